Background: an optimization exercise with open tools, aiming at a short achievable clock period and few clock cycles. Do not read the settings as production practice.
The RTL was checked by simulation tests, not by an equivalence proof against the original design.
Runs are listed by start time; runs that overlapped did not see each other's results, and the first one shown may already differ from the original design.
Not every run is shown, and edits may drop behaviour that the tests do not exercise.
Power figures rest on the tool's default switching activity, not on a simulated workload.

==> design.v <==
/*verilator lint_off MULTITOP*/
module compare_1bit (
    input   logic   a_i,
    input   logic   b_i,
    output  logic   equal_o,
    output  logic   alarger_o,
    output  logic   blarger_o
);
    assign equal_o    = a_i~^b_i;
    assign alarger_o  = a_i&(~b_i);
    assign blarger_o  = (~a_i)&b_i;
endmodule
module compare_4bit (
    input logic [3:0] a_i,
    input logic [3:0] b_i,
    output logic equal_o,
    output logic alarger_o,
    output logic blarger_o
);
    logic [3:0] eq_t;
    logic [3:0] al_t;
    logic unused_01,unused_02,unused_03,unused_04;
    assign equal_o    = &eq_t;
    assign alarger_o  = al_t[3]|(al_t[2]&eq_t[3])|(al_t[1]&eq_t[3]&eq_t[2])|(al_t[0]&eq_t[3]&eq_t[2]&eq_t[1]);
    assign blarger_o  = ~(equal_o|alarger_o);                
    compare_1bit compare10(.a_i(a_i[0]),.b_i(b_i[0]),.equal_o(eq_t[0]),.alarger_o(al_t[0]),.blarger_o(unused_01));
    compare_1bit compare11(.a_i(a_i[1]),.b_i(b_i[1]),.equal_o(eq_t[1]),.alarger_o(al_t[1]),.blarger_o(unused_02));
    compare_1bit compare12(.a_i(a_i[2]),.b_i(b_i[2]),.equal_o(eq_t[2]),.alarger_o(al_t[2]),.blarger_o(unused_03));
    compare_1bit compare13(.a_i(a_i[3]),.b_i(b_i[3]),.equal_o(eq_t[3]),.alarger_o(al_t[3]),.blarger_o(unused_04));                                                                                                          
endmodule
/*verilator lint_off MULTITOP*/
module compare_8bit (
    input logic [7:0] a_i,
    input logic [7:0] b_i,
    output logic equal_o,
    output logic alarger_o,
    output logic blarger_o
);
    logic [1:0] eq_t;
    logic [1:0] al_t;
    logic unused_01,unused_02;
    assign equal_o   = &eq_t;
    assign alarger_o = al_t[1]|(al_t[0]&eq_t[1]);
    assign blarger_o = ~(equal_o|alarger_o);                
    compare_4bit compare40(.a_i(a_i[3:0]),.b_i(b_i[3:0]),.equal_o(eq_t[0]),.alarger_o(al_t[0]),.blarger_o(unused_01));
    compare_4bit compare41(.a_i(a_i[7:4]),.b_i(b_i[7:4]),.equal_o(eq_t[1]),.alarger_o(al_t[1]),.blarger_o(unused_02));
endmodule
/*verilator lint_off MULTITOP*/
module compare_16bit (
    input   logic   [15:0]  a_i,
    input   logic   [15:0]  b_i,
    output  logic           equal_o,
    output  logic           alarger_o,
    output  logic           blarger_o
);
    logic [3:0] eq_t;
    logic [3:0] al_t;
    logic unused_01,unused_02,unused_03,unused_04;
    assign equal_o   = &eq_t;
    assign alarger_o = al_t[3]|(al_t[2]&eq_t[3])|(al_t[1]&eq_t[3]&eq_t[2])|(al_t[0]&eq_t[3]&eq_t[2]&eq_t[1]);
    assign blarger_o = ~(equal_o|alarger_o);                
    compare_4bit compare10(.a_i(a_i[  3:0]),.b_i(b_i[  3:0]),.equal_o(eq_t[0]),.alarger_o(al_t[0]),.blarger_o(unused_01));
    compare_4bit compare11(.a_i(a_i[  7:4]),.b_i(b_i[  7:4]),.equal_o(eq_t[1]),.alarger_o(al_t[1]),.blarger_o(unused_02));
    compare_4bit compare12(.a_i(a_i[ 11:8]),.b_i(b_i[ 11:8]),.equal_o(eq_t[2]),.alarger_o(al_t[2]),.blarger_o(unused_03));
    compare_4bit compare13(.a_i(a_i[15:12]),.b_i(b_i[15:12]),.equal_o(eq_t[3]),.alarger_o(al_t[3]),.blarger_o(unused_04));                                                                                                                       
endmodule
module compare_32bit_u (
    input logic [31:0] a_i,
    input logic [31:0] b_i,
    output logic equal_o,
    output logic alarger_o,
    output logic blarger_o
);
    logic [1:0] el_t;
    logic [1:0] al_t;
    logic unused_01,unused_02;
    assign equal_o    = &el_t;
    assign alarger_o  = al_t[1]|(al_t[0]&el_t[1]);
    assign blarger_o  = ~(equal_o|alarger_o);            
    compare_16bit compare160(.a_i(a_i[15:0]),.b_i(b_i[15:0]),.equal_o(el_t[0]),.alarger_o(al_t[0]),.blarger_o(unused_01));
    compare_16bit compare161(.a_i(a_i[31:16]),.b_i(b_i[31:16]),.equal_o(el_t[1]),.alarger_o(al_t[1]),.blarger_o(unused_02));
endmodule
/*verilator lint_off MULTITOP*/
module compare_32bit_s (
    input logic [31:0] a_i,
    input logic [31:0] b_i,
    output logic equal_o,
    output logic alarger_o,
    output logic blarger_o
);
    logic [1:0] eq_t;
    logic [1:0] al_t;
    logic [1:0] bl_t;
    logic [31:0] a_t;
    logic [31:0] b_t;
    logic unused_01,unused_02,unused_03,unused_04;
    assign a_t = ~(a_i)+1;
    assign b_t = ~(b_i)+1;
    compare_32bit_u compare32u_0(.a_i(a_i[31:0]),.b_i(b_i[31:0]),.equal_o(eq_t[0]),.alarger_o(al_t[0]),.blarger_o(bl_t[0]));
    compare_32bit_u compare32u_1(.a_i(a_t[31:0]),.b_i(b_t[31:0]),.equal_o(eq_t[1]),.alarger_o(al_t[1]),.blarger_o(bl_t[1]));
    always_comb begin 
        case({a_i[31],b_i[31]})
        2'b00:  begin 
            equal_o     =   eq_t[0];
            alarger_o   =   al_t[0];
            blarger_o   =   bl_t[0];
        end
        2'b01:  begin 
            equal_o     =   1'b0;
            alarger_o   =   1'b1;
            blarger_o   =   1'b0;
        end
        2'b10:  begin 
            equal_o     =   1'b0;
            alarger_o   =   1'b0;
            blarger_o   =   1'b1;
        end
        2'b11:  begin 
            equal_o     =   eq_t[1];
            alarger_o   =   ~al_t[1] & ~eq_t[1];
            blarger_o   =   ~bl_t[1] & ~eq_t[1];
        end
        default: begin 
        end 
        endcase
    end
endmodule
/*verilator lint_off UNUSED*/
module logic_shift_left_32bit(
    input logic [31:0] data_i,
    input logic [4:0] shamt_i,  
    output logic [31:0] data_o
);
    logic [31:0] temp_data;
    always_comb begin
        temp_data = data_i;
        if (shamt_i[0]) temp_data = {temp_data[30:0], 1'b0};
        if (shamt_i[1]) temp_data = {temp_data[29:0], 2'b0};
        if (shamt_i[2]) temp_data = {temp_data[27:0], 4'b0};
        if (shamt_i[3]) temp_data = {temp_data[23:0], 8'b0};
        if (shamt_i[4]) temp_data = {temp_data[15:0], 16'b0};
    end
    assign data_o = temp_data;
endmodule
/*verilator lint_off UNUSED*/
module logic_shift_right_32bit(
    input logic [31:0] data_i, 
    input logic [4:0] shamt_i,  
    output logic [31:0] data_o
);
    logic [31:0] temp_data;
    always_comb begin
        temp_data = data_i;
        if (shamt_i[0]) temp_data = {1'b0, temp_data[31:1]};
        if (shamt_i[1]) temp_data = {2'b0, temp_data[31:2]};
        if (shamt_i[2]) temp_data = {4'b0, temp_data[31:4]};
        if (shamt_i[3]) temp_data = {8'b0, temp_data[31:8]};
        if (shamt_i[4]) temp_data = {16'b0, temp_data[31:16]};
    end
    assign data_o = temp_data;
endmodule
module arithmetic_shift_right_32bit(
    input logic [31:0] data_i,
    input logic [4:0] shamt_i,  
    output logic [31:0] data_o
);
    logic [31:0] temp_data;
    logic sign_bit;
    assign sign_bit = data_i[31];
    always_comb begin
        temp_data = data_i;
        if (shamt_i[0]) temp_data = {sign_bit, temp_data[31:1]};
        if (shamt_i[1]) temp_data = { {2{sign_bit}}, temp_data[31:2]};
        if (shamt_i[2]) temp_data = { {4{sign_bit}}, temp_data[31:4]};
        if (shamt_i[3]) temp_data = { {8{sign_bit}}, temp_data[31:8]};
        if (shamt_i[4]) temp_data = { {16{sign_bit}}, temp_data[31:16]};
    end
    assign data_o = temp_data;
endmodule
/*verilator lint_off UNUSED*/
module ALU(
    input signed [31:0] operand_a_i,
    input signed [31:0] operand_b_i,
    input logic [3:0] alu_op_i,
    output logic [31:0] alu_data
);
    logic [31:0] tmp_sub_data;
    logic [31:0] tmp_sll_data;
    logic [31:0] tmp_srl_data;
    logic [31:0] tmp_sra_data;
    logic [31:0] tmp_op_b_sub;
    logic_shift_left_32bit SLL(
        .data_i   (operand_a_i),
        .shamt_i  (operand_b_i[4:0]),
        .data_o   (tmp_sll_data)
    );
    logic_shift_right_32bit SRL(
        .data_i   (operand_a_i),
        .shamt_i  (operand_b_i[4:0]),
        .data_o   (tmp_srl_data)
    );
    arithmetic_shift_right_32bit SRA(
        .data_i   (operand_a_i),
        .shamt_i  (operand_b_i[4:0]),
        .data_o   (tmp_sra_data)
    );
    assign tmp_sub_data = operand_a_i + (~(operand_b_i) + 32'd1);
    always_comb begin
        case(alu_op_i)
            4'b0000: alu_data = operand_a_i + operand_b_i;
            4'b1000: alu_data = tmp_sub_data;
            4'b0010: begin
                if (operand_a_i[31] ^ operand_b_i[31]) begin
                    alu_data = (operand_a_i[31])?(32'd1):(32'd0);
                end
                else begin
                    alu_data = (tmp_sub_data[31])?(32'd1):(32'd0);
                end
            end
            4'b0011: begin 
                if (operand_a_i[31] ^ operand_b_i[31]) begin
                    alu_data = {31'b0,operand_b_i[31]};
                end
                else begin
                    alu_data  = (tmp_sub_data[31])?(32'd1):(32'd0);
                end
            end
            4'b0100: alu_data = operand_a_i ^ operand_b_i;
            4'b0110:  alu_data = operand_a_i | operand_b_i;
            4'b0111: alu_data = operand_a_i & operand_b_i;
            4'b0001: alu_data = tmp_sll_data;
            4'b0101: alu_data = tmp_srl_data;
            4'b1101: alu_data = tmp_sra_data;
				4'b1001 : alu_data = operand_b_i;
            default:  alu_data = 32'd0;
        endcase
    end
endmodule
/*verilator lint_off UNUSED*/
module brcomp(
    input   logic [31:0]  instr_i,
    input   logic [31:0]  operand_a_i,
    input   logic [31:0]  operand_b_i,
    input   logic         br_unsigned_i,
    output  logic         br_sel_o
);
    logic unused_01,unused_02;
    logic br_less_u;
    logic br_less_s;
    logic br_equal_u;
    logic br_equal_s;
    logic br_less;
    logic br_equal;
    compare_32bit_u compare32_u(
        .a_i(operand_a_i),
        .b_i(operand_b_i),
        .equal_o(br_equal_u),
        .alarger_o(unused_01),    
        .blarger_o(br_less_u)
    );
    compare_32bit_s compare32_s(
        .a_i(operand_a_i),
        .b_i(operand_b_i),
        .equal_o(br_equal_s),
        .alarger_o(unused_02),    
        .blarger_o(br_less_s)
    );
    always_comb
      if(instr_i[6:2] == 5'b11000)  
        case(instr_i [14:12])  
          3'b000:  
            br_sel_o = br_equal;
          3'b001:  
            br_sel_o = !br_equal;           
          3'b100:  
            br_sel_o = br_less;
          3'b101:  
            br_sel_o = (br_equal | !br_less);          
          3'b110:  
            br_sel_o = br_less;                 
          3'b111:  
            br_sel_o = (br_equal | !br_less);                       
          default:  
            br_sel_o = 1'b0;                
        endcase
      else if(instr_i[6:2] == 5'b11011 || instr_i[6:2] == 5'b11001) 
             br_sel_o = 1'b1;
      else br_sel_o = 1'b0;
assign br_less  = (br_unsigned_i)? br_less_u :br_less_s;
assign br_equal = (br_unsigned_i)? br_equal_u:br_equal_s;
endmodule
/*verilator lint_off UNUSED*/
module immgen(
    input logic [31:0] instr_i,
    output logic [31:0] imm_o
);
    always_comb begin
        case(instr_i[6:2])
            5'b01101,5'b00101: begin
                imm_o = {instr_i[31:12],12'b0};
            end
            5'b11011: begin
                if (instr_i[31]) imm_o = {11'h7FF,instr_i[31],instr_i[19:12],instr_i[20],instr_i[30:21],1'b0};
                else imm_o = {11'h0,instr_i[31],instr_i[19:12],instr_i[20],instr_i[30:21],1'b0};
            end
            5'b11001,5'b00000: begin
                if (instr_i[31]) imm_o = {20'hFFFFF,instr_i[31:20]};
                else imm_o = {20'h0,instr_i[31:20]};
            end
            5'b11000: begin
                if (instr_i[31]) imm_o = {19'h7FFFF,instr_i[31],instr_i[7],instr_i[30:25],instr_i[11:8],1'b0};
                else imm_o = {19'h0,instr_i[31],instr_i[7],instr_i[30:25],instr_i[11:8],1'b0};
            end
            5'b01000: begin
            if (instr_i[31]) imm_o = {20'hFFFFF,instr_i[31:25],instr_i[11:7]};
            else imm_o = {20'h0,instr_i[31:25],instr_i[11:7]};
            end
            5'b00100: begin
                if (instr_i[14:12] == 3'b001 | instr_i[14:12] == 3'b101) begin
                    imm_o = {27'h0,instr_i[24:20]};
                end 
                else begin
                    if (instr_i[31]) imm_o = {20'hFFFFF,instr_i[31:20]};
                    else imm_o = {20'h0,instr_i[31:20]};
                end
            end
            default: imm_o = 32'h0;
        endcase
    end
endmodule
/*verilator lint_off UNUSED*/
module ctrl_unit(
    input logic [31:0] instr_i,
    output logic is_load_o,
    output logic is_rs2_o,
    output logic br_unsigned_o, 
    output logic rd_wren_o,
    output logic op_a_sel_o,
    output logic op_b_sel_o,
    output logic mem_wren_o,
    output logic [3:0] alu_op_o,
    output logic [2:0] mem_op_o,
    output logic [1:0] wb_sel_o,
    output logic o_insn_vld   
);
    localparam CLEAR = 1'b0;
    localparam SET = 1'b1;
    always_comb begin
        is_load_o     = CLEAR;
        is_rs2_o      = CLEAR;
        br_unsigned_o = CLEAR;
        rd_wren_o     = CLEAR;
        op_a_sel_o    = 1'b0;
        op_b_sel_o    = 1'b0;
        mem_wren_o    = CLEAR;
        alu_op_o      = 4'b0000;
        mem_op_o      = 3'b010;
        wb_sel_o      = 2'b00;
        o_insn_vld    = SET; 
        case(instr_i[6:2])
            5'b01101: begin
                rd_wren_o     = SET;
                op_b_sel_o    = 1'b1;
                alu_op_o      = 4'b1001;
                o_insn_vld    = CLEAR;
            end
            5'b00101: begin
                rd_wren_o     = SET;
                op_a_sel_o    = 1'b1;
                op_b_sel_o    = 1'b1;
                o_insn_vld    = CLEAR;
            end
            5'b11011: begin
                rd_wren_o     = SET;
                wb_sel_o      = 2'b10;
                op_a_sel_o    = 1'b1;
                op_b_sel_o    = 1'b1;
                o_insn_vld    = CLEAR;
            end
            5'b11001: begin
                rd_wren_o     = SET;
                wb_sel_o      = 2'b10;
                op_b_sel_o    = 1'b1;
                o_insn_vld    = CLEAR;
            end
            5'b11000: begin
                br_unsigned_o = ((instr_i[14:12] == 3'b110) || (instr_i[14:12] == 3'b111));
                op_a_sel_o    = 1'b1;
                op_b_sel_o    = 1'b1;
                is_rs2_o      = SET;
                o_insn_vld    = CLEAR;
            end
            5'b00000: begin
                rd_wren_o     = SET;
                op_b_sel_o    = 1'b1;
                mem_op_o      = instr_i[14:12];
                wb_sel_o      = 2'b01;
                is_load_o     = SET;
                o_insn_vld    = CLEAR;
            end
            5'b01000: begin
                mem_wren_o    = SET;
                mem_op_o      = instr_i[14:12];
                op_b_sel_o    = 1'b1;
                is_rs2_o      = SET;
                o_insn_vld    = CLEAR;
            end
            5'b00100: begin
                rd_wren_o     = SET;
                alu_op_o      = {((instr_i[14:12] == 3'b001)||(instr_i[14:12] == 3'b101)) ? instr_i[30] : 1'b0, instr_i[14:12]};
                op_b_sel_o    = 1'b1;
                o_insn_vld    = CLEAR;
            end
            5'b01100: begin
                rd_wren_o     = SET;
                alu_op_o      = {instr_i[30], instr_i[14:12]};
                is_rs2_o      = SET;
                o_insn_vld    = CLEAR;
            end
            default: begin
                o_insn_vld    = CLEAR; 
            end
        endcase
    end
endmodule
/*verilator lint_off UNUSED*/
module reg_file(
    input logic clk_i,
    input logic rst_ni,
    input logic rd_wren_i,
    input logic [4:0] rs1_addr_i,
    input logic [4:0] rs2_addr_i,
    input logic [4:0] rd_addr_i,
    input logic [31:0] rd_data_i,
    output logic [31:0] rs1_data_o,
    output logic [31:0] rs2_data_o
    );
logic [31:0] memory [0:31];
logic Write;
logic CheckRd;
assign rs1_data_o = memory[rs1_addr_i];
assign rs2_data_o = memory[rs2_addr_i];
assign CheckRd = (|rd_addr_i);  
assign Write = rd_wren_i & CheckRd;
always @(posedge clk_i)
    begin
       if (Write) begin 
           memory[0] <= 32'd0;
           memory[rd_addr_i] <= rd_data_i;
       end
       else 
           memory[0] <= 32'd0;
    end
endmodule 
module IF_ID(
    input logic clk_i,
    input logic rst_ni,
    input logic enable_i,
    input logic [31:0] pc_i,
    input logic [31:0] instr_i,
    output logic [31:0] pc_o,
    output logic [31:0] instr_o
);
    always_ff @(posedge clk_i) begin
        if (!rst_ni) begin           
            pc_o    <= 32'h0;
            instr_o <= 32'h00000013;
        end                          
        else if (enable_i) begin
            pc_o    <= pc_i;
            instr_o <= instr_i;
        end
    end
endmodule
module ID_EX(
    input logic clk_i,
    input logic rst_ni,
    input logic enable_i,
    input logic is_rs2_i,
    input logic rd_wren_i,
    input logic is_load_i,
    input logic mem_wren_i,
    input logic op_sel_a_i,
    input logic op_sel_b_i,
    input logic br_unsigned_i,
    input logic [1:0] wb_sel_i,
    input logic [2:0] mem_op_i,
    input logic [3:0] alu_op_i,
    input logic [31:0] pc_i,
    input logic [31:0] instr_i,
    input logic [31:0] rs1_data_i,
    input logic [31:0] rs2_data_i,
    output logic is_rs2_o,
    output logic rd_wren_o,
    output logic is_load_o,
    output logic mem_wren_o,
    output logic op_sel_a_o,
    output logic op_sel_b_o,
    output logic br_unsigned_o,
    output logic [1:0] wb_sel_o,
    output logic [2:0] mem_op_o,
    output logic [3:0] alu_op_o,
    output logic [31:0] pc_o,
    output logic [31:0] instr_o,
    output logic [31:0] rs1_data_o,
    output logic [31:0] rs2_data_o
);
    always_ff @(posedge clk_i) begin
        if (!rst_ni) begin               
            is_rs2_o      <= 1'b0;
            rd_wren_o     <= 1'b0;
            is_load_o     <= 1'b0;
            mem_wren_o    <= 1'b0;
            op_sel_a_o    <= 1'b0;
            op_sel_b_o    <= 1'b0;
            br_unsigned_o <= 1'b0;
            wb_sel_o      <= 2'h0;
            mem_op_o      <= 3'h0;
            alu_op_o      <= 4'h0;
            pc_o          <= 32'h0;
            instr_o       <= 32'h00000013;
            rs1_data_o    <= 32'h0;
            rs2_data_o    <= 32'h0;
        end
        else if (enable_i) begin         
            is_rs2_o      <= is_rs2_i;
            rd_wren_o     <= rd_wren_i;
            is_load_o     <= is_load_i;
            mem_wren_o    <= mem_wren_i;
            op_sel_a_o    <= op_sel_a_i;
            op_sel_b_o    <= op_sel_b_i;
            br_unsigned_o <= br_unsigned_i;
            wb_sel_o      <= wb_sel_i;
            mem_op_o      <= mem_op_i;
            alu_op_o      <= alu_op_i;
            pc_o          <= pc_i;
            instr_o       <= instr_i;
            rs1_data_o    <= rs1_data_i;
            rs2_data_o    <= rs2_data_i;
        end
    end
endmodule
module EX_ME(
    input logic clk_i,
    input logic rst_ni,
    input logic enable_i,
    input logic rd_wren_i,
    input logic is_load_i,
    input logic mem_wren_i,
    input logic [1:0] wb_sel_i,
    input logic [2:0] mem_op_i,
    input logic [31:0] pc_i,
    input logic [31:0] instr_i,
    input logic [31:0] rs2_data_i,
    input logic [31:0] alu_data_i,
    output logic rd_wren_o,
    output logic is_load_o,
    output logic mem_wren_o,
    output logic [1:0] wb_sel_o,
    output logic [2:0] mem_op_o,
    output logic [31:0] pc_o,
    output logic [31:0] instr_o,
    output logic [31:0] rs2_data_o,
    output logic [31:0] alu_data_o
);
    always_ff @(posedge clk_i) begin
        if (!rst_ni) begin           
            rd_wren_o   <= 1'b0;
            is_load_o   <= 1'b0;
            mem_wren_o  <= 1'b0;
            wb_sel_o    <= 2'h0;
            mem_op_o    <= 3'h0;
            pc_o        <= 32'h0;
            instr_o     <= 32'h00000013;
            rs2_data_o  <= 32'h0;
            alu_data_o  <= 32'h0;
        end
        else if (enable_i) begin     
            rd_wren_o   <= rd_wren_i;
            is_load_o   <= is_load_i;
            mem_wren_o  <= mem_wren_i;
            wb_sel_o    <= wb_sel_i;
            mem_op_o    <= mem_op_i;
            pc_o        <= pc_i;
            instr_o     <= instr_i;
            rs2_data_o  <= rs2_data_i;
            alu_data_o  <= alu_data_i;
        end
    end
endmodule
module ME_WB(
    input logic clk_i,
    input logic rst_ni,
    input logic enable_i,
    input logic rd_wren_i,
    input logic is_load_i,
    input logic mem_wren_i,
    input logic [1:0] wb_sel_i,
    input logic [31:0] pc_i,
    input logic [31:0] instr_i,
    input logic [31:0] alu_data_i,
    input logic [31:0] ld_data_i,
    output logic rd_wren_o,
    output logic is_load_o,
    output logic mem_wren_o,
    output logic [1:0] wb_sel_o,
    output logic [31:0] pc_o,
    output logic [31:0] instr_o,
    output logic [31:0] alu_data_o,
    output logic [31:0] ld_data_o
);
    always_ff @(posedge clk_i) begin
        if (!rst_ni) begin
            rd_wren_o   <= 1'h0;
            is_load_o   <= 1'h0;
            mem_wren_o  <= 1'h0;
            wb_sel_o    <= 2'h0;
            pc_o        <= 32'h0;
            instr_o     <= 32'h00000013;
            alu_data_o  <= 32'h0;
            ld_data_o   <= 32'h0;
        end
        else if (enable_i) begin
            rd_wren_o   <= rd_wren_i;
            is_load_o   <= is_load_i;
            mem_wren_o  <= mem_wren_i;
            wb_sel_o    <= wb_sel_i;
            pc_o        <= pc_i;
            instr_o     <= instr_i;
            alu_data_o  <= alu_data_i;
            ld_data_o   <= ld_data_i;
        end
    end  
endmodule
module LSU (
  input logic clk_i, rst_ni, st_en_i,
  input logic [31:0] addr_i,
  input logic [31:0] st_data_i,
  input logic [31:0] io_sw_i,
  output logic        dmem_we_o,
  output logic [31:0] dmem_addr_o,
  output logic [31:0] dmem_wdata_o,
  input  logic [31:0] dmem_rdata_i,
  output logic [31:0] ld_data_o,
  output logic [31:0] io_ledr_o,
  output logic [31:0] io_ledg_o,
  output logic [ 6:0] io_hex0_o, io_hex1_o, io_hex2_o, io_hex3_o, io_hex4_o, io_hex5_o, io_hex6_o, io_hex7_o,
  output logic [31:0] io_lcd_o);
logic ouput_wren;
logic [1:0] sel_addr;  
localparam sel_IM = 2'b00;
localparam sel_DM = 2'b01;
localparam sel_IO = 2'b11;
localparam sel_NO = 2'b10;
logic [31:0] output_memory [0:15];         
logic [31:0] data_input, data_output;
always_comb case (addr_i[15:13])
                3'b000: sel_addr = sel_IM;  
                3'b001: sel_addr = sel_DM;  
                3'b011: sel_addr = sel_IO;  
                default: begin
                sel_addr = sel_NO;
                end
            endcase
always_comb begin
          if (!st_en_i) begin
            case (sel_addr)
            sel_IM: ld_data_o = dmem_rdata_i;
            sel_DM: ld_data_o = dmem_rdata_i;
            sel_IO: if (addr_i[11]) ld_data_o = data_input;  
                  else ld_data_o = data_output;
            default: begin
                        ld_data_o = 0;
                  end
            endcase
          end
          else ld_data_o = 0;
          end
assign dmem_addr_o  = addr_i;
assign dmem_wdata_o = st_data_i;
assign dmem_we_o    = ((sel_addr==sel_IM)|(sel_addr==sel_DM))&st_en_i;
assign data_input = io_sw_i;
assign data_output = output_memory[addr_i[5:2]];
assign io_ledr_o = output_memory[0];
assign io_ledg_o = output_memory[4];
assign io_hex0_o = output_memory[8][6:0];
assign io_hex1_o = output_memory[8][14:8];
assign io_hex2_o = output_memory[8][22:16];
assign io_hex3_o = output_memory[8][30:24];
assign io_hex4_o = output_memory[9][6:0];
assign io_hex5_o = output_memory[9][14:8];
assign io_hex6_o = output_memory[9][22:16];
assign io_hex7_o = output_memory[9][30:24];
assign io_lcd_o  = output_memory[12];
assign ouput_wren = (sel_addr==sel_IO)&st_en_i&(!addr_i[11]);
always_ff @(posedge clk_i)
      begin
        if (!rst_ni) begin
          for (int i = 0; i < 16; i++) output_memory[i] <= 32'h0;
          end
        else if (ouput_wren) begin
          output_memory[addr_i[5:2]] <= st_data_i;
          end
      end
endmodule
/*verilator lint_off UNUSED*/
module hazard_detect(
    input logic br_sel_i,
    input logic id_is_rs2_i,
    input logic ex_is_rs2_i,
    input logic ex_is_load_i,
    input logic mem_is_load_i,
    input logic wb_is_load_i,
    input logic ex_rd_wren_i,
    input logic mem_rd_wren_i,
    input logic wb_rd_wren_i,
    input logic [4:0] ex_rs1_addr_i,
    input logic [4:0] ex_rs2_addr_i,
    input logic [4:0] ex_rd_addr_i,
    input logic [4:0] mem_rd_addr_i,
    input logic [4:0] wb_rd_addr_i,
    input logic [4:0] id_rs1_addr_i,
    input logic [4:0] id_rs2_addr_i,
    output logic id_enable_o,
    output logic ex_enable_o,
    output logic mem_enable_o,
    output logic wb_enable_o,
    output logic pc_enable_o,
    output logic id_reset_no,
    output logic ex_reset_no,
    output logic mem_reset_no,
    output logic wb_reset_no
);
    logic hazard_1,hazard_2,hazard_3;
    assign hazard_1 = (wb_rd_wren_i)  && (wb_rd_addr_i != 5'h0)  && ((wb_rd_addr_i == id_rs1_addr_i)  || ((wb_rd_addr_i == id_rs2_addr_i)  && (id_is_rs2_i)));
    assign hazard_2 = (ex_rd_wren_i)  && (ex_rd_addr_i != 5'h0)  && (ex_is_load_i)          
                      && ((ex_rd_addr_i == id_rs1_addr_i)  || ((ex_rd_addr_i == id_rs2_addr_i)  && (id_is_rs2_i)));
    assign hazard_3 = (ex_is_load_i) && (mem_is_load_i) && (ex_rd_wren_i) && (mem_rd_wren_i) && (ex_rd_addr_i != 5'h0) && (mem_rd_addr_i != 5'h0)
                      && ((ex_rd_addr_i == id_rs1_addr_i)  || ((ex_rd_addr_i == id_rs2_addr_i)  && (id_is_rs2_i)))
                      && ((mem_rd_addr_i == id_rs1_addr_i) || ((mem_rd_addr_i == id_rs2_addr_i) && (id_is_rs2_i)));
    always_comb begin
        id_enable_o  = 1'b1;
        ex_enable_o  = 1'b1;
        mem_enable_o = 1'b1;
        wb_enable_o  = 1'b1;
        pc_enable_o  = 1'b1;
        id_reset_no  = 1'b1;
        ex_reset_no  = 1'b1;
        mem_reset_no = 1'b1;
        wb_reset_no  = 1'b1;
        if (hazard_1 || hazard_2 || hazard_3) begin
            ex_reset_no = 1'b0;
            id_enable_o = 1'b0;
            pc_enable_o = br_sel_i;
        end
        if (br_sel_i) begin
            id_reset_no = 1'b0;
            ex_reset_no = 1'b0;
        end
    end
endmodule
module forwarding_unit(
    input logic mem_rd_wren_i,
    input logic wb_rd_wren_i,
    input logic [4:0] mem_rd_addr_i,
    input logic [4:0] wb_rd_addr_i,
    input logic [4:0] ex_rs1_addr_i,
    input logic [4:0] ex_rs2_addr_i,
    output logic [1:0] forward_a_o,
    output logic [1:0] forward_b_o
);
    always_comb begin
        forward_a_o = 2'b00;
        forward_b_o = 2'b00;
        if ((mem_rd_wren_i) && (mem_rd_addr_i != 5'h0) && (mem_rd_addr_i == ex_rs1_addr_i)) begin
            forward_a_o = 2'b10;
        end
        else if ((wb_rd_wren_i) && (wb_rd_addr_i != 5'h0) && (wb_rd_addr_i == ex_rs1_addr_i)) begin
            forward_a_o = 2'b11;
        end
        if ((mem_rd_wren_i) && (mem_rd_addr_i != 5'h0) && (mem_rd_addr_i == ex_rs2_addr_i)) begin
            forward_b_o = 2'b10;
        end
        else if ((wb_rd_wren_i) && (wb_rd_addr_i != 5'h0) && (wb_rd_addr_i == ex_rs2_addr_i)) begin
            forward_b_o = 2'b11;
        end
    end
endmodule
/*verilator lint_off UNUSED*/
module singlecycle(
    input logic clk_i,
    input logic rst_ni,
    input logic [31:0] io_sw_i,
    output logic [31:0] imem_addr_o,
    input logic [31:0] imem_rdata_i,
    output logic        dmem_we_o,
    output logic [31:0] dmem_addr_o,
    output logic [31:0] dmem_wdata_o,
    input logic [31:0] dmem_rdata_i,
    output logic [31:0] io_lcd_o,
    output logic [31:0] io_ledg_o,
    output logic [31:0] io_ledr_o,
    output logic [ 6:0] io_hex0_o,
    output logic [ 6:0] io_hex1_o,
    output logic [ 6:0] io_hex2_o,
    output logic [ 6:0] io_hex3_o,
    output logic [ 6:0] io_hex4_o,
    output logic [ 6:0] io_hex5_o,
    output logic [ 6:0] io_hex6_o,
    output logic [ 6:0] io_hex7_o
);
    logic id_rst_ni,ex_rst_ni,mem_rst_ni,wb_rst_ni;
    logic enable_ID,enable_EX,enable_ME,enable_WB;
    logic is_rs2_ID,is_rs2_EX;
    logic rd_wren_ID,rd_wren_EX,rd_wren_ME,rd_wren_WB;
    logic is_load_ID,is_load_EX,is_load_ME,is_load_WB;
    logic mem_wren_ID,mem_wren_EX,mem_wren_ME,mem_wren_WB;
    logic op_a_sel_ID,op_a_sel_EX;
    logic op_b_sel_ID,op_b_sel_EX;
    logic br_unsigned_ID,br_unsigned_EX;
    logic pc_enable;
    logic br_sel;
    logic [1:0] forward_a,forward_b;
    logic [1:0] wb_sel_ID,wb_sel_EX,wb_sel_ME,wb_sel_WB;
    logic [2:0] mem_op_ID,mem_op_EX,mem_op_ME;
    logic [3:0] alu_op_ID,alu_op_EX;
    logic [31:0] rs1_data_ID,rs1_data_EX,rs1_data_WB;
    logic [31:0] rs2_data_ID,rs2_data_EX,rs2_data_ME,rs2_data_WB;
    logic [31:0] alu_data_EX,alu_data_ME,alu_data_WB;
    logic [31:0] ld_data_ME,ld_data_WB;
    logic [31:0] next_pc;
    logic [31:0] operand_a,operand_b;
    logic [31:0] wb_data_WB;
    logic [31:0] pc_IF,pc_ID,pc_EX,pc_ME,pc_WB,pc_four_IF,pc_four_WB;
    logic [31:0] imm_EX;
    logic [31:0] instr_IF,instr_ID,instr_EX,instr_ME,instr_WB;
    logic id_hd_rst_ni,ex_hd_rst_ni,mem_hd_rst_ni,wb_hd_rst_ni;
    assign imem_addr_o = pc_IF;
    assign instr_IF    = imem_rdata_i;
    assign id_rst_ni  = rst_ni & id_hd_rst_ni;
    assign ex_rst_ni  = rst_ni & ex_hd_rst_ni;
    assign mem_rst_ni = rst_ni & mem_hd_rst_ni;
    assign wb_rst_ni  = rst_ni & wb_hd_rst_ni;
    IF_ID reg01(
        .clk_i    (clk_i),
        .rst_ni   (id_rst_ni),
        .enable_i (enable_ID),
        .pc_i     (pc_IF),
        .instr_i  (instr_IF),
        .pc_o     (pc_ID),
        .instr_o  (instr_ID)
    );
    reg_file RF(
        .clk_i      (clk_i),
        .rst_ni     (rst_ni),
        .rs1_addr_i (instr_ID[19:15]), 
        .rs2_addr_i (instr_ID[24:20]), 
        .rd_addr_i  (instr_WB[11:7]),
        .rd_data_i  (wb_data_WB),
        .rd_wren_i  (rd_wren_WB),
        .rs1_data_o (rs1_data_ID),
        .rs2_data_o (rs2_data_ID)
    );
    ctrl_unit CU(
        .instr_i        (instr_ID),
        .is_load_o      (is_load_ID),
        .is_rs2_o       (is_rs2_ID),
        .br_unsigned_o  (br_unsigned_ID), 
        .rd_wren_o      (rd_wren_ID),
        .op_a_sel_o     (op_a_sel_ID),
        .op_b_sel_o     (op_b_sel_ID),
        .mem_wren_o     (mem_wren_ID),
        .alu_op_o       (alu_op_ID),
        .mem_op_o       (mem_op_ID),
        .wb_sel_o       (wb_sel_ID),
        .o_insn_vld     ()
    );
    ID_EX reg02(
        .clk_i          (clk_i),
        .rst_ni         (ex_rst_ni),
        .enable_i       (enable_EX),
        .is_rs2_i       (is_rs2_ID),
        .rd_wren_i      (rd_wren_ID),
        .is_load_i      (is_load_ID),
        .mem_wren_i     (mem_wren_ID),
        .op_sel_a_i     (op_a_sel_ID),
        .op_sel_b_i     (op_b_sel_ID),
        .br_unsigned_i  (br_unsigned_ID),
        .wb_sel_i       (wb_sel_ID),
        .mem_op_i       (mem_op_ID),
        .alu_op_i       (alu_op_ID),
        .pc_i           (pc_ID),
        .instr_i        (instr_ID),
        .rs1_data_i     (rs1_data_ID),
        .rs2_data_i     (rs2_data_ID),
        .is_rs2_o       (is_rs2_EX),
        .rd_wren_o      (rd_wren_EX),
        .is_load_o      (is_load_EX),
        .mem_wren_o     (mem_wren_EX),
        .op_sel_a_o     (op_a_sel_EX),
        .op_sel_b_o     (op_b_sel_EX),
        .br_unsigned_o  (br_unsigned_EX),
        .wb_sel_o       (wb_sel_EX),
        .mem_op_o       (mem_op_EX),
        .alu_op_o       (alu_op_EX),
        .pc_o           (pc_EX),
        .instr_o        (instr_EX),
        .rs1_data_o     (rs1_data_EX),
        .rs2_data_o     (rs2_data_EX)
    );
    immgen IG(
        .instr_i (instr_EX),
        .imm_o   (imm_EX)
    );
    ALU alu(
        .operand_a_i (operand_a),
        .operand_b_i (operand_b),
        .alu_op_i    (alu_op_EX),
        .alu_data  (alu_data_EX)
    );
    brcomp BC(
        .instr_i        (instr_EX),
        .operand_a_i     (rs1_data_WB),
        .operand_b_i     (rs2_data_WB),
        .br_unsigned_i  (br_unsigned_EX),
        .br_sel_o       (br_sel)
    );
    EX_ME reg03(
        .clk_i      (clk_i),
        .rst_ni     (mem_rst_ni),
        .enable_i   (enable_ME),
        .rd_wren_i  (rd_wren_EX),
        .is_load_i  (is_load_EX),
        .mem_wren_i (mem_wren_EX),
        .wb_sel_i   (wb_sel_EX),
        .mem_op_i   (mem_op_EX),
        .pc_i       (pc_EX),
        .instr_i    (instr_EX),
        .rs2_data_i (rs2_data_WB),
        .alu_data_i (alu_data_EX),
        .rd_wren_o  (rd_wren_ME),
        .is_load_o  (is_load_ME),
        .mem_wren_o (mem_wren_ME),
        .wb_sel_o   (wb_sel_ME),
        .mem_op_o   (mem_op_ME),
        .pc_o       (pc_ME),
        .instr_o    (instr_ME),
        .rs2_data_o (rs2_data_ME),
        .alu_data_o (alu_data_ME)
    );
    LSU lsu(
        .clk_i      (clk_i),
        .rst_ni     (rst_ni),
        .st_en_i    (mem_wren_ME),
        .addr_i     (alu_data_ME),
        .st_data_i  (rs2_data_ME),
        .io_sw_i    (io_sw_i),
        .dmem_we_o    (dmem_we_o),
        .dmem_addr_o  (dmem_addr_o),
        .dmem_wdata_o (dmem_wdata_o),
        .dmem_rdata_i (dmem_rdata_i),
        .ld_data_o  (ld_data_ME),
        .io_lcd_o   (io_lcd_o),
        .io_ledg_o  (io_ledg_o),
        .io_ledr_o  (io_ledr_o),
        .io_hex0_o  (io_hex0_o),
        .io_hex1_o  (io_hex1_o),
        .io_hex2_o  (io_hex2_o),
        .io_hex3_o  (io_hex3_o),
        .io_hex4_o  (io_hex4_o),
        .io_hex5_o  (io_hex5_o),
        .io_hex6_o  (io_hex6_o),
        .io_hex7_o  (io_hex7_o)
    );
    ME_WB reg04(
        .clk_i       (clk_i),
        .rst_ni      (wb_rst_ni),
        .enable_i    (enable_WB),
        .rd_wren_i   (rd_wren_ME),
        .is_load_i   (is_load_ME),
        .mem_wren_i  (mem_wren_ME),
        .wb_sel_i    (wb_sel_ME),
        .pc_i        (pc_ME),
        .instr_i     (instr_ME),
        .alu_data_i  (alu_data_ME),
        .ld_data_i   (ld_data_ME),
        .rd_wren_o   (rd_wren_WB),
        .is_load_o   (is_load_WB),
        .mem_wren_o  (mem_wren_WB),
        .wb_sel_o    (wb_sel_WB),
        .pc_o        (pc_WB),
        .instr_o     (instr_WB),
        .alu_data_o  (alu_data_WB),
        .ld_data_o   (ld_data_WB)
    );
    hazard_detect HD(
        .br_sel_i       (br_sel),
        .id_is_rs2_i    (is_rs2_ID),
        .ex_is_rs2_i    (is_rs2_EX),
        .ex_is_load_i   (is_load_EX),
        .mem_is_load_i  (is_load_ME),
        .wb_is_load_i   (is_load_WB),
        .ex_rd_wren_i   (rd_wren_EX),
        .mem_rd_wren_i  (rd_wren_ME),
        .wb_rd_wren_i   (rd_wren_WB),
        .ex_rs1_addr_i  (instr_EX[19:15]),
        .ex_rs2_addr_i  (instr_EX[24:20]),
        .ex_rd_addr_i   (instr_EX[11:7]),
        .mem_rd_addr_i  (instr_ME[11:7]),
        .wb_rd_addr_i   (instr_WB[11:7]),
        .id_rs1_addr_i  (instr_ID[19:15]),
        .id_rs2_addr_i  (instr_ID[24:20]),
        .id_enable_o    (enable_ID),
        .ex_enable_o    (enable_EX),
        .mem_enable_o   (enable_ME),
        .wb_enable_o    (enable_WB),
        .pc_enable_o    (pc_enable),
        .id_reset_no    (id_hd_rst_ni),
        .ex_reset_no    (ex_hd_rst_ni),
        .mem_reset_no   (mem_hd_rst_ni),
        .wb_reset_no    (wb_hd_rst_ni)
    );
    forwarding_unit FU(
        .mem_rd_wren_i  (rd_wren_ME),
        .wb_rd_wren_i   (rd_wren_WB),
        .mem_rd_addr_i  (instr_ME[11:7]),
        .wb_rd_addr_i   (instr_WB[11:7]),
        .ex_rs1_addr_i  (instr_EX[19:15]),
        .ex_rs2_addr_i  (instr_EX[24:20]),
        .forward_a_o    (forward_a),
        .forward_b_o    (forward_b)
    );
    assign pc_four_WB = pc_WB + 32'h4;
    always_comb begin
        case (wb_sel_WB)
            2'b00:  wb_data_WB = alu_data_WB;
            2'b01: wb_data_WB = ld_data_WB;
            2'b10:  wb_data_WB = pc_four_WB;
            default: wb_data_WB = 32'h0;
        endcase
    end
    assign pc_four_IF = pc_IF + 32'h4;
    assign next_pc = (br_sel)?(alu_data_EX):(pc_four_IF);
    assign operand_a = (op_a_sel_EX)?(pc_EX):(rs1_data_WB);
    assign operand_b = (op_b_sel_EX)?(imm_EX):(rs2_data_WB);
    always_ff @(posedge clk_i) begin
        if (!rst_ni) pc_IF <= 32'h0;
        else pc_IF <= (pc_enable)?(next_pc):(pc_IF);
    end
    always_comb begin
        case(forward_a)
            2'b00:        rs1_data_WB = rs1_data_EX;
            2'b10:    rs1_data_WB = alu_data_ME;
            2'b11: rs1_data_WB = wb_data_WB;
            default:               rs1_data_WB = 32'h0;
        endcase
    end
    always_comb begin
        case(forward_b)
            2'b00:        rs2_data_WB = rs2_data_EX;
            2'b10:    rs2_data_WB = alu_data_ME;
            2'b11: rs2_data_WB = wb_data_WB;
            default:               rs2_data_WB = 32'h0;
        endcase
    end
endmodule
==> run.sh <==
#!/bin/bash
# synth_recipe.tcl (not shown) runs the flow's synth.tcl, then flattens the netlist and writes it again
# the make line also repeats each setting of config.mk as NAME=value (left out here)
make -C /OpenROAD-flow-scripts/flow DESIGN_CONFIG=/design/flow/config.mk WORK_HOME=/design/flow/orfs CLKGATE_MAP_FILE= SYNTH_SCRIPT=/design/flow/synth_recipe.tcl finish
==> config.mk <==
export PLATFORM = sky130hd
export DESIGN_NAME = singlecycle
export DESIGN_NICKNAME = singlecycle
export VERILOG_FILES = /design/flow/design.v
export SDC_FILE = /design/flow/constraint.sdc
export NUM_CORES = 4
export LEC_CHECK = 0
export CAP_MARGIN = 20
export CORE_MARGIN = 2
export CORE_UTILIZATION = 40
export SLEW_MARGIN = 20
==> constraint.sdc <==
create_clock -name core_clock -period 10.0 [get_ports {clk_i}]
set_input_delay 2.0000 -clock core_clock [delete_from_list [all_inputs] [get_ports {clk_i}]]
set_output_delay 2.0000 -clock core_clock [all_outputs]
set_load 0.01 [all_outputs]
==> flow_summary.yaml, run 1 <==
synth:
  synth_flop_cell: "edfxtp_1"
  syn-instance-count: 7323
  syn_area_um2: 100700
  synth-simple-area-share_pct: 10.90
  synth-xor-area-share_pct: 1.416
  synth_seq_cells: 1977
  synth_top_family_by_area: "multiplexers"
  yosysSeqAreaShare_pct: 54.27
  yosysWarnings: 17
  synthAdderAreaFrac_pct: 2.130
  async_flop_share_pct: 0
  synth_mux_area_share_pct: 21.43
  synth-compound-area-share_pct: 6.626
  synth-edff-count: 1504
  synth.distinct_cells: 120
  avgSynthCellArea_um2: 13.75
setup_path:
  path_max_fanout: 33
  worst-r2r-cell-count: 26
  r2r-end: "reg02.mem_wren_o$_SDFF_PN0_"
  path_class: "reg -> reg"
  start_kind: "flip-flop"
  ff2ff_setup_slack_ns: 0.98
  crit_path_frequent_cell: "nand2_1"
  cp_slowest_stage_delay_ns: 0.76
  cpMaxStageDelayCell: "dfxtp_2"
  worstSetupEndpointType: "flip-flop"
  critPathTopFamily: "simple AND/OR/NAND/NOR gates"
  path_buf_inv: 2
  cp.required_ns: 10.74
  crit-reg2reg-launch: "reg04.wb_sel_o[0]$_SDFF_PN0_"
  arrival_ns: 9.76
placed_design:
  dp_hpwl_mm: 261.4
  portBuffers: 344
  gp_congestion: 1.032
  post-place-ws_ns: 1.325
  dp_cells: 10710
clock_network:
  cts_post_setup_buffers_inserted: 0
  htree_levels: 4
  numCtsBuffers: 210
  cts_tree: "done"
  cts.sinks: 1977
  cts-root-buf: "clkbuf_16"
  clk_pin_slew_ns: 0.06
  cts-resized-gates: 0
  clk_latency_ns: 0.89
  cts_hold_buf: 0
  cts_buffer_depth: 3
hold_path:
  hp-start: "reg01.instr_o[26]$_SDFFE_PN0P_"
  holdCritPathClass: "reg -> reg"
  whs_path_depth: 1
  min_to: "reg02.instr_o[26]$_SDFF_PN0_"
final_layout:
  layout_common_cells: "1504 x edfxtp_1, 812 x mux4_2, 699 x and2_1"
  drive_above_1_share_pct: 21.14
  fin_nets: 7838
  areaGrowthSynthToFinish_pct: 14.93
  fin_cells: 11110
  final_common_cell: "edfxtp_1"
  nFillCells: 22000
  fin_util_pct: 46.15
die:
  num_rows: 184
  die-area_um2: 255700
  dieHeight_um: 505.7
  coreArea_um2: 250700
  die_x_um: 505.7
  initial_core_util_pct: 40.15
  io_pins: 347
timing:
  rsz0062_at_grt: "no"
  min_period_ns: 9.021
  timing.fmax_mhz: 110.9
  period_share_pct: 90.21
  max-slew-margin-rel_pct: 13.93
  setup-tns-final_ns: 0
  setup_slack_ns: 0.9793
  fin_skew_ns: 0.09328
  final-hold-violation-count: 0
  setup_viol: 0
  tightestPinTransition_ns: 1.291
  slew_viol_final: 0
routing:
  vias_per_cell: 6.240
  drt-wirelength-per-cell_um: 34.69
  wl_mm: 385.5
  route.detailed.drc: 0
  postRouteAntennaNets: 0
  drt_iter0_drc: 9336
  num_vias: 69330
  drt_pass1_iterations: 9
global_route:
  grt_max_degree: 129
  grt_pass1_wl_mm: 534.3
  grt_pass1_vias: 68070
  antenna_found_initial: 29
  grt_overflow_total: 0
  grt_use_total_pct: 29.53
power_and_ir_drop:
  ir_drop_mv: 0.1643
  power_leakage_nw: 39.12
  p_per_area_nw_per_um2: 183.4
job:
  maxCapViolCount: 0
outcome:
  status: "finished clean"
## Yosys cell counts, types with 12 or more instances
library cell	number	area share, %
inv_1	155	0.58
o21a_1	15	0.11
nand4_1	48	0.30
o21ai_1	23	0.11
or3_1	17	0.11
a221oi_1	17	0.15
o31a_1	16	0.14
nor2b_1	23	0.14
nand2b_1	34	0.21
xor2_1	46	0.40
edfxtp_1	1504	45
buf_2	62	0.31
dfxtp_1	473	9.4
a21o_1	36	0.27
nor3_1	109	0.54
a211oi_1	75	0.56
or4_1	17	0.13
and3_1	34	0.21
o31ai_1	35	0.26
o221ai_1	25	0.22
a31oi_1	29	0.18
mux2i_1	292	2.9
mux4_2	812	18
clkbuf_1	391	1.5
o22ai_1	47	0.29
o21ai_0	176	0.88
and2_1	700	4.4
xnor2_1	113	0.98
ha_1	165	2.1
nor2_1	589	2.2
o21bai_1	12	0.089
and4_1	15	0.13
nor4_1	36	0.22
a211o_1	14	0.12
mux2_2	20	0.22
buf_1	89	0.33
o211ai_1	42	0.31
nand3_1	104	0.52
buf_4	64	0.48
a21oi_1	225	1.1
a22oi_1	21	0.16
o221a_2	16	0.18
nand2_1	355	1.3
## stage by stage
stage | cell area (um2) | power, mW | hold slack (ns)
after floorplan | 100800 | 11.61 | 0.4119
after global placement | 108500 | 13.34 | 0.4166
after detailed placement | 108500 | 13.35 | 0.4177
after CTS | 115600 | 21.23 | 0.4193
after global routing | 115700 | 21.80 | 0.4426
final | 115700 | 21.22 | 0.4056
## power by group
part	total [mW]	leakage, nW	switching (mW)	internal [mW]
Sequential	9.42	18.3	0.318	9.10
Combinational	3.88	17.3	2.48	1.40
Clock	7.93	3.48	3.41	4.52
Total	21.2	39.1	6.21	15.0
## worst max path at each step
stage,slack (ns),cells past startpoint,to,from
detailed placement,1.33,26,reg02.pc_o[2]$_SDFF_PN0_,reg04.instr_o[9]$_SDFF_PN0_
finish,0.98,26,reg02.mem_wren_o$_SDFF_PN0_,reg04.wb_sel_o[0]$_SDFF_PN0_
CTS,1.29,25,reg02.wb_sel_o[0]$_SDFF_PN0_,reg04.instr_o[9]$_SDFF_PN0_
global placement,1.40,23,reg02.pc_o[9]$_SDFF_PN0_,reg04.instr_o[9]$_SDFF_PN0_
global route,0.67,26,reg02.is_load_o$_SDFF_PN0_,reg04.instr_o[9]$_SDFF_PN0_
floorplan,2.31,32,pc_IF[31]$_SDFFE_PN0P_,reg04.wb_sel_o[0]$_SDFF_PN0_
## logic make-up after synthesis
family | Yosys count
AOI/OAI and AO/OA | 971
xor gates and xnor gates | 161
adders and majority gates | 169
buffers and inverters | 771
DFF | 1977
muxes | 1132
other | 1
and+or+nand+nor | 2141
## layout make-up
cell class | count | area [um2] | share of cell area [%]
Tap cell | 3348 | 4189 | 3.621
Antenna cell | 10 | 25.02 | 0.02163
Sequential cell | 1977 | 54690 | 47.27
Clock inverter | 115 | 1250 | 1.080
Inverter | 161 | 609.3 | 0.5267
Timing Repair Buffer | 615 | 5558 | 4.804
Clock buffer | 280 | 5858 | 5.063
Multi-Input combinational cell | 4606 | 43520 | 37.61
## state kept, by name (all words and copies together) (netlist names), 32 cells and up
register,count
reg04.ld_data_o,32
lsu.output_memory,512
reg03.alu_data_o,32
reg02.rs1_data_o,32
reg01.pc_o,32
reg03.pc_o,32
reg03.rs2_data_o,32
pc_IF,32
reg02.pc_o,32
reg04.pc_o,32
RF.memory,1024
reg02.rs2_data_o,32
reg04.alu_data_o,32
## layer usage
layer,vias up,part of all wire (%),global-route usage (%)
met5,-,0.0093,0
met4,6,5.1,13.40
met1,36060,39,39.68
met3,778,9.0,5.383
met2,3890,46,46.67
li1,28600,-,-
Testbench counts, summed over its fixed seeds: cycles 207,589.
==> run 2: changes to the inputs <==
==> design.v (replaced) <==
module singlecycle(
    input  logic        clk_i,
    input  logic        rst_ni,
    input  logic [31:0] io_sw_i,
    output logic [31:0] imem_addr_o,
    input  logic [31:0] imem_rdata_i,
    output logic        dmem_we_o,
    output logic [31:0] dmem_addr_o,
    output logic [31:0] dmem_wdata_o,
    input  logic [31:0] dmem_rdata_i,
    output logic [31:0] io_lcd_o,
    output logic [31:0] io_ledg_o,
    output logic [31:0] io_ledr_o,
    output logic [ 6:0] io_hex0_o,
    output logic [ 6:0] io_hex1_o,
    output logic [ 6:0] io_hex2_o,
    output logic [ 6:0] io_hex3_o,
    output logic [ 6:0] io_hex4_o,
    output logic [ 6:0] io_hex5_o,
    output logic [ 6:0] io_hex6_o,
    output logic [ 6:0] io_hex7_o
);
    logic [31:0] pc_q;
    logic        id_v_q;
    logic [31:0] id_pc_q, id_pc4_q, id_ins_q;
    logic        ex_rd_we_q, ex_ld_q, ex_st_q;
    logic [4:0]  ex_rd_q;
    logic        ex_c_al_q, ex_c_eq_q, ex_c_ne_q, ex_c_lt_q, ex_c_ge_q, ex_c_ltu_q, ex_c_geu_q;
    logic        ex_jalr_q;
    logic        ex_s_add_q, ex_s_slt_q, ex_s_sltu_q, ex_s_xor_q, ex_s_or_q, ex_s_and_q;
    logic        ex_s_sll_q, ex_s_srl_q, ex_s_sra_q, ex_s_k_q, ex_sub_q;
    logic        ex_fa_q, ex_fb_q, ex_fs_q;
    logic [31:0] ex_a_q, ex_b_q, ex_s_q, ex_k_q, ex_alt_q;
    logic        me_rd_we_q, me_ld_q, me_we_q, me_iowe_q, me_ldm_q, me_ldio_q, me_ldsw_q;
    logic [4:0]  me_rd_q;
    logic [31:0] me_res_q, me_addr_q, me_wd_q;
    logic [31:0] rf [1:31];
    logic [31:0] iom [0:15];
    logic [31:0] me_ld_data, me_result;
    assign dmem_addr_o  = me_addr_q;
    assign dmem_wdata_o = me_wd_q;
    assign dmem_we_o    = me_we_q;
    assign me_ld_data = ({32{me_ldm_q}}  & dmem_rdata_i)
                      | ({32{me_ldio_q}} & iom[me_addr_q[5:2]])
                      | ({32{me_ldsw_q}} & io_sw_i);
    assign me_result  = me_ld_q ? me_ld_data : me_res_q;
    always_ff @(posedge clk_i) begin
        if (!rst_ni) begin
            for (int i = 0; i < 16; i++) iom[i] <= 32'h0;
        end else if (me_iowe_q) begin
            iom[me_addr_q[5:2]] <= me_wd_q;
        end
    end
    always_ff @(posedge clk_i) begin
        if (me_rd_we_q) rf[me_rd_q] <= me_result;
    end
    assign io_ledr_o = iom[0];
    assign io_ledg_o = iom[4];
    assign io_hex0_o = iom[8][6:0];
    assign io_hex1_o = iom[8][14:8];
    assign io_hex2_o = iom[8][22:16];
    assign io_hex3_o = iom[8][30:24];
    assign io_hex4_o = iom[9][6:0];
    assign io_hex5_o = iom[9][14:8];
    assign io_hex6_o = iom[9][22:16];
    assign io_hex7_o = iom[9][30:24];
    assign io_lcd_o  = iom[12];
    logic [31:0] a, b, sdat, sum, bx, res;
    logic        eq, lt, ltu, ex_redirect;
    logic [31:0] ex_target;
    assign a    = ex_fa_q ? me_res_q : ex_a_q;
    assign b    = ex_fb_q ? me_res_q : ex_b_q;
    assign sdat = ex_fs_q ? me_res_q : ex_s_q;
    assign bx   = b ^ {32{ex_sub_q}};
    assign sum  = a + bx + {31'b0, ex_sub_q};
    assign eq   = (a == b);
    assign ltu  = (a < b);
    assign lt   = (a[31] ^ b[31]) ? a[31] : ltu;
    assign res  = ({32{ex_s_add_q}}  & sum)
                | ({32{ex_s_slt_q}}  & {31'b0, lt})
                | ({32{ex_s_sltu_q}} & {31'b0, ltu})
                | ({32{ex_s_xor_q}}  & (a ^ b))
                | ({32{ex_s_or_q}}   & (a | b))
                | ({32{ex_s_and_q}}  & (a & b))
                | ({32{ex_s_sll_q}}  & (a << b[4:0]))
                | ({32{ex_s_srl_q}}  & (a >> b[4:0]))
                | ({32{ex_s_sra_q}}  & ((a >> b[4:0]) | ({32{a[31]}} & ~(32'hFFFFFFFF >> b[4:0]))))
                | ({32{ex_s_k_q}}    & ex_k_q);
    assign ex_redirect = ex_c_al_q | (ex_c_eq_q & eq) | (ex_c_ne_q & ~eq)
                       | (ex_c_lt_q & lt) | (ex_c_ge_q & ~lt)
                       | (ex_c_ltu_q & ltu) | (ex_c_geu_q & ~ltu);
    assign ex_target = ex_jalr_q ? sum : ex_alt_q;
    always_ff @(posedge clk_i) begin
        if (!rst_ni) begin
            me_rd_we_q <= 1'b0; me_ld_q <= 1'b0; me_we_q <= 1'b0; me_iowe_q <= 1'b0;
            me_ldm_q <= 1'b0; me_ldio_q <= 1'b0; me_ldsw_q <= 1'b0;
        end else begin
            me_rd_we_q <= ex_rd_we_q;
            me_ld_q    <= ex_ld_q;
            me_we_q    <= ex_st_q & (sum[15:14] == 2'b00);
            me_iowe_q  <= ex_st_q & (sum[15:13] == 3'b011) & ~sum[11];
            me_ldm_q   <= ex_ld_q & (sum[15:14] == 2'b00);
            me_ldio_q  <= ex_ld_q & (sum[15:13] == 3'b011) & ~sum[11];
            me_ldsw_q  <= ex_ld_q & (sum[15:13] == 3'b011) &  sum[11];
        end
        me_rd_q   <= ex_rd_q;
        me_res_q  <= res;
        me_addr_q <= sum;
        me_wd_q   <= sdat;
    end
    logic [31:0] ins;
    logic [4:0]  opc, rs1, rs2, rd;
    logic [2:0]  f3;
    logic is_lui, is_auipc, is_jal, is_jalr, is_br, is_ld, is_st, is_opi, is_op;
    logic use1, use2, wr, b_imm, stall, id_go, id_redirect, pred;
    logic [31:0] immI, immS, immB, immJ, immU, imm_pc, id_sum, rs1v, rs2v;
    assign ins = id_ins_q;
    assign opc = ins[6:2];
    assign rs1 = ins[19:15];
    assign rs2 = ins[24:20];
    assign rd  = ins[11:7];
    assign f3  = ins[14:12];
    assign is_lui   = (opc == 5'b01101);
    assign is_auipc = (opc == 5'b00101);
    assign is_jal   = (opc == 5'b11011);
    assign is_jalr  = (opc == 5'b11001);
    assign is_br    = (opc == 5'b11000);
    assign is_ld    = (opc == 5'b00000);
    assign is_st    = (opc == 5'b01000);
    assign is_opi   = (opc == 5'b00100);
    assign is_op    = (opc == 5'b01100);
    assign use1 = is_jalr | is_br | is_ld | is_st | is_opi | is_op;
    assign use2 = is_br | is_st | is_op;
    assign wr   = (is_lui | is_auipc | is_jal | is_jalr | is_ld | is_opi | is_op) & (rd != 5'd0);
    assign b_imm = is_jalr | is_ld | is_st | is_opi;
    assign immI = {{20{ins[31]}}, ins[31:20]};
    assign immS = {{20{ins[31]}}, ins[31:25], ins[11:7]};
    assign immB = {{19{ins[31]}}, ins[31], ins[7], ins[30:25], ins[11:8], 1'b0};
    assign immJ = {{11{ins[31]}}, ins[31], ins[19:12], ins[20], ins[30:21], 1'b0};
    assign immU = {ins[31:12], 12'b0};
    assign imm_pc = is_br ? immB : (is_jal ? immJ : immU);
    assign id_sum = id_pc_q + imm_pc;
    assign rs1v = (rs1 == 5'd0) ? 32'h0 : ((me_rd_we_q && me_rd_q == rs1) ? me_result : rf[rs1]);
    assign rs2v = (rs2 == 5'd0) ? 32'h0 : ((me_rd_we_q && me_rd_q == rs2) ? me_result : rf[rs2]);
    assign stall = id_v_q & ex_ld_q & ex_rd_we_q &
                   ((use1 & (ex_rd_q == rs1)) | (use2 & (ex_rd_q == rs2)));
    assign id_go = id_v_q & ~stall & ~ex_redirect;
    assign pred  = is_jal | (is_br & ins[31]);
    assign id_redirect = id_v_q & ~stall & pred;
    always_ff @(posedge clk_i) begin
        if (!rst_ni || !id_go) begin
            ex_rd_we_q <= 1'b0; ex_ld_q <= 1'b0; ex_st_q <= 1'b0;
            ex_c_al_q <= 1'b0; ex_c_eq_q <= 1'b0; ex_c_ne_q <= 1'b0; ex_c_lt_q <= 1'b0;
            ex_c_ge_q <= 1'b0; ex_c_ltu_q <= 1'b0; ex_c_geu_q <= 1'b0;
        end else begin
            ex_rd_we_q <= wr;
            ex_ld_q    <= is_ld;
            ex_st_q    <= is_st;
            ex_c_al_q  <= is_jalr;
            ex_c_eq_q  <= is_br & (pred ? (f3 == 3'b001) : (f3 == 3'b000));
            ex_c_ne_q  <= is_br & (pred ? (f3 == 3'b000) : (f3 == 3'b001));
            ex_c_lt_q  <= is_br & (pred ? (f3 == 3'b101) : (f3 == 3'b100));
            ex_c_ge_q  <= is_br & (pred ? (f3 == 3'b100) : (f3 == 3'b101));
            ex_c_ltu_q <= is_br & (pred ? (f3 == 3'b111) : (f3 == 3'b110));
            ex_c_geu_q <= is_br & (pred ? (f3 == 3'b110) : (f3 == 3'b111));
        end
        ex_jalr_q  <= is_jalr;
        ex_rd_q    <= rd;
        ex_sub_q   <= is_op & ins[30] & (f3 == 3'b000);
        ex_s_add_q <= ((is_op | is_opi) & (f3 == 3'b000)) | is_ld | is_st;
        ex_s_slt_q <= (is_op | is_opi) & (f3 == 3'b010);
        ex_s_sltu_q<= (is_op | is_opi) & (f3 == 3'b011);
        ex_s_xor_q <= (is_op | is_opi) & (f3 == 3'b100);
        ex_s_or_q  <= (is_op | is_opi) & (f3 == 3'b110);
        ex_s_and_q <= (is_op | is_opi) & (f3 == 3'b111);
        ex_s_sll_q <= (is_op | is_opi) & (f3 == 3'b001);
        ex_s_srl_q <= (is_op | is_opi) & (f3 == 3'b101) & ~ins[30];
        ex_s_sra_q <= (is_op | is_opi) & (f3 == 3'b101) &  ins[30];
        ex_s_k_q   <= is_lui | is_auipc | is_jal | is_jalr;
        ex_k_q     <= is_lui ? immU : (is_auipc ? id_sum : id_pc4_q);
        ex_alt_q   <= pred ? id_pc4_q : id_sum;
        ex_fa_q    <= ex_rd_we_q & (ex_rd_q == rs1);
        ex_fb_q    <= ~b_imm & ex_rd_we_q & (ex_rd_q == rs2);
        ex_fs_q    <= ex_rd_we_q & (ex_rd_q == rs2);
        ex_a_q     <= rs1v;
        ex_b_q     <= b_imm ? (is_st ? immS : immI) : rs2v;
        ex_s_q     <= rs2v;
    end
    logic [31:0] pc4, pc_next;
    assign pc4 = pc_q + 32'd4;
    assign imem_addr_o = pc_q;
    always_comb begin
        if (ex_redirect)      pc_next = ex_target;
        else if (stall)       pc_next = pc_q;
        else if (id_redirect) pc_next = id_sum;
        else                  pc_next = pc4;
    end
    always_ff @(posedge clk_i) begin
        if (!rst_ni) begin
            pc_q   <= 32'h0;
            id_v_q <= 1'b0;
        end else begin
            pc_q <= pc_next;
            if (ex_redirect || (id_redirect && !stall)) id_v_q <= 1'b0;
            else if (!stall)                            id_v_q <= 1'b1;
        end
        if (!stall) begin
            id_pc_q  <= pc_q;
            id_pc4_q <= pc4;
            id_ins_q <= imem_rdata_i;
        end
    end
endmodule
--- a/config.mk
+++ b/config.mk
@@ -5,7 +5,9 @@
 export SDC_FILE = /design/flow/constraint.sdc
 export NUM_CORES = 4
 export LEC_CHECK = 0
+export ABC_CLOCK_PERIOD_IN_PS = 3000
 export CAP_MARGIN = 20
 export CORE_MARGIN = 2
 export CORE_UTILIZATION = 40
+export SETUP_SLACK_MARGIN = 5
 export SLEW_MARGIN = 20
==> flow_summary.yaml, run 2 <==
outcome:
  status: "finished clean"
power_and_ir_drop:
  power_frac_comb_pct: 19.3
  fin_total_pwr_mw: 21.15
  p_per_area_nw_per_um2: 193.6
  internal_power_mw: 14.97
  power_leakage_nw: 38.17
  power.switching_mw: 6.179
  p_clk_share_pct: 36.5
  switching_share_pct: 29.21
  seq_power_share_pct: 44.2
  ir_drop_mv: 0.1515
timing:
  timing.fmax_mhz: 198.3
  setup_viol: 0
  max-slew-margin-rel_pct: 16.25
  min_period_ns: 5.044
  setup_slack_ns: 4.956
  fin_skew_ns: 0.09445
  final-hold-violation-count: 0
  setup-tns-final_ns: 0
  slew_viol_final: 0
  period_share_pct: 50.44
  rsz0062_at_grt: "yes"
  tightestPinTransition_ns: 1.256
setup_path:
  critPathTopFamily: "compound AO/OA/AOI/OAI gates"
  worstPathCellList: "clkbuf_8 -> mux2i_1 -> inv_1 -> ha_1 -> a2111o_1 -> o211ai_1 -> a311oi_1 -> buf_4 -> o21ai_0 -> o21ai_0 -> xnor2_1 -> nand2_1 -> a221oi_1"
  cp.required_ns: 10.76
  cpMaxStageDelayCell: "mux2i_1"
  crit-reg2reg-launch: "ex_fa_q$_DFF_P_"
  worstSetupEndpointType: "flip-flop"
  start_kind: "flip-flop"
  path_buf_inv: 3
  startpoint: "ex_fa_q$_DFF_P_"
  path_max_fanout: 34
  arrival_ns: 5.80
  cp_slowest_stage_delay_ns: 0.61
  path_class: "reg -> reg"
  crit_path_frequent_cell: "o21ai_0"
synth:
  syn_area_um2: 94770
  synth_flop_cell: "edfxtp_1"
  synth_most_common_cell: "edfxtp_1"
  synth-edff-count: 1596
  synth_area_leaders: "edfxtp_1 51%, mux4_2 16%, dfxtp_1 7.1%"
  synth_seq_cells: 1932
  async_flop_share_pct: 0
  avgSynthCellArea_um2: 14.39
  yosysSeqAreaShare_pct: 57.67
  yosysWarnings: 1
  syn-instance-count: 6585
  synth.distinct_cells: 77
  synth_top_cells_by_count: "1596 x edfxtp_1, 656 x mux4_2, 523 x and2_1"
  yosys.area.top_type_share_pct: 50.57
  yosys.area.top_type: "edfxtp_1"
die:
  io_pins: 347
  coreArea_um2: 235400
  initial_core_util_pct: 40.26
  die_x_um: 490.8
  die-area_um2: 240800
  num_rows: 178
  dieHeight_um: 490.8
global_route:
  grt_pass1_wl_mm: 476.1
  antenna_found_initial: 20
  grt_pass1_vias: 61100
  grt_overflow_total: 0
  grt_use_total_pct: 27.75
  grt_max_degree: 110
clock_network:
  clk_pin_slew_ns: 0.06
  cts.sinks: 1932
  htree_levels: 4
  clk_latency_ns: 0.91
  cts_buffer_depth: 3
  numCtsBuffers: 207
  cts_tree: "done"
  cts-root-buf: "clkbuf_16"
final_layout:
  drive_above_1_share_pct: 20.90
  final_common_cell: "edfxtp_1"
  nFillCells: 20480
  largest_reg_flops: 992
  areaGrowthSynthToFinish_pct: 15.28
  fin_nets: 7044
  layout_common_cells: "1596 x edfxtp_1, 656 x mux4_2, 523 x and2_1"
  fin_area_um2: 109300
routing:
  drt_iter0_drc: 8173
  vias_per_cell: 6.206
  drt_pass1_iterations: 6
  postRouteAntennaNets: 0
  drt-wirelength-per-cell_um: 33.79
  num_vias: 62830
  route.detailed.drc: 0
  wl_mm: 342.1
hold_path:
  hp-start: "ex_rd_q[0]$_DFF_P_"
  holdCritPathClass: "reg -> reg"
placed_design:
  portBuffers: 344
  dp_hpwl_mm: 222.1
  dpl_cell_area_um2: 102000
  post-place-ws_ns: 3.867
  gp_congestion: 0.9906
job:
  maxCapViolCount: 0
run 2: cell count changes in the layout (fill, tap and decap cells not counted), moves of 41 or more:
cell	change
nand3_1	-58
mux2_2	+82
a211oi_1	+41
dfxtp_1	-137
buf_4	-71
mux4_2	-156
inv_1	-41
nor2_1	-266
and2_1	-176
edfxtp_1	+92
nor3_1	-51
o21ai_0	+81
run 2: cell families (layout without fill, tap and decap cells):
family	after synthesis	in the layout	synth area share, %
buf+inv	694	1074	3.070
other cells	0	9	0
simple gates	1496	1496	8.065
mux	1065	1065	20.06
fa+ha+maj	160	160	2.128
flops	1932	1932	57.67
compound gates	1108	1108	7.812
xor+xnor	130	130	1.201
run 2: path summary, 6_finish.rpt:
| kind | end | slack, ns | cells past startpoint |
|---|---|---|---|
| max | pc_q[22]$_SDFFE_PN0P_ | 4.96 | 13 |
| min reg2reg | me_rd_q[0]$_DFF_P_ | 0.39 | 0 |
| min | me_rd_q[0]$_DFF_P_ | 0.39 | 0 |
| max reg2reg | pc_q[22]$_SDFFE_PN0P_ | 4.96 | 13 |
run 2: timing repair:
action,in CTS,in global routing
cloned,1,1
endpoints found under the setup margin,179,149
resized for setup,23,24
buffers inserted,9,2
hold endpoints to repair,0,0
hold buffers,0,0
pin swaps,1,1
run 2: cell type report:
cell class	count	area (um2)	area share, %
Sequential cell	1932	54700	50.07
Multi-Input combinational cell	3959	38010	34.79
Clock buffer	294	5833	5.339
Timing Repair Buffer	560	5235	4.792
Tap cell	3150	3941	3.607
Clock inverter	94	1022	0.9356
Inverter	124	475.5	0.4352
Antenna cell	9	22.52	0.02061
Timing Repair inverter	2	12.51	0.01145
run 2: per-layer routing:
metal	routed length [um]	global-route usage [%]	vias up
li1	-	-	26010
met5	39	0	-
met3	33860	6.320	613
met4	14510	11.29	6
met1	133700	37.04	32740
met2	159900	43.82	3463
run 2: worst reg2reg max path, cell delays in order, from the launching register on:
cell and delay, ns:
dfxtp_2 0.32, clkbuf_8 0.40, mux2i_1 0.63, inv_1 0.35
ha_1 0.45, a2111o_1 0.45, o211ai_1 0.26, a311oi_1 0.14
buf_4 0.20, o21ai_0 0.61, o21ai_0 0.20, xnor2_1 0.52
nand2_1 0.12, a221oi_1 0.29
run 2: power groups by stage:
stage	Combinational, mW	Sequential (mW)	Clock [mW]
floorplan	2.43	9.31	0
detailed placement	3.99	9.52	0
CTS	4.02	9.36	7.81
finish	4.08	9.36	7.72
global route	4.24	9.39	8.12
global placement	3.98	9.52	0
run 2: stage by stage:
stage                     hold WS [ns]  utilization, %  std cells
after CTS                       0.3963           46.32      10110
after global placement          0.3862           43.33       9708
after floorplan                 0.3741               -       6585
after global routing            0.4024           46.40      10120
final                           0.3936           46.41      10120
after detailed placement        0.3860           43.34       9710
Testbench counts for the RTL of run 2, summed over its fixed seeds: cycles 193,791.
==> run 3: changes to the inputs <==
--- a/design.v
+++ b/design.v
@@ -23,6 +23,7 @@
     logic [31:0] pc_q;
     logic        id_v_q;
     logic [31:0] id_pc_q, id_pc4_q, id_ins_q;
+    logic        ex_kill_q;
     logic        ex_rd_we_q, ex_ld_q, ex_st_q;
     logic [4:0]  ex_rd_q;
     logic        ex_c_al_q, ex_c_eq_q, ex_c_ne_q, ex_c_lt_q, ex_c_ge_q, ex_c_ltu_q, ex_c_geu_q;
@@ -65,17 +66,34 @@
     assign io_hex6_o = iom[9][22:16];
     assign io_hex7_o = iom[9][30:24];
     assign io_lcd_o  = iom[12];
-    logic [31:0] a, b, sdat, sum, bx, res;
+    logic [31:0] m, a, b, sdat, bx0, mx, res;
+    logic [31:0] sum00, sum10, sum01, sum11, sum;
+    logic        eq00, eq10, eq01, ltu00, ltu10, ltu01, lt00, lt10, lt01;
     logic        eq, lt, ltu, ex_redirect;
     logic [31:0] ex_target;
-    assign a    = ex_fa_q ? me_res_q : ex_a_q;
-    assign b    = ex_fb_q ? me_res_q : ex_b_q;
-    assign sdat = ex_fs_q ? me_res_q : ex_s_q;
-    assign bx   = b ^ {32{ex_sub_q}};
-    assign sum  = a + bx + {31'b0, ex_sub_q};
-    assign eq   = (a == b);
-    assign ltu  = (a < b);
-    assign lt   = (a[31] ^ b[31]) ? a[31] : ltu;
+    assign m    = me_res_q;
+    assign a    = ex_fa_q ? m : ex_a_q;
+    assign b    = ex_fb_q ? m : ex_b_q;
+    assign sdat = ex_fs_q ? m : ex_s_q;
+    assign bx0   = ex_b_q ^ {32{ex_sub_q}};
+    assign mx    = m ^ {32{ex_sub_q}};
+    assign sum00 = ex_a_q + bx0 + {31'b0, ex_sub_q};
+    assign sum10 = m      + bx0 + {31'b0, ex_sub_q};
+    assign sum01 = ex_a_q + mx  + {31'b0, ex_sub_q};
+    assign sum11 = m      + mx  + {31'b0, ex_sub_q};
+    assign sum   = ex_fa_q ? (ex_fb_q ? sum11 : sum10) : (ex_fb_q ? sum01 : sum00);
+    assign eq00  = (ex_a_q == ex_b_q);
+    assign eq10  = (m == ex_b_q);
+    assign eq01  = (ex_a_q == m);
+    assign ltu00 = (ex_a_q < ex_b_q);
+    assign ltu10 = (m < ex_b_q);
+    assign ltu01 = (ex_a_q < m);
+    assign lt00  = (ex_a_q[31] ^ ex_b_q[31]) ? ex_a_q[31] : ltu00;
+    assign lt10  = (m[31] ^ ex_b_q[31])      ? m[31]      : ltu10;
+    assign lt01  = (ex_a_q[31] ^ m[31])      ? ex_a_q[31] : ltu01;
+    assign eq  = ex_fa_q ? (ex_fb_q | eq10) : (ex_fb_q ? eq01 : eq00);
+    assign ltu = ex_fa_q ? (~ex_fb_q & ltu10) : (ex_fb_q ? ltu01 : ltu00);
+    assign lt  = ex_fa_q ? (~ex_fb_q & lt10) : (ex_fb_q ? lt01 : lt00);
     assign res  = ({32{ex_s_add_q}}  & sum)
                 | ({32{ex_s_slt_q}}  & {31'b0, lt})
                 | ({32{ex_s_sltu_q}} & {31'b0, ltu})
@@ -86,12 +104,12 @@
                 | ({32{ex_s_srl_q}}  & (a >> b[4:0]))
                 | ({32{ex_s_sra_q}}  & ((a >> b[4:0]) | ({32{a[31]}} & ~(32'hFFFFFFFF >> b[4:0]))))
                 | ({32{ex_s_k_q}}    & ex_k_q);
-    assign ex_redirect = ex_c_al_q | (ex_c_eq_q & eq) | (ex_c_ne_q & ~eq)
+    assign ex_redirect = ~ex_kill_q & (ex_c_al_q | (ex_c_eq_q & eq) | (ex_c_ne_q & ~eq)
                        | (ex_c_lt_q & lt) | (ex_c_ge_q & ~lt)
-                       | (ex_c_ltu_q & ltu) | (ex_c_geu_q & ~ltu);
+                       | (ex_c_ltu_q & ltu) | (ex_c_geu_q & ~ltu));
     assign ex_target = ex_jalr_q ? sum : ex_alt_q;
     always_ff @(posedge clk_i) begin
-        if (!rst_ni) begin
+        if (!rst_ni || ex_kill_q) begin
             me_rd_we_q <= 1'b0; me_ld_q <= 1'b0; me_we_q <= 1'b0; me_iowe_q <= 1'b0;
             me_ldm_q <= 1'b0; me_ldio_q <= 1'b0; me_ldsw_q <= 1'b0;
         end else begin
@@ -112,7 +130,7 @@
     logic [4:0]  opc, rs1, rs2, rd;
     logic [2:0]  f3;
     logic is_lui, is_auipc, is_jal, is_jalr, is_br, is_ld, is_st, is_opi, is_op;
-    logic use1, use2, wr, b_imm, stall, id_go, id_redirect, pred;
+    logic use1, use2, wr, b_imm, stall, id_go, pred;
     logic [31:0] immI, immS, immB, immJ, immU, imm_pc, id_sum, rs1v, rs2v;
     assign ins = id_ins_q;
     assign opc = ins[6:2];
@@ -138,16 +156,17 @@
     assign immB = {{19{ins[31]}}, ins[31], ins[7], ins[30:25], ins[11:8], 1'b0};
     assign immJ = {{11{ins[31]}}, ins[31], ins[19:12], ins[20], ins[30:21], 1'b0};
     assign immU = {ins[31:12], 12'b0};
-    assign imm_pc = is_br ? immB : (is_jal ? immJ : immU);
+    assign imm_pc = is_br ? immB : immU;
     assign id_sum = id_pc_q + imm_pc;
     assign rs1v = (rs1 == 5'd0) ? 32'h0 : ((me_rd_we_q && me_rd_q == rs1) ? me_result : rf[rs1]);
     assign rs2v = (rs2 == 5'd0) ? 32'h0 : ((me_rd_we_q && me_rd_q == rs2) ? me_result : rf[rs2]);
     assign stall = id_v_q & ex_ld_q & ex_rd_we_q &
                    ((use1 & (ex_rd_q == rs1)) | (use2 & (ex_rd_q == rs2)));
-    assign id_go = id_v_q & ~stall & ~ex_redirect;
-    assign pred  = is_jal | (is_br & ins[31]);
-    assign id_redirect = id_v_q & ~stall & pred;
-    always_ff @(posedge clk_i) begin
+    assign id_go = id_v_q & ~stall;
+    assign pred  = is_br & ins[31];
+    always_ff @(posedge clk_i) begin
+        if (!rst_ni) ex_kill_q <= 1'b0;
+        else         ex_kill_q <= ex_redirect;
         if (!rst_ni || !id_go) begin
             ex_rd_we_q <= 1'b0; ex_ld_q <= 1'b0; ex_st_q <= 1'b0;
             ex_c_al_q <= 1'b0; ex_c_eq_q <= 1'b0; ex_c_ne_q <= 1'b0; ex_c_lt_q <= 1'b0;
@@ -163,6 +182,7 @@
             ex_c_ge_q  <= is_br & (pred ? (f3 == 3'b100) : (f3 == 3'b101));
             ex_c_ltu_q <= is_br & (pred ? (f3 == 3'b111) : (f3 == 3'b110));
             ex_c_geu_q <= is_br & (pred ? (f3 == 3'b110) : (f3 == 3'b111));
+            if (is_br & pred & ((f3 == 3'b010) | (f3 == 3'b011))) ex_c_al_q <= 1'b1;
         end
         ex_jalr_q  <= is_jalr;
         ex_rd_q    <= rd;
@@ -179,21 +199,27 @@
         ex_s_k_q   <= is_lui | is_auipc | is_jal | is_jalr;
         ex_k_q     <= is_lui ? immU : (is_auipc ? id_sum : id_pc4_q);
         ex_alt_q   <= pred ? id_pc4_q : id_sum;
-        ex_fa_q    <= ex_rd_we_q & (ex_rd_q == rs1);
-        ex_fb_q    <= ~b_imm & ex_rd_we_q & (ex_rd_q == rs2);
-        ex_fs_q    <= ex_rd_we_q & (ex_rd_q == rs2);
+        ex_fa_q    <= ex_rd_we_q & ~ex_kill_q & (ex_rd_q == rs1);
+        ex_fb_q    <= ~b_imm & ex_rd_we_q & ~ex_kill_q & (ex_rd_q == rs2);
+        ex_fs_q    <= ex_rd_we_q & ~ex_kill_q & (ex_rd_q == rs2);
         ex_a_q     <= rs1v;
         ex_b_q     <= b_imm ? (is_st ? immS : immI) : rs2v;
         ex_s_q     <= rs2v;
     end
-    logic [31:0] pc4, pc_next;
+    logic [31:0] pc4, pc_pred, pc_next, if_ins, if_imm, if_target;
+    logic        if_pred;
+    assign imem_addr_o = pc_q;
+    assign if_ins = imem_rdata_i;
     assign pc4 = pc_q + 32'd4;
-    assign imem_addr_o = pc_q;
+    assign if_pred = (if_ins[6:2] == 5'b11011) | ((if_ins[6:2] == 5'b11000) & if_ins[31]);
+    assign if_imm  = if_ins[3] ? {{11{if_ins[31]}}, if_ins[31], if_ins[19:12], if_ins[20], if_ins[30:21], 1'b0}
+                               : {{19{if_ins[31]}}, if_ins[31], if_ins[7], if_ins[30:25], if_ins[11:8], 1'b0};
+    assign if_target = pc_q + if_imm;
+    assign pc_pred = if_pred ? if_target : pc4;
     always_comb begin
-        if (ex_redirect)      pc_next = ex_target;
-        else if (stall)       pc_next = pc_q;
-        else if (id_redirect) pc_next = id_sum;
-        else                  pc_next = pc4;
+        if (ex_redirect) pc_next = ex_target;
+        else if (stall)  pc_next = pc_q;
+        else             pc_next = pc_pred;
     end
     always_ff @(posedge clk_i) begin
         if (!rst_ni) begin
@@ -201,8 +227,8 @@
             id_v_q <= 1'b0;
         end else begin
             pc_q <= pc_next;
-            if (ex_redirect || (id_redirect && !stall)) id_v_q <= 1'b0;
-            else if (!stall)                            id_v_q <= 1'b1;
+            if (ex_redirect) id_v_q <= 1'b0;
+            else if (!stall) id_v_q <= 1'b1;
         end
         if (!stall) begin
             id_pc_q  <= pc_q;
==> flow_summary.yaml, run 3 <==
setup_path:
  arrival_ns: 5.72
  worst-r2r-cell-count: 14
  path_max_fanout: 30
  cp.required_ns: 10.76
  r2r-end: "pc_q[30]$_SDFFE_PN0P_"
  path_class: "reg -> reg"
  crit-reg2reg-launch: "ex_a_q[27]$_SDFF_PN0_"
  start_kind: "flip-flop"
  worstSetupEndpointType: "flip-flop"
  ff2ff_setup_slack_ns: 5.04
routing:
  drt-wirelength-per-cell_um: 33.62
  vias_per_cell: 6.286
  wl_mm: 394.0
  num_vias: 73660
  postRouteAntennaNets: 0
  drt_iter0_drc: 9857
  drt_pass1_iterations: 6
  route.detailed.drc: 0
hold_path:
  hp-start: "ex_rd_q[4]$_DFF_P_"
  whs_path_depth: 0
  holdCritPathClass: "reg -> reg"
  min_to: "me_rd_q[4]$_DFF_P_"
clock_network:
  numCtsBuffers: 201
  cts.sinks: 1933
  cts-root-buf: "clkbuf_16"
  cts_tree: "done"
  htree_levels: 4
  cts_buffer_depth: 3
  clk_pin_slew_ns: 0.06
  clk_latency_ns: 0.95
timing:
  slew_viol_final: 0
  rsz0062_at_grt: "yes"
  setup-tns-final_ns: 0
  final-hold-violation-count: 0
  setup_viol: 0
  max-slew-margin-rel_pct: 16.60
  setup_slack_ns: 5.044
  min_period_ns: 4.956
  fin_skew_ns: 0.1661
  tightestPinTransition_ns: 1.238
  timing.fmax_mhz: 201.8
  period_share_pct: 49.56
synth:
  synth_most_common_cell: "edfxtp_1"
  synth-edff-count: 1596
  syn-instance-count: 7943
  async_flop_share_pct: 0
  yosys.area.top_type: "edfxtp_1"
  synth_area_leaders: "edfxtp_1 46%, mux4_2 15%, dfxtp_1 6.5%"
  synth_seq_cells: 1933
  synth_flop_cell: "edfxtp_1"
  avgSynthCellArea_um2: 13.07
  yosys.area.top_type_share_pct: 46.18
  yosysWarnings: 1
  syn_area_um2: 103800
  yosysSeqAreaShare_pct: 52.68
  synth_top_cells_by_count: "1596 x edfxtp_1, 698 x mux4_2, 547 x nor2_1"
  synth.distinct_cells: 98
die:
  dieHeight_um: 513.4
  initial_core_util_pct: 40.10
  coreArea_um2: 258800
  die-area_um2: 263500
  num_rows: 187
  io_pins: 347
  die_x_um: 513.4
final_layout:
  largest_reg_flops: 992
  layout_common_cells: "1596 x edfxtp_1, 698 x mux4_2, 534 x and2_1"
  areaGrowthSynthToFinish_pct: 14.33
  final_common_cell: "edfxtp_1"
  fin_nets: 8575
  drive_above_1_share_pct: 18.35
job:
  maxCapViolCount: 0
outcome:
  status: "finished clean"
placed_design:
  dp_hpwl_mm: 267.3
  portBuffers: 344
  post-place-ws_ns: 3.776
  gp_congestion: 0.9677
global_route:
  antenna_found_initial: 35
  grt_overflow_total: 0
  grt_max_degree: 159
  grt_use_total_pct: 29.19
  grt_pass1_wl_mm: 546.9
  grt_pass1_vias: 71070
power_and_ir_drop:
  ir_drop_mv: 0.1976
  p_per_area_nw_per_um2: 187.6
  power_leakage_nw: 43.10
==> run 3: cell types whose count changed after synthesis, sizes merged, moves of 52 or more <==
cell   before  now
nand3      46   98
ha        158  342
inv       119  219
xor2       45  156
nor2      321  548
a21oi     266  457
nand2     337  497
==> run 3: area by class of cell <==
| cell class | instances | area (um2) |
|---|---|---|
| fill | 22870 | 140100 |
| inverter | 222 | 833.3 |
| sequential | 1933 | 54720 |
| multi-input combinational | 5168 | 46560 |
| clock inverter | 107 | 1214 |
| tap | 3402 | 4257 |
| clock buffer | 267 | 5449 |
| timing repair buffer | 604 | 5587 |
| antenna | 14 | 35.03 |
==> run 3: layer usage <==
layer / up-vias / GRT usage (%) / routed length [um] / share of wire (%)
li1: 30940 / - / - / -
met1: 37870 / 39.36 / 156700 / 40
met2: 4080 / 45.78 / 180500 / 46
met3: 744 / 6.627 / 39170 / 9.9
met4: 20 / 11.41 / 17440 / 4.4
met5: - / 0 / 121 / 0.031
==> run 3: worst max-delay path by stage <==
stage                                from                  endpoint  slack [ns]  depth (start not counted)
floorplan                          rst_ni  iom[15][0]$_SDFFCE_PN0P_        4.68                          3
global placement          imem_rdata_i[3]     pc_q[28]$_SDFFE_PN0P_        3.72                         16
detailed placement        imem_rdata_i[3]     pc_q[28]$_SDFFE_PN0P_        3.78                         16
CTS                 id_ins_q[5]$_DFFE_PN_        ex_k_q[31]$_DFF_P_        4.79                         16
global route        id_ins_q[5]$_DFFE_PN_        ex_k_q[31]$_DFF_P_        4.91                         19
finish              ex_a_q[27]$_SDFF_PN0_     pc_q[30]$_SDFFE_PN0P_        5.04                         14
==> run 3: what timing repair did <==
item | CTS | global route
setup buffers | 3 | 15
gates cloned | 0 | 1
hold buffers | 0 | 0
gates resized for setup | 20 | 38
setup endpoints to repair | 32 | 76
pin swaps | 2 | 5
==> run 3: per-stage QoR <==
stage	power, mW	util, %	instances	hold slack, ns	area, um2
CTS	22.22	45.71	11690	0.3932	118300
global placement	14.71	43.09	11310	0.3854	111500
global route	22.90	45.84	11700	0.3933	118600
detailed placement	14.73	43.09	11310	0.3808	111500
floorplan	12.42	-	7943	0.3730	103800
finish	22.26	45.85	11720	0.3925	118700
==> run 3: power breakdown <==
part	switching (mW)	total, mW	internal, mW
Clock	3.36	7.54	4.19
Sequential	0.448	9.47	9.02
Combinational	3.22	5.25	2.02
==> run 3: cell families (layout without fill, tap and decap cells) <==
logic type                 Yosys count  in the layout  share of synthesized area [%]
buffers and inverters              842           1200                          3.354
adders and majority gates          347            347                          4.220
other                                0             14                              0
AOI/OAI and AO/OA                 1522           1522                          9.621
DFF                               1933           1933                          52.68
and+or+nand+nor                   1998           1998                          9.417
muxes                             1027           1027                          18.39
xor gates and xnor gates           274            274                          2.312
==> run 3: worst max-delay path, stage by stage (launching register included) <==
cell and delay [ns]:
dfxtp_1 0.75, ha_1 0.26, nand3_1 0.16, nor4_1 0.62, and4_1 0.44, a221oi_1 0.11
a21o_1 0.29, mux2_1 0.34, nor4b_1 0.31, a31oi_2 0.17, buf_4 0.27, nand2_2 0.27
buf_4 0.31, nor2_1 0.15, a211o_1 0.31
Testbench counts for the RTL of run 3, summed over its fixed seeds: cycles 184,348.
==> run 4: changes to the inputs <==
--- a/design.v
+++ b/design.v
@@ -23,37 +23,69 @@
     logic [31:0] pc_q;
     logic        id_v_q;
     logic [31:0] id_pc_q, id_pc4_q, id_ins_q;
+    logic        id_pred_q;
     logic        ex_kill_q;
     logic        ex_rd_we_q, ex_ld_q, ex_st_q;
     logic [4:0]  ex_rd_q;
     logic        ex_c_al_q, ex_c_eq_q, ex_c_ne_q, ex_c_lt_q, ex_c_ge_q, ex_c_ltu_q, ex_c_geu_q;
-    logic        ex_jalr_q;
+    logic        ex_jalr_q, ex_bu_q, ex_pred_q;
+    logic [5:0]  ex_bidx_q;
+    logic [63:0] bht_v_q, bht_t_q;
+    logic        me_bu_q, me_btk_q;
+    logic [5:0]  me_bidx_q;
     logic        ex_s_add_q, ex_s_slt_q, ex_s_sltu_q, ex_s_xor_q, ex_s_or_q, ex_s_and_q;
     logic        ex_s_sll_q, ex_s_srl_q, ex_s_sra_q, ex_s_k_q, ex_sub_q;
     logic        ex_fa_q, ex_fb_q, ex_fs_q;
-    logic [31:0] ex_a_q, ex_b_q, ex_s_q, ex_k_q, ex_alt_q;
-    logic        me_rd_we_q, me_ld_q, me_we_q, me_iowe_q, me_ldm_q, me_ldio_q, me_ldsw_q;
+    logic [31:0] ex_a_q, ex_b_q, ex_bn_q, ex_s_q, ex_k_q, ex_alt_q;
+    logic        me_rd_we_q, me_ld_q, me_we_q, me_ldm_q, me_ldsw_q;
+    logic [15:0] me_iowe_q, me_iord_q;    
     logic [4:0]  me_rd_q;
     logic [31:0] me_res_q, me_addr_q, me_wd_q;
     logic [31:0] rf [1:31];
     logic [31:0] iom [0:15];
+    function automatic logic predict(input logic [31:0] w);
+        logic same, z1, z2, t;
+        same = (w[19:15] == w[24:20]);
+        z1   = (w[19:15] == 5'd0);
+        z2   = (w[24:20] == 5'd0);
+        case (w[14:12])
+            3'b000:  t = same;
+            3'b001:  t = ~same;
+            3'b100:  t = ~same & ~z2;
+            3'b101:  t = same | z2;
+            3'b110:  t = ~same & ~z2;
+            3'b111:  t = same | z2;
+            default: t = 1'b0;
+        endcase
+        predict = w[31] | t;
+    endfunction
     logic [31:0] me_ld_data, me_result;
     assign dmem_addr_o  = me_addr_q;
     assign dmem_wdata_o = me_wd_q;
     assign dmem_we_o    = me_we_q;
+    logic [31:0] me_io_data;
+    always_comb begin
+        me_io_data = 32'h0;
+        for (int i = 0; i < 16; i++) me_io_data = me_io_data | ({32{me_iord_q[i]}} & iom[i]);
+    end
     assign me_ld_data = ({32{me_ldm_q}}  & dmem_rdata_i)
-                      | ({32{me_ldio_q}} & iom[me_addr_q[5:2]])
+                      | me_io_data
                       | ({32{me_ldsw_q}} & io_sw_i);
     assign me_result  = me_ld_q ? me_ld_data : me_res_q;
     always_ff @(posedge clk_i) begin
         if (!rst_ni) begin
             for (int i = 0; i < 16; i++) iom[i] <= 32'h0;
-        end else if (me_iowe_q) begin
-            iom[me_addr_q[5:2]] <= me_wd_q;
+        end else begin
+            for (int i = 0; i < 16; i++) if (me_iowe_q[i]) iom[i] <= me_wd_q;
         end
     end
     always_ff @(posedge clk_i) begin
         if (me_rd_we_q) rf[me_rd_q] <= me_result;
+    end
+    always_ff @(posedge clk_i) begin
+        if (!rst_ni) bht_v_q <= 64'h0;
+        else if (me_bu_q) bht_v_q[me_bidx_q] <= 1'b1;
+        if (me_bu_q) bht_t_q[me_bidx_q] <= me_btk_q;
     end
     assign io_ledr_o = iom[0];
     assign io_ledg_o = iom[4];
@@ -66,7 +98,7 @@
     assign io_hex6_o = iom[9][22:16];
     assign io_hex7_o = iom[9][30:24];
     assign io_lcd_o  = iom[12];
-    logic [31:0] m, a, b, sdat, bx0, mx, res;
+    logic [31:0] m, a, b, sdat, res;
     logic [31:0] sum00, sum10, sum01, sum11, sum;
     logic        eq00, eq10, eq01, ltu00, ltu10, ltu01, lt00, lt10, lt01;
     logic        eq, lt, ltu, ex_redirect;
@@ -75,27 +107,33 @@
     assign a    = ex_fa_q ? m : ex_a_q;
     assign b    = ex_fb_q ? m : ex_b_q;
     assign sdat = ex_fs_q ? m : ex_s_q;
-    assign bx0   = ex_b_q ^ {32{ex_sub_q}};
-    assign mx    = m ^ {32{ex_sub_q}};
-    assign sum00 = ex_a_q + bx0 + {31'b0, ex_sub_q};
-    assign sum10 = m      + bx0 + {31'b0, ex_sub_q};
-    assign sum01 = ex_a_q + mx  + {31'b0, ex_sub_q};
-    assign sum11 = m      + mx  + {31'b0, ex_sub_q};
+    logic [31:0] sum01a, sum01s;
+    logic        co00, co10, co01, unused_co;
+    ks_add32 add00 (.a(ex_a_q), .b(ex_bn_q), .ci(ex_sub_q), .s(sum00), .co(unused_co));
+    ks_add32 add10 (.a(m),      .b(ex_bn_q), .ci(ex_sub_q), .s(sum10), .co());
+    ks_add32 add01a(.a(ex_a_q), .b(m),       .ci(1'b0),     .s(sum01a), .co());
+    ks_add32 add01s(.a(ex_a_q), .b(~m),      .ci(1'b1),     .s(sum01s), .co());
+    assign sum01 = ex_sub_q ? sum01s : sum01a;
+    assign sum11 = ex_sub_q ? 32'h0 : {m[30:0], 1'b0};
     assign sum   = ex_fa_q ? (ex_fb_q ? sum11 : sum10) : (ex_fb_q ? sum01 : sum00);
+    ks_add32 cmp00 (.a(ex_a_q), .b(~ex_b_q), .ci(1'b1), .s(), .co(co00));
+    ks_add32 cmp10 (.a(m),      .b(~ex_b_q), .ci(1'b1), .s(), .co(co10));
+    ks_add32 cmp01 (.a(ex_a_q), .b(~m),      .ci(1'b1), .s(), .co(co01));
     assign eq00  = (ex_a_q == ex_b_q);
     assign eq10  = (m == ex_b_q);
     assign eq01  = (ex_a_q == m);
-    assign ltu00 = (ex_a_q < ex_b_q);
-    assign ltu10 = (m < ex_b_q);
-    assign ltu01 = (ex_a_q < m);
+    assign ltu00 = ~co00;
+    assign ltu10 = ~co10;
+    assign ltu01 = ~co01;
     assign lt00  = (ex_a_q[31] ^ ex_b_q[31]) ? ex_a_q[31] : ltu00;
     assign lt10  = (m[31] ^ ex_b_q[31])      ? m[31]      : ltu10;
     assign lt01  = (ex_a_q[31] ^ m[31])      ? ex_a_q[31] : ltu01;
     assign eq  = ex_fa_q ? (ex_fb_q | eq10) : (ex_fb_q ? eq01 : eq00);
     assign ltu = ex_fa_q ? (~ex_fb_q & ltu10) : (ex_fb_q ? ltu01 : ltu00);
     assign lt  = ex_fa_q ? (~ex_fb_q & lt10) : (ex_fb_q ? lt01 : lt00);
-    assign res  = ({32{ex_s_add_q}}  & sum)
-                | ({32{ex_s_slt_q}}  & {31'b0, lt})
+    logic [31:0] res_other;
+    assign res  = ({32{ex_s_add_q}} & sum) | res_other;
+    assign res_other = ({32{ex_s_slt_q}}  & {31'b0, lt})
                 | ({32{ex_s_sltu_q}} & {31'b0, ltu})
                 | ({32{ex_s_xor_q}}  & (a ^ b))
                 | ({32{ex_s_or_q}}   & (a | b))
@@ -110,27 +148,32 @@
     assign ex_target = ex_jalr_q ? sum : ex_alt_q;
     always_ff @(posedge clk_i) begin
         if (!rst_ni || ex_kill_q) begin
-            me_rd_we_q <= 1'b0; me_ld_q <= 1'b0; me_we_q <= 1'b0; me_iowe_q <= 1'b0;
-            me_ldm_q <= 1'b0; me_ldio_q <= 1'b0; me_ldsw_q <= 1'b0;
+            me_rd_we_q <= 1'b0; me_ld_q <= 1'b0; me_we_q <= 1'b0; me_iowe_q <= 16'h0;
+            me_ldm_q <= 1'b0; me_iord_q <= 16'h0; me_ldsw_q <= 1'b0;
         end else begin
             me_rd_we_q <= ex_rd_we_q;
             me_ld_q    <= ex_ld_q;
             me_we_q    <= ex_st_q & (sum[15:14] == 2'b00);
-            me_iowe_q  <= ex_st_q & (sum[15:13] == 3'b011) & ~sum[11];
+            for (int i = 0; i < 16; i++) begin
+                me_iowe_q[i] <= ex_st_q & (sum[15:13] == 3'b011) & ~sum[11] & (sum[5:2] == i);
+                me_iord_q[i] <= ex_ld_q & (sum[15:13] == 3'b011) & ~sum[11] & (sum[5:2] == i);
+            end
             me_ldm_q   <= ex_ld_q & (sum[15:14] == 2'b00);
-            me_ldio_q  <= ex_ld_q & (sum[15:13] == 3'b011) & ~sum[11];
             me_ldsw_q  <= ex_ld_q & (sum[15:13] == 3'b011) &  sum[11];
         end
         me_rd_q   <= ex_rd_q;
         me_res_q  <= res;
         me_addr_q <= sum;
         me_wd_q   <= sdat;
+        me_bu_q   <= ex_bu_q & ~ex_kill_q & ~ex_c_al_q;
+        me_btk_q  <= ex_pred_q ^ ex_redirect;
+        me_bidx_q <= ex_bidx_q;
     end
     logic [31:0] ins;
     logic [4:0]  opc, rs1, rs2, rd;
     logic [2:0]  f3;
     logic is_lui, is_auipc, is_jal, is_jalr, is_br, is_ld, is_st, is_opi, is_op;
-    logic use1, use2, wr, b_imm, stall, id_go, pred;
+    logic use1, use2, wr, b_imm, stall, id_go, pred, id_jal;
     logic [31:0] immI, immS, immB, immJ, immU, imm_pc, id_sum, rs1v, rs2v;
     assign ins = id_ins_q;
     assign opc = ins[6:2];
@@ -156,14 +199,15 @@
     assign immB = {{19{ins[31]}}, ins[31], ins[7], ins[30:25], ins[11:8], 1'b0};
     assign immJ = {{11{ins[31]}}, ins[31], ins[19:12], ins[20], ins[30:21], 1'b0};
     assign immU = {ins[31:12], 12'b0};
-    assign imm_pc = is_br ? immB : immU;
-    assign id_sum = id_pc_q + imm_pc;
+    assign imm_pc = is_br ? immB : (is_jal ? immJ : immU);
+    ks_add32 idadd(.a(id_pc_q), .b(imm_pc), .ci(1'b0), .s(id_sum), .co());
     assign rs1v = (rs1 == 5'd0) ? 32'h0 : ((me_rd_we_q && me_rd_q == rs1) ? me_result : rf[rs1]);
     assign rs2v = (rs2 == 5'd0) ? 32'h0 : ((me_rd_we_q && me_rd_q == rs2) ? me_result : rf[rs2]);
     assign stall = id_v_q & ex_ld_q & ex_rd_we_q &
                    ((use1 & (ex_rd_q == rs1)) | (use2 & (ex_rd_q == rs2)));
     assign id_go = id_v_q & ~stall;
-    assign pred  = is_br & ins[31];
+    assign id_jal = id_v_q & is_jal;
+    assign pred  = is_br & id_pred_q;
     always_ff @(posedge clk_i) begin
         if (!rst_ni) ex_kill_q <= 1'b0;
         else         ex_kill_q <= ex_redirect;
@@ -185,6 +229,9 @@
             if (is_br & pred & ((f3 == 3'b010) | (f3 == 3'b011))) ex_c_al_q <= 1'b1;
         end
         ex_jalr_q  <= is_jalr;
+        ex_bu_q    <= is_br & id_go;
+        ex_pred_q  <= pred;
+        ex_bidx_q  <= id_pc_q[7:2];
         ex_rd_q    <= rd;
         ex_sub_q   <= is_op & ins[30] & (f3 == 3'b000);
         ex_s_add_q <= ((is_op | is_opi) & (f3 == 3'b000)) | is_ld | is_st;
@@ -204,21 +251,32 @@
         ex_fs_q    <= ex_rd_we_q & ~ex_kill_q & (ex_rd_q == rs2);
         ex_a_q     <= rs1v;
         ex_b_q     <= b_imm ? (is_st ? immS : immI) : rs2v;
+        ex_bn_q    <= b_imm ? (is_st ? immS : immI) : ((is_op & ins[30] & (f3 == 3'b000)) ? ~rs2v : rs2v);
         ex_s_q     <= rs2v;
     end
-    logic [31:0] pc4, pc_pred, pc_next, if_ins, if_imm, if_target;
+    logic [31:0] pc4, pc_pred, pc_next, if_ins, if_target;
     logic        if_pred;
     assign imem_addr_o = pc_q;
     assign if_ins = imem_rdata_i;
     assign pc4 = pc_q + 32'd4;
-    assign if_pred = (if_ins[6:2] == 5'b11011) | ((if_ins[6:2] == 5'b11000) & if_ins[31]);
-    assign if_imm  = if_ins[3] ? {{11{if_ins[31]}}, if_ins[31], if_ins[19:12], if_ins[20], if_ins[30:21], 1'b0}
-                               : {{19{if_ins[31]}}, if_ins[31], if_ins[7], if_ins[30:25], if_ins[11:8], 1'b0};
-    assign if_target = pc_q + if_imm;
+    assign if_pred = (if_ins[6:2] == 5'b11000) & (bht_v_q[pc_q[7:2]] ? bht_t_q[pc_q[7:2]] : predict(if_ins));
+    logic [13:0] if_lo_b;
+    logic [31:0] if_tb;
+    logic [18:0] pc_hb, pc_hb_p, pc_hb_m;
+    assign if_lo_b = {1'b0, pc_q[12:0]} + {1'b0, if_ins[31], if_ins[7], if_ins[30:25], if_ins[11:8], 1'b0};
+    assign pc_hb   = pc_q[31:13];
+    assign pc_hb_p = pc_q[31:13] + 19'd1;
+    assign pc_hb_m = pc_q[31:13] - 19'd1;
+    assign if_tb[12:0]  = if_lo_b[12:0];
+    assign if_tb[31:13] = ({19{if_lo_b[13] == if_ins[31]}}  & pc_hb)
+                        | ({19{if_lo_b[13] & ~if_ins[31]}}  & pc_hb_p)
+                        | ({19{~if_lo_b[13] & if_ins[31]}}  & pc_hb_m);
+    assign if_target = if_tb;
     assign pc_pred = if_pred ? if_target : pc4;
     always_comb begin
         if (ex_redirect) pc_next = ex_target;
         else if (stall)  pc_next = pc_q;
+        else if (id_jal) pc_next = id_sum;
         else             pc_next = pc_pred;
     end
     always_ff @(posedge clk_i) begin
@@ -227,13 +285,42 @@
             id_v_q <= 1'b0;
         end else begin
             pc_q <= pc_next;
-            if (ex_redirect) id_v_q <= 1'b0;
-            else if (!stall) id_v_q <= 1'b1;
+            if (ex_redirect)      id_v_q <= 1'b0;
+            else if (stall)       id_v_q <= id_v_q;
+            else                  id_v_q <= ~id_jal;
         end
         if (!stall) begin
             id_pc_q  <= pc_q;
             id_pc4_q <= pc4;
+            id_pred_q <= if_pred;
             id_ins_q <= imem_rdata_i;
         end
     end
 endmodule
+module ks_add32(
+    input  logic [31:0] a,
+    input  logic [31:0] b,
+    input  logic        ci,
+    output logic [31:0] s,
+    output logic        co
+);
+    logic [5:0][31:0] g, p;
+    always_comb begin
+        g[0] = a & b;
+        p[0] = a ^ b;
+        g[0][0] = (a[0] & b[0]) | ((a[0] ^ b[0]) & ci);
+        for (int l = 0; l < 5; l++) begin
+            for (int i = 0; i < 32; i++) begin
+                if (i >= (1 << l)) begin
+                    g[l+1][i] = g[l][i] | (p[l][i] & g[l][i - (1 << l)]);
+                    p[l+1][i] = p[l][i] & p[l][i - (1 << l)];
+                end else begin
+                    g[l+1][i] = g[l][i];
+                    p[l+1][i] = p[l][i];
+                end
+            end
+        end
+        s  = (a ^ b) ^ {g[5][30:0], ci};
+        co = g[5][31];
+    end
+endmodule
==> flow/run.sh (new file) <==
#!/bin/bash
set -euo pipefail
bash standard.sh SETUP_SLACK_MARGIN=6.5 finish > layout.log 2>&1
==> standard.sh (new file) <==
#!/bin/bash
# synth_recipe.tcl (not shown) runs the flow's synth.tcl, then flattens the netlist and writes it again
# the make line also repeats each setting of config.mk as NAME=value (left out here)
make -C /OpenROAD-flow-scripts/flow DESIGN_CONFIG=/design/flow/config.mk WORK_HOME=/design/flow/orfs CLKGATE_MAP_FILE= SYNTH_SCRIPT=/design/flow/synth_recipe.tcl "${@:-finish}"
--- a/config.mk
+++ b/config.mk
@@ -5,9 +5,8 @@
 export SDC_FILE = /design/flow/constraint.sdc
 export NUM_CORES = 4
 export LEC_CHECK = 0
-export ABC_CLOCK_PERIOD_IN_PS = 3000
 export CAP_MARGIN = 20
 export CORE_MARGIN = 2
 export CORE_UTILIZATION = 40
-export SETUP_SLACK_MARGIN = 5
 export SLEW_MARGIN = 20
+export TNS_END_PERCENT = 10
removed: run.sh
==> flow_summary.yaml, run 4 <==
die:
  coreArea_um2: 270800
  die-area_um2: 276500
  die_x_um: 525.9
  initial_core_util_pct: 40.23
  num_rows: 191
  dieHeight_um: 525.9
  io_pins: 347
power_and_ir_drop:
  power.switching_mw: 7.028
  switching_share_pct: 30.28
  p_per_area_nw_per_um2: 176.4
  seq_power_share_pct: 42.2
  ir_drop_mv: 0.1502
  p_clk_share_pct: 36.7
  power_frac_comb_pct: 21.1
  power_leakage_nw: 46.77
  internal_power_mw: 16.18
timing:
  timing.fmax_mhz: 221.2
  slew_viol_final: 0
  tightestPinTransition_ns: 1.377
  setup-tns-final_ns: 0
  timing.hold.ws_ns: 0.3244
  rsz0062_at_grt: "yes"
  setup_viol: 0
  min_period_ns: 4.522
  final-hold-violation-count: 0
  period_share_pct: 45.22
  max-slew-margin-rel_pct: 8.204
  fin_skew_ns: 0.1098
routing:
  route.detailed.drc: 0
  wl_mm: 446.2
  vias_per_cell: 6.366
  drt_pass1_iterations: 9
  drt-wirelength-per-cell_um: 32.87
  num_vias: 86410
  postRouteAntennaNets: 0
  drt_iter0_drc: 11490
synth:
  async_flop_share_pct: 0
  avgSynthCellArea_um2: 11.61
  synth_area_leaders: "edfxtp_1 32%, dfxtp_1 18%, mux4_2 11%"
  yosysWarnings: 3
  synth_most_common_cell: "nor2_1"
  synth_seq_cells: 2140
  yosys.area.top_type: "edfxtp_1"
  yosysSeqAreaShare_pct: 49.89
  syn-instance-count: 9380
  yosys.area.top_type_share_pct: 31.67
  synth.distinct_cells: 92
  syn_area_um2: 108900
  synth_top_cells_by_count: "1226 x nor2_1, 1149 x edfxtp_1, 991 x dfxtp_1"
  synth_flop_cell: "edfxtp_1"
  synth-edff-count: 1149
setup_path:
  ff2ff_setup_slack_ns: 5.56
  cp.required_ns: 10.75
  worstPathCellList: "buf_8 -> ha_4 -> inv_2 -> fa_2 -> nor2b_2 -> o21ai_2 -> a21boi_2 -> o21ai_2 -> a211oi_2 -> o21ai_2 -> nand2b_1 -> a21o_1 -> a21o_1 -> inv_2 -> ha_4 -> a221oi_4 -> a21oi_2 -> mux2_4 -> mux2_4 -> mux2i_1 -> o22ai_1"
  worstSetupEndpointType: "flip-flop"
  cp_slowest_stage_delay_ns: 0.36
  path_buf_inv: 3
  arrival_ns: 5.28
  path_class: "in -> reg"
  crit-reg2reg-launch: "id_ins_q[6]$_DFFE_PN_"
  crit_path_frequent_cell: "o21ai_2"
  cpMaxStageDelayCell: "fa_2"
  r2r-end: "ex_k_q[31]$_DFF_P_"
  path_max_fanout: 7
  worst-r2r-cell-count: 17
  critPathTopFamily: "compound AO/OA/AOI/OAI gates"
  start_kind: "input pin"
placed_design:
  dp_hpwl_mm: 280.5
  dpl_cell_area_um2: 116100
  gp_congestion: 0.9445
  portBuffers: 344
final_layout:
  final_common_cell: "edfxtp_1"
  largest_reg_flops: 992
  areaGrowthSynthToFinish_pct: 20.81
  multiInputGateArea_um2: 54360
  seqCellArea_um2: 54590
  fin_nets: 10210
  fin_area_um2: 131600
  drive_above_1_share_pct: 22.54
  layout_common_cells: "1149 x edfxtp_1, 1148 x nor2_1, 878 x dfxtp_1"
  nFillCells: 23740
clock_network:
  cts_buffer_depth: 4
  cts-root-buf: "clkbuf_16"
  cts_hold_buf: 0
  numCtsBuffers: 229
  htree_levels: 4
  cts.sinks: 2140
  clk_latency_ns: 0.93
  clk_pin_slew_ns: 0.06
  cts_tree: "done"
global_route:
  grt_pass1_vias: 81350
  antenna_found_initial: 32
  grt_overflow_total: 0
  grt_use_total_pct: 29.91
  grt_pass1_wl_mm: 601.8
  grt_max_degree: 247
job:
  maxCapViolCount: 0
outcome:
  status: "finished clean"
hold_path:
  holdCritPathClass: "reg -> reg"
  whs_path_depth: 0
  hp-start: "ex_bidx_q[2]$_DFF_P_"
  min_to: "me_bidx_q[2]$_DFF_P_"
-- run 4: per-layer routing --
metal	wire, um	GRT usage [%]
met3	47770	5.388
met1	174600	40.07
met5	45	0
met4	24970	15.17
met2	198900	46.44
-- run 4: worst max-delay path by stage --
stage	endpoint	from	cells past startpoint
floorplan	pc_q[31]$_SDFFE_PN0P_	imem_rdata_i[8]	21
global placement	pc_q[30]$_SDFFE_PN0P_	imem_rdata_i[8]	21
detailed placement	pc_q[25]$_SDFFE_PN0P_	imem_rdata_i[8]	21
CTS	pc_q[23]$_SDFFE_PN0P_	imem_rdata_i[8]	21
global route	pc_q[23]$_SDFFE_PN0P_	imem_rdata_i[8]	21
finish	pc_q[23]$_SDFFE_PN0P_	imem_rdata_i[8]	21
-- run 4: layout make-up --
type                    count  share of cell area [%]
flip-flops and latches   2140                   41.48
multi-input cells        6272                   41.31
repair buffers            935                   7.469
clock buffers             309                   4.884
well taps                3570                   3.394
clock inverters           107                  0.7330
inverters                 219                  0.6893
diodes                     22                 0.04183
-- run 4: through the flow --
step	util, %	instances	total power, mW	setup WS (ns)
final	48.60	13570	23.21	5.478
after global placement	42.87	12780	14.02	3.645
after CTS	46.76	13330	22.80	5.527
after global routing	48.59	13550	23.84	5.335
after detailed placement	42.88	12780	14.05	3.708
after floorplan	-	9380	12.17	4.989
-- run 4: what timing repair did --
action | 4_1_cts | 5_1_grt
endpoints found under the setup margin | 686 | 1023
endpoints found under the hold margin | 0 | 0
buffers inserted | 124 | 183
gates cloned | 9 | 39
resized for setup | 453 | 720
pin swaps | 104 | 200
-- run 4: cell families after synthesis --
group	synth area share (%)
xor+xnor	1.592
simple gates	9.510
flops	49.89
fa+ha+maj	3.616
mux	19.68
buf+inv	3.735
compound gates	11.99
-- run 4: power groups by stage --
stage / registers [mW] / clock network (mW) / logic [mW]
after floorplan: 9.88 / 0 / 2.29
after global placement: 10.0 / 0 / 4.01
after detailed placement: 10.0 / 0 / 4.03
after CTS: 9.83 / 8.57 / 4.40
after global routing: 9.81 / 8.93 / 5.09
final: 9.81 / 8.51 / 4.89
Testbench counts for the RTL of run 4, summed over its fixed seeds: cycles 171,293.
==> run 5: changes to the inputs <==
--- a/design.v
+++ b/design.v
@@ -23,16 +23,21 @@
     logic [31:0] pc_q;
     logic        id_v_q;
     logic [31:0] id_pc_q, id_pc4_q, id_ins_q;
-    logic        id_pred_q;
+    logic        id_hit_q, id_take_q;    
+    logic [8:0]  id_cls_q;
+    logic        id_use1_q, id_use2_q, id_wr_q, id_bimm_q, id_static_q;
+    logic [31:0] id_immpc_q, id_immx_q, id_immu_q;
     logic        ex_kill_q;
     logic        ex_rd_we_q, ex_ld_q, ex_st_q;
     logic [4:0]  ex_rd_q;
     logic        ex_c_al_q, ex_c_eq_q, ex_c_ne_q, ex_c_lt_q, ex_c_ge_q, ex_c_ltu_q, ex_c_geu_q;
-    logic        ex_jalr_q, ex_bu_q, ex_pred_q;
-    logic [5:0]  ex_bidx_q;
-    logic [63:0] bht_v_q, bht_t_q;
+    logic        ex_jalr_q, ex_bu_q, ex_jal_q, ex_pred_q;
+    logic [31:0] ex_pc_q, ex_btgt_q;
+    logic [31:0] btb_v_q, btb_t_q;
+    logic [24:0] btb_tag_q [0:31];
+    logic [31:0] btb_tgt_q [0:31];
     logic        me_bu_q, me_btk_q;
-    logic [5:0]  me_bidx_q;
+    logic [31:0] me_bpc_q, me_btgt_q;
     logic        ex_s_add_q, ex_s_slt_q, ex_s_sltu_q, ex_s_xor_q, ex_s_or_q, ex_s_and_q;
     logic        ex_s_sll_q, ex_s_srl_q, ex_s_sra_q, ex_s_k_q, ex_sub_q;
     logic        ex_fa_q, ex_fb_q, ex_fs_q;
@@ -41,6 +46,9 @@
     logic [15:0] me_iowe_q, me_iord_q;    
     logic [4:0]  me_rd_q;
     logic [31:0] me_res_q, me_addr_q, me_wd_q;
+    logic        wb_we_q;
+    logic [4:0]  wb_rd_q;
+    logic [31:0] wb_data_q;
     logic [31:0] rf [1:31];
     logic [31:0] iom [0:15];
     function automatic logic predict(input logic [31:0] w);
@@ -80,12 +88,20 @@
         end
     end
     always_ff @(posedge clk_i) begin
-        if (me_rd_we_q) rf[me_rd_q] <= me_result;
+        if (!rst_ni) wb_we_q <= 1'b0;
+        else         wb_we_q <= me_rd_we_q;
+        wb_rd_q   <= me_rd_q;
+        wb_data_q <= me_result;
+        if (wb_we_q) rf[wb_rd_q] <= wb_data_q;
     end
     always_ff @(posedge clk_i) begin
-        if (!rst_ni) bht_v_q <= 64'h0;
-        else if (me_bu_q) bht_v_q[me_bidx_q] <= 1'b1;
-        if (me_bu_q) bht_t_q[me_bidx_q] <= me_btk_q;
+        if (!rst_ni) btb_v_q <= 32'h0;
+        else if (me_bu_q) btb_v_q[me_bpc_q[6:2]] <= 1'b1;
+        if (me_bu_q) begin
+            btb_t_q[me_bpc_q[6:2]]   <= me_btk_q;
+            btb_tag_q[me_bpc_q[6:2]] <= me_bpc_q[31:7];
+            btb_tgt_q[me_bpc_q[6:2]] <= me_btgt_q;
+        end
     end
     assign io_ledr_o = iom[0];
     assign io_ledg_o = iom[4];
@@ -165,49 +181,45 @@
         me_res_q  <= res;
         me_addr_q <= sum;
         me_wd_q   <= sdat;
-        me_bu_q   <= ex_bu_q & ~ex_kill_q & ~ex_c_al_q;
-        me_btk_q  <= ex_pred_q ^ ex_redirect;
-        me_bidx_q <= ex_bidx_q;
+        me_bu_q   <= (ex_bu_q | ex_jal_q) & ~ex_kill_q & ~ex_c_al_q;
+        me_btk_q  <= ex_jal_q | (ex_pred_q ^ ex_redirect);
+        me_bpc_q  <= ex_pc_q;
+        me_btgt_q <= ex_btgt_q;
     end
     logic [31:0] ins;
     logic [4:0]  opc, rs1, rs2, rd;
     logic [2:0]  f3;
     logic is_lui, is_auipc, is_jal, is_jalr, is_br, is_ld, is_st, is_opi, is_op;
-    logic use1, use2, wr, b_imm, stall, id_go, pred, id_jal;
-    logic [31:0] immI, immS, immB, immJ, immU, imm_pc, id_sum, rs1v, rs2v;
+    logic use1, use2, wr, b_imm, stall, id_go, pred, id_redirect;
+    logic [31:0] id_fix_pc;
+    logic [31:0] immU, imm_pc, id_sum, rs1v, rs2v;
     assign ins = id_ins_q;
     assign opc = ins[6:2];
     assign rs1 = ins[19:15];
     assign rs2 = ins[24:20];
     assign rd  = ins[11:7];
     assign f3  = ins[14:12];
-    assign is_lui   = (opc == 5'b01101);
-    assign is_auipc = (opc == 5'b00101);
-    assign is_jal   = (opc == 5'b11011);
-    assign is_jalr  = (opc == 5'b11001);
-    assign is_br    = (opc == 5'b11000);
-    assign is_ld    = (opc == 5'b00000);
-    assign is_st    = (opc == 5'b01000);
-    assign is_opi   = (opc == 5'b00100);
-    assign is_op    = (opc == 5'b01100);
-    assign use1 = is_jalr | is_br | is_ld | is_st | is_opi | is_op;
-    assign use2 = is_br | is_st | is_op;
-    assign wr   = (is_lui | is_auipc | is_jal | is_jalr | is_ld | is_opi | is_op) & (rd != 5'd0);
-    assign b_imm = is_jalr | is_ld | is_st | is_opi;
-    assign immI = {{20{ins[31]}}, ins[31:20]};
-    assign immS = {{20{ins[31]}}, ins[31:25], ins[11:7]};
-    assign immB = {{19{ins[31]}}, ins[31], ins[7], ins[30:25], ins[11:8], 1'b0};
-    assign immJ = {{11{ins[31]}}, ins[31], ins[19:12], ins[20], ins[30:21], 1'b0};
-    assign immU = {ins[31:12], 12'b0};
-    assign imm_pc = is_br ? immB : (is_jal ? immJ : immU);
+    assign {is_lui, is_auipc, is_jal, is_jalr, is_br, is_ld, is_st, is_opi, is_op} = id_cls_q;
+    assign use1 = id_use1_q;
+    assign use2 = id_use2_q;
+    assign wr   = id_wr_q;
+    assign b_imm = id_bimm_q;
+    assign immU = id_immu_q;
+    assign imm_pc = id_immpc_q;
     ks_add32 idadd(.a(id_pc_q), .b(imm_pc), .ci(1'b0), .s(id_sum), .co());
-    assign rs1v = (rs1 == 5'd0) ? 32'h0 : ((me_rd_we_q && me_rd_q == rs1) ? me_result : rf[rs1]);
-    assign rs2v = (rs2 == 5'd0) ? 32'h0 : ((me_rd_we_q && me_rd_q == rs2) ? me_result : rf[rs2]);
+    logic [31:0] rf1, rf2;
+    assign rf1  = (wb_we_q && wb_rd_q == rs1) ? wb_data_q : rf[rs1];
+    assign rf2  = (wb_we_q && wb_rd_q == rs2) ? wb_data_q : rf[rs2];
+    assign rs1v = (rs1 == 5'd0) ? 32'h0 : ((me_rd_we_q && me_rd_q == rs1) ? me_result : rf1);
+    assign rs2v = (rs2 == 5'd0) ? 32'h0 : ((me_rd_we_q && me_rd_q == rs2) ? me_result : rf2);
     assign stall = id_v_q & ex_ld_q & ex_rd_we_q &
                    ((use1 & (ex_rd_q == rs1)) | (use2 & (ex_rd_q == rs2)));
     assign id_go = id_v_q & ~stall;
-    assign id_jal = id_v_q & is_jal;
-    assign pred  = is_br & id_pred_q;
+    assign id_redirect = id_v_q & ~stall &
+                         (id_take_q ? ~(is_br | is_jal)
+                                    : (is_jal | (is_br & ~id_hit_q & id_static_q)));
+    assign id_fix_pc = (is_br | is_jal) ? id_sum : id_pc4_q;
+    assign pred  = is_br & (id_hit_q ? id_take_q : id_static_q);
     always_ff @(posedge clk_i) begin
         if (!rst_ni) ex_kill_q <= 1'b0;
         else         ex_kill_q <= ex_redirect;
@@ -230,8 +242,10 @@
         end
         ex_jalr_q  <= is_jalr;
         ex_bu_q    <= is_br & id_go;
+        ex_jal_q   <= is_jal & id_go;
         ex_pred_q  <= pred;
-        ex_bidx_q  <= id_pc_q[7:2];
+        ex_pc_q    <= id_pc_q;
+        ex_btgt_q  <= id_sum;
         ex_rd_q    <= rd;
         ex_sub_q   <= is_op & ins[30] & (f3 == 3'b000);
         ex_s_add_q <= ((is_op | is_opi) & (f3 == 3'b000)) | is_ld | is_st;
@@ -250,33 +264,39 @@
         ex_fb_q    <= ~b_imm & ex_rd_we_q & ~ex_kill_q & (ex_rd_q == rs2);
         ex_fs_q    <= ex_rd_we_q & ~ex_kill_q & (ex_rd_q == rs2);
         ex_a_q     <= rs1v;
-        ex_b_q     <= b_imm ? (is_st ? immS : immI) : rs2v;
-        ex_bn_q    <= b_imm ? (is_st ? immS : immI) : ((is_op & ins[30] & (f3 == 3'b000)) ? ~rs2v : rs2v);
+        ex_b_q     <= b_imm ? id_immx_q : rs2v;
+        ex_bn_q    <= b_imm ? id_immx_q : ((is_op & ins[30] & (f3 == 3'b000)) ? ~rs2v : rs2v);
         ex_s_q     <= rs2v;
     end
-    logic [31:0] pc4, pc_pred, pc_next, if_ins, if_target;
-    logic        if_pred;
+    logic [31:0] pc4, pc_pred, pc_next;
     assign imem_addr_o = pc_q;
-    assign if_ins = imem_rdata_i;
     assign pc4 = pc_q + 32'd4;
-    assign if_pred = (if_ins[6:2] == 5'b11000) & (bht_v_q[pc_q[7:2]] ? bht_t_q[pc_q[7:2]] : predict(if_ins));
-    logic [13:0] if_lo_b;
-    logic [31:0] if_tb;
-    logic [18:0] pc_hb, pc_hb_p, pc_hb_m;
-    assign if_lo_b = {1'b0, pc_q[12:0]} + {1'b0, if_ins[31], if_ins[7], if_ins[30:25], if_ins[11:8], 1'b0};
-    assign pc_hb   = pc_q[31:13];
-    assign pc_hb_p = pc_q[31:13] + 19'd1;
-    assign pc_hb_m = pc_q[31:13] - 19'd1;
-    assign if_tb[12:0]  = if_lo_b[12:0];
-    assign if_tb[31:13] = ({19{if_lo_b[13] == if_ins[31]}}  & pc_hb)
-                        | ({19{if_lo_b[13] & ~if_ins[31]}}  & pc_hb_p)
-                        | ({19{~if_lo_b[13] & if_ins[31]}}  & pc_hb_m);
-    assign if_target = if_tb;
-    assign pc_pred = if_pred ? if_target : pc4;
+    logic [31:0] w;
+    logic [4:0]  wop;
+    logic [8:0]  w_cls;
+    logic        w_lui, w_auipc, w_jal, w_jalr, w_br, w_ld, w_st, w_opi, w_op;
+    assign w   = imem_rdata_i;
+    assign wop = w[6:2];
+    assign w_lui   = (wop == 5'b01101);
+    assign w_auipc = (wop == 5'b00101);
+    assign w_jal   = (wop == 5'b11011);
+    assign w_jalr  = (wop == 5'b11001);
+    assign w_br    = (wop == 5'b11000);
+    assign w_ld    = (wop == 5'b00000);
+    assign w_st    = (wop == 5'b01000);
+    assign w_opi   = (wop == 5'b00100);
+    assign w_op    = (wop == 5'b01100);
+    assign w_cls   = {w_lui, w_auipc, w_jal, w_jalr, w_br, w_ld, w_st, w_opi, w_op};
+    logic [4:0]  if_idx;
+    logic        if_hit, if_take;
+    assign if_idx  = pc_q[6:2];
+    assign if_hit  = btb_v_q[if_idx] & (btb_tag_q[if_idx] == pc_q[31:7]);
+    assign if_take = if_hit & btb_t_q[if_idx];
+    assign pc_pred = if_take ? btb_tgt_q[if_idx] : pc4;
     always_comb begin
         if (ex_redirect) pc_next = ex_target;
         else if (stall)  pc_next = pc_q;
-        else if (id_jal) pc_next = id_sum;
+        else if (id_redirect) pc_next = id_fix_pc;
         else             pc_next = pc_pred;
     end
     always_ff @(posedge clk_i) begin
@@ -287,12 +307,24 @@
             pc_q <= pc_next;
             if (ex_redirect)      id_v_q <= 1'b0;
             else if (stall)       id_v_q <= id_v_q;
-            else                  id_v_q <= ~id_jal;
+            else                  id_v_q <= ~id_redirect;
         end
         if (!stall) begin
             id_pc_q  <= pc_q;
             id_pc4_q <= pc4;
-            id_pred_q <= if_pred;
+            id_hit_q  <= if_hit;
+            id_cls_q  <= w_cls;
+            id_use1_q <= w_jalr | w_br | w_ld | w_st | w_opi | w_op;
+            id_use2_q <= w_br | w_st | w_op;
+            id_wr_q   <= (w_lui | w_auipc | w_jal | w_jalr | w_ld | w_opi | w_op) & (w[11:7] != 5'd0);
+            id_bimm_q <= w_jalr | w_ld | w_st | w_opi;
+            id_static_q <= predict(w);
+            id_immpc_q <= w_br  ? {{19{w[31]}}, w[31], w[7], w[30:25], w[11:8], 1'b0}
+                        : w_jal ? {{11{w[31]}}, w[31], w[19:12], w[20], w[30:21], 1'b0}
+                        :         {w[31:12], 12'b0};
+            id_immx_q  <= w_st ? {{20{w[31]}}, w[31:25], w[11:7]} : {{20{w[31]}}, w[31:20]};
+            id_immu_q  <= {w[31:12], 12'b0};
+            id_take_q <= if_take;
             id_ins_q <= imem_rdata_i;
         end
     end
==> flow/run.sh (replaced) <==
#!/bin/bash
set -euo pipefail
bash standard.sh SETUP_SLACK_MARGIN=6.5 MATCH_CELL_FOOTPRINT=0 \
  "BUFFER_PORTS_ARGS=-buffer_cell sky130_fd_sc_hd__buf_4" finish > layout.log 2>&1
--- a/config.mk
+++ b/config.mk
@@ -9,4 +9,3 @@
 export CORE_MARGIN = 2
 export CORE_UTILIZATION = 40
 export SLEW_MARGIN = 20
-export TNS_END_PERCENT = 10
==> flow_summary.yaml, run 5 <==
outcome:
  status: "finished clean"
timing:
  final-hold-violation-count: 0
  slew_viol_final: 0
  setup_viol: 0
  timing.fmax_mhz: 240.6
  period_share_pct: 41.56
  setup-tns-final_ns: 0
  max-slew-margin-rel_pct: 20.15
  fin_skew_ns: 0.07353
  rsz0062_at_grt: "yes"
  min_period_ns: 4.156
  tightestPinTransition_ns: 1.185
synth:
  synth_top_cells_by_count: "2986 x edfxtp_1, 1243 x nor2_1, 1120 x dfxtp_1"
  yosys.area.top_type: "edfxtp_1"
  yosysSeqAreaShare_pct: 62.24
  synth.distinct_cells: 91
  synth-edff-count: 2986
  synth_seq_cells: 4106
  yosys.area.top_type_share_pct: 49.79
  avgSynthCellArea_um2: 14.80
  async_flop_share_pct: 0
  synth_area_leaders: "edfxtp_1 50%, mux4_2 13%, dfxtp_1 12%"
  syn_area_um2: 180100
  yosysWarnings: 3
  synth_most_common_cell: "edfxtp_1"
  syn-instance-count: 12170
  synth_flop_cell: "edfxtp_1"
final_layout:
  fin_cells: 19380
  layout_common_cells: "2986 x edfxtp_1, 1158 x nor2_1, 1063 x mux4_2"
  areaGrowthSynthToFinish_pct: 20.12
  drive_above_1_share_pct: 30.59
  fin_area_um2: 216300
  largest_reg_flops: 1024
  fin_nets: 13420
  fin_util_pct: 48.21
  final_common_cell: "edfxtp_1"
setup_path:
  start_kind: "flip-flop"
  worstSetupEndpointType: "flip-flop"
  ff2ff_setup_slack_ns: 5.84
  arrival_ns: 5.03
  path_max_fanout: 8
  cp.required_ns: 10.87
  path_class: "reg -> reg"
placed_design:
  dp_cells: 17920
  dpl_cell_area_um2: 189900
  dp_hpwl_mm: 383.0
  portBuffers: 344
  gp_congestion: 0.9716
die:
  dieHeight_um: 675.0
  die_x_um: 675.0
  coreArea_um2: 448800
  initial_core_util_pct: 40.13
  die-area_um2: 455600
  num_rows: 246
  io_pins: 347
clock_network:
  clk_latency_ns: 1.04
  cts_hold_buf: 0
  clk_pin_slew_ns: 0.07
  cts_buffer_depth: 4
  htree_levels: 5
  cts-root-buf: "clkbuf_16"
  numCtsBuffers: 418
  cts.sinks: 4106
  cts_tree: "done"
power_and_ir_drop:
  power.switching_mw: 11.39
  fin_total_pwr_mw: 42.15
  p_per_area_nw_per_um2: 194.8
  power_frac_comb_pct: 16.1
  seq_power_share_pct: 45.4
  switching_share_pct: 27.03
  p_clk_share_pct: 38.5
  power_leakage_nw: 73.19
  ir_drop_mv: 0.1597
  internal_power_mw: 30.76
routing:
  drt-wirelength-per-cell_um: 33.00
  postRouteAntennaNets: 0
  num_vias: 118300
  wl_mm: 639.4
  route.detailed.drc: 0
  drt_iter0_drc: 16400
  drt_pass1_iterations: 8
  vias_per_cell: 6.106
job:
  maxCapViolCount: 0
hold_path:
  holdCritPathClass: "reg -> reg"
  hp-start: "ex_pc_q[6]$_DFF_P_"
global_route:
  grt_max_degree: 173
  antenna_found_initial: 65
  grt_pass1_wl_mm: 880.4
  grt_pass1_vias: 112300
  grt_use_total_pct: 27.20
  grt_overflow_total: 0
==> run 5: cell types whose count changed after synthesis, moves of 76 or more <==
cell,change
a22oi_1,+76
inv_1,+83
mux2i_1,+97
dfxtp_1,+129
mux4_2,+534
clkbuf_1,+84
edfxtp_1,+1837
==> run 5: repair_timing <==
action	4_1_cts	5_1_grt
setup buffers	433	148
pin swaps	172	145
gates resized for setup	1237	304
cloned	41	15
setup endpoints to repair	1862	1000
==> run 5: final cells by class <==
class	count	area, um2
sequential	4106	112800
clock inverter	203	2349
clock buffer	584	11870
timing repair buffer	1310	13530
tap	5952	7447
inverter	298	1196
multi-input combinational	6889	67100
fill	38300	232400
antenna	32	80.08
timing repair inverter	1	11.26
==> run 5: stage by stage <==
| stage | setup slack [ns] | hold slack, ns |
|---|---|---|
| finish | 5.844 | 0.3206 |
| global route | 5.795 | 0.3255 |
| CTS | 5.998 | 0.3171 |
| detailed placement | 4.276 | 0.3121 |
| global placement | 4.199 | 0.3104 |
| floorplan | 5.582 | 0.3096 |
==> run 5: kinds of logic after synthesis <==
logic type / Yosys count / synth area share, %
AO/OA/AOI/OAI: 1845 / 6.897
buffers and inverters: 1180 / 2.739
multiplexers: 2088 / 19.05
flip-flops: 4106 / 62.24
adder cells (fa/ha/maj): 293 / 2.065
AND/OR/NAND/NOR: 2425 / 5.876
XOR/XNOR: 233 / 1.133
==> run 5: power groups by stage <==
stage | Clock, mW | Combinational [mW] | Sequential (mW)
final | 16.2 | 6.80 | 19.1
after global routing | 17.0 | 7.05 | 19.2
after CTS | 16.4 | 6.31 | 19.1
after detailed placement | 0 | 5.33 | 19.6
after global placement | 0 | 5.34 | 19.5
after floorplan | 0 | 3.33 | 19.2
==> run 5: worst paths after layout <==
check	endpoint	cells past startpoint
worst max-delay path	pc_q[2]$_SDFFE_PN0N_	13
worst min register to register	me_bpc_q[6]$_DFF_P_	0
worst max register to register	pc_q[2]$_SDFFE_PN0N_	13
worst min-delay path	me_bpc_q[6]$_DFF_P_	0
==> run 5: layer usage <==
metal  up-vias  global-route usage, %  wire length (um)
met4        18                  13.21             35440
li1      49100                      -                 -
met5         -                      0               119
met1     61310                  37.57            253500
met3      1290                  5.295             64530
met2      6586                  41.27            285800
==> run 5: worst max-delay path, stage by stage (launching register included) <==
cell and delay [ns]:
dfxtp_4 0.48, buf_16 0.18, buf_4 0.13, mux4_2 0.49, a22oi_2 0.29, nand4_1 0.35, xor2_2 0.30, or4_4 0.61
nor3_4 0.17, buf_12 0.18, nand2_8 0.09, or4_1 0.40, a31oi_1 0.18, a211oi_2 0.08
Testbench counts for the RTL of run 5, summed over its fixed seeds: cycles 174,045.
==> run 6: changes to the inputs <==
--- a/design.v
+++ b/design.v
@@ -23,7 +23,9 @@
     logic [31:0] pc_q;
     logic        id_v_q;
     logic [31:0] id_pc_q, id_pc4_q, id_ins_q;
-    logic        id_hit_q, id_take_q;    
+    logic        id_hit_q, id_t_q, id_take_q;
+    logic [25:0] id_tag_q;
+    logic [31:0] id_rs1oh_q, id_rs2oh_q;    
     logic [8:0]  id_cls_q;
     logic        id_use1_q, id_use2_q, id_wr_q, id_bimm_q, id_static_q;
     logic [31:0] id_immpc_q, id_immx_q, id_immu_q;
@@ -32,10 +34,11 @@
     logic [4:0]  ex_rd_q;
     logic        ex_c_al_q, ex_c_eq_q, ex_c_ne_q, ex_c_lt_q, ex_c_ge_q, ex_c_ltu_q, ex_c_geu_q;
     logic        ex_jalr_q, ex_bu_q, ex_jal_q, ex_pred_q;
+    logic        ex_f_eq_q, ex_f_ne_q, ex_f_lt_q, ex_f_ge_q, ex_f_ltu_q, ex_f_geu_q;   
     logic [31:0] ex_pc_q, ex_btgt_q;
-    logic [31:0] btb_v_q, btb_t_q;
-    logic [24:0] btb_tag_q [0:31];
-    logic [31:0] btb_tgt_q [0:31];
+    logic [15:0] btb_v_q, btb_t_q;
+    logic [25:0] btb_tag_q [0:15];
+    logic [31:0] btb_tgt_q [0:15];
     logic        me_bu_q, me_btk_q;
     logic [31:0] me_bpc_q, me_btgt_q;
     logic        ex_s_add_q, ex_s_slt_q, ex_s_sltu_q, ex_s_xor_q, ex_s_or_q, ex_s_and_q;
@@ -95,12 +98,12 @@
         if (wb_we_q) rf[wb_rd_q] <= wb_data_q;
     end
     always_ff @(posedge clk_i) begin
-        if (!rst_ni) btb_v_q <= 32'h0;
-        else if (me_bu_q) btb_v_q[me_bpc_q[6:2]] <= 1'b1;
+        if (!rst_ni) btb_v_q <= 16'h0;
+        else if (me_bu_q) btb_v_q[me_bpc_q[5:2]] <= 1'b1;
         if (me_bu_q) begin
-            btb_t_q[me_bpc_q[6:2]]   <= me_btk_q;
-            btb_tag_q[me_bpc_q[6:2]] <= me_bpc_q[31:7];
-            btb_tgt_q[me_bpc_q[6:2]] <= me_btgt_q;
+            btb_t_q[me_bpc_q[5:2]]   <= me_btk_q;
+            btb_tag_q[me_bpc_q[5:2]] <= me_bpc_q[31:6];
+            btb_tgt_q[me_bpc_q[5:2]] <= me_btgt_q;
         end
     end
     assign io_ledr_o = iom[0];
@@ -124,23 +127,25 @@
     assign b    = ex_fb_q ? m : ex_b_q;
     assign sdat = ex_fs_q ? m : ex_s_q;
     logic [31:0] sum01a, sum01s;
-    logic        co00, co10, co01, unused_co;
-    ks_add32 add00 (.a(ex_a_q), .b(ex_bn_q), .ci(ex_sub_q), .s(sum00), .co(unused_co));
-    ks_add32 add10 (.a(m),      .b(ex_bn_q), .ci(ex_sub_q), .s(sum10), .co());
+    logic        unused_co;
+    logic [31:0] sum00a, sum00s, sum10a, sum10s;
+    ks_add32 add00a(.a(ex_a_q), .b(ex_bn_q), .ci(1'b0), .s(sum00a), .co(unused_co));
+    ks_add32 add00s(.a(ex_a_q), .b(ex_bn_q), .ci(1'b1), .s(sum00s), .co());
+    ks_add32 add10a(.a(m),      .b(ex_bn_q), .ci(1'b0), .s(sum10a), .co());
+    ks_add32 add10s(.a(m),      .b(ex_bn_q), .ci(1'b1), .s(sum10s), .co());
+    assign sum00 = ex_sub_q ? sum00s : sum00a;
+    assign sum10 = ex_sub_q ? sum10s : sum10a;
     ks_add32 add01a(.a(ex_a_q), .b(m),       .ci(1'b0),     .s(sum01a), .co());
     ks_add32 add01s(.a(ex_a_q), .b(~m),      .ci(1'b1),     .s(sum01s), .co());
     assign sum01 = ex_sub_q ? sum01s : sum01a;
     assign sum11 = ex_sub_q ? 32'h0 : {m[30:0], 1'b0};
     assign sum   = ex_fa_q ? (ex_fb_q ? sum11 : sum10) : (ex_fb_q ? sum01 : sum00);
-    ks_add32 cmp00 (.a(ex_a_q), .b(~ex_b_q), .ci(1'b1), .s(), .co(co00));
-    ks_add32 cmp10 (.a(m),      .b(~ex_b_q), .ci(1'b1), .s(), .co(co10));
-    ks_add32 cmp01 (.a(ex_a_q), .b(~m),      .ci(1'b1), .s(), .co(co01));
+    cmp_ltu32 cmp00 (.a(ex_a_q), .b(ex_b_q), .lt(ltu00));
+    cmp_ltu32 cmp10 (.a(m),      .b(ex_b_q), .lt(ltu10));
+    cmp_ltu32 cmp01 (.a(ex_a_q), .b(m),      .lt(ltu01));
     assign eq00  = (ex_a_q == ex_b_q);
     assign eq10  = (m == ex_b_q);
     assign eq01  = (ex_a_q == m);
-    assign ltu00 = ~co00;
-    assign ltu10 = ~co10;
-    assign ltu01 = ~co01;
     assign lt00  = (ex_a_q[31] ^ ex_b_q[31]) ? ex_a_q[31] : ltu00;
     assign lt10  = (m[31] ^ ex_b_q[31])      ? m[31]      : ltu10;
     assign lt01  = (ex_a_q[31] ^ m[31])      ? ex_a_q[31] : ltu01;
@@ -162,6 +167,9 @@
                        | (ex_c_lt_q & lt) | (ex_c_ge_q & ~lt)
                        | (ex_c_ltu_q & ltu) | (ex_c_geu_q & ~ltu));
     assign ex_target = ex_jalr_q ? sum : ex_alt_q;
+    logic ex_taken;
+    assign ex_taken = (ex_f_eq_q & eq) | (ex_f_ne_q & ~eq) | (ex_f_lt_q & lt) | (ex_f_ge_q & ~lt)
+                    | (ex_f_ltu_q & ltu) | (ex_f_geu_q & ~ltu);
     always_ff @(posedge clk_i) begin
         if (!rst_ni || ex_kill_q) begin
             me_rd_we_q <= 1'b0; me_ld_q <= 1'b0; me_we_q <= 1'b0; me_iowe_q <= 16'h0;
@@ -182,7 +190,7 @@
         me_addr_q <= sum;
         me_wd_q   <= sdat;
         me_bu_q   <= (ex_bu_q | ex_jal_q) & ~ex_kill_q & ~ex_c_al_q;
-        me_btk_q  <= ex_jal_q | (ex_pred_q ^ ex_redirect);
+        me_btk_q  <= ex_jal_q | ex_taken;
         me_bpc_q  <= ex_pc_q;
         me_btgt_q <= ex_btgt_q;
     end
@@ -207,19 +215,30 @@
     assign immU = id_immu_q;
     assign imm_pc = id_immpc_q;
     ks_add32 idadd(.a(id_pc_q), .b(imm_pc), .ci(1'b0), .s(id_sum), .co());
-    logic [31:0] rf1, rf2;
-    assign rf1  = (wb_we_q && wb_rd_q == rs1) ? wb_data_q : rf[rs1];
-    assign rf2  = (wb_we_q && wb_rd_q == rs2) ? wb_data_q : rf[rs2];
-    assign rs1v = (rs1 == 5'd0) ? 32'h0 : ((me_rd_we_q && me_rd_q == rs1) ? me_result : rf1);
-    assign rs2v = (rs2 == 5'd0) ? 32'h0 : ((me_rd_we_q && me_rd_q == rs2) ? me_result : rf2);
+    logic [31:0] rf1r, rf2r, rf1, rf2;
+    always_comb begin
+        rf1r = 32'h0;
+        rf2r = 32'h0;
+        for (int i = 1; i < 32; i++) begin
+            rf1r = rf1r | ({32{id_rs1oh_q[i]}} & rf[i]);
+            rf2r = rf2r | ({32{id_rs2oh_q[i]}} & rf[i]);
+        end
+    end
+    assign rf1  = (wb_we_q && wb_rd_q == rs1) ? wb_data_q : rf1r;
+    assign rf2  = (wb_we_q && wb_rd_q == rs2) ? wb_data_q : rf2r;
+    assign rs1v = (me_rd_we_q && me_rd_q == rs1) ? me_result : rf1;
+    assign rs2v = (me_rd_we_q && me_rd_q == rs2) ? me_result : rf2;
     assign stall = id_v_q & ex_ld_q & ex_rd_we_q &
                    ((use1 & (ex_rd_q == rs1)) | (use2 & (ex_rd_q == rs2)));
     assign id_go = id_v_q & ~stall;
-    assign id_redirect = id_v_q & ~stall &
-                         (id_take_q ? ~(is_br | is_jal)
-                                    : (is_jal | (is_br & ~id_hit_q & id_static_q)));
-    assign id_fix_pc = (is_br | is_jal) ? id_sum : id_pc4_q;
-    assign pred  = is_br & (id_hit_q ? id_take_q : id_static_q);
+    logic tag_ok, hit, brt, want;
+    assign tag_ok = (id_tag_q == id_pc_q[31:6]);
+    assign hit    = id_hit_q & tag_ok;
+    assign brt    = hit ? id_t_q : id_static_q;
+    assign want   = is_jal | (is_br & brt);
+    assign id_redirect = id_v_q & ~stall & ((want ^ id_take_q) | (id_take_q & ~hit));
+    assign id_fix_pc = want ? id_sum : id_pc4_q;
+    assign pred  = is_br & brt;
     always_ff @(posedge clk_i) begin
         if (!rst_ni) ex_kill_q <= 1'b0;
         else         ex_kill_q <= ex_redirect;
@@ -244,6 +263,12 @@
         ex_bu_q    <= is_br & id_go;
         ex_jal_q   <= is_jal & id_go;
         ex_pred_q  <= pred;
+        ex_f_eq_q  <= f3 == 3'b000;
+        ex_f_ne_q  <= f3 == 3'b001;
+        ex_f_lt_q  <= f3 == 3'b100;
+        ex_f_ge_q  <= f3 == 3'b101;
+        ex_f_ltu_q <= f3 == 3'b110;
+        ex_f_geu_q <= f3 == 3'b111;
         ex_pc_q    <= id_pc_q;
         ex_btgt_q  <= id_sum;
         ex_rd_q    <= rd;
@@ -287,12 +312,23 @@
     assign w_opi   = (wop == 5'b00100);
     assign w_op    = (wop == 5'b01100);
     assign w_cls   = {w_lui, w_auipc, w_jal, w_jalr, w_br, w_ld, w_st, w_opi, w_op};
-    logic [4:0]  if_idx;
-    logic        if_hit, if_take;
-    assign if_idx  = pc_q[6:2];
-    assign if_hit  = btb_v_q[if_idx] & (btb_tag_q[if_idx] == pc_q[31:7]);
-    assign if_take = if_hit & btb_t_q[if_idx];
-    assign pc_pred = if_take ? btb_tgt_q[if_idx] : pc4;
+    logic [3:0]  if_idx;
+    logic        if_hit, if_t, if_take;
+    assign if_idx  = pc_q[5:2];
+    logic [15:0] if_sel, if_hits;
+    logic [31:0] if_tgt;
+    always_comb begin
+        if_tgt = 32'h0;
+        for (int i = 0; i < 16; i++) begin
+            if_sel[i]  = (pc_q[5:2] == i);
+            if_hits[i] = if_sel[i] & btb_v_q[i] & (btb_tag_q[i][7:0] == pc_q[13:6]);
+            if_tgt     = if_tgt | ({32{if_sel[i]}} & btb_tgt_q[i]);
+        end
+    end
+    assign if_hit  = |if_hits;
+    assign if_t    = |(if_sel & btb_t_q);
+    assign if_take = |(if_hits & btb_t_q);
+    assign pc_pred = if_take ? if_tgt : pc4;
     always_comb begin
         if (ex_redirect) pc_next = ex_target;
         else if (stall)  pc_next = pc_q;
@@ -313,6 +349,12 @@
             id_pc_q  <= pc_q;
             id_pc4_q <= pc4;
             id_hit_q  <= if_hit;
+            id_t_q    <= if_t;
+            id_tag_q  <= btb_tag_q[if_idx];
+            for (int i = 0; i < 32; i++) begin
+                id_rs1oh_q[i] <= (i != 0) && (w[19:15] == i);
+                id_rs2oh_q[i] <= (i != 0) && (w[24:20] == i);
+            end
             id_cls_q  <= w_cls;
             id_use1_q <= w_jalr | w_br | w_ld | w_st | w_opi | w_op;
             id_use2_q <= w_br | w_st | w_op;
@@ -356,3 +398,35 @@
         co = g[5][31];
     end
 endmodule
+module cmp_ltu32(
+    input  logic [31:0] a,
+    input  logic [31:0] b,
+    output logic        lt
+);
+    logic [31:0] l0, e0;
+    logic [15:0] l1, e1;
+    logic [7:0]  l2, e2;
+    logic [3:0]  l3, e3;
+    logic [1:0]  l4, e4;
+    always_comb begin
+        l0 = ~a & b;
+        e0 = ~(a ^ b);
+        for (int i = 0; i < 16; i++) begin
+            l1[i] = l0[2*i+1] | (e0[2*i+1] & l0[2*i]);
+            e1[i] = e0[2*i+1] & e0[2*i];
+        end
+        for (int i = 0; i < 8; i++) begin
+            l2[i] = l1[2*i+1] | (e1[2*i+1] & l1[2*i]);
+            e2[i] = e1[2*i+1] & e1[2*i];
+        end
+        for (int i = 0; i < 4; i++) begin
+            l3[i] = l2[2*i+1] | (e2[2*i+1] & l2[2*i]);
+            e3[i] = e2[2*i+1] & e2[2*i];
+        end
+        for (int i = 0; i < 2; i++) begin
+            l4[i] = l3[2*i+1] | (e3[2*i+1] & l3[2*i]);
+            e4[i] = e3[2*i+1] & e3[2*i];
+        end
+        lt = l4[1] | (e4[1] & l4[0]);
+    end
+endmodule
==> flow/run.sh (replaced) <==
#!/bin/bash
set -euo pipefail
bash standard.sh SETUP_SLACK_MARGIN=6.5 MATCH_CELL_FOOTPRINT=0 \
  "BUFFER_PORTS_ARGS=-buffer_cell sky130_fd_sc_hd__buf_4" PLACE_DENSITY=0.70 finish > layout.log 2>&1
==> flow_summary.yaml, run 6 <==
outcome:
  status: "complete, but fails checks"
  so.violations: "max-capacitance violations, max-slew violations"
die:
  dieHeight_um: 602.1
  die_x_um: 602.1
  initial_core_util_pct: 40.20
  num_rows: 219
  die-area_um2: 362500
  coreArea_um2: 355900
  io_pins: 347
synth:
  avgSynthCellArea_um2: 12.53
  synth_seq_cells: 3257
  syn_area_um2: 143100
  yosys.area.top_type: "edfxtp_1"
  yosysSeqAreaShare_pct: 60.70
  async_flop_share_pct: 0
  synth_most_common_cell: "edfxtp_1"
  syn-instance-count: 11420
  synth_area_leaders: "edfxtp_1 45%, dfxtp_1 15%, mux2i_1 4.7%"
  synth-edff-count: 2163
  synth.distinct_cells: 106
  yosysWarnings: 4
  yosys.area.top_type_share_pct: 45.39
  synth_flop_cell: "edfxtp_1"
  synth_top_cells_by_count: "2163 x edfxtp_1, 1094 x dfxtp_1, 1034 x nor2_1"
final_layout:
  final_common_cell: "edfxtp_1"
  fin_nets: 12360
  fin_util_pct: 47.73
  layout_common_cells: "2163 x edfxtp_1, 972 x nor2_1, 866 x dfxtp_1"
  largest_reg_flops: 992
  areaGrowthSynthToFinish_pct: 18.74
  fin_cells: 17000
  drive_above_1_share_pct: 20.79
setup_path:
  cp_slowest_stage_delay_ns: 0.50
  start_kind: "flip-flop"
  cpMaxStageDelayCell: "nand4_1"
  crit_path_frequent_cell: "buf_12"
  arrival_ns: 4.68
  path_max_fanout: 5
  critPathTopFamily: "compound AO/OA/AOI/OAI gates"
  cp.required_ns: 10.87
  worstPathCellList: "buf_12 -> ha_4 -> fa_2 -> nand2b_4 -> a2111o_1 -> a211oi_4 -> buf_12 -> a2111oi_4 -> buf_4 -> a21boi_4 -> o21ai_4 -> and2_4 -> o31a_1 -> nand4_1 -> a311oi_2"
  worstSetupEndpointType: "flip-flop"
  path_buf_inv: 3
  path_class: "reg -> reg"
clock_network:
  cts.sinks: 3257
  numCtsBuffers: 333
  cts_hold_buf: 0
  htree_levels: 5
  cts_buffer_depth: 4
  clk_pin_slew_ns: 0.06
  cts_tree: "done"
  cts-root-buf: "clkbuf_16"
  clk_latency_ns: 1.00
hold_path:
  holdCritPathClass: "reg -> reg"
timing:
  setup_viol: 0
  fin_skew_ns: 0.1440
  setup_slack_ns: 6.191
  slew_viol_final: 1
  max-slew-margin-rel_pct: -0.4826
  min_period_ns: 3.809
  tightestPinTransition_ns: 1.493
  period_share_pct: 38.09
  rsz0062_at_grt: "yes"
  timing.fmax_mhz: 262.5
  final-hold-violation-count: 0
  setup-tns-final_ns: 0
placed_design:
  gp_congestion: 1.017
  post-place-ws_ns: 4.583
  portBuffers: 344
  dp_hpwl_mm: 358.9
  dp_cells: 15990
global_route:
  grt_overflow_total: 0
  grt_max_degree: 186
  grt_pass1_vias: 106500
  antenna_found_initial: 68
  grt_pass1_wl_mm: 840.4
  grt_use_total_pct: 32.60
routing:
  drt-wirelength-per-cell_um: 36.41
  vias_per_cell: 6.770
  postRouteAntennaNets: 0
  drt_pass1_iterations: 14
  route.detailed.drc: 0
  drt_iter0_drc: 22910
  num_vias: 115100
  wl_mm: 618.9
power_and_ir_drop:
  power_leakage_nw: 58.64
  p_per_area_nw_per_um2: 197.3
  ir_drop_mv: 0.1815
job:
  maxCapViolCount: 1
run 6: routing by layer:
layer | global-route usage, % | part of all wire (%)
met3 | 12.07 | 16
met5 | 0.1453 | 0.072
met2 | 46.29 | 41
met1 | 41.62 | 35
met4 | 21.05 | 8.1
run 6: what timing repair did:
| action | in CTS | in global routing |
|---|---|---|
| pin swaps | 139 | 119 |
| gates resized for setup | 897 | 241 |
| gates cloned | 22 | 2 |
| endpoints found under the setup margin | 745 | 456 |
| setup buffers | 247 | 90 |
run 6: worst register-to-register path, stage by stage, from the launching register on:
cell and delay (ns):
dfxtp_2 0.33, buf_12 0.15, ha_4 0.17, fa_2 0.37, nand2b_4 0.09, a2111o_1 0.20
a211oi_4 0.09, buf_12 0.15, a2111oi_4 0.28, buf_4 0.20, a21boi_4 0.08, o21ai_4 0.24
and2_4 0.17, o31a_1 0.29, nand4_1 0.51, a311oi_2 0.40
run 6: final timing paths:
check	slack, ns	cells after the start	endpoint	from
setup / recovery	6.19	15	pc_q[30]$_SDFFE_PN0P_	me_res_q[0]$_DFF_P_
hold / removal	0.31	0	me_bpc_q[8]$_DFF_P_	ex_pc_q[8]$_DFF_P_
setup reg to reg	6.19	15	pc_q[30]$_SDFFE_PN0P_	me_res_q[0]$_DFF_P_
hold reg to reg	0.31	0	me_bpc_q[8]$_DFF_P_	ex_pc_q[8]$_DFF_P_
run 6: report_power, final:
part / total, mW / leakage, nW / internal [mW] / switching, mW
logic: 5.54 / 23.7 / 1.95 / 3.59
clock network: 12.8 / 5.39 / 7.28 / 5.50
registers: 15.2 / 29.5 / 14.7 / 0.476
run 6: cell families after synthesis:
kind of cell    share of synthesized area (%)
flops                                   60.70
compound gates                          15.29
simple gates                            8.220
buf+inv                                 3.231
mux                                     7.531
xor+xnor                                2.142
fa+ha+maj                               2.884
run 6: layout make-up:
class / count / area (um2)
inverters: 301 / 1212
clock buffers: 463 / 9298
flip-flops and latches: 3257 / 87360
multi-input cells: 7017 / 55080
clock inverters: 154 / 1790
diodes: 32 / 80.08
repair buffers: 1025 / 9136
well taps: 4751 / 5944
fillers: 30950 / 186000
run 6: through the flow:
stage / instance area (um2) / total power, mW / hold WS, ns
after global routing: 169900 / 34.20 / 0.3269
final: 169900 / 33.52 / 0.3098
after floorplan: 143200 / 17.69 / 0.3096
after detailed placement: 151200 / 19.85 / 0.3121
after CTS: 168100 / 33.00 / 0.3258
after global placement: 151200 / 19.84 / 0.3106
Testbench counts for the RTL of run 6, summed over its fixed seeds: cycles 174,690.

[static timing again, ports no longer ideal]
In the flow no input, the clock included, has a driving cell. The finished layouts below were timed again as built, in two steps. Step 1 sets driving cells, clkbuf_16 on the clock port and buf_2 on the other inputs (assumed; they add their load-dependent delay and slew). Step 2 moves the port delays by t, midway between the first and last clock arrival at a register: inputs arrive t later, outputs are due t later. That takes back most of the time a late clock gives input paths. Three values: ideal ports, drivers, drivers and shift; two values: the first two.
run | shift t [ns] | slack for setup (ns) | worst setup path after step 2 | clock arrival spread, ns | worst data-port slew with drivers (ns)
run 1 | 0.943 | 0.979 / 0.979 / 0.979 | register to register | 0.094 / 0.094 | 0.15
run 2 | 0.953 | 4.956 / 4.956 / 4.862 | input to register | 0.098 / 0.098 | 0.06
run 3 | 0.965 | 5.044 / 5.044 / 4.245 | input to register | 0.167 / 0.166 | 0.18
run 4 | 0.970 | 5.478 / 5.515 / 4.545 | input to register | 0.113 / 0.113 | 0.17
run 5 | 1.112 | 5.844 / 5.844 / 4.838 | input to register | 0.093 / 0.092 | 0.34
run 6 | 1.043 | 6.191 / 6.191 / 5.301 | input to register | 0.150 / 0.150 | 0.34
For run 5, which loses most, drivers alone change the setup slack by 0.000 ns; drivers and shift together by -1.006 ns.
